What follows belongs to an exercise in optimizing a design on an open flow for small area; a production flow would make more cautious choices.
At most, simulation tests tie the RTL to the original design; equivalence was not proved.
Runs are listed by start time; runs that overlapped did not see each other's results, and the first one shown may already differ from the original design.
The series may have gaps, and a smaller design here may also do less where the tests do not look.
No functional check of the RTL was part of runs 1 and 4 to 7.
The clock port is modelled as an ideal driver; clocking choices that lean on that would not hold on a real chip.
Power is estimated from default activity; no workload was simulated.

==> flow/design.v <==
module RCServo(clk, rst, RxD_data, RCServo_pulse);
input clk;
input rst;
input [9:0] RxD_data;
output RCServo_pulse;
reg [9:0] RxD_data_reg;
always @(posedge clk) if(rst) RxD_data_reg <= 10'd0; else RxD_data_reg <= RxD_data;
parameter ClkDiv = 195;   
reg [7:0] ClkCount;
reg ClkTick;
always @(posedge clk) if(rst) ClkTick <= 1'b0; else ClkTick <= (ClkCount==ClkDiv-2);  
always @(posedge clk) if(rst) ClkCount <= 8'b0; else if(ClkTick) ClkCount <= 8'b0; else ClkCount <= ClkCount + 1'b1; 
reg [11:0] PulseCount;
always @(posedge clk) if(rst) PulseCount <= 12'b0; else if(ClkTick) PulseCount <= PulseCount + 1'b1;  
reg [9:0] RCServo_position;
always @(posedge clk) if(rst) RCServo_position <= 10'd0; else if(PulseCount==0) RCServo_position <= RxD_data_reg; 
reg RCServo_pulse;
always @(posedge clk) if(rst) RCServo_pulse <= 1'b0; else RCServo_pulse <= (PulseCount < {2'b00,RCServo_position}); 
endmodule
module multiplexerServo(select, normalSort, servoTest, muxOut);
input [0:0] select;		 
input [9:0] normalSort, servoTest;	 
output [9:0] muxOut;	 
reg [9:0] muxOut;	 
parameter normal = 1'b0, test = 1'b1;  
always@(select or normalSort or servoTest)
	begin
		case(select)
			normal:
				begin
				muxOut <= normalSort;	 
				end
			test:
				begin
				muxOut <= servoTest;	 
				end
		endcase
	end
endmodule
module multiplexerFour(select, muxOut, startOut, controllerInput, maintenanceInput, controllerStart, maintenanceStart);
input [0:0] select;	 
input controllerStart, maintenanceStart;	 
input [2:0] controllerInput, maintenanceInput;	 
output startOut;	 
output [2:0] muxOut;	 
reg startOut;
reg [2:0] muxOut;
parameter controller = 1'b0, maintenance = 1'b1; 
always@(select or controllerInput or maintenanceStart or controllerStart or maintenanceInput)
	begin
		case(select)
			controller:
				begin
				startOut <= controllerStart;	 
				muxOut <= controllerInput;	 
				end
			maintenance:
				begin
				startOut <= maintenanceStart;	 
				muxOut <= maintenanceInput;	 
				end
		endcase
	end
endmodule
module multiplexerOutput(select, normalOutput, maintenanceOutput, muxOut);
input [0:0] select;		 
input [2:0] normalOutput, maintenanceOutput;	 
output [2:0] muxOut;	 
reg [2:0] muxOut;	 
parameter normal = 1'b0, maintenance = 1'b1;  
always@(select or normalOutput or maintenanceOutput)
	begin
		case(select)
			normal:
				begin
				muxOut <= normalOutput;	 
				end
			maintenance:
				begin
				muxOut <= maintenanceOutput;	 
				end
		endcase
	end
endmodule
module multiplexerSeven(select, mbedInput, controllerOutput, maintenanceOutput);
input [0:0] select;	 
input [6:0] mbedInput;	 
output [6:0] controllerOutput, maintenanceOutput;	 
reg [6:0] controllerOutput, maintenanceOutput;	 
parameter controller = 1'b0, maintenance = 1'b1;  
always@(select or mbedInput)
	begin
		case(select)
			controller:
				begin
				controllerOutput <= mbedInput;	 
				maintenanceOutput <= 7'b0111111;	 
				end
			maintenance:
				begin
				maintenanceOutput <= mbedInput;	 
				controllerOutput <= 7'b1101110;	 
				end
		endcase
	end
endmodule
module multiplexerThree(select, controllerInput, maintenanceInput, controllerStart, maintenanceStart, startOut, muxOut);
input [0:0] select;
input [0:0] controllerStart, maintenanceStart;
input [1:0] controllerInput, maintenanceInput;
output [0:0] startOut;
output [1:0] muxOut;
reg [0:0] startOut;
reg [1:0] muxOut;
parameter controller = 1'b0, maintenance = 1'b1; 
always@(select or controllerStart or controllerInput or maintenanceStart or maintenanceInput)
	begin
		case(select)
			controller:
				begin
				startOut <= controllerStart;
				muxOut <= controllerInput;
				end
			maintenance:
				begin
				startOut <= maintenanceStart;
				muxOut <= maintenanceInput;
				end
		endcase
	end
endmodule
module controller(clk, rst, mbedInput, mbedOutput, sortStart, sortColour, dispenseStart, dispense, sortCompleteIn, dispenseCompleteIn);
input rst;
input clk;					 
input [6:0] mbedInput;		 
input sortCompleteIn, dispenseCompleteIn;
output [2:0] mbedOutput;	 
output [2:0] sortColour;	 
output [0:0] sortStart, dispenseStart;	 
output [1:0] dispense;		 
reg [6:0] mbedInput_reg;	 
reg [6:0] mbedInputCheck;
reg [0:0] sortStart;
reg [2:0] sortColour;
reg [0:0] dispenseStart;
reg [1:0] dispense;			
reg [2:0] mbedOutput;
reg sortCompleteOut, dispenseCompleteOut;
reg recieved;
reg [15:0] count;
always@(posedge clk)
	if(rst)
		begin
		mbedInput_reg <= 0;
		mbedInputCheck <= 0;
		sortStart <= 0;
		sortColour <= 0;
		dispenseStart <= 0;
		dispense <= 0;
		mbedOutput <= 0;
		sortCompleteOut <= 0;
		dispenseCompleteOut <= 0;
		recieved <= 0;
		count <= 0;
		end
	else
	begin
	if(sortCompleteIn == 1'b1)	 
		begin
		sortCompleteOut <= 1'b1;	 
		end
	if(dispenseCompleteIn == 1'b1)  
		begin
		dispenseCompleteOut <= 1'b1;  
		end
	if(mbedInputCheck != mbedInput)
		begin
		mbedInputCheck <= mbedInput;	 
		mbedInput_reg <= mbedInput;	 
		recieved <= 1'b1;	 
		sortCompleteOut <= 1'b0;	 
		dispenseCompleteOut <= 1'b0;	 
		end
	else
		begin
		if(count >= 50000)	 
			begin
			count <= 16'b0;
			recieved <= 1'b0;
			end
		else
			begin
			count <= count + 1'b1;
			end
		end
	sortStart <= mbedInput_reg[0:0];		 
	sortColour <= mbedInput_reg[3:1];	 
	dispenseStart <= mbedInput_reg[4:4];	 
	dispense <= mbedInput_reg[6:5];		 
	mbedOutput[0:0] <= recieved;		 
	mbedOutput[1:1] <= sortCompleteOut;	 
	mbedOutput[2:2] <= dispenseCompleteOut;	 
	end
endmodule
module dispense(clk, rst, start, dispense, dispenseServoRed, dispenseServoGreenBlue, complete, redLED, greenLED, blueLED);
input rst;
input clk, start;  
input [1:0] dispense;	 
output [9:0] dispenseServoRed, dispenseServoGreenBlue;	 
output complete;
output [0:0] redLED, greenLED, blueLED;
reg [3:0] state;  
reg [9:0] dispenseServoRed, dispenseServoGreenBlue;  
reg [14:0] pause;  
reg [1:0] dispense_reg, dispenseCheck;  
reg complete;
reg [0:0] redLED, greenLED, blueLED;
parameter control = 4'd0, red = 4'd1, redSecond = 4'd2, redThird = 4'd3, green = 4'd4, greenSecond = 4'd5, greenThird = 4'd6, blue = 4'd7, blueSecond = 4'd8, blueThird = 4'd9;
always@(posedge clk)
	if(rst)
		begin
		dispenseServoRed <= 10'd440;
		dispenseServoGreenBlue <= 10'd375;
		state <= 0;
		pause <= 0;
		dispense_reg <= 0;
		dispenseCheck <= 0;
		complete <= 0;
		redLED <= 0;
		greenLED <= 0;
		blueLED <= 0;
		end
	else
	begin
		if(dispense != dispenseCheck)	 
			begin
			dispenseCheck <= dispense;	 
			dispense_reg <= dispense;	 
			complete <= 1'b0;
			end
		if(start == 1'b1)	 
			begin
				case(state)
						control:		 
							begin
							if(dispense_reg == 2'b00)	 
								begin
								dispense_reg <= 2'b11;	 
								state <= red;			 
								end
							else if(dispense_reg == 2'b01)	 
								begin
								dispense_reg <= 2'b11;	 
								state <= green;			 
								end
							else if(dispense_reg == 2'b10)	 
								begin
								dispense_reg <= 2'b11;	 
								state <= blue;			 
								end
							else
								begin
								state <= control;		 
								end
							end
						red:			 
							begin
							redLED <= 1'b1;
							dispenseServoRed <= 10'd200;	 
							state <= redSecond;			 
							end
						redSecond:		 
							begin
							if(pause >= 30000)		 
								begin
								pause <= 15'b0;				 
								dispenseServoRed <= 10'd440;	 
								state <= redThird;
								end
							else
								begin
								pause <= pause + 1'b1;		 
								state <= redSecond;		 
								end
							end
						redThird:
							begin
							if(pause >= 20000)		 
								begin
								pause <= 15'b0;
								complete <= 1'b1;	 
								redLED <= 1'b0;
								state <= control;	 
								end
							else
								begin
								pause <= pause + 1'b1;
								state <= redThird;
								end
							end
						green:			 
							begin
							greenLED <= 1'b1;
							dispenseServoGreenBlue <= 10'd355;
							if(pause >= 15000)		 
								begin
								pause <= 15'b0;
								state <= greenSecond;				 
								end
							else
								begin
								pause <= pause + 1'b1;
								state <= green;
								end						
							end
						greenSecond:	 
							begin
							dispenseServoGreenBlue <= 10'd590;	 
							if(pause >= 20000)		 
								begin
								pause <= 15'b0;				 
								state <= greenThird;
								end
							else
								begin
								pause <= pause + 1'b1;		 
								state <= greenSecond;	 
								end
							end
						greenThird:
							begin
							dispenseServoGreenBlue <= 10'd375;	 
							if(pause >= 20000)		 
								begin
								pause <= 15'b0;
								complete <= 1'b1;	 
								greenLED <= 1'b0;
								state <= control;	 
								end
							else
								begin
								pause <= pause + 1'b1;
								state <= greenThird;
								end
							end
						blue:			 
							begin
							blueLED <= 1'b1;
							dispenseServoGreenBlue <= 10'd395;
							if(pause >= 15000)		 
								begin
								pause <= 15'b0;
								state <= blueSecond;			 
								end
							else
								begin
								pause <= pause + 1'b1;
								state <= blue;
								end
							end
						blueSecond:		 
							begin
							dispenseServoGreenBlue <= 10'd10;	 
							if(pause >= 20000)			 
								begin
								pause <= 15'b0;					 
								state <= blueThird;
								end
							else
								begin
								pause <= pause + 1'b1;		 
								state <= blueSecond;	 
								end
							end
						blueThird:
							begin
								dispenseServoGreenBlue <= 10'd375;	 
								if(pause >= 20000)		 
								begin
								pause <= 15'b0;
								complete <= 1'b1;	 
								blueLED <= 1'b0;
								state <= control;	 
								end
							else
								begin
								pause <= pause + 1'b1;
								state <= blueThird;
								end
							end
				endcase
			end
	end	
endmodule
module sort(clk, rst, start, colour, sortServoRedBlue, sortServoGreenOther, sortServoBinRecycle, liftUp, liftDown, complete, redLED, greenLED, blueLED);
input rst;
input clk, start;
input [2:0] colour;
output [9:0] sortServoRedBlue, sortServoGreenOther, sortServoBinRecycle;
output [0:0] liftUp, liftDown;
output complete;
output [0:0] redLED, greenLED, blueLED;
reg [9:0] sortServoRedBlue, sortServoGreenOther, sortServoBinRecycle;
reg [0:0] liftUp, liftDown;
reg [3:0] state;
reg [16:0] pause;
reg [2:0] colour_reg, colourCheck;
reg complete;
reg [0:0] redLED, greenLED, blueLED;
parameter colourSense = 4'd0, red = 4'd1, redSecond = 4'd2, green = 4'd3, greenSecond = 4'd4,
		  blue = 4'd5, blueSecond = 4'd6, bin = 4'd7, binSecond = 4'd8, binThird = 4'd9,
		  recycle = 4'd10, recycleSecond = 4'd11, recycleThird = 4'd12, lift = 4'd13, liftTwo = 4'd14, liftThree = 4'd15;
always@(posedge clk)
	if(rst)
		begin
		sortServoRedBlue <= 10'd355;
		sortServoGreenOther <= 10'd340;
		sortServoBinRecycle <= 10'd580;
		liftUp <= 1'b1;
		liftDown <= 1'b0;
		state <= 0;
		pause <= 0;
		colour_reg <= 0;
		colourCheck <= 0;
		complete <= 0;
		redLED <= 0;
		greenLED <= 0;
		blueLED <= 0;
		end
	else
	begin
		if(colour != colourCheck)
				begin
					colourCheck <= colour;
					colour_reg <= colour;
					complete <= 1'b0;
				end
		if(start == 1'b1)
			begin
				case(state)
					colourSense:					 
						begin
							if(colour_reg == 3'b000)	 
								begin
								colour_reg <= 3'b111;	 
								state <= red;
								end
							else if(colour_reg == 3'b001)  
								begin
								colour_reg <= 3'b111;	 
								state <= green;
								end
							else if(colour_reg == 3'b010)	 
								begin
								colour_reg <= 3'b111;	 
								state <= blue;
								end
							else if(colour_reg == 3'b011)	 
								begin
								colour_reg <= 3'b111;	 
								state <= bin;
								end
							else if(colour_reg == 3'b100)	 
								begin
								colour_reg <= 3'b111;	 
								state <= recycle;
								end
							else if(colour_reg == 3'b101)	 
								begin
								colour_reg <= 3'b111;	 
								state <= lift;
								end
							else
								begin
								state <= colourSense;
								end
						end
					red:							 
						begin
						redLED <= 1'b1;
						sortServoRedBlue <= 10'd570;   
							if(pause >= 20000)		 
								begin
								pause <= 17'b0;                  
								sortServoRedBlue <= 10'd355;     
								state <= redSecond;  
								end
							else
								begin
								pause <= pause + 1'b1;	 
								state <= red;	 
								end                    
						end
					redSecond:
						begin
						if(pause >= 5000)		 
							begin
							pause <= 17'b0;
							complete <= 1'b1;	 
							redLED <= 1'b0;
							state <= colourSense;  
							end
						else
							begin
							pause <= pause + 1'b1;
							state <= redSecond;
							end
						end
					green:							 
						begin
						greenLED <= 1'b1;
						sortServoGreenOther <= 10'd70; 	 
							if(pause >= 20000)		 
								begin
								pause <= 17'b0;
								sortServoGreenOther <= 10'd340;	 
								state <= greenSecond;			 
								end
							else						 
								begin
								pause <= pause + 1'b1;	 
								state <= green;			 
								end				 
						end
					greenSecond:
						begin
						if(pause >= 5000)		 
							begin
							pause <= 17'b0;
							complete <= 1'b1;	 
							greenLED <= 1'b0;
							state <= colourSense;  
							end
						else
							begin
							pause <= pause + 1'b1;	 
							state <= greenSecond;	 
							end	
						end
					blue:							 
						begin
						blueLED <= 1'b1;
						sortServoRedBlue <= 10'd185;   
							if(pause >= 20000)	 
								begin
								pause <= 17'b0;                  
								sortServoRedBlue <= 10'd355;     
								state <= blueSecond;
								end
							else
								begin
								pause <= pause + 1'b1;	 
								state <= blue;	 
								end					
						end
					blueSecond:
						begin
						if(pause >= 5000)	 
							begin
							pause <= 17'b0;
							complete <= 1'b1;	 
							blueLED <= 1'b0;
							state <= colourSense;		 
							end
						else
							begin
							pause <= pause + 1'b1;
							state <= blueSecond;
							end
						end
					bin:							 
						begin
						sortServoGreenOther <= 10'd560;	 
						sortServoBinRecycle <= 10'd350;	 
							if(pause >= 20000)	 
								begin
								pause <= 17'b0;																
								sortServoGreenOther <= 10'd340;	 
								state <= binSecond;	 
								end
							else
								begin
								pause <= pause + 1'b1;	 
								state <= bin;	 
								end			
						end
					binSecond:
						begin
						if(pause >= 20000)	 
								begin
								pause <= 17'b0;
								sortServoBinRecycle <= 10'd580;	 
								state <= binThird;
								end
							else
								begin
								pause <= pause + 1'b1;	 
								state <= binSecond;	 
								end
						end
					binThird:
						begin
						if(pause >= 5000)	 
							begin
							pause <= 17'b0;
							complete <= 1'b1;	 
							state <= colourSense;			 
							end
						else
							begin
							pause <= pause + 1'b1;
							state <= binThird;
							end
						end
					recycle:						 
						begin
						sortServoGreenOther <= 10'd560;	 
						sortServoBinRecycle <= 10'd580;	 
							if(pause >= 20000)	 
								begin
								pause <= 17'b0;								
								sortServoGreenOther <= 10'd340;	 
								state <= recycleSecond;		 
								end
							else
								begin
								pause <= pause + 1'b1;	 
								state <= recycle;	 
								end										
						end
					recycleSecond:
						begin
						if(pause >= 20000)	 
							begin
							pause <= 17'b0;
							sortServoBinRecycle <= 10'd350;	 
							state <= recycleThird;
							end
						else
							begin
							pause <= pause + 1'b1;	 
							state <= recycleSecond;	 
							end	
						end
					recycleThird:
						begin
						if(pause >= 5000)		 
							begin
							pause <= 17'b0;
							complete <= 1'b1;	 
							state <= colourSense;	 
							end
						else
							begin
							pause <= pause + 1'b1;
							state <= recycleThird;
							end
						end
					lift:				 
						begin
						liftUp <= 1'b0; 
						liftDown <= 1'b0; 
						if(pause >= 100000)	 
							begin
							pause <= 17'b0;
							state <= liftTwo;	 
							end
						else
							begin
							pause <= pause + 1'b1;
							state <= lift;
							end
						end
					liftTwo:
						begin
						liftUp <= 1'b1; 
						liftDown <= 1'b0; 
						if(pause >= 10000)		 
							begin
							pause <= 17'b0;
							state <= liftThree;
							end
						else
							begin
							pause <= pause + 1'b1;
							state <= liftTwo;
							end
						end
					liftThree:
						begin
						liftUp <= 1'b1;  
						liftDown <= 1'b1; 
						if(pause >= 100000)		 
							begin
							pause <= 17'b0;
							liftUp <= 1'b1; 
							liftDown <= 1'b0; 
							complete <= 1'b1;	 
							state <= colourSense;
							end
						else
							begin
							pause <= pause + 1'b1;
							state <= liftThree;
							end
						end
				endcase
		end
	end
endmodule
module maintenance(clk, rst, inputSignal, results, sortStart, dispenseStart, sortColour, dispense, sortComplete, dispenseComplete,
			selectRedBlue, selectGreenOther, selectBinRecycle, selectRed, selectGreenBlue, positionRedBlue, positionGreenOther, positionBinRecycle, positionRed, positionGreenBlue, state);
input rst;
input clk;
input [6:0] inputSignal;
input sortComplete, dispenseComplete;
output [2:0] results;
output [2:0] sortColour;	 
output sortStart, dispenseStart;	 
output [1:0] dispense;		 
output [9:0] positionRedBlue, positionGreenOther, positionBinRecycle, positionRed, positionGreenBlue;
output selectRedBlue, selectGreenOther, selectBinRecycle, selectRed, selectGreenBlue;
output [4:0] state;
reg [4:0] state;
reg [0:0] start;
reg [5:0] controlSignal;
reg [5:0] controlSignal_reg;
reg [5:0] controlSignalCheck;
reg [2:0] sortColour;
reg sortStart, dispenseStart;
reg [1:0] dispense;
reg [2:0] results;
reg [0:0] complete;
reg [0:0] received;
reg [14:0] pause;
reg [15:0] count;
reg [9:0] positionRedBlue, positionGreenOther, positionBinRecycle, positionRed, positionGreenBlue;
reg selectRedBlue, selectGreenOther, selectBinRecycle, selectRed, selectGreenBlue;
parameter control = 5'd0, binHopper = 5'd1, dispenseRed = 5'd2, dispenseGreen = 5'd3, dispenseBlue = 5'd4,
		  testRedBlueLeft = 5'd5, testRedBlueCentre = 5'd6, testRedBlueRight = 5'd7, testGreenOtherUp = 5'd8,
		  testGreenOtherCentre = 5'd9, testGreenOtherDown = 5'd10, testBinRecycleLeft = 5'd11,
		  testBinRecycleRight = 5'd12, testRedPush = 5'd13, testRedHome = 5'd14, testGreenBlueLeft = 5'd15,
		  testGreenBlueCentre = 5'd16, testGreenBlueRight = 5'd17, maintenanceEND = 5'd18;
always@(posedge clk)
	if(rst) results <= 3'b0; else
	begin
	results[0:0] <= received;
	results[1:1] <= complete;
	results[2:2] <= 1'b0;
	end
always@(posedge clk)
	if(rst)
		begin
		dispense <= 2'b11;
		sortColour <= 3'b111;
		state <= 0;
		pause <= 0;
		count <= 0;
		start <= 0;
		controlSignal <= 0;
		controlSignal_reg <= 0;
		controlSignalCheck <= 0;
		sortStart <= 0;
		dispenseStart <= 0;
		complete <= 0;
		received <= 0;
		positionRedBlue <= 0;
		positionGreenOther <= 0;
		positionBinRecycle <= 0;
		positionRed <= 0;
		positionGreenBlue <= 0;
		selectRedBlue <= 0;
		selectGreenOther <= 0;
		selectBinRecycle <= 0;
		selectRed <= 0;
		selectGreenBlue <= 0;
		end
	else
	begin
		controlSignal <= inputSignal[5:0];	 
		start <= inputSignal[6:6];			 
		if(controlSignal != controlSignalCheck)	 
			begin
			controlSignalCheck <= controlSignal;	 
			controlSignal_reg <= controlSignal;		 
			received <= 1'b1;	 
			complete <= 1'b0;	 
			end
		else if(count == 50000)	 
			begin
			count <= 16'b0;
			received <= 1'b0;
			end
		else
			begin
			count <= count + 1'b1;
			end
		if(start)	 
			begin
				case(state)
					control:
						begin
							if(controlSignal_reg == 6'b000001)	 
								begin
								controlSignal_reg <= 6'b111111;	 
								state <= binHopper;
								end
							else if(controlSignal_reg == 6'b000010)	 
								begin
								controlSignal_reg <= 6'b111111;	 
								state <= dispenseRed;
								end
							else if(controlSignal_reg == 6'b000011)	 
								begin
								controlSignal_reg <= 6'b111111;	 
								state <= dispenseGreen;
								end
							else if(controlSignal_reg == 6'b000100)	 
								begin
								controlSignal_reg <= 6'b111111;	 
								state <= dispenseBlue;
								end
							else if(controlSignal_reg == 6'b000101)	 
								begin
								controlSignal_reg <= 6'b111111;	 
								state <= testRedBlueLeft;
								end
							else if(controlSignal_reg == 6'b000110)	 
								begin
								controlSignal_reg <= 6'b111111;	 
								state <= testRedBlueCentre;
								end
							else if(controlSignal_reg == 6'b000111)	 
								begin
								controlSignal_reg <= 6'b111111;	 
								state <= testRedBlueRight;
								end
							else if(controlSignal_reg == 6'b001000)	 
								begin
								controlSignal_reg <= 6'b111111;	 
								state <= testGreenOtherUp;
								end
							else if(controlSignal_reg == 6'b001001)	 
								begin
								controlSignal_reg <= 6'b111111;	 
								state <= testGreenOtherCentre;
								end
							else if(controlSignal_reg == 6'b001010)	 
								begin
								controlSignal_reg <= 6'b111111;	 
								state <= testGreenOtherDown;
								end
							else if(controlSignal_reg == 6'b001011)	 
								begin
								controlSignal_reg <= 6'b111111;	 
								state <= testBinRecycleLeft;
								end
							else if(controlSignal_reg == 6'b001100)	 
								begin
								controlSignal_reg <= 6'b111111;	 
								state <= testBinRecycleRight;
								end
							else if(controlSignal_reg == 6'b001101)	 
								begin
								controlSignal_reg <= 6'b111111;	 
								state <= testRedPush;	
								end
							else if(controlSignal_reg == 6'b001110)	 
								begin
								controlSignal_reg <= 6'b111111;	 
								state <= testRedHome;
								end
							else if(controlSignal_reg == 6'b001111)	 
								begin
								controlSignal_reg <= 6'b111111;	 
								state <= testGreenBlueLeft;
								end
							else if(controlSignal_reg == 6'b010000)	 
								begin
								controlSignal_reg <= 6'b111111;	 
								state <= testGreenBlueCentre;
								end
							else if(controlSignal_reg == 6'b010001)	 
								begin
								controlSignal_reg <= 6'b111111;	 
								state <= testGreenBlueRight;
								end
							else if(controlSignal_reg == 6'b010010)	 
								begin
								controlSignal_reg <= 6'b111111;	 
								state <= maintenanceEND;
								end
							else		 
								begin
								state <= control;
								end
						end
					binHopper:			 
						begin
						sortStart <= 1'b1;	 
						sortColour <= 3'b011;	 
						if(sortComplete)	 
							begin
							sortColour <= 3'b111;	 
							sortStart <= 1'b0;		 
							complete <= 1'b1;		 
							state <= control;		
							end
						else				 
							begin
							state <= binHopper;
							end
						end
					dispenseRed:		 
						begin
						dispenseStart <= 1'b1;	 
						dispense <= 2'b00;		 
						if(dispenseComplete)	 
							begin
							dispense <= 2'b11;	 
							dispenseStart <= 1'b0;	 
							complete <= 1'b1;	 
							state <= control;	 
							end
						else
							begin
							state <= dispenseRed;	 
							end
						end
					dispenseGreen:		 
						begin
						dispenseStart <= 1'b1;	 
						dispense <= 2'b01;		 
						if(dispenseComplete)	 
							begin
							dispense <= 2'b11;	 
							dispenseStart <= 1'b0;	 
							complete <= 1'b1;	 
							state <= control;	 
							end
						else
							begin
							state <= dispenseGreen;	 
							end
						end
					dispenseBlue:		 
						begin
						dispenseStart <= 1'b1;	 
						dispense <= 2'b10;		 
						if(dispenseComplete)	 
							begin
							dispense <= 2'b11;	 
							dispenseStart <= 1'b0;	 
							complete <= 1'b1;	 
							state <= control;	 
							end
						else
							begin
							state <= dispenseBlue;  
							end
						end
					testRedBlueLeft:
						begin
						selectRedBlue <= 1'b1;
						positionRedBlue <= 10'd570;	 
						if(pause == 25000)	 
							begin
							pause <= 15'b0;	 
							complete <= 1'b1;
							state <= control;	 
							end
						else
							begin
							pause <= pause + 1'b1;
							state <= testRedBlueLeft;
							end
						end
					testRedBlueCentre:
						begin
						selectRedBlue <= 1'b1;
						positionRedBlue <= 10'd355;	 
						if(pause == 25000)	 
							begin
							pause <= 15'b0;	 
							complete <= 1'b1;
							state <= control;	 
							end
						else
							begin
							pause <= pause + 1'b1;	 
							state <= testRedBlueCentre;	 
							end
						end
					testRedBlueRight:
						begin
						selectRedBlue <= 1'b1;
						positionRedBlue <= 10'd185;	 
						if(pause == 25000)	 
							begin
							pause <= 15'b0;	 
							complete <= 1'b1;
							state <= control;	 
							end
						else
							begin
							pause <= pause + 1'b1;	 
							state <= testRedBlueRight;	 
							end
						end
					testGreenOtherUp:
						begin
						selectGreenOther <= 1'b1;
						positionGreenOther <= 10'd560;	 
						if(pause == 25000)	 
							begin
							pause <= 15'b0;	 
							complete <= 1'b1;
							state <= control;	 
							end
						else
							begin
							pause <= pause + 1'b1;	 
							state <= testGreenOtherUp;	 
							end
						end
					testGreenOtherCentre:
						begin
						selectGreenOther <= 1'b1;
						positionGreenOther <= 10'd340;	 
						if(pause == 25000)	 
							begin
							pause <= 15'b0;	 
							complete <= 1'b1;
							state <= control;	 
							end
						else
							begin
							pause <= pause + 1'b1;	 
							state <= testGreenOtherCentre;	 
							end
						end
					testGreenOtherDown:
						begin
						selectGreenOther <= 1'b1;
						positionGreenOther <= 10'd70;	 
						if(pause == 25000)	 
							begin
							pause <= 15'b0;	 
							complete <= 1'b1;
							state <= control;	 
							end
						else
							begin
							pause <= pause + 1'b1;	 
							state <= testGreenOtherDown;	 
							end
						end
					testBinRecycleLeft:
						begin
						selectBinRecycle <= 1'b1;
						positionBinRecycle <= 10'd350;	 
						if(pause == 25000)	 
							begin
							pause <= 15'b0;	 
							complete <= 1'b1;
							state <= control;	 
							end
						else
							begin
							pause <= pause + 1'b1;	 
							state <= testBinRecycleLeft;	 
							end
						end
					testBinRecycleRight:
						begin
						selectBinRecycle <= 1'b1;
						positionBinRecycle <= 10'd580;	 
						if(pause == 25000)	 
							begin
							pause <= 15'b0;	 
							complete <= 1'b1;
							state <= control;	 
							end
						else
							begin
							pause <= pause + 1'b1;	 
							state <= testBinRecycleRight;	 
							end
						end
					testRedPush:
						begin
						selectRed <= 1'b1;
						positionRed <= 10'd200;	 
						if(pause == 25000)	 
							begin
							pause <= 15'b0;	 
							complete <= 1'b1;
							state <= control;	 
							end
						else
							begin
							pause <= pause + 1'b1;	 
							state <= testRedPush;	 
							end
						end
					testRedHome:
						begin
						selectRed <= 1'b1;
						positionRed <= 10'd440;	 
						if(pause == 25000)	 
							begin
							pause <= 15'b0;	 
							complete <= 1'b1;
							state <= control;	 
							end
						else
							begin
							pause <= pause + 1'b1;	 
							state <= testRedHome;	 
							end
						end
					testGreenBlueLeft:
						begin
						selectGreenBlue <= 1'b1;
						positionGreenBlue <= 10'd550;	 
						if(pause == 25000)	 
							begin
							pause <= 15'b0;	 
							complete <= 1'b1;
							state <= control;	 
							end
						else
							begin
							pause <= pause + 1'b1;	 
							state <= testGreenBlueLeft;	 
							end
						end
					testGreenBlueCentre:
						begin
						selectGreenBlue <= 1'b1;
						positionGreenBlue <= 10'd355;	 
						if(pause == 25000)	 
							begin
							pause <= 15'b0;	 
							complete <= 1'b1;
							state <= control;	 
							end
						else
							begin
							pause <= pause + 1'b1;	 
							state <= testGreenBlueCentre;	 
							end
						end
					testGreenBlueRight:
						begin
						selectGreenBlue <= 1'b1;
						positionGreenBlue <= 10'd10;	 
						if(pause == 25000)	 
							begin
							pause <= 15'b0;	 
							complete <= 1'b1;
							state <= control;	 
							end
						else
							begin
							pause <= pause + 1'b1;	 
							state <= testGreenBlueRight;	 
							end
						end
					maintenanceEND:
						begin
						selectRedBlue <= 1'b1;
						selectGreenOther <= 1'b1;
						selectBinRecycle <= 1'b1;
						selectRed <= 1'b1;
						selectGreenBlue <= 1'b1;
						positionRedBlue <= 10'd355;
						positionGreenOther <= 10'd355;
						positionBinRecycle <= 10'd580;
						positionRed <= 10'd440;
						positionGreenBlue <= 10'd355;
						if(pause == 25000)	 
							begin
							pause <= 15'b0;
							selectRedBlue <= 1'b0;
							selectGreenOther <= 1'b0;
							selectBinRecycle <= 1'b0;
							selectRed <= 1'b0;
							selectGreenBlue <= 1'b0;
							complete <= 1'b1;
							state <= control;
							end
						else
							begin
							pause <= pause + 1'b1;
							state <= maintenanceEND;
							end
						end
				endcase
			end
	end
endmodule
module System(
	clk,
	rst,
	mbed,
	select,
	GreenBlueServoOut,
	RedServoOut,
	BinRecycleServoOut,
	RedBlueServoOut,
	GreenOtherServoOut,
	dispenseBlueLED,
	dispenseComplete,
	dispenseGreenLED,
	dispenseRedLED,
	mainState,
	mbedOutput,
	results,
	sortBlueLED,
	sortComplete,
	sortGreenLED,
	sortRedLED
);
input	clk;
input	rst;
input	[6:0] mbed;
input	[0:0] select;
output	GreenBlueServoOut;
output	RedServoOut;
output	BinRecycleServoOut;
output	RedBlueServoOut;
output	GreenOtherServoOut;
output	[0:0] dispenseBlueLED;
output	[0:0] dispenseComplete;
output	[0:0] dispenseGreenLED;
output	[0:0] dispenseRedLED;
output	[4:0] mainState;
output	[2:0] mbedOutput;
output	[2:0] results;
output	[0:0] sortBlueLED;
output	[0:0] sortComplete;
output	[0:0] sortGreenLED;
output	[0:0] sortRedLED;
wire	[1:0] conDispenseColour;
wire	[0:0] conDispenseStart;
wire	[2:0] conSortColour;
wire	[0:0] conSortStart;
wire	[2:0] controllerOutput;
wire	[0:0] dispenseComplete_ALTERA_SYNTHESIZED;
wire	[9:0] mainBinRecycle;
wire	[1:0] mainDispenseColour;
wire	[0:0] maindispenseStart;
wire	[9:0] mainGreenBlue;
wire	[9:0] mainGreenOther;
wire	[9:0] mainRed;
wire	[9:0] mainRedBlue;
wire	[2:0] mainSortColour;
wire	[0:0] mainSortStart;
wire	[2:0] maintenanceOutput;
wire	[9:0] normalBinRecycle;
wire	[9:0] normalGreenBlue;
wire	[9:0] normalGreenOther;
wire	[9:0] normalRed;
wire	[9:0] normalRedBlue;
wire	[0:0] selectBinRecycle;
wire	[0:0] selectGreenBlue;
wire	[0:0] selectGreenOther;
wire	[0:0] selectRed;
wire	[0:0] selectRedBlue;
wire	[0:0] sortComplete_ALTERA_SYNTHESIZED;
wire	[0:0] startSort;
wire	[9:0] SYNTHESIZED_WIRE_0;
wire	[9:0] SYNTHESIZED_WIRE_1;
wire	[9:0] SYNTHESIZED_WIRE_2;
wire	[2:0] SYNTHESIZED_WIRE_3;
wire	[6:0] SYNTHESIZED_WIRE_4;
wire	[6:0] SYNTHESIZED_WIRE_5;
wire	[0:0] SYNTHESIZED_WIRE_6;
wire	[1:0] SYNTHESIZED_WIRE_7;
wire	[9:0] SYNTHESIZED_WIRE_8;
wire	[9:0] SYNTHESIZED_WIRE_9;
RCServo	b2v_BinRecycleServo(.clk(clk),.rst(rst),
.RxD_data(SYNTHESIZED_WIRE_0),.RCServo_pulse(BinRecycleServoOut));
defparam	b2v_BinRecycleServo.ClkDiv = 4;
multiplexerServo	b2v_BinRecycleServoMux(.normalSort(normalBinRecycle),
.select(selectBinRecycle),.servoTest(mainBinRecycle),.muxOut(SYNTHESIZED_WIRE_0));
defparam	b2v_BinRecycleServoMux.normal = 'b0;
defparam	b2v_BinRecycleServoMux.test = 'b1;
RCServo	b2v_GreenBlueServo(.clk(clk),.rst(rst),
.RxD_data(SYNTHESIZED_WIRE_1),.RCServo_pulse(GreenBlueServoOut));
defparam	b2v_GreenBlueServo.ClkDiv = 4;
multiplexerServo	b2v_GreenBlueServoMux(.normalSort(normalGreenBlue),
.select(selectGreenBlue),.servoTest(mainGreenBlue),.muxOut(SYNTHESIZED_WIRE_1));
defparam	b2v_GreenBlueServoMux.normal = 'b0;
defparam	b2v_GreenBlueServoMux.test = 'b1;
RCServo	b2v_GreenOtherServo(.clk(clk),.rst(rst),
.RxD_data(SYNTHESIZED_WIRE_2),.RCServo_pulse(GreenOtherServoOut));
defparam	b2v_GreenOtherServo.ClkDiv = 4;
multiplexerServo	b2v_GreenOtherServoMux(.normalSort(normalGreenOther),
.select(selectGreenOther),.servoTest(mainGreenOther),.muxOut(SYNTHESIZED_WIRE_2));
defparam	b2v_GreenOtherServoMux.normal = 'b0;
defparam	b2v_GreenOtherServoMux.test = 'b1;
sort	b2v_inst(.clk(clk),.rst(rst),
.start(startSort),.colour(SYNTHESIZED_WIRE_3),.complete(sortComplete_ALTERA_SYNTHESIZED),.blueLED(sortBlueLED),.greenLED(sortGreenLED),.redLED(sortRedLED),.sortServoBinRecycle(normalBinRecycle),.sortServoGreenOther(normalGreenOther),.sortServoRedBlue(normalRedBlue));
defparam	b2v_inst.bin = 'b0111;
defparam	b2v_inst.binSecond = 'b1000;
defparam	b2v_inst.binThird = 'b1001;
defparam	b2v_inst.blue = 'b0101;
defparam	b2v_inst.blueSecond = 'b0110;
defparam	b2v_inst.colourSense = 'b0000;
defparam	b2v_inst.green = 'b0011;
defparam	b2v_inst.greenSecond = 'b0100;
defparam	b2v_inst.recycle = 'b1010;
defparam	b2v_inst.recycleSecond = 'b1011;
defparam	b2v_inst.recycleThird = 'b1100;
defparam	b2v_inst.red = 'b0001;
defparam	b2v_inst.redSecond = 'b0010;
multiplexerFour	b2v_inst11(.controllerStart(conSortStart),
.maintenanceStart(mainSortStart),.controllerInput(conSortColour),.maintenanceInput(mainSortColour),.select(select),.startOut(startSort),.muxOut(SYNTHESIZED_WIRE_3));
defparam	b2v_inst11.controller = 'b0;
defparam	b2v_inst11.maintenance = 'b1;
multiplexerOutput	b2v_inst12(.maintenanceOutput(maintenanceOutput),
.normalOutput(controllerOutput),.select(select),.muxOut(mbedOutput));
defparam	b2v_inst12.maintenance = 'b1;
defparam	b2v_inst12.normal = 'b0;
multiplexerThree	b2v_inst17(.controllerInput(conDispenseColour),
.controllerStart(conDispenseStart),.maintenanceInput(mainDispenseColour),.maintenanceStart(maindispenseStart),.select(select),.muxOut(SYNTHESIZED_WIRE_7),.startOut(SYNTHESIZED_WIRE_6));
defparam	b2v_inst17.controller = 'b0;
defparam	b2v_inst17.maintenance = 'b1;
maintenance	b2v_inst2(.clk(clk),.rst(rst),
.sortComplete(sortComplete_ALTERA_SYNTHESIZED),.dispenseComplete(dispenseComplete_ALTERA_SYNTHESIZED),.inputSignal(SYNTHESIZED_WIRE_4),.sortStart(mainSortStart),.dispenseStart(maindispenseStart),.selectRedBlue(selectRedBlue),.selectGreenOther(selectGreenOther),.selectBinRecycle(selectBinRecycle),.selectRed(selectRed),.selectGreenBlue(selectGreenBlue),.dispense(mainDispenseColour),.positionBinRecycle(mainBinRecycle),.positionGreenBlue(mainGreenBlue),.positionGreenOther(mainGreenOther),.positionRed(mainRed),.positionRedBlue(mainRedBlue),.results(maintenanceOutput),.sortColour(mainSortColour),.state(mainState));
defparam	b2v_inst2.binHopper = 'b00001;
defparam	b2v_inst2.control = 'b00000;
defparam	b2v_inst2.dispenseBlue = 'b00100;
defparam	b2v_inst2.dispenseGreen = 'b00011;
defparam	b2v_inst2.dispenseRed = 'b00010;
defparam	b2v_inst2.maintenanceEND = 'b10010;
defparam	b2v_inst2.testBinRecycleLeft = 'b01011;
defparam	b2v_inst2.testBinRecycleRight = 'b01100;
defparam	b2v_inst2.testGreenBlueCentre = 'b10000;
defparam	b2v_inst2.testGreenBlueLeft = 'b01111;
defparam	b2v_inst2.testGreenBlueRight = 'b10001;
defparam	b2v_inst2.testGreenOtherCentre = 'b01001;
defparam	b2v_inst2.testGreenOtherDown = 'b01010;
defparam	b2v_inst2.testGreenOtherUp = 'b01000;
defparam	b2v_inst2.testRedBlueCentre = 'b00110;
defparam	b2v_inst2.testRedBlueLeft = 'b00101;
defparam	b2v_inst2.testRedBlueRight = 'b00111;
defparam	b2v_inst2.testRedHome = 'b01110;
defparam	b2v_inst2.testRedPush = 'b01101;
controller	b2v_inst3(.clk(clk),.rst(rst),
.sortCompleteIn(sortComplete_ALTERA_SYNTHESIZED),.dispenseCompleteIn(dispenseComplete_ALTERA_SYNTHESIZED),.mbedInput(SYNTHESIZED_WIRE_5),.dispense(conDispenseColour),.dispenseStart(conDispenseStart),.mbedOutput(controllerOutput),.sortColour(conSortColour),.sortStart(conSortStart));
multiplexerSeven	b2v_inst4(.mbedInput(mbed),
.select(select),.controllerOutput(SYNTHESIZED_WIRE_5),.maintenanceOutput(SYNTHESIZED_WIRE_4));
defparam	b2v_inst4.controller = 'b0;
defparam	b2v_inst4.maintenance = 'b1;
dispense	b2v_inst6(.clk(clk),.rst(rst),
.start(SYNTHESIZED_WIRE_6),.dispense(SYNTHESIZED_WIRE_7),.complete(dispenseComplete_ALTERA_SYNTHESIZED),.blueLED(dispenseBlueLED),.dispenseServoGreenBlue(normalGreenBlue),.dispenseServoRed(normalRed),.greenLED(dispenseGreenLED),.redLED(dispenseRedLED));
defparam	b2v_inst6.blue = 'b0111;
defparam	b2v_inst6.blueSecond = 'b1000;
defparam	b2v_inst6.blueThird = 'b1001;
defparam	b2v_inst6.control = 'b0000;
defparam	b2v_inst6.green = 'b0100;
defparam	b2v_inst6.greenSecond = 'b0101;
defparam	b2v_inst6.greenThird = 'b0110;
defparam	b2v_inst6.red = 'b0001;
defparam	b2v_inst6.redSecond = 'b0010;
defparam	b2v_inst6.redThird = 'b0011;
RCServo	b2v_RedBlueServo(.clk(clk),.rst(rst),
.RxD_data(SYNTHESIZED_WIRE_8),.RCServo_pulse(RedBlueServoOut));
defparam	b2v_RedBlueServo.ClkDiv = 4;
multiplexerServo	b2v_RedBlueServoMux(.normalSort(normalRedBlue),
.select(selectRedBlue),.servoTest(mainRedBlue),.muxOut(SYNTHESIZED_WIRE_8));
defparam	b2v_RedBlueServoMux.normal = 'b0;
defparam	b2v_RedBlueServoMux.test = 'b1;
RCServo	b2v_RedServo(.clk(clk),.rst(rst),
.RxD_data(SYNTHESIZED_WIRE_9),.RCServo_pulse(RedServoOut));
defparam	b2v_RedServo.ClkDiv = 4;
multiplexerServo	b2v_RedServoMux(.normalSort(normalRed),
.select(selectRed),.servoTest(mainRed),.muxOut(SYNTHESIZED_WIRE_9));
defparam	b2v_RedServoMux.normal = 'b0;
defparam	b2v_RedServoMux.test = 'b1;
assign	dispenseComplete = dispenseComplete_ALTERA_SYNTHESIZED;
assign	results = maintenanceOutput;
assign	sortComplete = sortComplete_ALTERA_SYNTHESIZED;
endmodule
==> flow/run.sh <==
#!/bin/bash
# synth_recipe.tcl (not shown) runs the flow's synth.tcl, then flattens the netlist and writes it again
# the make line also repeats each setting of config.mk as NAME=value (left out here)
make -C /OpenROAD-flow-scripts/flow DESIGN_CONFIG=/design/flow/config.mk WORK_HOME=/design/flow/orfs CLKGATE_MAP_FILE= SYNTH_SCRIPT=/design/flow/synth_recipe.tcl finish
==> flow/config.mk <==
export PLATFORM = sky130hd
export DESIGN_NAME = System
export DESIGN_NICKNAME = System
export VERILOG_FILES = /design/flow/design.v
export SDC_FILE = /design/flow/constraint.sdc
export NUM_CORES = 4
export LEC_CHECK = 0
export CAP_MARGIN = 20
export CORE_MARGIN = 2
export CORE_UTILIZATION = 40
export SLEW_MARGIN = 20
==> flow/constraint.sdc <==
create_clock -name core_clock -period 10.0 [get_ports {clk}]
set_input_delay 2.0000 -clock core_clock [delete_from_list [all_inputs] [get_ports {clk}]]
set_output_delay 2.0000 -clock core_clock [all_outputs]
set_load 0.01 [all_outputs]
==> impl_results.md, run 1 <==
- Period utilization: just under 60%
- RSZ-0062 raised after global routing: no
- Crit path largest cell delay: 0.73 ns
- Post-Route Setup TNS: 0 ns
- Clock-pin slew on the worst setup and hold paths: 0.06 ns
- Leakage: about 7.3 nW
- Crit end category: output pin
- Synth Register Bits: ~380
- Final ANT Viol Nets: 0
- Wirelength per Cell: 13.8 microns
- Cell variety after synth: 77
- Adder-Cell Fraction of Synth Area: 4.81%
- Critical Path RT: 8.00 ns
- Worst hold slack: 0.446 ns
- Clock Sink Count: 382
- Register area: 7650 sq um
- Setup repair bufs after CTS: 0
- Startpoint Class: input pin
- Drt first pass iters: 5
- Critical path's slowest cell: clkdlybuf4s50_1
- Clock Tree Buf Depth: 3
- Post-Syn Instances: 2,084
- Cell mode on critical path: clkdlybuf4s50_1
- # DRC: 0
- Nets: 2,142
- CTS root buf: clkbuf_16
- Die W: approximately 210 microns
- Largest family of logic cells by synthesized area: simple AND/OR/NAND/NOR gates
- Fin worst setup slack: roughly 4.2 ns
- DRT Wirelength: 37,000 microns
- Rows: 76
- Biggest regs: b2v_inst.pause (17), b2v_inst2.count (16), b2v_inst3.count (16)
- Max_cap viols: 0
- Post-cts resize count: 0
- Worst EP arrival: about 3.8 ns
- Largest net degree at the start of global routing: 155
- Syn_nets: 2,161
- Synth Warn #: 10
- Max reg flops: 17
- Min Tclk post-route: 5.81 ns
- Placer Congestion: 0.839
- Global-route usage over all layers: 16.1%
- Outcome: no timing/DRC/antenna violations
- Critical path class: in2out
- First-pass GRT wire length: 64,000 microns
- Final setup viols: 0
- Worst vdd rail ir drop: 0.000115 V
- Min-Delay Path Class: reg2reg
- Mean post-synth cell area: roughly 8.5 sq um
- Dpl ws: 4.23 ns
- Post-synthesis compound-gate area fraction: 13.5%
- Predominant post-synthesis flop cell: dfxtp_1
- Slew Viols, Final: 0
- # H-tree levels: 2
- Vias: between 10k and 15k
- Crit-path max FO: 18
- Vias per cell: between 5 and 6
- Initial core utilization: 40.8%
- Multi-input logic area: 9230 sq um
- # fillers: 4,217
- CTS tree: yes
- Mux contribution to synthesized area: 3.95%
- Worst Tran Pin Value: 0.953 ns
- Area delta synth->final: 12.4%
- Final Hold Violating Endpoints: 0
- Share of cells above drive strength 1: 4.96%
- CTS Buf Count: 42
- Die height: between 200 and 250 microns
- Diode count: 0
- Total core area: 43,300 sq um
- Post-synthesis async set-or-reset flop share: 0%
- Detailed Place HPWL: 24,700 microns
- F_max: 172 MHz
- Biggest register: b2v_inst.pause
- Vias in the first global route: 13.3k
- Clock Latency Late Sink: 0.56 ns
- Netlist Area Pre-Place: 17,600 sq um
- Simple-Gate Fraction of Synth Area: 23.3%
- Number of top-level pins: 34
- Port Buffers: 32
- Initial antenna violation count: 0
- Hold buffer count at cts: 0
- Global route total overflow: 0
- Xor and xnor area share after synthesis: roughly 6.7%
- Worst path cell trace: clkdlybuf4s50_1, buf_4, nor2b_1, clkdlybuf4s50_1
- Die area: 45,800 sq um
- Cell Pwr Density: between 150 and 200 nW/um^2
- Seq/Total Area, Yosys: 43.3%
- EDFF count, synth: 0
- DRT iter0 DRCs: 928
- Skew final: 0.0190 ns
- Slew Limit Headroom: 35.9%
[Yosys cell counts, drive strengths merged, types with 42 or more instances]
cell type    n  area share (%)
xnor2       56             2.8
nor3        47             1.3
nor2       311             6.7
a21oi      128             3.6
ha          67             4.8
o21ai       93             2.6
and3        42             1.5
inv        100             2.1
nand2      162             3.4
nand3       72             2.0
dfxtp      382              43
clkbuf      81             1.7
mux2i       64             3.6
xor2        79             3.9
[final timing paths]
check,start,end,slack (ns),depth (start not counted)
min,b2v_inst6.dispenseServoGreenBlue[3],b2v_inst6.dispenseServoGreenBlue[3],0.45,2
max reg2reg,b2v_inst3.mbedInput_reg[5],b2v_inst3.count[6],7.48,6
min reg2reg,b2v_inst6.dispenseServoGreenBlue[3],b2v_inst6.dispenseServoGreenBlue[3],0.45,2
max,select[0],mbedOutput[2],4.19,4
[worst max-delay path: cells and delay by family]
kind                   cells  cell delay, ns
buffers and inverters      3            1.65
and+or+nand+nor            1            0.15
[metal layers]
layer | vias to the layer above | GRT usage, % | routed length, microns
met5 | - | 0 | 0
met2 | 229 | 26.2 | 16700
li1 | 7200 | - | -
met4 | 0 | 6.55 | 1090
met1 | 6527 | 21.6 | 18000
met3 | 67 | 2.27 | 1250
[layout by cell type (no fill, tap or decap), drive strengths merged, types with 64 or more instances in the layout]
cell type and n:
xor2 79, nand3 72, ha 67, nor2 311, mux2i 64, dfxtp 382
nand2 162, inv 100, a21oi 128, o21ai 93
[metrics by stage]
| stage | instance area [sq um] | instances | utilization (%) | total power [mW] |
|---|---|---|---|---|
| after floorplan | 17600 | 2084 | - | 1.75 |
| after global placement | 18300 | 2606 | 42.4 | 1.79 |
| after global routing | 19800 | 2683 | 45.8 | 3.54 |
| after CTS | 19800 | 2683 | 45.8 | 3.45 |
| final | 19800 | 2683 | 45.8 | 3.39 |
| after detailed placement | 18300 | 2606 | 42.4 | 1.79 |
[report_power, final]
part	internal, mW	switching, mW	total, mW
sequential	1.56	0.0342	1.59
clock	1.01	0.621	1.64
combinational	0.0700	0.0939	0.164
total	2.64	0.749	3.39
[area by class of cell]
| cell class | count | area share [%] |
|---|---|---|
| Clock inverter | 17 | 1.26 |
| Tap cell | 585 | 3.69 |
| Clock buffer | 60 | 6.21 |
| Sequential cell | 382 | 38.6 |
| Multi-Input combinational cell | 1503 | 46.5 |
| Timing Repair Buffer | 36 | 1.85 |
| Inverter | 100 | 1.89 |
[logic make-up (layout without fill, tap and decap cells)]
| kind of cell | after synthesis | after routing |
|---|---|---|
| other | 1 | 1 |
| adder cells (fa/ha/maj) | 68 | 68 |
| AO/OA/AOI/OAI | 382 | 382 |
| AND/OR/NAND/NOR | 848 | 848 |
| flip-flops | 382 | 382 |
| multiplexers | 69 | 69 |
| XOR/XNOR | 135 | 135 |
| buffers and inverters | 199 | 213 |
==> run 2, diff against run 1 <==
==> flow/design.v (replaced) <==
module System(
	clk,
	rst,
	mbed,
	select,
	GreenBlueServoOut,
	RedServoOut,
	BinRecycleServoOut,
	RedBlueServoOut,
	GreenOtherServoOut,
	dispenseBlueLED,
	dispenseComplete,
	dispenseGreenLED,
	dispenseRedLED,
	mainState,
	mbedOutput,
	results,
	sortBlueLED,
	sortComplete,
	sortGreenLED,
	sortRedLED
);
input	clk;
input	rst;
input	[6:0] mbed;
input	[0:0] select;
output	GreenBlueServoOut;
output	RedServoOut;
output	BinRecycleServoOut;
output	RedBlueServoOut;
output	GreenOtherServoOut;
output	[0:0] dispenseBlueLED;
output	[0:0] dispenseComplete;
output	[0:0] dispenseGreenLED;
output	[0:0] dispenseRedLED;
output	[4:0] mainState;
output	[2:0] mbedOutput;
output	[2:0] results;
output	[0:0] sortBlueLED;
output	[0:0] sortComplete;
output	[0:0] sortGreenLED;
output	[0:0] sortRedLED;
wire [6:0] cIn = select ? 7'b1101110 : mbed;
reg  [6:0] cChk;	 
reg  [6:0] cOut;	 
reg  [2:0] cMo;
reg        cSCO, cDCO, cRcv;
reg  [15:0] cCnt;
wire cChg  = cChk != cIn;
wire cWrap = (cCnt & 16'd50000) == 16'd50000;	 
wire sCmp, dCmp;
always @(posedge clk)
	if (rst) begin
		cChk <= 7'd0;
		cOut <= 7'd0;
		cMo  <= 3'd0;
		cSCO <= 1'b0;
		cDCO <= 1'b0;
		cRcv <= 1'b0;
		cCnt <= 16'd0;
	end else begin
		cChk <= cIn;
		cOut <= cChk;
		cMo  <= {cDCO, cSCO, cRcv};
		cSCO <= ~cChg & (cSCO | sCmp);
		cDCO <= ~cChg & (cDCO | dCmp);
		if (cChg)
			cRcv <= 1'b1;
		else if (cWrap) begin
			cRcv <= 1'b0;
			cCnt <= 16'd0;
		end else
			cCnt <= cCnt + 1'b1;
	end
wire [6:0] mIn = select ? mbed : 7'b0111111;
reg  [5:0]  mY;		 
reg         mChg;	 
reg         mStart;
reg  [4:0]  mR;		 
reg  [4:0]  mState;
reg  [14:0] mPause;
reg  [15:0] mCnt;
reg         mRcv, mCmp;
reg  [1:0]  mRes;
reg         mAct;	 
reg  [1:0]  mRB;	 
reg  [2:0]  mGO;	 
reg  [1:0]  mBR;	 
reg  [1:0]  mRd;	 
reg  [1:0]  mGB;	 
wire [4:0] mEnc  = (~mY[5] & (~mY[4] | (mY[3:0] <= 4'd2))) ? mY[4:0] : 5'd0;
wire       mWrap = (mCnt & 16'd50000) == 16'd50000;	 
wire       mHit  = (mPause & 15'd25000) == 15'd25000;	 
wire       mIdle = mState == 5'd0;
wire       mSortSt = mState == 5'd1;
wire       mDispSt = (mState == 5'd2) | (mState == 5'd3) | (mState == 5'd4);
wire       mTestSt = ~mIdle & ~mSortSt & ~mDispSt;
wire       mEnd    = mState == 5'd18;
wire       mDone   = mStart & ((mSortSt & sCmp) | (mDispSt & dCmp) | (mTestSt & mHit));
wire       mSS = mAct & mSortSt;
wire       mDS = mAct & mDispSt;
wire [2:0] mSortColour = {~mSS, 2'b11};
wire [1:0] mDispense   = {~mDS | mState[2], ~mDS | mState[0]};
always @(posedge clk)
	if (rst) begin
		mY     <= 6'd0;
		mChg   <= 1'b0;
		mStart <= 1'b0;
		mR     <= 5'd0;
		mState <= 5'd0;
		mPause <= 15'd0;
		mCnt   <= 16'd0;
		mRcv   <= 1'b0;
		mCmp   <= 1'b0;
		mRes   <= 2'd0;
		mAct   <= 1'b0;
		mRB    <= 2'd0;
		mGO    <= 3'd0;
		mBR    <= 2'd0;
		mRd    <= 2'd0;
		mGB    <= 2'd0;
	end else begin
		mY     <= mIn[5:0];
		mChg   <= mIn[5:0] != mY;
		mStart <= mIn[6];
		mRes   <= {mCmp, mRcv};
		if (mChg)
			mRcv <= 1'b1;
		else if (mWrap) begin
			mRcv <= 1'b0;
			mCnt <= 16'd0;
		end else
			mCnt <= mCnt + 1'b1;
		if (mDone)
			mCmp <= 1'b1;
		else if (mChg)
			mCmp <= 1'b0;
		if (mStart & mIdle & (mR != 5'd0))
			mR <= 5'd0;
		else if (mChg)
			mR <= mEnc;
		if (mStart) begin
			if (mIdle)
				mState <= mR;
			else if (mDone)
				mState <= 5'd0;
			if (mSortSt) mAct <= ~sCmp;
			if (mDispSt) mAct <= ~dCmp;
			if (mTestSt)
				mPause <= mHit ? 15'd0 : mPause + 1'b1;
			case (mState)
				5'd5:  mRB <= 2'd1;
				5'd6:  mRB <= 2'd2;
				5'd7:  mRB <= 2'd3;
				5'd8:  mGO <= 3'b110;
				5'd9:  mGO <= 3'b100;
				5'd10: mGO <= 3'b101;
				5'd11: mBR <= 2'b11;
				5'd12: mBR <= 2'b10;
				5'd13: mRd <= 2'b11;
				5'd14: mRd <= 2'b10;
				5'd15: mGB <= 2'd1;
				5'd16: mGB <= 2'd2;
				5'd17: mGB <= 2'd3;
				5'd18: begin
					mRB <= mHit ? 2'd0 : 2'd2;
					mGO <= mHit ? 3'b000 : 3'b111;
					mBR <= mHit ? 2'b00 : 2'b10;
					mRd <= mHit ? 2'b00 : 2'b10;
					mGB <= mHit ? 2'd0 : 2'd2;
				end
				default: ;
			endcase
		end
	end
wire       sStart = select ? mSS : cOut[0];
wire [2:0] sCol   = select ? mSortColour : cOut[3:1];
reg  [2:0]  sChk;
reg         sUsed;
reg         sCmpR;
reg  [3:0]  sState;
reg  [16:0] sPause;
reg         sBR;	 
wire [2:0] sReg  = sUsed ? 3'b111 : sChk;
wire       sIdle = sState == 4'd0;
wire       sTake = sStart & sIdle & ~(sReg[2] & sReg[1]);
wire       sP    = |sPause;
reg        sHit, sLast;
always @* begin
	case (sState)
		4'd2, 4'd4, 4'd6, 4'd9, 4'd12:
			sHit = (sPause & 17'd5000) == 17'd5000;
		4'd14:
			sHit = (sPause & 17'd10000) == 17'd10000;
		4'd13, 4'd15:
			sHit = (sPause & 17'd100000) == 17'd100000;
		default:
			sHit = (sPause & 17'd20000) == 17'd20000;
	endcase
	case (sState)
		4'd2, 4'd4, 4'd6, 4'd9, 4'd12, 4'd15: sLast = 1'b1;
		default: sLast = 1'b0;
	endcase
end
always @(posedge clk)
	if (rst) begin
		sChk   <= 3'd0;
		sUsed  <= 1'b0;
		sCmpR  <= 1'b0;
		sState <= 4'd0;
		sPause <= 17'd0;
		sBR    <= 1'b0;
	end else begin
		sChk <= sCol;
		if (sTake)
			sUsed <= 1'b1;
		else if (sCol != sChk)
			sUsed <= 1'b0;
		if (sStart & ~sIdle & sHit & sLast)
			sCmpR <= 1'b1;
		else if (sCol != sChk)
			sCmpR <= 1'b0;
		if (sStart) begin
			if (sIdle) begin
				if (sTake)
					case (sReg)
						3'd0: sState <= 4'd1;
						3'd1: sState <= 4'd3;
						3'd2: sState <= 4'd5;
						3'd3: sState <= 4'd7;
						3'd4: sState <= 4'd10;
						default: sState <= 4'd13;
					endcase
			end else if (sHit) begin
				sPause <= 17'd0;
				sState <= sLast ? 4'd0 : sState + 1'b1;
			end else
				sPause <= sPause + 1'b1;
			if (sState == 4'd7) sBR <= 1'b1;
			if (sState == 4'd8 && sHit) sBR <= 1'b0;
			if (sState == 4'd10) sBR <= 1'b0;
			if (sState == 4'd11 && sHit) sBR <= 1'b1;
		end
	end
assign sCmp = sCmpR;
assign sortRedLED   = (sState == 4'd1 & sP) | (sState == 4'd2);
assign sortGreenLED = (sState == 4'd3 & sP) | (sState == 4'd4);
assign sortBlueLED  = (sState == 4'd5 & sP) | (sState == 4'd6);
assign sortComplete = sCmpR;
wire       dStart = select ? mDS : cOut[4];
wire [1:0] dCol   = select ? mDispense : cOut[6:5];
reg  [1:0]  dChk;
reg         dUsed;
reg         dCmpR;
reg  [3:0]  dState;
reg  [14:0] dPause;
wire [1:0] dReg  = dUsed ? 2'b11 : dChk;
wire       dIdle = dState == 4'd0;
wire       dTake = dStart & dIdle & ~(dReg[1] & dReg[0]);
wire       dP    = |dPause;
reg        dHit, dLast;
always @* begin
	case (dState)
		4'd2:       dHit = (dPause & 15'd30000) == 15'd30000;
		4'd4, 4'd7: dHit = (dPause & 15'd15000) == 15'd15000;
		4'd1:       dHit = 1'b1;
		default:    dHit = (dPause & 15'd20000) == 15'd20000;
	endcase
	case (dState)
		4'd3, 4'd6, 4'd9: dLast = 1'b1;
		default: dLast = 1'b0;
	endcase
end
always @(posedge clk)
	if (rst) begin
		dChk   <= 2'd0;
		dUsed  <= 1'b0;
		dCmpR  <= 1'b0;
		dState <= 4'd0;
		dPause <= 15'd0;
	end else begin
		dChk <= dCol;
		if (dTake)
			dUsed <= 1'b1;
		else if (dCol != dChk)
			dUsed <= 1'b0;
		if (dStart & ~dIdle & dHit & dLast)
			dCmpR <= 1'b1;
		else if (dCol != dChk)
			dCmpR <= 1'b0;
		if (dStart) begin
			if (dIdle) begin
				if (dTake)
					case (dReg)
						2'd0: dState <= 4'd1;
						2'd1: dState <= 4'd4;
						default: dState <= 4'd7;
					endcase
			end else if (dHit) begin
				dPause <= 15'd0;
				dState <= dLast ? 4'd0 : dState + 1'b1;
			end else
				dPause <= dPause + 1'b1;
		end
	end
assign dCmp = dCmpR;
assign dispenseRedLED   = (dState == 4'd2) | (dState == 4'd3);
assign dispenseGreenLED = (dState == 4'd4 & dP) | (dState == 4'd5) | (dState == 4'd6);
assign dispenseBlueLED  = (dState == 4'd7 & dP) | (dState == 4'd8) | (dState == 4'd9);
assign dispenseComplete = dCmpR;
assign mainState  = mState;
assign results    = {1'b0, mRes};
assign mbedOutput = select ? {1'b0, mRes} : cMo;
wire [1:0] nRB = (sState == 4'd1 & sP) ? 2'd1 : (sState == 4'd5 & sP) ? 2'd2 : 2'd0;
wire [1:0] nGO = (sState == 4'd3 & sP) ? 2'd1 :
                 ((sState == 4'd7 | sState == 4'd10) & sP) ? 2'd2 : 2'd0;
wire       nBR = sBR;
wire       nRD = dState == 4'd2;
reg  [2:0] nGB;
always @* begin
	case (dState)
		4'd4: nGB = dP ? 3'd1 : 3'd0;
		4'd5: nGB = dP ? 3'd2 : 3'd1;
		4'd6: nGB = dP ? 3'd0 : 3'd2;
		4'd7: nGB = dP ? 3'd3 : 3'd0;
		4'd8: nGB = dP ? 3'd4 : 3'd3;
		4'd9: nGB = dP ? 3'd0 : 3'd4;
		default: nGB = 3'd0;
	endcase
end
wire [1:0] eRB = (mRB == 2'd0) ? nRB : (mRB == 2'd1) ? 2'd1 : (mRB == 2'd2) ? 2'd0 : 2'd2;
wire [1:0] eGO = mGO[2] ? mGO[1:0] : nGO;
wire       eBR = mBR[1] ? mBR[0] : nBR;
wire       eRD = mRd[1] ? mRd[0] : nRD;
wire [2:0] eGB = (mGB == 2'd0) ? nGB : (mGB == 2'd1) ? 3'd5 : (mGB == 2'd2) ? 3'd1 : 3'd4;
reg  [13:0] pwmCnt;
reg         pwmRun;	 
reg  [1:0]  pRB, pGO;
reg         pBR, pRD;
reg  [2:0]  pGB;
reg         oRB, oGO, oBR, oRD, oGB;
wire [11:0] pc = pwmCnt[13:2];
reg [9:0] vRB, vGO, vBR, vRD, vGB;
always @* begin
	case (pRB)
		2'd1: vRB = 10'd570;
		2'd2: vRB = 10'd185;
		default: vRB = 10'd355;
	endcase
	case (pGO)
		2'd0: vGO = 10'd340;
		2'd1: vGO = 10'd70;
		2'd2: vGO = 10'd560;
		default: vGO = 10'd355;
	endcase
	vBR = pBR ? 10'd350 : 10'd580;
	vRD = pRD ? 10'd200 : 10'd440;
	case (pGB)
		3'd1: vGB = 10'd355;
		3'd2: vGB = 10'd590;
		3'd3: vGB = 10'd395;
		3'd4: vGB = 10'd10;
		3'd5: vGB = 10'd550;
		default: vGB = 10'd375;
	endcase
end
always @(posedge clk)
	if (rst) begin
		pwmCnt <= 14'd0;
		pwmRun <= 1'b0;
		oRB <= 1'b0;
		oGO <= 1'b0;
		oBR <= 1'b0;
		oRD <= 1'b0;
		oGB <= 1'b0;
	end else begin
		pwmCnt <= pwmCnt + 1'b1;
		pwmRun <= pwmRun | pwmCnt[0];
		oRB <= pwmRun & (pc < {2'b00, vRB});
		oGO <= pwmRun & (pc < {2'b00, vGO});
		oBR <= pwmRun & (pc < {2'b00, vBR});
		oRD <= pwmRun & (pc < {2'b00, vRD});
		oGB <= pwmRun & (pc < {2'b00, vGB});
	end
always @(posedge clk)
	if (rst) begin
		pRB <= 2'd0;
		pGO <= 2'd0;
		pBR <= 1'b0;
		pRD <= 1'b0;
		pGB <= 3'd0;
	end else if (pwmCnt == 14'd2) begin
		pRB <= eRB;
		pGO <= eGO;
		pBR <= eBR;
		pRD <= eRD;
		pGB <= eGB;
	end
assign RedBlueServoOut    = oRB;
assign GreenOtherServoOut = oGO;
assign BinRecycleServoOut = oBR;
assign RedServoOut        = oRD;
assign GreenBlueServoOut  = oGB;
endmodule
==> impl_results.md, run 2 <==
- Most common cell in the netlist: dfxtp_1
- Predominant post-synthesis flop cell: dfxtp_1
- Cell variety after synth: 76
- Tot Pwr: about 1.5 mW
- Post-synthesis compound-gate area fraction: between 10% and 20%
- Number of top-level pins: 34
- Worst Tran Pin Value: 0.852 ns
- Die W: 160 microns
- Adder-Cell Fraction of Synth Area: 7.61%
- Synth Register Bits: 180
- Largest net degree at the start of global routing: 67
- Seq/Total Area, Yosys: 37.1%
- Rows: 57
- Worst hold slack: 0.467 ns
- CTS Buf Count: 17
- Simple-Gate Fraction of Synth Area: 25.7%
- Biggest register: sPause
- Syn_nets: 1,259
- Area delta synth->final: 10.9%
- Min-Delay Path Class: reg2reg
- Final ANT Viol Nets: 0
- EDFF count, synth: 0
- # DRC: 0
- Placer Congestion: 0.779
- Leading area contributor after synthesis: dfxtp_1
- Startpoint Class: input pin
- Final setup viols: 0
- Final Hold Violating Endpoints: 0
- Critical path class: in2out
- Initial core utilization: around two fifths
- Synth Warn #: 1
- CTS tree: yes
- Biggest regs: sPause (17), cCnt (16), mCnt (16)
- First-pass GRT wire length: between 30,000 and 40,000 microns
- Wirelength per Cell: 13.3 microns
- Post-Syn Instances: approximately 1.2k
- Worst vdd rail ir drop: 0.0000958 V
- Xor and xnor area share after synthesis: approximately 6.0%
- Clock power frac: 43.0%
- Vias per cell: 5.21
- Post-synthesis async set-or-reset flop share: 0%
- Post-synth top cells: 180 x dfxtp_1, 176 x nor2_1, 91 x nand2_1, 77 x a21oi_1, 59 x ha_1
- RSZ-0062 raised after global routing: no
- Initial antenna violation count: 0
- Period utilization: 56.6%
- Skew final: 0.0145 ns
- Critical Path RT: 8.00 ns
- Setup repair bufs after CTS: 0
- Min Tclk post-route: 5.66 ns
- Crit-path max FO: 36
- Worst EP arrival: 3.66 ns
- Vias in the first global route: 7,301
- DRT iter0 DRCs: 397
- Diode count: 0
- Die area: 25,500 sq um
- CTS root buf: clkbuf_16
- Final instance area: ~11,000 sq um
- # H-tree levels: 4
- Total core area: around 24,000 sq um
- Detailed Place HPWL: 14,200 microns
- Global route total overflow: 0
- Max reg flops: 17
- Clock Latency Late Sink: 0.43 ns
- Commonest non-fill, non-tap cell in the layout: dfxtp_1
- Slew Limit Headroom: a little over two fifths
- Slew Viols, Final: 0
- DRT Wirelength: 20,400 microns
- Vias: ~8k
- Internal power: about 1.1 mW
- Share of cells above drive strength 1: 4.82%
- Die height: 160 microns
- Crit end category: output pin
- Dpl cell area: a little over 10,000 sq um
- Cell Pwr Density: 140 nW/um^2
- Top cells by area, synth: dfxtp_1 37%, ha_1 7.6%, nor2_1 6.8%, a21oi_1 4.0%, xor2_1 3.7%
- Post-cts resize count: 0
- Netlist Area Pre-Place: 9700 sq um
- Nets: 1,259
- Sequential power share: 49.9%
- Most frequent cells in the layout: 180 x dfxtp_1, 176 x nor2_1, 91 x nand2_1
- Yosys top cell area share: 37.1%
- Mux contribution to synthesized area: 1.79%
- Port Buffers: 32
- Post-Route Setup TNS: 0 ns
- NetSw: 0.389 mW
- Mean post-synth cell area: 8.15 sq um
- Drt first pass iters: 5
- Outcome: no timing/DRC/antenna violations
- Clock Tree Buf Depth: 2
- Combinational power share: 7.1%
- Hold buffer count at cts: 0
- Max_cap viols: 0
- Sw Share: 25.9%
- Global-route usage over all layers: 16.2%
- Largest family of logic cells by synthesized area: simple AND/OR/NAND/NOR gates
- F_max: 177 MHz
- Clock-pin slew on the worst setup and hold paths: 0.07 ns
- Clock Sink Count: 180
- Leakage: about 4 nW
[run 2: per-layer routing]
metal	global-route usage [%]	up-vias	share of wire (%)
met4	4.55	0	1.0
met2	26.8	81	46
li1	-	4183	-
met5	0	-	0
met1	22.0	3684	51
met3	2.60	13	1.9
[run 2: final timing paths]
kind              from            end  slack [ns]  depth (start not counted)
min reg2reg       cSCO         cMo[1]        0.47                          1
max reg2reg  mState[1]     sPause[16]        7.20                          7
max          select[0]  mbedOutput[0]        4.34                          4
min               cSCO         cMo[1]        0.47                          1
[run 2: per-stage QoR]
| stage | utilization (%) | std cells | setup slack, ns |
|---|---|---|---|
| after floorplan | - | 1190 | 4.97 |
| after global placement | 42.5 | 1495 | 4.34 |
| after detailed placement | 42.5 | 1495 | 4.34 |
| after CTS | 44.8 | 1527 | 4.33 |
| after global routing | 44.8 | 1527 | 4.27 |
| final | 44.8 | 1527 | 4.34 |
[run 2: worst max-delay path, cell delays in order]
cell and delay (ns):
clkdlybuf4s50_1 0.45, buf_4 0.34, mux2_2 0.38, clkdlybuf4s50_1 0.48
[run 2: kinds of logic (layout without fill, tap and decap cells)]
logic type	after synthesis	after routing
AND/OR/NAND/NOR	510	510
AO/OA/AOI/OAI	250	250
flip-flops	180	180
buffers and inverters	106	119
XOR/XNOR	67	67
adder cells (fa/ha/maj)	59	59
multiplexers	17	17
other	1	1
[run 2: area by class of cell]
class                           count  area, sq um
Tap cell                          324          405
Inverter                           53          199
Multi-Input combinational cell    904         5660
Clock buffer                       20          447
Timing Repair Buffer               34          333
Fill cell                        2411        13300
Sequential cell                   180         3600
Clock inverter                     12          110
[run 2: power groups by stage]
stage | Sequential (mW) | Combinational, mW | Clock, mW
finish | 0.749 | 0.107 | 0.646
detailed placement | 0.766 | 0.108 | 0
floorplan | 0.760 | 0.0839 | 0
CTS | 0.749 | 0.108 | 0.666
global placement | 0.765 | 0.106 | 0
global route | 0.752 | 0.122 | 0.693
==> run 3, diff against run 2 <==
--- a/flow/config.mk
+++ b/flow/config.mk
@@ -9,3 +9,4 @@
 export CORE_MARGIN = 2
-export CORE_UTILIZATION = 40
+export CORE_UTILIZATION = 70
+export PLACE_DENSITY = 0.8
 export SLEW_MARGIN = 20
==> impl_results.md, run 3 <==
- Post-cts resize count: 0
- Post-Route Setup TNS: 0 ns
- Leakage: 3.99 nW
- Outcome: no timing/DRC/antenna violations
- Final Non-Filler Cells: 1,383
- Synth Warn #: 1
- Wirelength per Cell: 14.4 microns
- Hold buffer count at cts: 0
- Finished Core Util: between 70% and 80%
- Diode count: 0
- # DRC: 0
- Crit-path max FO: 36
- Yosys top cell area share: 37.1%
- # H-tree levels: 4
- Top cells by area, synth: dfxtp_1 37%, ha_1 7.6%, nor2_1 6.8%, a21oi_1 4.0%, xor2_1 3.7%
- Rows: 43
- RSZ-0062 raised after global routing: no
- Biggest register: sPause
- Initial antenna violation count: 0
- Seq/Total Area, Yosys: a little under two fifths
- Vias per cell: 5.96
- Die area: 14,800 sq um
- Period utilization: a little under three fifths
- Worst EP arrival: between 3 and 4 ns
- Global-route usage over all layers: 27.1%
- Largest net degree at the start of global routing: 58
- Leading area contributor after synthesis: dfxtp_1
- Most frequent cells in the layout: 180 x dfxtp_1, 176 x nor2_1, 91 x nand2_1
- Slew Limit Headroom: 40.0%
- Nets: 1,259
- Synth Register Bits: 180
- F_max: 177 MHz
- Max reg flops: 17
- Global route total overflow: 0
- Placed cells: 1,351
- Final ANT Viol Nets: 0
- Critical Path RT: ~8 ns
- Clock Tree Buf Depth: 2
- Critical path class: in2out
- Detailed Place HPWL: 13,500 microns
- Die W: between 100 and 150 microns
- Predominant post-synthesis flop cell: dfxtp_1
- Worst Tran Pin Value: 0.894 ns
- CTS tree: yes
- Skew final: 0.00737 ns
- First-pass GRT wire length: 33,500 microns
- Post-Syn Instances: 1,190
- Commonest non-fill, non-tap cell in the layout: dfxtp_1
- Final Hold Violating Endpoints: 0
- Mean post-synth cell area: between 8 and 9 sq um
- Final setup viols: 0
- Biggest regs: sPause (17), cCnt (16), mCnt (16)
- Netlist Area Pre-Place: 9700 sq um
- Number of top-level pins: 34
- CTS root buf: clkbuf_16
- Total core area: 13,700 sq um
- # fillers: 1,017
- Port Buffers: 32
- Most common cell in the netlist: dfxtp_1
- Initial core utilization: between 70% and 80%
- DRT Wirelength: 20,000 microns
- Post-synthesis async set-or-reset flop share: 0%
- Max_cap viols: 0
- Clock Sink Count: 180
- Cell variety after synth: 76
- Min-Delay Path Class: reg2reg
- DRT iter0 DRCs: 646
- Min Tclk post-route: around 5.6 ns
- Slew Viols, Final: 0
- Startpoint Class: input pin
- Register area: 3600 sq um
- Placer Congestion: ~0.84
- Share of cells above drive strength 1: approximately 4.8%
- EDFF count, synth: 0
- Die height: 122 microns
- Worst vdd rail ir drop: around 0.00012 V
- Multi-input logic area: 5660 sq um
- Setup repair bufs after CTS: 0
- Vias in the first global route: 7,341
- Clock-pin slew on the worst setup and hold paths: 0.06 ns
- CTS Buf Count: 17
- Clock Latency Late Sink: 0.43 ns
- Crit end category: output pin
- Area delta synth->final: 9.14%
- Drt first pass iters: 7
- Syn_nets: 1,259
- Cell Pwr Density: about 140 nW/um^2
- Post-synth top cells: 180 x dfxtp_1, 176 x nor2_1, 91 x nand2_1, 77 x a21oi_1, 59 x ha_1
- Vias: 8,240
==> run 3: cell types whose count changed in the layout (fill, tap and decap cells not counted), sizes merged <==
cell / previous run / this run
bufinv: 0 / 1
clkinv: 3 / 4
inv: 61 / 57
clkinvlp: 1 / 3
==> run 3: worst max-delay path: stages <==
cell	delay (ns)
clkdlybuf4s50_1	0.46
buf_4	0.31
mux2_2	0.37
clkdlybuf4s50_1	0.47
==> run 3: worst paths after layout <==
check        startpoint  slack (ns)  cells after the start            end
max           select[0]        4.36                      4  mbedOutput[0]
max reg2reg   sState[2]        7.22                      7     sPause[16]
min reg2reg        cDCO        0.47                      1         cMo[2]
min                cDCO        0.47                      1         cMo[2]
==> run 3: kinds of logic after synthesis <==
group | share of synthesized area (%)
adder cells (fa/ha/maj) | 7.61
buffers and inverters | 4.51
flip-flops | 37.1
AND/OR/NAND/NOR | 25.7
other | 0.0386
XOR/XNOR | 6.05
AO/OA/AOI/OAI | 17.1
multiplexers | 1.79
==> run 3: through the flow <==
step	setup slack [ns]	power (mW)	hold slack, ns	area [sq um]
2_1_floorplan	4.97	0.843	0.433	9700
3_3_place_gp	4.37	0.868	0.447	10000
3_5_place_dp	4.36	0.871	0.453	10000
4_1_cts	4.36	1.51	0.466	10600
5_1_grt	4.28	1.55	0.475	10600
6_report	4.36	1.50	0.465	10600
==> run 3: power breakdown <==
part	switching, mW	total [mW]	leakage (nW)	internal, mW
Clock	0.284	0.639	0.270	0.355
Combinational	0.0628	0.108	2.25	0.0453
Sequential	0.0170	0.750	1.46	0.733
Total	0.364	1.50	3.99	1.13
==> run 3: final cells by class <==
cell class / count / share of cell area, %
sequential: 180 / 34.0
inverter: 53 / 1.88
multi-input combinational: 904 / 53.5
clock inverter: 12 / 1.15
clock buffer: 20 / 4.22
tap: 180 / 2.13
timing repair buffer: 34 / 3.14
==> run 3: layer usage <==
metal | up-vias | track usage, % | part of all wire, %
met5 | - | 0 | 0
met4 | 0 | 7.83 | 1.4
met3 | 23 | 5.01 | 4.2
met2 | 200 | 45.4 | 48
met1 | 3824 | 35.9 | 46
li1 | 4193 | - | -
==> run 4, diff against run 3 <==
--- a/flow/design.v
+++ b/flow/design.v
@@ -68,7 +68,5 @@
 			cRcv <= 1'b1;
-		else if (cWrap) begin
+		else if (cWrap)
 			cRcv <= 1'b0;
-			cCnt <= 16'd0;
-		end else
-			cCnt <= cCnt + 1'b1;
+		cCnt <= (cWrap & ~cChg) ? 16'd0 : cCnt + {15'd0, ~cChg};
 	end
@@ -128,7 +126,6 @@
 			mRcv <= 1'b1;
-		else if (mWrap) begin
+		else if (mWrap)
 			mRcv <= 1'b0;
-			mCnt <= 16'd0;
-		end else
-			mCnt <= mCnt + 1'b1;
+		mCnt <= (mWrap & ~mChg) ? 16'd0 : mCnt + {15'd0, ~mChg};
+		mPause <= (mStart & mTestSt & mHit) ? 15'd0 : mPause + {14'd0, mStart & mTestSt};
 		if (mDone)
@@ -148,4 +145,2 @@
 			if (mDispSt) mAct <= ~dCmp;
-			if (mTestSt)
-				mPause <= mHit ? 15'd0 : mPause + 1'b1;
 			case (mState)
@@ -214,2 +209,3 @@
 		sChk <= sCol;
+		sPause <= (sStart & ~sIdle & sHit) ? 17'd0 : sPause + {16'd0, sStart & ~sIdle};
 		if (sTake)
@@ -233,7 +229,4 @@
 					endcase
-			end else if (sHit) begin
-				sPause <= 17'd0;
+			end else if (sHit)
 				sState <= sLast ? 4'd0 : sState + 1'b1;
-			end else
-				sPause <= sPause + 1'b1;
 			if (sState == 4'd7) sBR <= 1'b1;
@@ -282,2 +275,3 @@
 		dChk <= dCol;
+		dPause <= (dStart & ~dIdle & dHit) ? 15'd0 : dPause + {14'd0, dStart & ~dIdle};
 		if (dTake)
@@ -298,7 +292,4 @@
 					endcase
-			end else if (dHit) begin
-				dPause <= 15'd0;
+			end else if (dHit)
 				dState <= dLast ? 4'd0 : dState + 1'b1;
-			end else
-				dPause <= dPause + 1'b1;
 		end
--- a/flow/config.mk
+++ b/flow/config.mk
@@ -9,4 +9,6 @@
 export CORE_MARGIN = 2
-export CORE_UTILIZATION = 70
-export PLACE_DENSITY = 0.8
+export CORE_UTILIZATION = 60
+export CTS_BUF_LIST = sky130_fd_sc_hd__clkbuf_8
+export CTS_CLUSTER_DIAMETER = 100
+export CTS_CLUSTER_SIZE = 30
 export SLEW_MARGIN = 20
==> impl_results.md, run 4 <==
- Outcome: no timing/DRC/antenna violations
- Internal power: between 1 and 1.5 mW
- Share of cells above drive strength 1: ~3.7%
- Clock power frac: 37.4%
- Die height: 129 microns
- DRT iter0 DRCs: 431
- Final ANT Viol Nets: 0
- Clock Latency Late Sink: between 0.4 and 0.5 ns
- Synth Register Bits: 180
- Nets: 1,219
- Post-synthesis async set-or-reset flop share: 0%
- Startpoint Class: input pin
- Cell Pwr Density: 132 nW/um^2
- Predominant post-synthesis flop cell: dfxtp_1
- Netlist Area Pre-Place: around 9400 sq um
- Worst EP arrival: 3.71 ns
- Critical Path Sink: mbedOutput[1]
- Min Tclk post-route: 5.71 ns
- Leading area contributor after synthesis: dfxtp_1
- Vias per cell: 5.50
- NetSw: approximately 0.34 mW
- Mean post-synth cell area: 8.20 sq um
- Slew Viols, Final: 0
- Worst vdd rail ir drop: 0.0000993 V
- Number of top-level pins: 34
- Setup repair bufs after CTS: 0
- Crit end category: output pin
- Post-cts resize count: 0
- Global route total overflow: 0
- FF-to-FF End: dPause[14]
- RSZ-0062 raised after global routing: no
- Sequential power share: 55.5%
- Vias: 7,541
- Post-Syn Instances: ~1.1k
- Biggest regs: sPause (17), cCnt (16), mCnt (16)
- EDFF count, synth: 0
- Final setup viols: 0
- Area delta synth->final: 8.39%
- Rows: 45
- Port Buffers: 32
- Die area: 16,700 sq um
- Vias in the first global route: 6,847
- Detailed Place HPWL: about 13,000 microns
- Worst Tran Pin Value: just under 0.7 ns
- Initial core utilization: 61.6%
- Combinational power share: 7.1%
- Skew final: 0.0151 ns
- Synth Warn #: 1
- FF-to-FF path depth: 11
- Diode count: 0
- Largest net degree at the start of global routing: 62
- Wirelength per Cell: 13.5 microns
- Post-synth top cells: 203 x nor2_1, 180 x dfxtp_1, 70 x nand2_1, 63 x ha_1, 60 x inv_1
- Syn_nets: 1,219
- Biggest register: sPause
- Min-Delay Path Class: reg2reg
- Setup crit start: select[0]
- Leakage: between 3 and 4 nW
- Seq/Total Area, Yosys: between 30% and 40%
- Max_cap viols: 0
- First-pass GRT wire length: between 30,000 and 40,000 microns
- # H-tree levels: 4
- Post-Route Setup TNS: 0 ns
- Slew Limit Headroom: 54.9%
- Register area: between 3000 and 4000 sq um
- # fillers: 1,318
- F_max: 175 MHz
- Max reg flops: 17
- Die W: 129 microns
- CTS Buf Count: 17
- Hold buffer count at cts: 0
- Cell variety after synth: 65
- Critical path class: in2out
- Clock Tree Buf Depth: 2
- Global-route usage over all layers: about a quarter
- Multi-input logic area: 5360 sq um
- Sw Share: 25.4%
- # DRC: 0
- CTS root buf: clkbuf_8
- Final Hold Violating Endpoints: 0
- Critical Path RT: 8.00 ns
- Clock-pin slew on the worst setup and hold paths: 0.09 ns
- Most common cell in the netlist: nor2_1
- Drt first pass iters: 5
- Reg2reg start: mState[2]
- Crit-path max FO: 43
- Top cells by area, synth: dfxtp_1 38%, ha_1 8.4%, nor2_1 8.1%, xor2_1 5.4%, xnor2_1 3.0%
- Yosys top cell area share: 38.4%
- Commonest non-fill, non-tap cell in the layout: nor2_1
- CTS tree: yes
- Clock Sink Count: 180
- Worst hold slack: about 0.45 ns
- Most frequent cells in the layout: 203 x nor2_1, 180 x dfxtp_1, 70 x nand2_1
- Placer Congestion: 0.845
- Total core area: 15,300 sq um
- Period utilization: between 50% and 60%
- DRT Wirelength: about 19,000 microns
- Initial antenna violation count: 0
- R2R setup slack: 6.77 ns
run 4: cell type report:
type | instances | area share [%]
Timing Repair Buffer | 34 | 3.24
Inverter | 60 | 2.21
Clock inverter | 14 | 1.50
Multi-Input combinational cell | 853 | 52.6
Clock buffer | 18 | 2.43
Sequential cell | 180 | 35.4
Tap cell | 211 | 2.59
run 4: routing by layer:
| metal | vias to the layer above | share of wire [%] | track usage, % | wire length (microns) |
|---|---|---|---|---|
| met1 | 3449 | 51 | 32.6 | 9460 |
| met3 | 18 | 3.1 | 4.54 | 569 |
| met5 | - | 0 | 0 | 0 |
| li1 | 3963 | - | - | - |
| met2 | 111 | 45 | 37.1 | 8310 |
| met4 | 0 | 1.0 | 6.27 | 194 |
run 4: per-stage QoR:
step	setup WS, ns	instance area, sq um	instances	power (mW)	util [%]
3_3_place_gp	4.29	9780	1338	0.858	64.1
6_report	4.29	10200	1370	1.34	66.7
2_1_floorplan	4.52	9400	1146	0.833	-
4_1_cts	4.29	10200	1370	1.36	66.7
5_1_grt	4.23	10200	1370	1.40	66.7
3_5_place_dp	4.29	9780	1338	0.859	64.1
run 4: cells by family after synthesis:
kind of cell,count (synthesis),share of synthesized area (%)
flops,180,38.4
xor+xnor,90,8.39
simple gates,487,24.7
buf+inv,113,4.59
fa+ha+maj,63,8.39
mux,11,1.28
compound gates,201,14.3
other cells,1,0.0399
run 4: worst min-delay path by stage:
stage	slack [ns]	startpoint	depth (start not counted)	end
4_1_cts	0.46	cRcv	2	cMo[0]
2_1_floorplan	0.42	cRcv	2	cMo[0]
6_report	0.45	cRcv	2	cMo[0]
5_1_grt	0.49	cRcv	2	cMo[0]
3_5_place_dp	0.45	cRcv	2	cMo[0]
3_3_place_gp	0.44	cDCO	2	cDCO
run 4: worst max-delay path, cell delays in order:
cell	delay [ns]
clkdlybuf4s50_1	0.45
buf_4	0.38
mux2_2	0.39
clkdlybuf4s50_1	0.47
run 4: power groups by stage:
stage                     sequential, mW  combinational [mW]  clock [mW]
after floorplan                    0.758              0.0753           0
after global placement             0.763              0.0942           0
after detailed placement           0.764              0.0956           0
after CTS                          0.747              0.0964       0.515
after global routing               0.750               0.108       0.546
final                              0.747              0.0955       0.502
==> run 5, diff against run 4 <==
==> flow/flow/run.sh (new file) <==
#!/bin/bash
# Own layout flow: the standard ORFS flow (standard.sh, unchanged synthesis),
# with smaller port buffers and a clock tree without dummy loads.
set -euo pipefail
export BUFFER_PORTS_ARGS="-buffer_cell sky130_fd_sc_hd__buf_1"
export CTS_ARGS="-sink_clustering_enable -repair_clock_nets -dont_use_dummy_load -buf_list sky130_fd_sc_hd__clkbuf_8 -sink_clustering_size 30 -sink_clustering_max_diameter 100"
bash standard.sh synth     > log_1_synth.log     2>&1
bash standard.sh floorplan > log_2_floorplan.log 2>&1
bash standard.sh place     > log_3_place.log     2>&1
bash standard.sh cts       > log_4_cts.log       2>&1
bash standard.sh route     > log_5_route.log     2>&1
bash standard.sh finish    > log_6_finish.log    2>&1
==> flow/standard.sh (new file) <==
#!/bin/bash
# synth_recipe.tcl (not shown) runs the flow's synth.tcl, then flattens the netlist and writes it again
# the make line also repeats each setting of config.mk as NAME=value (left out here)
make -C /OpenROAD-flow-scripts/flow DESIGN_CONFIG=/design/flow/config.mk WORK_HOME=/design/flow/orfs CLKGATE_MAP_FILE= SYNTH_SCRIPT=/design/flow/synth_recipe.tcl "${@:-finish}"
--- a/flow/config.mk
+++ b/flow/config.mk
@@ -10,5 +10,2 @@
 export CORE_UTILIZATION = 60
-export CTS_BUF_LIST = sky130_fd_sc_hd__clkbuf_8
-export CTS_CLUSTER_DIAMETER = 100
-export CTS_CLUSTER_SIZE = 30
 export SLEW_MARGIN = 20
removed: flow/run.sh
==> impl_results.md, run 5 <==
- Clock Sink Count: 180
- Die area: roughly 17,000 sq um
- Initial core utilization: 61.6%
- DRT iter0 DRCs: 548
- Most frequent cells in the layout: 203 x nor2_1, 180 x dfxtp_1, 70 x nand2_1
- Biggest regs: sPause (17), cCnt (16), mCnt (16)
- Initial antenna violation count: 0
- RSZ-0062 raised after global routing: no
- R2R setup slack: 6.75 ns
- Area delta synth->final: 4.59%
- Netlist Area Pre-Place: 9400 sq um
- Nets: 1,219
- Port Buffers: 32
- Seq/Total Area, Yosys: 38.4%
- Worst EP arrival: 2.97 ns
- Internal power: 0.917 mW
- Detailed Place HPWL: between 10,000 and 15,000 microns
- Max_cap viols: 0
- Largest net degree at the start of global routing: 78
- Final Hold Violating Endpoints: 0
- Most common cell in the netlist: nor2_1
- Clock-pin slew on the worst setup and hold paths: around 0.080 ns
- CTS tree: yes
- Clock Latency Late Sink: 0.46 ns
- DRT Wirelength: 18,200 microns
- Predominant post-synthesis flop cell: dfxtp_1
- # DRC: 0
- Sequential power share: 61.8%
- CTS root buf: clkbuf_8
- Yosys top cell area share: 38.4%
- Sw Share: 24.1%
- Setup repair bufs after CTS: 0
- Min-Delay Path Class: reg2reg
- Post-synthesis async set-or-reset flop share: 0%
- Final Non-Filler Cells: 1,355
- Final ANT Viol Nets: 0
- Rows: 45
- Mean post-synth cell area: 8.20 sq um
- Post-Syn Instances: ~1.1k
- Skew final: 0.0305 ns
- Vias per cell: 5.54
- CTS Buf Count: 17
- Top cells by area, synth: dfxtp_1 38%, ha_1 8.4%, nor2_1 8.1%, xor2_1 5.4%, xnor2_1 3.0%
- Synth Warn #: 1
- Crit end category: output pin
- Hold buffer count at cts: 0
- Post-cts resize count: 0
- Cell variety after synth: 65
- Biggest register: sPause
- Global route total overflow: 0
- Crit-path max FO: 43
- Number of top-level pins: 34
- Final setup viols: 0
- Placer Congestion: 0.837
- Worst Tran Pin Value: 0.760 ns
- Commonest non-fill, non-tap cell in the layout: nor2_1
- Share of cells above drive strength 1: 2.71%
- Clock Tree Buf Depth: 2
- Leakage: 3.77 nW
- Dpl cell area: 9590 sq um
- NetSw: 0.291 mW
- Max reg flops: 17
- Slew Limit Headroom: 49.4%
- Die height: 129 microns
- EDFF count, synth: 0
- Vias in the first global route: 6,710
- Critical Path RT: 8.00 ns
- Post-Route Setup TNS: 0 ns
- Tot Pwr: 1.21 mW
- Diode count: 0
- Cell Pwr Density: 123 nW/um^2
- Placed cells: 1,338
- Post-synth top cells: 203 x nor2_1, 180 x dfxtp_1, 70 x nand2_1, 63 x ha_1, 60 x inv_1
- Critical path class: in2out
- Slew Viols, Final: 0
- Period utilization: 49.7%
- F_max: 201 MHz
- Syn_nets: 1,219
- Final instance area: 9830 sq um
- Min Tclk post-route: 4.97 ns
- Global-route usage over all layers: 22.9%
- Die W: 129 microns
- Drt first pass iters: 5
- Combinational power share: 7.5%
- # H-tree levels: 4
- Outcome: no timing/DRC/antenna violations
- Worst vdd rail ir drop: 0.000106 V
- Wirelength per Cell: around 13 microns
- Vias: between 7k and 8k
- Total core area: approximately 15,000 sq um
- Startpoint Class: input pin
- Leading area contributor after synthesis: dfxtp_1
- Clock power frac: 30.7%
- First-pass GRT wire length: about 31,000 microns
- Synth Register Bits: 180
[run 5: cell types whose count changed in the layout (fill, tap and decap cells not counted), sizes merged]
cell	delta
clkdlybuf4s50	-31
bufinv	-2
buf	+29
clkinvlp	-1
clkbuf	+1
clkinv	-5
inv	-6
[run 5: critical path, stage by stage]
cell	delay [ns]
clkbuf_2	0.07
buf_4	0.36
mux2_2	0.39
buf_1	0.12
[run 5: power groups by stage]
stage	Combinational, mW	Clock [mW]	Sequential (mW)
floorplan	0.0753	0	0.758
global placement	0.0896	0	0.763
detailed placement	0.0910	0	0.763
CTS	0.0913	0.385	0.747
global route	0.105	0.412	0.749
finish	0.0902	0.371	0.747
[run 5: logic make-up after synthesis]
kind of cell             Yosys count  share of synthesized area, %
AND/OR/NAND/NOR                  487                          24.7
AO/OA/AOI/OAI                    201                          14.3
flip-flops                       180                          38.4
buffers and inverters            113                          4.59
XOR/XNOR                          90                          8.39
adder cells (fa/ha/maj)           63                          8.39
multiplexers                      11                          1.28
other                              1                        0.0399
[run 5: final cells by class]
class                   count  area (sq um)
repair buffers             34           140
multi-input cells         853          5360
fillers                  1341          5430
inverters                  60           225
clock buffers              17           234
flip-flops and latches    180          3600
well taps                 211           264
[run 5: path summary, 6_finish.rpt]
check | start | cells past startpoint | to
max | select[0] | 4 | mbedOutput[1]
min | cRcv | 2 | cMo[0]
max reg2reg | mState[4] | 11 | sPause[12]
min reg2reg | cRcv | 2 | cMo[0]
[run 5: metrics by stage]
stage          utilization, %  setup slack, ns  hold WS [ns]
4_1_cts                  64.4             5.03         0.457
3_3_place_gp             62.9             5.03         0.437
2_1_floorplan               -             4.52         0.416
6_report                 64.4             5.03         0.457
5_1_grt                  64.4             4.96         0.487
3_5_place_dp             62.9             5.03         0.445
[run 5: per-layer routing]
layer  GRT usage, %  up-vias  wire (microns)
li1               -     3951               -
met3           4.29       19             583
met1           32.5     3416            9310
met5              0        -               0
met2           35.8      114            8100
met4           6.65        0             201
==> run 6, diff against run 5 <==
--- a/flow/design.v
+++ b/flow/design.v
@@ -54,3 +54,4 @@
 		cChk <= 7'd0;
-		cOut <= 7'd0;
+		cOut[0] <= 1'b0;
+		cOut[4] <= 1'b0;
 		cMo  <= 3'd0;
@@ -62,3 +63,4 @@
 		cChk <= cIn;
-		cOut <= cChk;
+		cOut[0] <= cChk[0];
+		cOut[4] <= cChk[4];
 		cMo  <= {cDCO, cSCO, cRcv};
@@ -201,3 +203,2 @@
 	if (rst) begin
-		sChk   <= 3'd0;
 		sUsed  <= 1'b0;
@@ -208,3 +209,2 @@
 	end else begin
-		sChk <= sCol;
 		sPause <= (sStart & ~sIdle & sHit) ? 17'd0 : sPause + {16'd0, sStart & ~sIdle};
@@ -268,3 +268,2 @@
 	if (rst) begin
-		dChk   <= 2'd0;
 		dUsed  <= 1'b0;
@@ -274,3 +273,2 @@
 	end else begin
-		dChk <= dCol;
 		dPause <= (dStart & ~dIdle & dHit) ? 15'd0 : dPause + {14'd0, dStart & ~dIdle};
@@ -296,2 +294,7 @@
 	end
+always @(posedge clk) begin
+	{cOut[6:5], cOut[3:1]} <= {cChk[6:5], cChk[3:1]};
+	sChk <= sCol;
+	dChk <= dCol;
+end
 assign dCmp = dCmpR;
@@ -333,24 +336,26 @@
 wire [11:0] pc = pwmCnt[13:2];
-reg [9:0] vRB, vGO, vBR, vRD, vGB;
+wire pcZero = pc == 12'd0;
+reg eRBq, eGOq, eBRq, eRDq, eGBq;
+wire [9:0] p10 = pc[9:0];
 always @* begin
 	case (pRB)
-		2'd1: vRB = 10'd570;
-		2'd2: vRB = 10'd185;
-		default: vRB = 10'd355;
+		2'd1: eRBq = p10 == 10'd570;
+		2'd2: eRBq = p10 == 10'd185;
+		default: eRBq = p10 == 10'd355;
 	endcase
 	case (pGO)
-		2'd0: vGO = 10'd340;
-		2'd1: vGO = 10'd70;
-		2'd2: vGO = 10'd560;
-		default: vGO = 10'd355;
+		2'd0: eGOq = p10 == 10'd340;
+		2'd1: eGOq = p10 == 10'd70;
+		2'd2: eGOq = p10 == 10'd560;
+		default: eGOq = p10 == 10'd355;
 	endcase
-	vBR = pBR ? 10'd350 : 10'd580;
-	vRD = pRD ? 10'd200 : 10'd440;
+	eBRq = pBR ? (p10 == 10'd350) : (p10 == 10'd580);
+	eRDq = pRD ? (p10 == 10'd200) : (p10 == 10'd440);
 	case (pGB)
-		3'd1: vGB = 10'd355;
-		3'd2: vGB = 10'd590;
-		3'd3: vGB = 10'd395;
-		3'd4: vGB = 10'd10;
-		3'd5: vGB = 10'd550;
-		default: vGB = 10'd375;
+		3'd1: eGBq = p10 == 10'd355;
+		3'd2: eGBq = p10 == 10'd590;
+		3'd3: eGBq = p10 == 10'd395;
+		3'd4: eGBq = p10 == 10'd10;
+		3'd5: eGBq = p10 == 10'd550;
+		default: eGBq = p10 == 10'd375;
 	endcase
@@ -369,16 +374,10 @@
 		pwmRun <= pwmRun | pwmCnt[0];
-		oRB <= pwmRun & (pc < {2'b00, vRB});
-		oGO <= pwmRun & (pc < {2'b00, vGO});
-		oBR <= pwmRun & (pc < {2'b00, vBR});
-		oRD <= pwmRun & (pc < {2'b00, vRD});
-		oGB <= pwmRun & (pc < {2'b00, vGB});
+		oRB <= pwmRun & (pcZero | (oRB & ~eRBq));
+		oGO <= pwmRun & (pcZero | (oGO & ~eGOq));
+		oBR <= pwmRun & (pcZero | (oBR & ~eBRq));
+		oRD <= pwmRun & (pcZero | (oRD & ~eRDq));
+		oGB <= pwmRun & (pcZero | (oGB & ~eGBq));
 	end
 always @(posedge clk)
-	if (rst) begin
-		pRB <= 2'd0;
-		pGO <= 2'd0;
-		pBR <= 1'b0;
-		pRD <= 1'b0;
-		pGB <= 3'd0;
-	end else if (pwmCnt == 14'd2) begin
+	if (pwmCnt == 14'd2) begin
 		pRB <= eRB;
--- a/flow/flow/run.sh
+++ b/flow/flow/run.sh
@@ -5,3 +5,3 @@
 export BUFFER_PORTS_ARGS="-buffer_cell sky130_fd_sc_hd__buf_1"
-export CTS_ARGS="-sink_clustering_enable -repair_clock_nets -dont_use_dummy_load -buf_list sky130_fd_sc_hd__clkbuf_8 -sink_clustering_size 30 -sink_clustering_max_diameter 100"
+export CTS_ARGS="-sink_clustering_enable -repair_clock_nets -dont_use_dummy_load -buf_list sky130_fd_sc_hd__clkbuf_8 -sink_clustering_size 60 -sink_clustering_max_diameter 300"
 bash standard.sh synth     > log_1_synth.log     2>&1
==> impl_results.md, run 6 <==
- Outcome: no timing/DRC/antenna violations
- Global-route usage over all layers: 23.0%
- Dpl ws: 4.69 ns
- Share of cells above drive strength 1: 3.29%
- Final instance area: 9350 sq um
- Nets: 1,136
- # DRC: 0
- Synth Register Bits: 180
- Crit path largest cell delay: 0.60 ns
- Rows: 44
- Global route total overflow: 0
- Min-Delay Path Class: reg2reg
- Placer Congestion: 0.848
- Detailed Place HPWL: 12,700 microns
- Critical path's slowest cell: clkbuf_2
- Clock Latency Late Sink: 0.47 ns
- Worst EP arrival: around 3.2 ns
- Commonest non-fill, non-tap cell in the layout: nor2_1
- Worst vdd rail ir drop: 0.000150 V
- CP delay by family, top: buffers and inverters
- Critical Path RT: 8.00 ns
- Worst Path Buf+Inv: 2
- Leading area contributor after synthesis: dfxtp_1
- Yosys top cell area share: 38.2%
- Startpoint Class: input pin
- F_max: 194 MHz
- Synth Warn #: 1
- Most common cell in the netlist: nor2_1
- Die height: about 130 microns
- Area delta synth->final: 4.34%
- Crit-path max FO: 45
- Slew Limit Headroom: 46.5%
- Min Tclk post-route: slightly above 5 ns
- Period utilization: 51.5%
- Drt first pass iters: 5
- Predominant post-synthesis flop cell: dfxtp_1
- Leakage: 3.33 nW
- Worst Tran Pin Value: between 0.8 and 0.9 ns
- Biggest register: sPause
- EDFF count, synth: 9
- Post-Route Setup TNS: 0 ns
- Vias per cell: 5.74
- Seq/Total Area, Yosys: 41.2%
- # H-tree levels: 4
- Clock Sink Count: 180
- Mean post-synth cell area: 8.22 sq um
- Largest net degree at the start of global routing: 67
- Slew Viols, Final: 0
- Port Buffers: 32
- Die W: 126 microns
- Worst hold slack: 0.381 ns
- Post-cts resize count: 0
- Most frequent cells in the layout: 179 x nor2_1, 171 x dfxtp_1, 93 x nand2_1
- Worst path cell trace: clkbuf_2, mux2_2, buf_1
- Final Hold Violating Endpoints: 0
- DRT iter0 DRCs: 586
- Diode count: 0
- RSZ-0062 raised after global routing: no
- Netlist Area Pre-Place: 8960 sq um
- Dpl cell area: slightly above 9000 sq um
- Post-synthesis async set-or-reset flop share: 0%
- Placed cells: 1,260
- Initial core utilization: 61.4%
- Final setup viols: 0
- CTS Buf Count: 17
- Post-synth top cells: 179 x nor2_1, 171 x dfxtp_1, 93 x nand2_1, 66 x a21oi_1, 55 x xor2_1
- Top cells by area, synth: dfxtp_1 38%, nor2_1 7.5%, xor2_1 5.4%, ha_1 4.3%, nand2_1 3.9%
- DRT Wirelength: 18,200 microns
- Skew final: between 0.02 and 0.03 ns
- Finished Core Util: 64.1%
- CTS root buf: clkbuf_8
- Crit end category: output pin
- Total core area: around 15,000 sq um
- Clock Tree Buf Depth: 2
- Vias: between 7k and 8k
- Post-Syn Instances: 1,090
- Max reg flops: 17
- Critical path class: in2out
- Final Non-Filler Cells: 1,277
- Setup repair bufs after CTS: 0
- Final ANT Viol Nets: 0
- Number of top-level pins: 34
- Hold buffer count at cts: 0
- Fin worst setup slack: 4.85 ns
- Biggest regs: sPause (17), cCnt (16), mCnt (16)
- Wirelength per Cell: 14.3 microns
- CTS tree: yes
- First-pass GRT wire length: 30,400 microns
- Initial antenna violation count: 0
- Syn_nets: between 1k and 1.5k
- Tot Pwr: 1.19 mW
- Vias in the first global route: 6,513
- Max_cap viols: 0
- Cell variety after synth: 72
- Clock-pin slew on the worst setup and hold paths: 0.08 ns
- Die area: 15,900 sq um
- Cell Pwr Density: 127 nW/um^2
-- run 6: changes by cell type after synthesis, sizes merged, moves of 10 or more --
| cell | before | now |
|---|---|---|
| a21oi | 53 | 66 |
| clkbuf | 47 | 36 |
| ha | 63 | 31 |
| nand2 | 70 | 93 |
| nor2 | 203 | 180 |
| or3 | 5 | 15 |
-- run 6: path summary, 6_finish.rpt --
check,from,to,slack [ns],cells after the start
min,cChk[2],cOut[2],0.38,0
max,select[0],mbedOutput[1],4.85,3
max reg2reg,mState[0],sPause[16],6.48,12
min reg2reg,cChk[2],cOut[2],0.38,0
-- run 6: metal layers --
layer	wire length [microns]	GRT usage (%)	vias up
li1	-	-	3792
met1	9060	31.7	3346
met2	8060	36.2	171
met3	806	4.93	17
met4	289	7.63	0
met5	0	0	-
-- run 6: cells by family after synthesis --
group / after synthesis / share of synthesized area [%]
simple gates: 487 / 25.9
flops: 180 / 41.2
fa+ha+maj: 31 / 4.33
compound gates: 195 / 14.3
buf+inv: 100 / 4.66
xor+xnor: 88 / 8.60
mux: 8 / 0.963
other cells: 1 / 0.0418
-- run 6: area by class of cell --
type | instances | area, sq um
Clock buffer | 17 | 234
Fill cell | 1308 | 5240
Inverter | 53 | 199
Multi-Input combinational cell | 810 | 4870
Sequential cell | 180 | 3690
Tap cell | 184 | 230
Timing Repair Buffer | 33 | 130
-- run 6: power breakdown --
group	switching, mW	internal [mW]
Combinational	0.0459	0.0268
Sequential	0.0156	0.737
Clock	0.216	0.150
Total	0.278	0.914
==> run 7, diff against run 6 <==
--- a/flow/flow/run.sh
+++ b/flow/flow/run.sh
@@ -5,3 +5,3 @@
 export BUFFER_PORTS_ARGS="-buffer_cell sky130_fd_sc_hd__buf_1"
-export CTS_ARGS="-sink_clustering_enable -repair_clock_nets -dont_use_dummy_load -buf_list sky130_fd_sc_hd__clkbuf_8 -sink_clustering_size 60 -sink_clustering_max_diameter 300"
+export CTS_ARGS="-sink_clustering_enable -repair_clock_nets -dont_use_dummy_load -buf_list sky130_fd_sc_hd__clkbuf_16 -sink_clustering_size 50 -sink_clustering_max_diameter 300"
 bash standard.sh synth     > log_1_synth.log     2>&1
==> impl_results.md, run 7 <==
- Outcome: no timing/DRC/antenna violations
- Rows: 44
- First-pass GRT wire length: 30,600 microns
- Diode count: 0
- Crit path largest cell delay: 0.61 ns
- Clock Tree Buf Depth: 2
- Area delta synth->final: 6.48%
- Register area: between 3000 and 4000 sq um
- Mean post-synth cell area: 8.22 sq um
- Final instance area: 9540 sq um
- Largest net degree at the start of global routing: 67
- Startpoint Class: input pin
- Placer Congestion: 0.848
- Clock power frac: 39.2%
- DRT Wirelength: 18,300 microns
- Vias in the first global route: 6,574
- Max reg flops: 17
- Post-synthesis async set-or-reset flop share: 0%
- Most frequent cells in the layout: 179 x nor2_1, 171 x dfxtp_1, 93 x nand2_1
- Max_cap viols: 0
- Vias: 7,361
- Detailed Place HPWL: roughly 13,000 microns
- Finished Core Util: 65.4%
- Hold buffer count at cts: 0
- Dpl cell area: 9120 sq um
- Total core area: approximately 15,000 sq um
- Leading area contributor after synthesis: dfxtp_1
- Wirelength per Cell: around 14 microns
- Predominant post-synthesis flop cell: dfxtp_1
- Slew Limit Headroom: 46.1%
- Commonest non-fill, non-tap cell in the layout: nor2_1
- Most common cell in the netlist: nor2_1
- Drt first pass iters: 5
- # H-tree levels: 4
- Final ANT Viol Nets: 0
- Initial antenna violation count: 0
- Post-cts resize count: 0
- Synth Warn #: 1
- Worst hold slack: 0.380 ns
- Clock Latency Late Sink: 0.43 ns
- Final setup viols: 0
- # fillers: 1,288
- NetSw: ~0.30 mW
- Cell variety after synth: 72
- Multi-input logic area: 4870 sq um
- Post-Syn Instances: ~1.1k
- CTS Buf Count: 17
- Critical path class: in2out
- Clock Sink Count: 180
- RSZ-0062 raised after global routing: no
- Skew final: 0.0185 ns
- EDFF count, synth: 9
- Die W: 126 microns
- # DRC: 0
- Nets: 1,136
- Top cells by area, synth: dfxtp_1 38%, nor2_1 7.5%, xor2_1 5.4%, ha_1 4.3%, nand2_1 3.9%
- Dpl ws: approximately 4.7 ns
- Final Hold Violating Endpoints: 0
- Worst path cell trace: clkbuf_2, mux2_2, buf_1
- Number of top-level pins: 34
- Period utilization: 51.5%
- Yosys top cell area share: 38.2%
- Combinational power share: 5.3%
- Slew Viols, Final: 0
- CTS tree: yes
- Share of cells above drive strength 1: 3.29%
- Fin worst setup slack: 4.85 ns
- Worst Tran Pin Value: 0.809 ns
- Critical Path RT: around 8 ns
- Post-synth top cells: 179 x nor2_1, 171 x dfxtp_1, 93 x nand2_1, 66 x a21oi_1, 55 x xor2_1
- Crit-path max FO: 45
- Leakage: roughly 3.4 nW
- Netlist Area Pre-Place: 8960 sq um
- Min-Delay Path Class: reg2reg
- Internal power: 1.06 mW
- Initial core utilization: 61.4%
- Biggest regs: sPause (17), cCnt (16), mCnt (16)
- Sw Share: between 20% and 30%
- Port Buffers: 32
- Setup repair bufs after CTS: 0
- Synth Register Bits: 180
- Vias per cell: 5.76
- Post-Route Setup TNS: 0 ns
- Syn_nets: 1,131
- Cell Pwr Density: 142 nW/um^2
- Min Tclk post-route: 5.15 ns
- Critical path's slowest cell: clkbuf_2
- Seq/Total Area, Yosys: 41.2%
- F_max: around 190 MHz
- Worst EP arrival: ~3.2 ns
- Die area: 15,900 sq um
- Crit end category: output pin
- Sequential power share: 55.5%
- Die height: 126 microns
- Biggest register: sPause
- DRT iter0 DRCs: roughly 580
- Global route total overflow: 0
- Global-route usage over all layers: ~23%
- Worst vdd rail ir drop: between 0.0001 and 0.00015 V
- CTS root buf: clkbuf_16
- Clock-pin slew on the worst setup and hold paths: 0.06 ns
[run 7: cell counts after synthesis]
Identical to the previous run, type by type.
[run 7: path summary, 6_finish.rpt]
check,depth (start not counted),endpoint,slack [ns],from
hold reg to reg,0,cOut[2],0.38,cChk[2]
setup reg to reg,12,sPause[16],6.45,mState[0]
hold / removal,0,cOut[2],0.38,cChk[2]
setup / recovery,3,mbedOutput[1],4.85,select[0]
[run 7: critical path: cells and delay by family]
kind	cells	cell delay [ns]
buffers and inverters	2	0.73
multiplexers	1	0.41
[run 7: layout make-up]
class / count / share of cell area [%]
flip-flops and latches: 180 / 38.7
inverters: 53 / 2.08
well taps: 184 / 2.41
repair buffers: 33 / 1.36
multi-input cells: 810 / 51.0
clock buffers: 17 / 4.46
[run 7: routing by layer]
| layer | routed length, microns | global-route usage [%] |
|---|---|---|
| met1 | 8980 | 31.9 |
| met2 | 8110 | 36.4 |
| met3 | 880 | 4.63 |
| met4 | 359 | 8.66 |
| met5 | 0 | 0 |
[run 7: logic make-up (layout without fill, tap and decap cells)]
group / count (synthesis) / in the layout / synth area share, %
DFF: 180 / 180 / 41.2
xor gates and xnor gates: 88 / 88 / 8.60
other: 1 / 1 / 0.0418
and+or+nand+nor: 487 / 487 / 25.9
buffers and inverters: 100 / 103 / 4.66
AOI/OAI and AO/OA: 195 / 195 / 14.3
adders and majority gates: 31 / 31 / 4.33
muxes: 8 / 8 / 0.963
[run 7: per-stage QoR]
| stage | std cells | power [mW] |
|---|---|---|
| finish | 1277 | 1.36 |
| CTS | 1277 | 1.37 |
| floorplan | 1090 | 0.822 |
| global placement | 1260 | 0.840 |
| global route | 1277 | 1.41 |
| detailed placement | 1260 | 0.841 |
[run 7: power groups by stage]
stage / Combinational [mW] / Clock [mW] / Sequential [mW]
2_1_floorplan: 0.0588 / 0 / 0.764
3_3_place_gp: 0.0712 / 0 / 0.769
3_5_place_dp: 0.0721 / 0 / 0.769
4_1_cts: 0.0728 / 0.548 / 0.753
5_1_grt: 0.0825 / 0.567 / 0.756
6_report: 0.0726 / 0.532 / 0.754
==> run 8, diff against run 7 <==
--- a/flow/design.v
+++ b/flow/design.v
@@ -336,26 +336,29 @@
 wire [11:0] pc = pwmCnt[13:2];
-wire pcZero = pc == 12'd0;
+wire pcZ = pc == 12'd0;
+wire k0  = pcZ & (pwmCnt[1:0] == 2'd0);
+wire k2  = pcZ & (pwmCnt[1:0] == 2'd2);
 reg eRBq, eGOq, eBRq, eRDq, eGBq;
-wire [9:0] p10 = pc[9:0];
 always @* begin
 	case (pRB)
-		2'd1: eRBq = p10 == 10'd570;
-		2'd2: eRBq = p10 == 10'd185;
-		default: eRBq = p10 == 10'd355;
+		2'd1: eRBq = &{pc[9], pc[5:3], pc[1]};		 
+		2'd2: eRBq = &{pc[7], pc[5:3], pc[0]};		 
+		default: eRBq = &{pc[8], pc[6:5], pc[1:0]};	 
 	endcase
 	case (pGO)
-		2'd0: eGOq = p10 == 10'd340;
-		2'd1: eGOq = p10 == 10'd70;
-		2'd2: eGOq = p10 == 10'd560;
-		default: eGOq = p10 == 10'd355;
+		2'd0: eGOq = &{pc[8], pc[6], pc[4], pc[2]};	 
+		2'd1: eGOq = &{pc[6], pc[2:1]};			 
+		2'd2: eGOq = &{pc[9], pc[5:4]};			 
+		default: eGOq = &{pc[8], pc[6:5], pc[1:0]};	 
 	endcase
-	eBRq = pBR ? (p10 == 10'd350) : (p10 == 10'd580);
-	eRDq = pRD ? (p10 == 10'd200) : (p10 == 10'd440);
+	eBRq = pBR ? &{pc[8], pc[6], pc[4:1]}		 
+	           : &{pc[9], pc[6], pc[2]};		 
+	eRDq = pRD ? &{pc[7:6], pc[3]}			 
+	           : &{pc[8:7], pc[5:3]};		 
 	case (pGB)
-		3'd1: eGBq = p10 == 10'd355;
-		3'd2: eGBq = p10 == 10'd590;
-		3'd3: eGBq = p10 == 10'd395;
-		3'd4: eGBq = p10 == 10'd10;
-		3'd5: eGBq = p10 == 10'd550;
-		default: eGBq = p10 == 10'd375;
+		3'd1: eGBq = &{pc[8], pc[6:5], pc[1:0]};	 
+		3'd2: eGBq = &{pc[9], pc[6], pc[3:1]};		 
+		3'd3: eGBq = &{pc[8:7], pc[3], pc[1:0]};	 
+		3'd4: eGBq = &{pc[3], pc[1]};			 
+		3'd5: eGBq = &{pc[9], pc[5], pc[2:1]};		 
+		default: eGBq = &{pc[8], pc[6:4], pc[2:0]};	 
 	endcase
@@ -373,11 +376,11 @@
 		pwmCnt <= pwmCnt + 1'b1;
-		pwmRun <= pwmRun | pwmCnt[0];
-		oRB <= pwmRun & (pcZero | (oRB & ~eRBq));
-		oGO <= pwmRun & (pcZero | (oGO & ~eGOq));
-		oBR <= pwmRun & (pcZero | (oBR & ~eBRq));
-		oRD <= pwmRun & (pcZero | (oRD & ~eRDq));
-		oGB <= pwmRun & (pcZero | (oGB & ~eGBq));
+		pwmRun <= pwmRun | k2;
+		oRB <= (k0 & pwmRun) | (k2 & ~pwmRun) | (oRB & ~eRBq);
+		oGO <= (k0 & pwmRun) | (k2 & ~pwmRun) | (oGO & ~eGOq);
+		oBR <= (k0 & pwmRun) | (k2 & ~pwmRun) | (oBR & ~eBRq);
+		oRD <= (k0 & pwmRun) | (k2 & ~pwmRun) | (oRD & ~eRDq);
+		oGB <= (k0 & pwmRun) | (k2 & ~pwmRun) | (oGB & ~eGBq);
 	end
 always @(posedge clk)
-	if (pwmCnt == 14'd2) begin
+	if (k2) begin
 		pRB <= eRB;
--- a/flow/flow/run.sh
+++ b/flow/flow/run.sh
@@ -5,3 +5,3 @@
 export BUFFER_PORTS_ARGS="-buffer_cell sky130_fd_sc_hd__buf_1"
-export CTS_ARGS="-sink_clustering_enable -repair_clock_nets -dont_use_dummy_load -buf_list sky130_fd_sc_hd__clkbuf_16 -sink_clustering_size 50 -sink_clustering_max_diameter 300"
+export CTS_ARGS="-sink_clustering_enable -repair_clock_nets -dont_use_dummy_load -root_buf sky130_fd_sc_hd__clkbuf_4 -buf_list sky130_fd_sc_hd__clkbuf_8"
 bash standard.sh synth     > log_1_synth.log     2>&1
==> impl_results.md, run 8 <==
- Slew Viols, Final: 0
- First-pass GRT wire length: between 20,000 and 30,000 microns
- Final ANT Viol Nets: 0
- Post-cts resize count: 0
- Worst path cell trace: buf_1, buf_4, mux2_2, buf_1
- Max reg flops: 17
- Drt first pass iters: 5
- Worst vdd rail ir drop: 0.000110 V
- Final setup viols: 0
- Final Hold Violating Endpoints: 0
- Die area: 15,600 sq um
- Total core area: 14,400 sq um
- Clock Tree Buf Depth: 2
- Clock Latency Late Sink: 0.60 ns
- Reg2reg start: mState[1]
- Clock power frac: 30.6%
- # fillers: 1,293
- HP Start: cChk[1]
- Crit-path max FO: 32
- Largest net degree at the start of global routing: 70
- Area delta synth->final: 4.89%
- Worst Tran Pin Value: 0.907 ns
- Initial antenna violation count: 1
- Rows: 44
- Cell Pwr Density: 129 nW/um^2
- RSZ-0062 raised after global routing: no
- Max_cap viols: 0
- Vias per cell: approximately 5.7
- Combinational power share: 5.8%
- GRT busiest layer: met2
- Most frequent cells in the layout: 171 x dfxtp_1, 136 x nor2_1, 95 x nand2_1
- DRT iter0 DRCs: 380
- Dpl ws: 5.15 ns
- Finished Core Util: 63.9%
- Post-synthesis async set-or-reset flop share: 0%
- Critical path class: in2out
- Top cells by area, synth: dfxtp_1 39%, nor2_1 5.8%, xor2_1 4.7%, nand2_1 4.1%, ha_1 4.0%
- Nets: 1,086
- NetSw: 0.275 mW
- EDFF count, synth: 9
- Met2 Usage GRT: between 30% and 40%
- Synth Warn #: 1
- R2R setup slack: just under 7 ns
- F_max: slightly above 200 MHz
- Critical Path RT: 8.00 ns
- Cell mode on critical path: buf_1
- Worst Hold End: cOut[1]
- Post-synth top cells: 171 x dfxtp_1, 136 x nor2_1, 95 x nand2_1, 57 x a21oi_1, 47 x xor2_1
- Yosys top cell area share: 39.1%
- M3 GR Usage: 3.99%
- CTS tree: yes
- Multi-input logic area: 4730 sq um
- Critical path's slowest cell: mux2_2
- Die height: 125 microns
- DRT Wirelength: 17,600 microns
- Share of cells above drive strength 1: 3.82%
- Biggest regs: sPause (17), cCnt (16), mCnt (16)
- Die W: 125 microns
- Sequential power share: 63.6%
- Initial core utilization: 60.9%
- Vias: 7,052
- Post-Syn Instances: around 1.0k
- Slew Limit Headroom: 38.7%
- Predominant post-synthesis flop cell: dfxtp_1
- Crit path largest cell delay: ~0.37 ns
- Hold buffer count at cts: 0
- Port Buffers: 32
- Post-Route Setup TNS: 0 ns
- Worst hold slack: 0.372 ns
- Register area: 3690 sq um
- Hold Crit Depth: 0
- FF-to-FF path depth: 12
- FF-to-FF End: dPause[14]
- Skew final: 0.0329 ns
- Vias in the first global route: between 6k and 7k
- Min-Delay Path Class: reg2reg
- Internal power: 0.908 mW
- Synth Register Bits: 180
- Global-route usage over all layers: 22.7%
- Global route total overflow: 0
- Syn_nets: 1,080
- Cell variety after synth: 71
- Fin worst setup slack: 5.15 ns
- Crit end category: output pin
- Most common cell in the netlist: dfxtp_1
- Commonest non-fill, non-tap cell in the layout: dfxtp_1
- Min Tclk post-route: a little under 5 ns
- Wirelength per Cell: 14.3 microns
- Setup repair bufs after CTS: 0
- Startpoint Class: input pin
- CTS root buf: clkbuf_4
- Clock Sink Count: 180
- Outcome: no timing/DRC/antenna violations
- Placer Congestion: 0.842
- Mean post-synth cell area: 8.40 sq um
- Leading area contributor after synthesis: dfxtp_1
- Leakage: 3.27 nW
- Sw Share: 23.2%
- CTS Buf Count: 17
- Seq/Total Area, Yosys: between 40% and 50%
- Worst EP arrival: 2.85 ns
- Tot Pwr: 1.18 mW
- Detailed Place HPWL: 12,100 microns
- Clock-pin slew on the worst setup and hold paths: 0.07 ns
- Number of top-level pins: 34
- # H-tree levels: 4
- Met1 Use GR: 32.1%
- Biggest register: sPause
- # DRC: 0
- Netlist Area Pre-Place: 8760 sq um
- Period utilization: 48.5%
run 8: cell types whose count changed after synthesis, sizes merged, moves of 8 or more:
cell   before  now
xor2       55   47
inv        52   41
a21oi      66   57
nor2      180  136
run 8: final cells by class:
class	instances	share of cell area (%)
diodes	1	0.0272
clock buffers	17	2.48
inverters	41	1.68
multi-input cells	773	51.5
flip-flops and latches	180	40.2
well taps	184	2.51
repair buffers	35	1.57
run 8: power groups by stage:
stage,combinational [mW],clock (mW),sequential (mW)
after floorplan,0.0514,0,0.765
after global placement,0.0675,0,0.768
after detailed placement,0.0680,0,0.769
after CTS,0.0683,0.373,0.752
after global routing,0.0773,0.394,0.755
final,0.0680,0.362,0.752
run 8: how the worst max path moves through the flow:
stage / start / end / slack, ns / depth (start not counted)
floorplan: select[0] / mbedOutput[0] / 5.09 / 3
global placement: select[0] / mbedOutput[0] / 5.15 / 4
detailed placement: select[0] / mbedOutput[0] / 5.15 / 4
CTS: select[0] / mbedOutput[1] / 5.15 / 4
global route: select[0] / mbedOutput[0] / 5.07 / 4
finish: select[0] / mbedOutput[1] / 5.15 / 4
run 8: stage by stage:
stage / std cells / instance area [sq um]
global route: 1231 / 9190
detailed placement: 1213 / 8950
CTS: 1230 / 9180
finish: 1231 / 9190
global placement: 1213 / 8950
floorplan: 1042 / 8760
run 8: metal layers:
layer	up-vias	wire length, microns
met5	-	0
met4	0	239
met3	21	521
met2	115	7870
met1	3264	8930
li1	3652	-
run 8: logic make-up after synthesis:
| group | after synthesis | synth area share [%] |
|---|---|---|
| simple gates | 454 | 25.3 |
| compound gates | 192 | 14.4 |
| flops | 180 | 42.2 |
| buf+inv | 89 | 3.93 |
| xor+xnor | 84 | 8.40 |
| fa+ha+maj | 28 | 4.00 |
| mux | 14 | 1.77 |
| other cells | 1 | 0.0428 |
run 8: worst max-delay path: cells and delay by family:
kind | cells | cell delay, ns
buffers and inverters | 3 | 0.47
muxes | 1 | 0.37
==> run 9, diff against run 8 <==
==> flow/run.sh (new file) <==
#!/bin/bash
# synth_recipe.tcl (not shown) runs the flow's synth.tcl, then flattens the netlist and writes it again
# the make line also repeats each setting of config.mk as NAME=value (left out here)
make -C /OpenROAD-flow-scripts/flow DESIGN_CONFIG=/design/flow/config.mk WORK_HOME=/design/flow/orfs CLKGATE_MAP_FILE= SYNTH_SCRIPT=/design/flow/synth_recipe.tcl finish
--- a/flow/config.mk
+++ b/flow/config.mk
@@ -10,2 +10,3 @@
 export CORE_UTILIZATION = 60
+export CTS_BUF_LIST = sky130_fd_sc_hd__clkbuf_8
 export SLEW_MARGIN = 20
removed: flow/flow/run.sh
removed: flow/standard.sh
==> impl_results.md, run 9 <==
- Outcome: no timing/DRC/antenna violations
- CTS tree: yes
- Post-cts resize count: 0
- Reg2reg start: mState[1]
- Initial core utilization: 60.9%
- Most frequent cells in the layout: 171 x dfxtp_1, 136 x nor2_1, 95 x nand2_1
- CTS root buf: clkbuf_8
- Initial antenna violation count: 0
- Leakage: 3.43 nW
- Clock Tree Buf Depth: 2
- Slew Viols, Final: 0
- Vias: 7,060
- Period utilization: 56.8%
- Critical path class: in2out
- Min-Delay Path Class: reg2reg
- CTS Buf Count: 17
- Global route total overflow: 0
- Top cells by area, synth: dfxtp_1 39%, nor2_1 5.8%, xor2_1 4.7%, nand2_1 4.1%, ha_1 4.0%
- Wirelength per Cell: approximately 14 microns
- Slew Limit Headroom: 39.1%
- Critical Path RT: around 8 ns
- Hold buffer count at cts: 0
- Clock-pin slew on the worst setup and hold paths: 0.08 ns
- Critical Path Sink: mbedOutput[0]
- Vias per cell: 5.67
- Most common cell in the netlist: dfxtp_1
- Biggest register: sPause
- Worst EP arrival: about 3.7 ns
- Netlist Area Pre-Place: between 8000 and 9000 sq um
- Max reg flops: 17
- Number of top-level pins: 34
- Clock power frac: 37.1%
- Sw Share: 24.1%
- Mean post-synth cell area: 8.40 sq um
- FF-to-FF path depth: 11
- Post-Route Setup TNS: 0 ns
- DRT Wirelength: 17,400 microns
- Placer Congestion: ~0.83
- # H-tree levels: 4
- Commonest non-fill, non-tap cell in the layout: dfxtp_1
- Cell Pwr Density: about 140 nW/um^2
- Clock Latency Late Sink: about 0.47 ns
- Worst vdd rail ir drop: 0.000150 V
- Final ANT Viol Nets: 0
- Min Tclk post-route: 5.68 ns
- First-pass GRT wire length: 29,600 microns
- Vias in the first global route: 6,395
- Synth Register Bits: 180
- Final setup viols: 0
- Clock Sink Count: 180
- Leading area contributor after synthesis: dfxtp_1
- Setup crit start: select[0]
- Final Hold Violating Endpoints: 0
- FF-to-FF End: sPause[12]
- RSZ-0062 raised after global routing: no
- Biggest regs: sPause (17), cCnt (16), mCnt (16)
- Skew final: 0.0128 ns
- Worst Tran Pin Value: 0.901 ns
- DRT iter0 DRCs: 403
- Predominant post-synthesis flop cell: dfxtp_1
- Share of cells above drive strength 1: under 10%
- Max_cap viols: 0
- Dpl ws: 4.32 ns
- Detailed Place HPWL: 12,000 microns
- Diode count: 0
- Post-synth top cells: 171 x dfxtp_1, 136 x nor2_1, 95 x nand2_1, 57 x a21oi_1, 47 x xor2_1
- Crit-path max FO: 29
- Setup repair bufs after CTS: 0
- Seq/Total Area, Yosys: 42.2%
- Largest net degree at the start of global routing: 71
- Sequential power share: 57.3%
- Drt first pass iters: 5
- Synth Warn #: 1
- F_max: 176 MHz
- Die W: between 100 and 150 microns
- Port Buffers: 32
- R2R setup slack: 6.81 ns
- Die area: 15,600 sq um
- Nets: 1,087
- Global-route usage over all layers: between 20 and 25%
- NetSw: around 0.32 mW
- Total core area: 14,400 sq um
- Cell variety after synth: 71
- Syn_nets: approximately 1.1k
- Internal power: 0.996 mW
- Yosys top cell area share: 39.1%
- Rows: 44
- EDFF count, synth: 9
- Combinational power share: 5.6%
- Die height: about 120 microns
- Crit end category: output pin
- Startpoint Class: input pin
- Post-synthesis async set-or-reset flop share: 0%
- Post-Syn Instances: ~1.0k
- Area delta synth->final: 8.87%
- Fin worst setup slack: about 4.3 ns
- # DRC: 0
-- run 9: per-stage QoR --
stage	std cells	area, sq um	hold slack (ns)	util [%]	total power [mW]
finish	1246	9530	0.369	66.4	1.31
global route	1246	9530	0.379	66.4	1.37
CTS	1246	9530	0.370	66.4	1.33
detailed placement	1214	9150	0.358	63.7	0.843
global placement	1213	9140	0.362	63.6	0.842
floorplan	1042	8760	0.347	-	0.817
-- run 9: power groups by stage --
stage	Combinational, mW	Clock (mW)	Sequential (mW)
global route	0.0833	0.529	0.755
global placement	0.0735	0	0.768
detailed placement	0.0742	0	0.769
finish	0.0741	0.487	0.752
floorplan	0.0514	0	0.765
CTS	0.0747	0.500	0.752
-- run 9: kinds of logic after synthesis --
kind of cell	share of synthesized area (%)
compound gates	14.4
buf+inv	3.93
flops	42.2
fa+ha+maj	4.00
xor+xnor	8.40
mux	1.77
other cells	0.0428
simple gates	25.3
-- run 9: how the worst min path moves through the flow --
stage,end,slack (ns),cells past startpoint,startpoint
2_1_floorplan,cOut[1],0.35,0,cChk[1]
3_3_place_gp,cOut[1],0.36,0,cChk[1]
3_5_place_dp,cOut[1],0.36,0,cChk[1]
4_1_cts,cOut[1],0.37,0,cChk[1]
5_1_grt,cOut[1],0.38,0,cChk[1]
6_report,cOut[1],0.37,0,cChk[1]
-- run 9: layer usage --
| metal | part of all wire, % | vias up | global-route usage [%] |
|---|---|---|---|
| met5 | 0 | - | 0 |
| met4 | 1.1 | 0 | 6.47 |
| met3 | 3.7 | 18 | 5.63 |
| met2 | 45 | 115 | 36.2 |
| met1 | 50 | 3255 | 30.8 |
| li1 | - | 3672 | - |
-- run 9: cell type report --
type / count / area, sq um
repair buffers: 36 / 345
well taps: 184 / 230
inverters: 41 / 154
clock inverters: 14 / 139
clock buffers: 18 / 248
fillers: 1267 / 4830
flip-flops and latches: 180 / 3690
multi-input cells: 773 / 4720
-- run 9: worst max-delay path, stage by stage --
cell and delay [ns]:
clkdlybuf4s50_1 0.53, buf_4 0.30, mux2_2 0.37, clkdlybuf4s50_1 0.48
==> run 10, diff against run 9 <==
--- a/flow/design.v
+++ b/flow/design.v
@@ -42,2 +42,6 @@
 output	[0:0] sortRedLED;
+wire [15:0] cCntInc, mCntInc;
+wire [14:0] mPauseInc, dPauseInc;
+wire [16:0] sPauseInc;
+wire [13:0] pwmCntInc;
 wire [6:0] cIn = select ? 7'b1101110 : mbed;
@@ -72,3 +76,3 @@
 			cRcv <= 1'b0;
-		cCnt <= (cWrap & ~cChg) ? 16'd0 : cCnt + {15'd0, ~cChg};
+		cCnt <= (cWrap & ~cChg) ? 16'd0 : cCntInc;
 	end
@@ -90,3 +94,3 @@
 reg  [1:0]  mGB;	 
-wire [4:0] mEnc  = (~mY[5] & (~mY[4] | (mY[3:0] <= 4'd2))) ? mY[4:0] : 5'd0;
+wire [4:0] mEnc  = (~mY[5] & (~mY[4] | (~mY[3] & ~mY[2] & ~(mY[1] & mY[0])))) ? mY[4:0] : 5'd0;
 wire       mWrap = (mCnt & 16'd50000) == 16'd50000;	 
@@ -130,4 +134,4 @@
 			mRcv <= 1'b0;
-		mCnt <= (mWrap & ~mChg) ? 16'd0 : mCnt + {15'd0, ~mChg};
-		mPause <= (mStart & mTestSt & mHit) ? 15'd0 : mPause + {14'd0, mStart & mTestSt};
+		mCnt <= (mWrap & ~mChg) ? 16'd0 : mCntInc;
+		mPause <= (mStart & mTestSt & mHit) ? 15'd0 : mPauseInc;
 		if (mDone)
@@ -185,2 +189,3 @@
 reg        sHit, sLast;
+wire [3:0] sNext;
 always @* begin
@@ -209,3 +214,3 @@
 	end else begin
-		sPause <= (sStart & ~sIdle & sHit) ? 17'd0 : sPause + {16'd0, sStart & ~sIdle};
+		sPause <= (sStart & ~sIdle & sHit) ? 17'd0 : sPauseInc;
 		if (sTake)
@@ -230,3 +235,3 @@
 			end else if (sHit)
-				sState <= sLast ? 4'd0 : sState + 1'b1;
+				sState <= sLast ? 4'd0 : sNext;
 			if (sState == 4'd7) sBR <= 1'b1;
@@ -254,2 +259,3 @@
 reg        dHit, dLast;
+wire [3:0] dNext;
 always @* begin
@@ -273,3 +279,3 @@
 	end else begin
-		dPause <= (dStart & ~dIdle & dHit) ? 15'd0 : dPause + {14'd0, dStart & ~dIdle};
+		dPause <= (dStart & ~dIdle & dHit) ? 15'd0 : dPauseInc;
 		if (dTake)
@@ -291,3 +297,3 @@
 			end else if (dHit)
-				dState <= dLast ? 4'd0 : dState + 1'b1;
+				dState <= dLast ? 4'd0 : dNext;
 		end
@@ -375,3 +381,3 @@
 	end else begin
-		pwmCnt <= pwmCnt + 1'b1;
+		pwmCnt <= pwmCntInc;
 		pwmRun <= pwmRun | k2;
@@ -396,2 +402,24 @@
 assign GreenBlueServoOut  = oGB;
+rippleInc #(16) u_cCnt  (.q(cCnt),   .ci(~cChg),               .s(cCntInc));
+rippleInc #(16) u_mCnt  (.q(mCnt),   .ci(~mChg),               .s(mCntInc));
+rippleInc #(15) u_mPause(.q(mPause), .ci(mStart & mTestSt),    .s(mPauseInc));
+rippleInc #(17) u_sPause(.q(sPause), .ci(sStart & ~sIdle),     .s(sPauseInc));
+rippleInc #(15) u_dPause(.q(dPause), .ci(dStart & ~dIdle),     .s(dPauseInc));
+rippleInc #(4)  u_sSt   (.q(sState), .ci(1'b1),                .s(sNext));
+rippleInc #(4)  u_dSt   (.q(dState), .ci(1'b1),                .s(dNext));
+rippleInc #(14) u_pwm   (.q(pwmCnt), .ci(1'b1),                .s(pwmCntInc));
+endmodule
+module rippleInc #(parameter W = 8) (q, ci, s);
+input  [W-1:0] q;
+input          ci;
+output [W-1:0] s;
+wire   [W:0]   c;
+assign c[0] = ci;
+genvar i;
+generate
+	for (i = 0; i < W; i = i + 1) begin : g
+		assign s[i]   = q[i] ^ c[i];
+		assign c[i+1] = q[i] & c[i];
+	end
+endgenerate
 endmodule
==> flow/flow/run.sh (new file) <==
#!/bin/bash
# Own layout flow: the standard ORFS flow (standard.sh, unchanged synthesis),
# with smaller port buffers and a clock tree without dummy loads.
set -euo pipefail
export BUFFER_PORTS_ARGS="-buffer_cell sky130_fd_sc_hd__buf_1"
export CTS_ARGS="-sink_clustering_enable -repair_clock_nets -dont_use_dummy_load -root_buf sky130_fd_sc_hd__clkbuf_4 -buf_list sky130_fd_sc_hd__clkbuf_8"
bash standard.sh synth     > log_1_synth.log     2>&1
bash standard.sh floorplan > log_2_floorplan.log 2>&1
bash standard.sh place     > log_3_place.log     2>&1
bash standard.sh cts       > log_4_cts.log       2>&1
bash standard.sh route     > log_5_route.log     2>&1
bash standard.sh finish    > log_6_finish.log    2>&1
==> flow/standard.sh (new file) <==
#!/bin/bash
# synth_recipe.tcl (not shown) runs the flow's synth.tcl, then flattens the netlist and writes it again
# the make line also repeats each setting of config.mk as NAME=value (left out here)
make -C /OpenROAD-flow-scripts/flow DESIGN_CONFIG=/design/flow/config.mk WORK_HOME=/design/flow/orfs CLKGATE_MAP_FILE= SYNTH_SCRIPT=/design/flow/synth_recipe.tcl "${@:-finish}"
--- a/flow/config.mk
+++ b/flow/config.mk
@@ -10,3 +10,2 @@
 export CORE_UTILIZATION = 60
-export CTS_BUF_LIST = sky130_fd_sc_hd__clkbuf_8
 export SLEW_MARGIN = 20
removed: flow/run.sh
==> impl_results.md, run 10 <==
- DRT Wirelength: 16,200 microns
- Seq/Total Area, Yosys: 43.1%
- Worst Tran Pin Value: 0.894 ns
- Post-Syn Instances: 890
- Most common cell in the netlist: dfxtp_1
- Commonest non-fill, non-tap cell in the layout: dfxtp_1
- Post-cts resize count: 0
- CP delay by family, top: adder cells
- Slew Viols, Final: 0
- Post-Route Setup TNS: 0 ns
- CTS Buf Count: 17
- Most frequent cells in the layout: 171 x dfxtp_1, 104 x ha_1, 77 x nor2_1
- Leakage: 3.94 nW
- CTS tree: yes
- First-pass GRT wire length: approximately 27,000 microns
- Combinational power share: slightly below 6%
- Number of top-level pins: 34
- Sw Share: 22.9%
- Vias in the first global route: about 5.8k
- Sequential power share: 63.8%
- Die area: 15,200 sq um
- Slew Limit Headroom: 40.4%
- Die height: 123 microns
- F_max: around 170 MHz
- Clock-pin slew on the worst setup and hold paths: 0.09 ns
- Worst EP arrival: ~6.3 ns
- Dpl ws: 3.59 ns
- Critical path's slowest cell: a41oi_2
- Finished Core Util: around 65%
- EDFF count, synth: 9
- # H-tree levels: 4
- Total core area: roughly 14,000 sq um
- Crit-path max FO: 44
- Final ANT Viol Nets: 0
- Global route total overflow: 0
- NetSw: 0.270 mW
- DRT iter0 DRCs: 365
- RSZ-0062 raised after global routing: no
- Synth Register Bits: 180
- Post-synthesis async set-or-reset flop share: 0%
- Crit path largest cell delay: 0.47 ns
- Critical path class: in2reg
- Skew final: ~0.03 ns
- Detailed Place HPWL: 11,700 microns
- Internal power: around 0.9 mW
- Post-synth top cells: 171 x dfxtp_1, 104 x ha_1, 77 x nor2_1, 72 x and2_1, 54 x a21oi_1
- Worst Path Buf+Inv: 2
- Biggest register: sPause
- # DRC: 0
- Initial antenna violation count: 1
- Vias per cell: roughly 5.8
- Predominant post-synthesis flop cell: dfxtp_1
- Die W: 123 microns
- Startpoint Class: input pin
- Final Hold Violating Endpoints: 0
- Nets: 1,021
- Clock power frac: 30.4%
- Biggest regs: sPause (17), cCnt (16), mCnt (16)
- Yosys top cell area share: 40.0%
- Clock Sink Count: 180
- # fillers: around 1.2k
- Synth Warn #: 1
- Critical Path RT: 10.48 ns
- Syn_nets: between 1k and 1.5k
- Largest net degree at the start of global routing: 80
- Cell Pwr Density: about 130 nW/um^2
- Hold buffer count at cts: 0
- Setup repair bufs after CTS: 0
- Fin worst setup slack: 4.20 ns
- Worst vdd rail ir drop: between 0.0001 and 0.00015 V
- Initial core utilization: 61.5%
- Min Tclk post-route: 5.80 ns
- Leading area contributor after synthesis: dfxtp_1
- Placer Congestion: 0.855
- Netlist Area Pre-Place: 8560 sq um
- CTS root buf: clkbuf_4
- Share of cells above drive strength 1: 5.30%
- Final setup viols: 0
- Max_cap viols: 0
- Period utilization: 58.0%
- Cell variety after synth: 71
- Vias: 6,278
- Max reg flops: 17
- Clock Tree Buf Depth: 2
- Rows: 43
- Mean post-synth cell area: 9.62 sq um
- Wirelength per Cell: 14.9 microns
- Global-route usage over all layers: 22.2%
- Port Buffers: 32
- Drt first pass iters: 5
- Area delta synth->final: 5.11%
- Min-Delay Path Class: reg2reg
- Worst path cell trace: buf_1, buf_4, nor2b_1, a41oi_2, nor2_1, ha_1, ha_1, ha_1, ha_1, ha_1, ha_1, ha_1, ha_1, ha_1, ha_1, ha_1, ha_1, ha_1, ha_1, ha_1, ha_1, xor2_1, and2_1
- Cell mode on critical path: ha_1
- Crit end category: register
- Outcome: no timing/DRC/antenna violations
- Clock Latency Late Sink: ~0.60 ns
- Top cells by area, synth: dfxtp_1 40%, ha_1 15%, and2_1 5.3%, nor2_1 3.4%, a21oi_1 3.2%
## run 10: cell count changes after synthesis, moves of 9 or more
cell,delta
ha_1,+76
and2_1,+63
nor2_1,-59
nand2_1,-47
xor2_1,-37
xnor2_1,-29
nand3_1,-26
and3_1,-21
o21ai_0,-21
nand4_1,-16
or3_1,-10
a22oi_1,-9
and2_4,+9
## run 10: worst paths after layout
check / startpoint / endpoint / slack (ns) / depth (start not counted)
hold / removal: cChk[1] / cOut[1] / 0.34 / 0
hold reg to reg: cChk[1] / cOut[1] / 0.34 / 0
setup / recovery: select[0] / sPause[16] / 4.20 / 23
setup reg to reg: mState[1] / sPause[16] / 5.23 / 21
## run 10: stage by stage
| step | instance area [sq um] | std cells | hold slack, ns | power, mW |
|---|---|---|---|---|
| 2_1_floorplan | 8560 | 890 | 0.331 | 0.818 |
| 3_3_place_gp | 8770 | 1068 | 0.344 | 0.833 |
| 3_5_place_dp | 8770 | 1068 | 0.357 | 0.837 |
| 4_1_cts | 9000 | 1085 | 0.348 | 1.19 |
| 5_1_grt | 9000 | 1086 | 0.348 | 1.23 |
| 6_report | 9000 | 1086 | 0.345 | 1.18 |
## run 10: final cells by class
| cell class | instances | area (sq um) | share of cell area, % |
|---|---|---|---|
| inverter | 35 | 131 | 1.46 |
| timing repair buffer | 34 | 136 | 1.52 |
| clock buffer | 17 | 228 | 2.53 |
| multi-input combinational | 639 | 4580 | 50.9 |
| tap | 180 | 225 | 2.50 |
| antenna | 1 | 2.50 | 0.0278 |
| sequential | 180 | 3690 | 41.0 |
## run 10: power groups by stage
stage	Clock, mW	Combinational (mW)	Sequential, mW
floorplan	0	0.0526	0.765
global placement	0	0.0658	0.768
detailed placement	0	0.0682	0.769
CTS	0.372	0.0685	0.752
global route	0.394	0.0771	0.754
finish	0.358	0.0683	0.752
## run 10: metal layers
metal  up-vias  share of wire (%)  track usage, %
li1       3168                  -               -
met1      2922                 46            28.1
met2       155                 47            36.6
met3        33                4.6            4.80
met4         0                2.1            9.52
met5         -                  0               0
## run 10: worst register-to-register path: stages, from the launching register on
cell and delay (ns):
dfxtp_1 0.60, nor2b_1 0.25, a41oi_2 0.53, nor2_1 0.09, ha_1 0.20, ha_1 0.18
ha_1 0.19, ha_1 0.18, ha_1 0.18, ha_1 0.19, ha_1 0.18, ha_1 0.18
ha_1 0.18, ha_1 0.18, ha_1 0.18, ha_1 0.18, ha_1 0.18, ha_1 0.19
ha_1 0.18, ha_1 0.18, xor2_1 0.14, and2_1 0.15
## run 10: cell families (layout without fill, tap and decap cells)
group	Yosys count	count (layout)	share of synthesized area, %
simple gates	339	339	21.4
buf+inv	71	86	3.33
fa+ha+maj	104	104	15.2
xor+xnor	18	18	1.84
mux	8	8	0.994
other cells	1	2	0.0438
compound gates	169	169	14.1
flops	180	180	43.1
==> run 11, diff against run 10 <==
--- a/flow/config.mk
+++ b/flow/config.mk
@@ -9,3 +9,4 @@
 export CORE_MARGIN = 2
-export CORE_UTILIZATION = 60
+export CORE_UTILIZATION = 75
+export PLACE_DENSITY = 0.9
 export SLEW_MARGIN = 20
==> impl_results.md, run 11 <==
- Outcome: no timing/DRC/antenna violations
- Critical path class: in2reg
- Crit end category: register
- RSZ-0062 raised after global routing: no
- Nets: 1,021
- Cell variety after synth: 71
- Period utilization: 57.9%
- Port Buffers: 32
- EDFF count, synth: 9
- Startpoint Class: input pin
- Total core area: 11,300 sq um
- Vias: 6,480
- Placed cells: between 1k and 1.5k
- Slew Limit Headroom: 40.4%
- Syn_nets: 1,004
- DRT Wirelength: 16,700 microns
- Final Non-Filler Cells: between 1k and 1.5k
- F_max: between 150 and 200 MHz
- # H-tree levels: 4
- Fin worst setup slack: 4.21 ns
- Clock Latency Late Sink: 0.60 ns
- Post-synth top cells: 171 x dfxtp_1, 104 x ha_1, 77 x nor2_1, 72 x and2_1, 54 x a21oi_1
- Largest net degree at the start of global routing: 80
- Clock Sink Count: 180
- Seq/Total Area, Yosys: roughly 43%
- Min Tclk post-route: 5.79 ns
- Vias per cell: 6.18
- Number of top-level pins: 34
- Rows: 39
- CTS root buf: clkbuf_4
- Share of cells above drive strength 1: roughly 5.3%
- Area delta synth->final: 4.54%
- Initial antenna violation count: 0
- Biggest regs: sPause (17), cCnt (16), mCnt (16)
- Crit-path max FO: 44
- First-pass GRT wire length: slightly below 30,000 microns
- Biggest register: sPause
- Top cells by area, synth: dfxtp_1 40%, ha_1 15%, and2_1 5.3%, nor2_1 3.4%, a21oi_1 3.2%
- Die area: 12,300 sq um
- Dpl ws: 3.63 ns
- Most frequent cells in the layout: 171 x dfxtp_1, 104 x ha_1, 77 x nor2_1
- Die W: approximately 110 microns
- Cell Pwr Density: 132 nW/um^2
- Setup repair bufs after CTS: 0
- Min-Delay Path Class: reg2reg
- Commonest non-fill, non-tap cell in the layout: dfxtp_1
- # DRC: 0
- Tot Pwr: 1.18 mW
- Post-synthesis async set-or-reset flop share: 0%
- CTS Buf Count: 17
- Diode count: 0
- Final setup viols: 0
- Placer Congestion: 0.859
- Drt first pass iters: 5
- Leakage: about 3.9 nW
- Most common cell in the netlist: dfxtp_1
- Final ANT Viol Nets: 0
- Detailed Place HPWL: 12,000 microns
- FF-to-FF path depth: 21
- CTS tree: yes
- Global route total overflow: 0
- Predominant post-synthesis flop cell: dfxtp_1
- Skew final: 0.0230 ns
- Synth Warn #: 1
- Global-route usage over all layers: 28.6%
- Worst EP arrival: around 6.3 ns
- Slew Viols, Final: 0
- DRT iter0 DRCs: 689
- Mean post-synth cell area: 9.62 sq um
- Critical Path RT: 10.47 ns
- Max reg flops: 17
- Hold buffer count at cts: 0
- Initial core utilization: between 70% and 80%
- Wirelength per Cell: 16.0 microns
- Post-cts resize count: 0
- Worst Tran Pin Value: 0.894 ns
- Yosys top cell area share: 40.0%
- Die height: 111 microns
- Hold Crit Depth: 0
- Clock Tree Buf Depth: 2
- Final Hold Violating Endpoints: 0
- Worst vdd rail ir drop: between 0.0001 and 0.00015 V
- Clock-pin slew on the worst setup and hold paths: 0.09 ns
- Netlist Area Pre-Place: 8560 sq um
- Worst hold slack: 0.346 ns
- Synth Register Bits: 180
- Post-Syn Instances: 890
- Leading area contributor after synthesis: dfxtp_1
- Post-Route Setup TNS: 0 ns
- Max_cap viols: 0
- Vias in the first global route: between 6k and 7k
-- run 11: cell counts after synthesis --
Identical to the previous run, type by type.
-- run 11: worst max-delay path, cell delays in order --
cell	delay, ns
buf_1	0.06
buf_4	0.35
nor2b_1	0.11
a41oi_2	0.47
nor2_1	0.09
ha_1	0.20
ha_1	0.18
ha_1	0.18
ha_1	0.18
ha_1	0.17
ha_1	0.18
ha_1	0.18
ha_1	0.18
ha_1	0.17
ha_1	0.18
ha_1	0.18
ha_1	0.18
ha_1	0.17
ha_1	0.18
ha_1	0.18
ha_1	0.19
xor2_1	0.14
and2_1	0.16
-- run 11: path summary, 6_finish.rpt --
path,start,endpoint,slack (ns)
max reg2reg,mState[1],sPause[16],5.27
min reg2reg,cChk[5],cOut[5],0.35
min,cChk[5],cOut[5],0.35
max,select[0],sPause[16],4.21
-- run 11: per-stage QoR --
step | util [%] | area, sq um
2_1_floorplan | - | 8560
3_3_place_gp | 77.4 | 8720
3_5_place_dp | 77.4 | 8720
4_1_cts | 79.4 | 8950
5_1_grt | 79.4 | 8950
6_report | 79.4 | 8950
-- run 11: power by group --
part / total [mW] / switching [mW] / internal, mW
logic: 0.0696 / 0.0441 / 0.0255
registers: 0.752 / 0.0139 / 0.738
clock network: 0.356 / 0.212 / 0.145
-- run 11: cell families after synthesis --
logic type      share of synthesized area, %
simple gates                            21.4
compound gates                          14.1
other cells                           0.0438
fa+ha+maj                               15.2
xor+xnor                                1.84
buf+inv                                 3.33
flops                                   43.1
mux                                    0.994
-- run 11: area by class of cell --
type | instances | area (sq um)
Multi-Input combinational cell | 639 | 4580
Sequential cell | 180 | 3690
Fill cell | 717 | 2320
Clock buffer | 17 | 228
Tap cell | 143 | 179
Timing Repair Buffer | 34 | 136
Inverter | 35 | 131
-- run 11: metal layers --
| metal | global-route usage (%) | up-vias | wire (microns) | share of wire (%) |
|---|---|---|---|---|
| li1 | - | 3167 | - | - |
| met1 | 34.1 | 3103 | 7120 | 43 |
| met2 | 51.0 | 179 | 8590 | 51 |
| met3 | 6.67 | 31 | 787 | 4.7 |
| met4 | 8.92 | 0 | 237 | 1.4 |
| met5 | 0 | - | 0 | 0 |
==> run 12, diff against run 11 <==
--- a/flow/design.v
+++ b/flow/design.v
@@ -47,3 +47,6 @@
 wire [6:0] cIn = select ? 7'b1101110 : mbed;
-reg  [6:0] cChk;	 
+reg  [6:0] mbD;
+reg        selD;
+wire       r0;
+wire [6:0] cChk = selD ? 7'b1101110 : mbD;	 
 reg  [6:0] cOut;	 
@@ -57,3 +60,2 @@
 	if (rst) begin
-		cChk <= 7'd0;
 		cOut[0] <= 1'b0;
@@ -66,3 +68,2 @@
 	end else begin
-		cChk <= cIn;
 		cOut[0] <= cChk[0];
@@ -79,5 +80,5 @@
 wire [6:0] mIn = select ? mbed : 7'b0111111;
-reg  [5:0]  mY;		 
+wire [5:0]  mY = selD ? mbD[5:0] : {6{~r0}};	 
 reg         mChg;	 
-reg         mStart;
+wire        mStart = selD & mbD[6];
 reg  [4:0]  mR;		 
@@ -109,5 +110,3 @@
 	if (rst) begin
-		mY     <= 6'd0;
 		mChg   <= 1'b0;
-		mStart <= 1'b0;
 		mR     <= 5'd0;
@@ -126,5 +125,3 @@
 	end else begin
-		mY     <= mIn[5:0];
 		mChg   <= mIn[5:0] != mY;
-		mStart <= mIn[6];
 		mRes   <= {mCmp, mRcv};
@@ -302,2 +299,4 @@
 	{cOut[6:5], cOut[3:1]} <= {cChk[6:5], cChk[3:1]};
+	mbD  <= rst ? 7'd0 : mbed;
+	selD <= ~rst & select;
 	sChk <= sCol;
@@ -342,2 +341,3 @@
 wire [11:0] pc = pwmCnt[13:2];
+assign r0 = ~pwmRun & (pwmCnt[1:0] == 2'd0);	 
 wire pcZ = pc == 12'd0;
--- a/flow/config.mk
+++ b/flow/config.mk
@@ -9,4 +9,3 @@
 export CORE_MARGIN = 2
-export CORE_UTILIZATION = 75
-export PLACE_DENSITY = 0.9
+export CORE_UTILIZATION = 60
 export SLEW_MARGIN = 20
==> impl_results.md, run 12 <==
- Predominant post-synthesis flop cell: dfxtp_1
- Rows: 43
- # DRC: 0
- # fillers: 1,133
- F_max: 176 MHz
- Min Tclk post-route: 5.69 ns
- Final Non-Filler Cells: ~1.1k
- Synth Warn #: 1
- Period utilization: 56.9%
- Skew final: 0.0352 ns
- Slew Viols, Final: 0
- Leading area contributor after synthesis: dfxtp_1
- Total core area: 13,900 sq um
- FF-to-FF End: dPause[14]
- Syn_nets: 1,002
- CTS tree: yes
- Cell variety after synth: 79
- Most common cell in the netlist: dfxtp_1
- Crit path largest cell delay: 0.35 ns
- Vias per cell: 5.75
- Placer Congestion: around 0.85
- Detailed Place HPWL: 11,600 microns
- Startpoint Class: input pin
- Reg2reg start: mState[2]
- Final Hold Violating Endpoints: 0
- EDFF count, synth: 9
- Cell Pwr Density: approximately 130 nW/um^2
- Hold Crit Depth: 1
- Post-Route Setup TNS: 0 ns
- Post-synthesis async set-or-reset flop share: 0%
- Clock Latency Late Sink: approximately 0.60 ns
- Vias in the first global route: 5,952
- Commonest non-fill, non-tap cell in the layout: dfxtp_1
- Worst Hold End: pwmCnt[0]
- Min-Delay Path Class: reg2reg
- Port Buffers: 32
- FF-to-FF path depth: 20
- Diode count: 0
- Mean post-synth cell area: 9.64 sq um
- DRT iter0 DRCs: 342
- Leakage: 3.93 nW
- Final ANT Viol Nets: 0
- Most frequent cells in the layout: 165 x dfxtp_1, 104 x ha_1, 81 x and2_1
- Clock-pin slew on the worst setup and hold paths: 0.08 ns
- Biggest register: sPause
- # H-tree levels: 4
- Seq/Total Area, Yosys: 41.7%
- Initial antenna violation count: 0
- Multi-input logic area: 4730 sq um
- Netlist Area Pre-Place: around 8600 sq um
- Initial core utilization: 61.5%
- Area delta synth->final: 5.04%
- Number of top-level pins: 34
- Clock Tree Buf Depth: 2
- Share of cells above drive strength 1: 6.28%
- Max_cap viols: 0
- Final setup viols: 0
- Biggest regs: sPause (17), cCnt (16), mCnt (16)
- Drt first pass iters: 7
- Die area: between 15,000 and 20,000 sq um
- CTS root buf: clkbuf_4
- Max reg flops: 17
- Worst Path Buf+Inv: 3
- Post-synth top cells: 165 x dfxtp_1, 104 x ha_1, 81 x and2_1, 68 x nor2_1, 55 x nand2_1
- Hold buffer count at cts: 0
- HP Start: pwmCnt[0]
- Register area: 3570 sq um
- R2R setup slack: 5.23 ns
- Post-Syn Instances: 888
- First-pass GRT wire length: approximately 27,000 microns
- Post-cts resize count: 0
- Top cells by area, synth: dfxtp_1 39%, ha_1 15%, and2_1 5.9%, edfxtp_1 3.2%, a21oi_1 3.1%
- DRT Wirelength: 15,900 microns
- Worst path cell trace: buf_1, buf_4, inv_1, a32oi_4, a21oi_1, ha_1, ha_1, ha_1, ha_1, ha_1, ha_1, ha_1, ha_1, ha_1, ha_1, ha_1, ha_1, ha_1, ha_1, ha_1, ha_1, xor2_1, and2_1
- Largest net degree at the start of global routing: 68
- Synth Register Bits: 174
- Critical Path RT: 10.47 ns
- Critical path's slowest cell: a32oi_4
- CP delay by family, top: adder cells
- Finished Core Util: 64.6%
- Crit-path max FO: 24
- CTS Buf Count: 17
- Cell mode on critical path: ha_1
- Critical path class: in2reg
- Crit end category: register
- Nets: 1,023
- Slew Limit Headroom: about 42%
- Global route total overflow: 0
- Clock Sink Count: 174
- Die W: 123 microns
- Setup repair bufs after CTS: 0
- Die height: 123 microns
- Worst EP arrival: 6.17 ns
- Vias: 6,245
- Yosys top cell area share: between 30 and 40%
- Worst vdd rail ir drop: 0.000114 V
- RSZ-0062 raised after global routing: no
- Outcome: no timing/DRC/antenna violations
- Placed cells: 1,070
- Worst Tran Pin Value: 0.869 ns
- Wirelength per Cell: 14.6 microns
- Global-route usage over all layers: 22.3%
[run 12: cell count changes after synthesis, moves of 7 or more]
cell      previous run  this run
and2_1              72        81
clkbuf_1            25        16
and2_4               9         0
inv_1               35        25
nand2_1             48        55
nor3_1              23        16
nor2_1              77        68
a22oi_1              0         7
[run 12: worst max-delay path by stage]
| stage | endpoint | depth (start not counted) | startpoint | slack (ns) |
|---|---|---|---|---|
| final | sPause[16] | 23 | select[0] | 4.31 |
| after global routing | sPause[16] | 23 | select[0] | 4.12 |
| after CTS | sPause[16] | 23 | select[0] | 4.33 |
| after detailed placement | sPause[16] | 23 | select[0] | 3.70 |
| after global placement | sPause[16] | 23 | select[0] | 3.80 |
| after floorplan | sPause[16] | 21 | select[0] | 4.31 |
[run 12: cell families after synthesis]
group	after synthesis	synth area share, %
muxes	11	1.37
AOI/OAI and AO/OA	169	14.2
and+or+nand+nor	351	22.4
DFF	174	41.7
xor gates and xnor gates	20	2.05
adders and majority gates	104	15.2
buffers and inverters	58	3.02
other	1	0.0438
[run 12: layout make-up]
cell class / instances / area share, %
clock buffer: 17 / 2.53
inverter: 25 / 1.04
multi-input combinational: 656 / 52.6
sequential: 174 / 39.7
tap: 180 / 2.50
timing repair buffer: 35 / 1.60
[run 12: layer usage]
metal  routed length (microns)  up-vias  track usage (%)
li1                          -     3170                -
met1                      7730     2926             29.1
met2                      7310      128             36.0
met3                       690       21             6.13
met4                       177        0             6.68
met5                         0        -                0
[run 12: power breakdown]
group          leakage [nW]  internal (mW)  switching [mW]
clock network         0.120          0.145           0.207
registers              1.42          0.714          0.0142
logic                  2.39         0.0314          0.0495
total                  3.93          0.890           0.271
[run 12: metrics by stage]
stage | total power [mW] | hold slack, ns | setup WS (ns) | instance area (sq um)
2_1_floorplan | 0.804 | 0.402 | 4.31 | 8560
3_3_place_gp | 0.822 | 0.419 | 3.80 | 8770
3_5_place_dp | 0.825 | 0.422 | 3.70 | 8770
4_1_cts | 1.17 | 0.443 | 4.33 | 8990
5_1_grt | 1.21 | 0.472 | 4.12 | 8990
6_report | 1.16 | 0.439 | 4.31 | 8990
==> run 13, diff against run 12 <==
--- a/flow/flow/run.sh
+++ b/flow/flow/run.sh
@@ -5,3 +5,4 @@
 export BUFFER_PORTS_ARGS="-buffer_cell sky130_fd_sc_hd__buf_1"
-export CTS_ARGS="-sink_clustering_enable -repair_clock_nets -dont_use_dummy_load -root_buf sky130_fd_sc_hd__clkbuf_4 -buf_list sky130_fd_sc_hd__clkbuf_8"
+export CTS_ARGS="-sink_clustering_enable -repair_clock_nets -dont_use_dummy_load -root_buf sky130_fd_sc_hd__clkbuf_4 -buf_list sky130_fd_sc_hd__clkbuf_4"
+export POST_CTS_TCL="$PWD/flow/post_cts.tcl"
 bash standard.sh synth     > log_1_synth.log     2>&1
==> flow/flow/post_cts.tcl (new file) <==
proc fix_clock_leaf_slew { limit } {
  estimate_parasitics -placement
  set n 0
  foreach inst [[ord::get_db_block] getInsts] {
    set m [[$inst getMaster] getName]
    if { $m ne "sky130_fd_sc_hd__clkbuf_4" } { continue }
    set worst 0.0
    foreach it [$inst getITerms] {
      if { ![$it isOutputSignal] } { continue }
      set net [$it getNet]
      if { $net eq "NULL" } { continue }
      foreach sink [$net getITerms] {
        if { [$sink isOutputSignal] } { continue }
        set pin [get_pins [[$sink getInst] getName]/[[$sink getMTerm] getName]]
        set s [get_property $pin slew_max]
        if { $s > $worst } { set worst $s }
      }
    }
    if { $worst > $limit } {
      replace_cell [get_cells [$inst getName]] sky130_fd_sc_hd__clkbuf_8
      incr n
    }
  }
  puts "fix_clock_leaf_slew: upsized $n clock buffers"
  return $n
}

fix_clock_leaf_slew 0.100
set result [catch { detailed_placement } msg]
if { $result != 0 } { error "Detailed placement failed after clock buffer upsizing: $msg" }
check_placement -verbose
==> impl_results.md, run 13 <==
- Outcome: no timing/DRC/antenna violations
- Rows: 43
- CTS tree: yes
- Most common cell in the netlist: dfxtp_1
- Detailed Place HPWL: 11,600 microns
- Total core area: 13,900 sq um
- Placer Congestion: 0.847
- Cell Pwr Density: 128 nW/um^2
- Worst Path Buf+Inv: 3
- Mean post-synth cell area: 9.64 sq um
- Nets: a little over 1k
- Yosys top cell area share: 38.6%
- Worst path cell trace: buf_1, buf_4, inv_1, a32oi_4, a21oi_1, ha_1, ha_1, ha_1, ha_1, ha_1, ha_1, ha_1, ha_1, ha_1, ha_1, ha_1, ha_1, ha_1, ha_1, ha_1, ha_1, xor2_1, and2_1
- DRT iter0 DRCs: 369
- Min Tclk post-route: 5.82 ns
- Clock-pin slew on the worst setup and hold paths: 0.09 ns
- Sw Share: 23.6%
- # fillers: 1,135
- Syn_nets: 1,002
- First-pass GRT wire length: 27,000 microns
- Wirelength per Cell: 14.7 microns
- Hold Crit Depth: 1
- Slew Viols, Final: 0
- Cell variety after synth: 79
- Global route total overflow: 0
- Critical path depth: 23
- Number of top-level pins: 34
- Crit-path max FO: 24
- Die area: 15,200 sq um
- Max_cap viols: 0
- Crit path largest cell delay: around 0.35 ns
- NetSw: ~0.27 mW
- Worst Tran Pin Value: 0.863 ns
- Die W: 123 microns
- Global-route usage over all layers: about 22%
- Vias per cell: 5.75
- Crit end category: register
- Combinational power share: about 7.1%
- Biggest regs: sPause (17), cCnt (16), mCnt (16)
- Slew Limit Headroom: 42.0%
- Critical Path RT: 10.35 ns
- Vias in the first global route: 5,943
- Skew final: 0.0240 ns
- Worst vdd rail ir drop: 0.000114 V
- Final ANT Viol Nets: 0
- Clock Latency Late Sink: 0.45 ns
- CP delay by family, top: adder cells
- Predominant post-synthesis flop cell: dfxtp_1
- Period utilization: 58.2%
- Biggest register: sPause
- Post-Syn Instances: 888
- Final setup viols: 0
- FF-to-FF path depth: 20
- Max reg flops: 17
- Area delta synth->final: 4.75%
- F_max: 172 MHz
- DRT Wirelength: 16,000 microns
- RSZ-0062 raised after global routing: no
- Cell mode on critical path: ha_1
- Seq/Total Area, Yosys: 41.7%
- Worst EP arrival: between 6 and 7 ns
- Largest net degree at the start of global routing: 68
- Netlist Area Pre-Place: around 8600 sq um
- Port Buffers: 32
- Vias: 6,251
- Critical path's slowest cell: a32oi_4
- Share of cells above drive strength 1: 6.28%
- Top cells by area, synth: dfxtp_1 39%, ha_1 15%, and2_1 5.9%, edfxtp_1 3.2%, a21oi_1 3.1%
- Initial core utilization: 61.5%
- Most frequent cells in the layout: 165 x dfxtp_1, 104 x ha_1, 81 x and2_1
- # DRC: 0
- Final Hold Violating Endpoints: 0
- Tot Pwr: ~1.1 mW
- Min-Delay Path Class: reg2reg
- Synth Warn #: 1
- Die height: approximately 120 microns
- Sequential power share: between 60% and 70%
- Leakage: 3.92 nW
- Clock Sink Count: 174
- Post-synthesis async set-or-reset flop share: 0%
- Post-synth top cells: 165 x dfxtp_1, 104 x ha_1, 81 x and2_1, 68 x nor2_1, 55 x nand2_1
- Commonest non-fill, non-tap cell in the layout: dfxtp_1
- Diode count: 0
- Leading area contributor after synthesis: dfxtp_1
- Clock power frac: between 20% and 30%
- EDFF count, synth: 9
- Initial antenna violation count: 0
- Startpoint Class: input pin
- Synth Register Bits: 174
- Internal power: 0.874 mW
- Post-Route Setup TNS: 0 ns
- Critical path class: in2reg
- Drt first pass iters: 5
## run 13: cell counts after synthesis
No cell type changed its count.
## run 13: final cells by class
cell class / count / area [sq um] / share of cell area [%]
timing repair buffer: 35 / 144 / 1.60
clock buffer: 17 / 203 / 2.26
sequential: 174 / 3570 / 39.8
tap: 180 / 225 / 2.51
inverter: 25 / 93.8 / 1.05
multi-input combinational: 656 / 4730 / 52.7
## run 13: power groups by stage
stage	clock, mW	combinational (mW)	sequential, mW
finish	0.335	0.0812	0.728
global placement	0	0.0786	0.743
floorplan	0	0.0634	0.740
detailed placement	0	0.0808	0.744
global route	0.373	0.0918	0.730
## run 13: worst reg2reg max path, stage by stage (launching register included)
cell and delay, ns:
dfxtp_1 0.77, and2b_1 0.29, o211ai_2 0.20, a21boi_2 0.37, nor2_1 0.08, ha_1 0.21, ha_1 0.18, ha_1 0.18
ha_1 0.18, ha_1 0.20, ha_1 0.20, ha_1 0.21, ha_1 0.20, ha_1 0.19, ha_1 0.19, ha_1 0.19
ha_1 0.19, ha_1 0.20, ha_1 0.21, xnor2_1 0.13, nor3_1 0.05
## run 13: path summary, 6_finish.rpt
check | start | to | slack, ns
worst max register to register | mState[2] | dPause[14] | 5.23
worst min register to register | pwmCnt[0] | pwmCnt[0] | 0.44
worst min-delay path | pwmCnt[0] | pwmCnt[0] | 0.44
worst max-delay path | select[0] | sPause[16] | 4.18
## run 13: per-layer routing
| layer | GRT usage, % | part of all wire (%) | vias to the layer above |
|---|---|---|---|
| met1 | 29.1 | 48 | 2928 |
| met5 | 0 | 0 | - |
| li1 | - | - | 3170 |
| met3 | 5.58 | 4.8 | 19 |
| met2 | 36.1 | 46 | 134 |
| met4 | 6.61 | 0.91 | 0 |
## run 13: logic make-up (layout without fill, tap and decap cells)
| family | count (synthesis) | count (layout) | share of synthesized area (%) |
|---|---|---|---|
| flops | 174 | 174 | 41.7 |
| buf+inv | 58 | 77 | 3.02 |
| mux | 11 | 11 | 1.37 |
| compound gates | 169 | 169 | 14.2 |
| simple gates | 351 | 351 | 22.4 |
| fa+ha+maj | 104 | 104 | 15.2 |
| xor+xnor | 20 | 20 | 2.05 |
| other cells | 1 | 1 | 0.0438 |
## run 13: stage by stage
step	util (%)	area, sq um	hold slack (ns)	std cells	setup WS, ns
6_report	64.4	8970	0.438	1087	4.18
3_5_place_dp	62.9	8770	0.422	1070	3.70
5_1_grt	64.4	8970	0.471	1087	3.98
2_1_floorplan	-	8560	0.402	888	4.31
3_3_place_gp	62.9	8770	0.419	1070	3.80
==> run 14, diff against run 13 <==
--- a/flow/flow/run.sh
+++ b/flow/flow/run.sh
@@ -2,3 +2,5 @@
 # Own layout flow: the standard ORFS flow (standard.sh, unchanged synthesis),
-# with smaller port buffers and a clock tree without dummy loads.
+# with smaller port buffers, a clock tree without dummy loads built from
+# clkbuf_4, and the leaf buffers whose clock pins see a slow slew upsized
+# to clkbuf_8 (flow/post_cts.tcl, run at the end of the cts step).
 set -euo pipefail
==> impl_results.md, run 14 <==
- Initial antenna violation count: 0
- Worst Tran Pin Value: 0.863 ns
- Post-synthesis async set-or-reset flop share: 0%
- Syn_nets: 1,002
- DRT iter0 DRCs: approximately 370
- Skew final: ~0.024 ns
- Clock Sink Count: 174
- Biggest regs: sPause (17), cCnt (16), mCnt (16)
- Post-Route Setup TNS: 0 ns
- # DRC: 0
- CP delay by family, top: adder cells
- Most frequent cells in the layout: 165 x dfxtp_1, 104 x ha_1, 81 x and2_1
- Cell mode on critical path: ha_1
- Worst path cell trace: buf_1, buf_4, inv_1, a32oi_4, a21oi_1, ha_1, ha_1, ha_1, ha_1, ha_1, ha_1, ha_1, ha_1, ha_1, ha_1, ha_1, ha_1, ha_1, ha_1, ha_1, ha_1, xor2_1, and2_1
- Vias per cell: roughly 5.8
- Top cells by area, synth: dfxtp_1 39%, ha_1 15%, and2_1 5.9%, edfxtp_1 3.2%, a21oi_1 3.1%
- Cell variety after synth: 79
- Critical path class: in2reg
- Worst Path Buf+Inv: 3
- First-pass GRT wire length: 27,000 microns
- EDFF count, synth: 9
- Min Tclk post-route: 5.82 ns
- Min-Delay Path Class: reg2reg
- Vias: roughly 6.3k
- Biggest register: sPause
- Most common cell in the netlist: dfxtp_1
- Startpoint Class: input pin
- Die area: between 15,000 and 20,000 sq um
- Nets: 1,023
- Worst vdd rail ir drop: 0.000114 V
- CTS tree: yes
- Final Hold Violating Endpoints: 0
- Placer Congestion: approximately 0.85
- Predominant post-synthesis flop cell: dfxtp_1
- Rows: 43
- Diode count: 0
- Drt first pass iters: 5
- Critical path's slowest cell: a32oi_4
- Initial core utilization: 61.5%
- Mean post-synth cell area: 9.64 sq um
- Global-route usage over all layers: 22.2%
- Synth Register Bits: approximately 170
- Detailed Place HPWL: 11,600 microns
- Netlist Area Pre-Place: 8560 sq um
- RSZ-0062 raised after global routing: no
- Global route total overflow: 0
- Final ANT Viol Nets: 0
- Largest net degree at the start of global routing: 68
- F_max: 172 MHz
- Commonest non-fill, non-tap cell in the layout: dfxtp_1
- Seq/Total Area, Yosys: 41.7%
- Cell Pwr Density: 128 nW/um^2
- Post-Syn Instances: 888
- Total core area: 13,900 sq um
- Number of top-level pins: 34
- Slew Limit Headroom: roughly 42%
- Area delta synth->final: 4.75%
- Worst EP arrival: 6.17 ns
- Slew Viols, Final: 0
- Crit path largest cell delay: 0.35 ns
- Die height: approximately 120 microns
- Dpl cell area: 8770 sq um
- Vias in the first global route: 5,943
- Leading area contributor after synthesis: dfxtp_1
- Final Non-Filler Cells: 1,087
- Synth Warn #: 1
- Yosys top cell area share: 38.6%
- Post-synth top cells: 165 x dfxtp_1, 104 x ha_1, 81 x and2_1, 68 x nor2_1, 55 x nand2_1
- Share of cells above drive strength 1: ~6.3%
- Die W: between 100 and 150 microns
- Clock Latency Late Sink: ~0.45 ns
- Worst hold slack: 0.438 ns
- Leakage: 3.92 nW
- Finished Core Util: 64.4%
- Crit end category: register
- Port Buffers: 32
- Clock-pin slew on the worst setup and hold paths: 0.09 ns
- Outcome: no timing/DRC/antenna violations
- Placed cells: 1,070
- Wirelength per Cell: 14.7 microns
- # fillers: 1,135
- Final setup viols: 0
- Max_cap viols: 0
- DRT Wirelength: 16,000 microns
- Crit-path max FO: 24
- Final instance area: 8970 sq um
- Period utilization: between 50% and 60%
- Critical Path RT: 10.35 ns
- Max reg flops: 17
run 14: cell counts in the layout (fill, tap and decap cells not counted):
Identical to the previous run, type by type.
run 14: path summary, 6_finish.rpt:
path / startpoint / to / slack [ns] / cells past startpoint
worst min register to register: pwmCnt[0] / pwmCnt[0] / 0.44 / 1
worst max-delay path: select[0] / sPause[16] / 4.18 / 23
worst min-delay path: pwmCnt[0] / pwmCnt[0] / 0.44 / 1
worst max register to register: mState[2] / dPause[14] / 5.23 / 20
run 14: logic make-up after synthesis:
family	count (synthesis)	synth area share (%)
simple gates	351	22.4
flops	174	41.7
compound gates	169	14.2
fa+ha+maj	104	15.2
buf+inv	58	3.02
xor+xnor	20	2.05
mux	11	1.37
other cells	1	0.0438
run 14: power breakdown:
part	total, mW	internal [mW]	switching (mW)
Sequential	0.728	0.714	0.0142
Combinational	0.0812	0.0314	0.0499
Clock	0.335	0.130	0.205
Total	1.14	0.874	0.269
run 14: worst register-to-register path, delay by kind of cell, from the launching register on:
kind	cells	cell delay, ns
fa+ha+maj	14	2.73
flops	1	0.77
compound gates	2	0.57
simple gates	3	0.42
xor+xnor	1	0.13
run 14: layout make-up:
cell class	instances	area [sq um]	share of cell area, %
Sequential cell	174	3570	39.8
Tap cell	180	225	2.51
Inverter	25	93.8	1.05
Multi-Input combinational cell	656	4730	52.7
Timing Repair Buffer	35	144	1.60
Clock buffer	17	203	2.26
run 14: through the flow:
| step | setup slack (ns) | power (mW) |
|---|---|---|
| after floorplan | 4.31 | 0.804 |
| after global placement | 3.80 | 0.822 |
| after detailed placement | 3.70 | 0.825 |
| after global routing | 3.98 | 1.19 |
| final | 4.18 | 1.14 |
run 14: routing by layer:
metal	part of all wire, %	GRT usage, %	routed length, microns	vias up
met4	0.91	6.61	145	0
met3	4.8	5.58	769	19
li1	-	-	-	3170
met1	48	29.1	7730	2928
met5	0	0	0	-
met2	46	36.1	7320	134
==> run 15, diff against run 14 <==
--- a/flow/design.v
+++ b/flow/design.v
@@ -178,3 +178,4 @@
 reg         sCmpR;
-reg  [3:0]  sState;
+reg  [2:0]  sC;		 
+reg  [1:0]  sPh;	 
 reg  [16:0] sPause;
@@ -182,21 +183,18 @@
 wire [2:0] sReg  = sUsed ? 3'b111 : sChk;
-wire       sIdle = sState == 4'd0;
+wire       sIdle = sPh == 2'd0;
 wire       sTake = sStart & sIdle & ~(sReg[2] & sReg[1]);
 wire       sP    = |sPause;
-reg        sHit, sLast;
-wire [3:0] sNext;
+wire       sLift = sC[2] & sC[0];		 
+wire       sBin  = (sC == 3'd3) | (sC == 3'd4);	 
+wire       sLast = (sPh == 2'd3) | ((sPh == 2'd2) & ~sC[2] & ~(sC[1] & sC[0]));
+wire m5000   = (sPause & 17'd5000)   == 17'd5000;
+wire m10000  = (sPause & 17'd10000)  == 17'd10000;
+wire m20000  = (sPause & 17'd20000)  == 17'd20000;
+wire m100000 = (sPause & 17'd100000) == 17'd100000;
+reg        sHit;
 always @* begin
-	case (sState)
-		4'd2, 4'd4, 4'd6, 4'd9, 4'd12:
-			sHit = (sPause & 17'd5000) == 17'd5000;
-		4'd14:
-			sHit = (sPause & 17'd10000) == 17'd10000;
-		4'd13, 4'd15:
-			sHit = (sPause & 17'd100000) == 17'd100000;
-		default:
-			sHit = (sPause & 17'd20000) == 17'd20000;
-	endcase
-	case (sState)
-		4'd2, 4'd4, 4'd6, 4'd9, 4'd12, 4'd15: sLast = 1'b1;
-		default: sLast = 1'b0;
+	case (sPh)
+		2'd1: sHit = sLift ? m100000 : m20000;
+		2'd2: sHit = sLift ? m10000 : sBin ? m20000 : m5000;
+		default: sHit = sLift ? m100000 : m5000;
 	endcase
@@ -207,3 +205,3 @@
 		sCmpR  <= 1'b0;
-		sState <= 4'd0;
+		sPh    <= 2'd0;
 		sPause <= 17'd0;
@@ -223,22 +221,19 @@
 				if (sTake)
-					case (sReg)
-						3'd0: sState <= 4'd1;
-						3'd1: sState <= 4'd3;
-						3'd2: sState <= 4'd5;
-						3'd3: sState <= 4'd7;
-						3'd4: sState <= 4'd10;
-						default: sState <= 4'd13;
-					endcase
+					sPh <= 2'd1;
 			end else if (sHit)
-				sState <= sLast ? 4'd0 : sNext;
-			if (sState == 4'd7) sBR <= 1'b1;
-			if (sState == 4'd8 && sHit) sBR <= 1'b0;
-			if (sState == 4'd10) sBR <= 1'b0;
-			if (sState == 4'd11 && sHit) sBR <= 1'b1;
+				sPh <= sLast ? 2'd0 : sPh + 1'b1;
+			if (sPh == 2'd1 && sC == 3'd3) sBR <= 1'b1;
+			if (sPh == 2'd2 && sC == 3'd3 && sHit) sBR <= 1'b0;
+			if (sPh == 2'd1 && sC == 3'd4) sBR <= 1'b0;
+			if (sPh == 2'd2 && sC == 3'd4 && sHit) sBR <= 1'b1;
 		end
 	end
+always @(posedge clk)
+	if (sTake) sC <= sReg;
 assign sCmp = sCmpR;
-assign sortRedLED   = (sState == 4'd1 & sP) | (sState == 4'd2);
-assign sortGreenLED = (sState == 4'd3 & sP) | (sState == 4'd4);
-assign sortBlueLED  = (sState == 4'd5 & sP) | (sState == 4'd6);
+wire sRun1 = (sPh == 2'd1) & sP;	 
+wire sLit  = sRun1 | (sPh == 2'd2);
+assign sortRedLED   = sLit & (sC == 3'd0);
+assign sortGreenLED = sLit & (sC == 3'd1);
+assign sortBlueLED  = sLit & (sC == 3'd2);
 assign sortComplete = sCmpR;
@@ -249,20 +244,18 @@
 reg         dCmpR;
-reg  [3:0]  dState;
+reg  [1:0]  dC;		 
+reg  [1:0]  dPh;	 
 reg  [14:0] dPause;
 wire [1:0] dReg  = dUsed ? 2'b11 : dChk;
-wire       dIdle = dState == 4'd0;
+wire       dIdle = dPh == 2'd0;
 wire       dTake = dStart & dIdle & ~(dReg[1] & dReg[0]);
 wire       dP    = |dPause;
-reg        dHit, dLast;
-wire [3:0] dNext;
+wire       dRed  = dC == 2'd0;
+wire       dLast = dPh == 2'd3;
+reg        dHit;
 always @* begin
-	case (dState)
-		4'd2:       dHit = (dPause & 15'd30000) == 15'd30000;
-		4'd4, 4'd7: dHit = (dPause & 15'd15000) == 15'd15000;
-		4'd1:       dHit = 1'b1;
-		default:    dHit = (dPause & 15'd20000) == 15'd20000;
-	endcase
-	case (dState)
-		4'd3, 4'd6, 4'd9: dLast = 1'b1;
-		default: dLast = 1'b0;
+	case (dPh)
+		2'd1:    dHit = dRed | ((dPause & 15'd15000) == 15'd15000);
+		2'd2:    dHit = dRed ? ((dPause & 15'd30000) == 15'd30000)
+		                     : ((dPause & 15'd20000) == 15'd20000);
+		default: dHit = (dPause & 15'd20000) == 15'd20000;
 	endcase
@@ -273,3 +266,3 @@
 		dCmpR  <= 1'b0;
-		dState <= 4'd0;
+		dPh    <= 2'd0;
 		dPause <= 15'd0;
@@ -288,11 +281,9 @@
 				if (dTake)
-					case (dReg)
-						2'd0: dState <= 4'd1;
-						2'd1: dState <= 4'd4;
-						default: dState <= 4'd7;
-					endcase
+					dPh <= 2'd1;
 			end else if (dHit)
-				dState <= dLast ? 4'd0 : dNext;
+				dPh <= dPh + 1'b1;	 
 		end
 	end
+always @(posedge clk)
+	if (dTake) dC <= dReg;
 always @(posedge clk) begin
@@ -305,5 +296,6 @@
 assign dCmp = dCmpR;
-assign dispenseRedLED   = (dState == 4'd2) | (dState == 4'd3);
-assign dispenseGreenLED = (dState == 4'd4 & dP) | (dState == 4'd5) | (dState == 4'd6);
-assign dispenseBlueLED  = (dState == 4'd7 & dP) | (dState == 4'd8) | (dState == 4'd9);
+wire dLit = ((dPh == 2'd1) & dP) | dPh[1];	 
+assign dispenseRedLED   = dRed & dPh[1];
+assign dispenseGreenLED = (dC == 2'd1) & dLit;
+assign dispenseBlueLED  = (dC == 2'd2) & dLit;
 assign dispenseComplete = dCmpR;
@@ -312,19 +304,9 @@
 assign mbedOutput = select ? {1'b0, mRes} : cMo;
-wire [1:0] nRB = (sState == 4'd1 & sP) ? 2'd1 : (sState == 4'd5 & sP) ? 2'd2 : 2'd0;
-wire [1:0] nGO = (sState == 4'd3 & sP) ? 2'd1 :
-                 ((sState == 4'd7 | sState == 4'd10) & sP) ? 2'd2 : 2'd0;
+wire [1:0] nRB = (sRun1 & sC == 3'd0) ? 2'd1 : (sRun1 & sC == 3'd2) ? 2'd2 : 2'd0;
+wire [1:0] nGO = (sRun1 & sC == 3'd1) ? 2'd1 : (sRun1 & sBin) ? 2'd2 : 2'd0;
 wire       nBR = sBR;
-wire       nRD = dState == 4'd2;
-reg  [2:0] nGB;
-always @* begin
-	case (dState)
-		4'd4: nGB = dP ? 3'd1 : 3'd0;
-		4'd5: nGB = dP ? 3'd2 : 3'd1;
-		4'd6: nGB = dP ? 3'd0 : 3'd2;
-		4'd7: nGB = dP ? 3'd3 : 3'd0;
-		4'd8: nGB = dP ? 3'd4 : 3'd3;
-		4'd9: nGB = dP ? 3'd0 : 3'd4;
-		default: nGB = 3'd0;
-	endcase
-end
+wire       nRD = dRed & (dPh == 2'd2);
+wire       gbA = ~dRed & (((dPh == 2'd1) & dP) | ((dPh == 2'd2) & ~dP));
+wire       gbB = ~dRed & (((dPh == 2'd2) & dP) | ((dPh == 2'd3) & ~dP));
+wire [2:0] nGB = {gbB, gbA, dC[1] & (gbA | gbB)};
 wire [1:0] eRB = (mRB == 2'd0) ? nRB : (mRB == 2'd1) ? 2'd1 : (mRB == 2'd2) ? 2'd0 : 2'd2;
@@ -333,3 +315,3 @@
 wire       eRD = mRd[1] ? mRd[0] : nRD;
-wire [2:0] eGB = (mGB == 2'd0) ? nGB : (mGB == 2'd1) ? 3'd5 : (mGB == 2'd2) ? 3'd1 : 3'd4;
+wire [2:0] eGB = (mGB == 2'd0) ? nGB : (mGB == 2'd1) ? 3'b001 : (mGB == 2'd2) ? 3'b010 : 3'b101;
 reg  [13:0] pwmCnt;
@@ -363,7 +345,7 @@
 	case (pGB)
-		3'd1: eGBq = &{pc[8], pc[6:5], pc[1:0]};	 
-		3'd2: eGBq = &{pc[9], pc[6], pc[3:1]};		 
-		3'd3: eGBq = &{pc[8:7], pc[3], pc[1:0]};	 
-		3'd4: eGBq = &{pc[3], pc[1]};			 
-		3'd5: eGBq = &{pc[9], pc[5], pc[2:1]};		 
+		3'b010: eGBq = &{pc[8], pc[6:5], pc[1:0]};	 
+		3'b100: eGBq = &{pc[9], pc[6], pc[3:1]};	 
+		3'b011: eGBq = &{pc[8:7], pc[3], pc[1:0]};	 
+		3'b101: eGBq = &{pc[3], pc[1]};			 
+		3'b001: eGBq = &{pc[9], pc[5], pc[2:1]};	 
 		default: eGBq = &{pc[8], pc[6:4], pc[2:0]};	 
@@ -407,4 +389,2 @@
 rippleInc #(15) u_dPause(.q(dPause), .ci(dStart & ~dIdle),     .s(dPauseInc));
-rippleInc #(4)  u_sSt   (.q(sState), .ci(1'b1),                .s(sNext));
-rippleInc #(4)  u_dSt   (.q(dState), .ci(1'b1),                .s(dNext));
 rippleInc #(14) u_pwm   (.q(pwmCnt), .ci(1'b1),                .s(pwmCntInc));
==> impl_results.md, run 15 <==
- Outcome: no timing/DRC/antenna violations
- Xor and xnor area share after synthesis: 1.91%
- Min Tclk post-route: 5.89 ns
- Worst Tran Pin Value: between 0.8 and 0.9 ns
- Placer Congestion: 0.852
- Detailed Place HPWL: around 11,000 microns
- Crit end category: register
- Drt first pass iters: 6
- Total core area: 13,300 sq um
- Vias in the first global route: 5,577
- Final setup viols: 0
- Adder-Cell Fraction of Synth Area: between 10% and 20%
- Startpoint Class: input pin
- Rows: between 40 and 50
- Simple-Gate Fraction of Synth Area: 21.3%
- Clock-pin slew on the worst setup and hold paths: approximately 0.09 ns
- Met1 Use GR: 28.7%
- Post-Syn Instances: 820
- GRT busiest layer: met2
- Share of cells above drive strength 1: 7.96%
- Most frequent cells in the layout: 161 x dfxtp_1, 103 x ha_1, 74 x and2_1
- NetSw: roughly 0.26 mW
- Met2 Usage GRT: a little under two fifths
- Wirelength per Cell: between 10 and 15 microns
- EDFF count, synth: 14
- Diode count: 0
- Internal power: 0.874 mW
- Skew final: 0.0287 ns
- Initial core utilization: 62.0%
- Max reg flops: 17
- Multi-input logic area: 4370 sq um
- Largest net degree at the start of global routing: 47
- Biggest regs: sPause (17), cCnt (16), mCnt (16)
- Initial antenna violation count: 0
- Combinational power share: under 10%
- Yosys top cell area share: 39.0%
- Mean post-synth cell area: 10.1 sq um
- Min-Delay Path Class: reg2reg
- Worst vdd rail ir drop: 0.000114 V
- Post-synthesis compound-gate area fraction: approximately an eighth
- Die W: 121 microns
- First-pass GRT wire length: 26,200 microns
- Critical Path RT: between 10 and 15 ns
- Leading area contributor after synthesis: dfxtp_1
- Largest family of logic cells by synthesized area: simple AND/OR/NAND/NOR gates
- Die height: 121 microns
- Area delta synth->final: 5.01%
- Final Hold Violating Endpoints: 0
- Post-synth top cells: 161 x dfxtp_1, 103 x ha_1, 74 x and2_1, 46 x nor2_1, 38 x nand2_1
- Commonest non-fill, non-tap cell in the layout: dfxtp_1
- Max_cap viols: 0
- Synth Register Bits: 175
- Vias per cell: around 5.7
- Crit-path max FO: 7
- Number of top-level pins: 34
- Sequential power share: 64.6%
- Sw Share: about 23%
- Final ANT Viol Nets: 0
- Global route total overflow: 0
- Die area: 14,700 sq um
- Slew Viols, Final: 0
- RSZ-0062 raised after global routing: no
- DRT Wirelength: 15,100 microns
- Cell variety after synth: 84
- Worst EP arrival: 6.23 ns
- Nets: 957
- Synth Warn #: 1
- Slew Limit Headroom: 40.1%
- Seq/Total Area, Yosys: 44.0%
- FF-to-FF path depth: 20
- Clock Sink Count: 175
- # fillers: 1,135
- Cell Pwr Density: ~130 nW/um^2
- # DRC: 0
- Syn_nets: 933
- Port Buffers: 32
- Global-route usage over all layers: 22.1%
- CTS tree: yes
- Biggest register: sPause
- Register area: 3640 sq um
- Hold Crit Depth: 1
- Vias: 5,839
- Mux contribution to synthesized area: 1.66%
- Clock power frac: 29.0%
- F_max: 170 MHz
- Post-synthesis async set-or-reset flop share: 0%
- Top cells by area, synth: dfxtp_1 39%, ha_1 16%, and2_1 5.6%, edfxtp_1 5.1%, nor2b_1 2.4%
- Leakage: 3.83 nW
- Critical path class: in2reg
- Clock Latency Late Sink: 0.44 ns
- Post-Route Setup TNS: 0 ns
- Netlist Area Pre-Place: 8270 sq um
- Predominant post-synthesis flop cell: dfxtp_1
- Most common cell in the netlist: dfxtp_1
- Period utilization: 58.9%
- DRT iter0 DRCs: 366
- M3 GR Usage: 5.64%
- Finished Core Util: 65.1%
==> run 15: cell types whose count changed after synthesis, sizes merged, moves of 6 or more <==
cell	before	now
o21a	12	5
a211oi	10	4
inv	25	32
a22oi	7	1
nor2	69	48
nand2	55	38
a21oi	54	36
==> run 15: worst max-delay path, cell delays in order <==
cell	delay, ns
buf_1	0.30
xnor2_1	0.13
a31oi_1	0.23
o32ai_1	0.12
and4_4	0.22
ha_1	0.18
ha_1	0.20
ha_1	0.19
ha_1	0.19
ha_1	0.19
ha_1	0.20
ha_1	0.20
ha_1	0.20
ha_1	0.19
ha_1	0.20
ha_1	0.19
ha_1	0.20
ha_1	0.21
ha_1	0.20
ha_1	0.20
xor2_1	0.13
and2_1	0.15
==> run 15: final cells by class <==
cell class | count | share of cell area (%)
tap | 176 | 2.53
inverter | 33 | 1.43
sequential | 175 | 41.9
timing repair buffer | 33 | 1.50
clock buffer | 17 | 2.26
multi-input combinational | 584 | 50.3
==> run 15: metrics by stage <==
step	power, mW	hold WS [ns]	area (sq um)	cells	setup slack, ns
finish	1.13	0.439	8690	1018	4.11
floorplan	0.802	0.402	8270	820	4.12
global placement	0.819	0.413	8490	1001	3.36
detailed placement	0.821	0.429	8490	1001	3.24
global route	1.19	0.458	8690	1018	3.95
==> run 15: power groups by stage <==
stage / Combinational [mW] / Sequential (mW) / Clock (mW)
after detailed placement: 0.0726 / 0.749 / 0
final: 0.0727 / 0.732 / 0.329
after global placement: 0.0707 / 0.748 / 0
after floorplan: 0.0566 / 0.745 / 0
after global routing: 0.0820 / 0.734 / 0.372
==> run 15: cells by family (layout without fill, tap and decap cells) <==
family / after synthesis / in the layout
xor+xnor: 18 / 18
compound gates: 139 / 139
mux: 13 / 13
buf+inv: 61 / 83
simple gates: 310 / 310
fa+ha+maj: 103 / 103
other cells: 1 / 1
flops: 175 / 175
==> run 15: final timing paths <==
check | start | end | slack [ns]
worst max-delay path | mbed[1] | cCnt[15] | 4.11
worst min-delay path | cOut[2] | sChk[1] | 0.44
worst max register to register | selD | cCnt[15] | 5.41
worst min register to register | cOut[2] | sChk[1] | 0.44
==> run 15: metal layers <==
| metal | part of all wire (%) | wire length [microns] | vias up |
|---|---|---|---|
| li1 | - | - | 2951 |
| met1 | 47 | 7180 | 2730 |
| met2 | 47 | 7090 | 140 |
| met3 | 4.5 | 684 | 18 |
| met4 | 1.2 | 185 | 0 |
| met5 | 0 | 0 | - |
==> run 16, diff against run 15 <==
--- a/flow/design.v
+++ b/flow/design.v
@@ -304,3 +304,3 @@
 assign mbedOutput = select ? {1'b0, mRes} : cMo;
-wire [1:0] nRB = (sRun1 & sC == 3'd0) ? 2'd1 : (sRun1 & sC == 3'd2) ? 2'd2 : 2'd0;
+wire [1:0] nRB = (sRun1 & sC == 3'd0) ? 2'd1 : (sRun1 & sC == 3'd2) ? 2'd3 : 2'd2;
 wire [1:0] nGO = (sRun1 & sC == 3'd1) ? 2'd1 : (sRun1 & sBin) ? 2'd2 : 2'd0;
@@ -310,4 +310,4 @@
 wire       gbB = ~dRed & (((dPh == 2'd2) & dP) | ((dPh == 2'd3) & ~dP));
-wire [2:0] nGB = {gbB, gbA, dC[1] & (gbA | gbB)};
-wire [1:0] eRB = (mRB == 2'd0) ? nRB : (mRB == 2'd1) ? 2'd1 : (mRB == 2'd2) ? 2'd0 : 2'd2;
+wire [2:0] nGB = {(gbA & dC[1]) | (gbB & ~dC[1]), gbA | (gbB & dC[1]), gbB & dC[1]};
+wire [1:0] eRB = (mRB == 2'd0) ? nRB : mRB;
 wire [1:0] eGO = mGO[2] ? mGO[1:0] : nGO;
@@ -315,3 +315,3 @@
 wire       eRD = mRd[1] ? mRd[0] : nRD;
-wire [2:0] eGB = (mGB == 2'd0) ? nGB : (mGB == 2'd1) ? 3'b001 : (mGB == 2'd2) ? 3'b010 : 3'b101;
+wire [2:0] eGB = (mGB == 2'd0) ? nGB : {1'b0, mGB};
 reg  [13:0] pwmCnt;
@@ -331,3 +331,3 @@
 		2'd1: eRBq = &{pc[9], pc[5:3], pc[1]};		 
-		2'd2: eRBq = &{pc[7], pc[5:3], pc[0]};		 
+		2'd3: eRBq = &{pc[7], pc[5:3], pc[0]};		 
 		default: eRBq = &{pc[8], pc[6:5], pc[1:0]};	 
@@ -347,4 +347,4 @@
 		3'b100: eGBq = &{pc[9], pc[6], pc[3:1]};	 
-		3'b011: eGBq = &{pc[8:7], pc[3], pc[1:0]};	 
-		3'b101: eGBq = &{pc[3], pc[1]};			 
+		3'b110: eGBq = &{pc[8:7], pc[3], pc[1:0]};	 
+		3'b011: eGBq = &{pc[3], pc[1]};			 
 		3'b001: eGBq = &{pc[9], pc[5], pc[2:1]};	 
==> impl_results.md, run 16 <==
- Port Buffers: 32
- Cell variety after synth: 73
- Synth Register Bits: 175
- Final Hold Violating Endpoints: 0
- Initial antenna violation count: 0
- Clock-pin slew on the worst setup and hold paths: 0.09 ns
- Cell mode on critical path: ha_1
- Vias per cell: 5.74
- FF-to-FF path depth: 22
- Post-synthesis async set-or-reset flop share: 0%
- Max reg flops: 17
- Outcome: no timing/DRC/antenna violations
- First-pass GRT wire length: 26,700 microns
- Initial core utilization: around three fifths
- Slew Viols, Final: 0
- Post-Route Setup TNS: 0 ns
- Max layer used: met4
- Area delta synth->final: 5.12%
- Biggest register: sPause
- Syn_nets: approximately 930
- Yosys top cell area share: roughly two fifths
- Crit end category: register
- DRT iter0 DRCs: 282
- WL met2: 7130 microns
- R2R setup slack: 5.25 ns
- Met3 WL: 602 microns
- Hold Crit Depth: 1
- Internal power: 0.883 mW
- CTS tree: yes
- Final instance area: 8580 sq um
- EDFF count, synth: 14
- Sequential power share: 64.0%
- Max_cap viols: 0
- NetSw: 0.261 mW
- Total core area: 13,200 sq um
- Netlist Area Pre-Place: a little over 8000 sq um
- Synth Warn #: 1
- Number of top-level pins: 34
- Dpl ws: 3.73 ns
- Clock Latency Late Sink: 0.45 ns
- Sw Share: 22.8%
- Final ANT Viol Nets: 0
- Seq/Total Area, Yosys: 44.6%
- Largest net degree at the start of global routing: 73
- Share of cells above drive strength 1: between 6 and 7%
- Rows: 42
- Slew Limit Headroom: 38.5%
- Startpoint Class: input pin
- Global-route usage over all layers: a little under a quarter
- Clock power frac: about 30%
- Clock Sink Count: 175
- Crit-path max FO: 31
- Dpl cell area: 8370 sq um
- Die area: 14,600 sq um
- DRT Wirelength: 15,100 microns
- Die height: 121 microns
- Worst Tran Pin Value: 0.910 ns
- Leading area contributor after synthesis: dfxtp_1
- Critical Path RT: between 10 and 15 ns
- Post-synth top cells: 161 x dfxtp_1, 96 x ha_1, 86 x and2_1, 52 x nor2_1, 39 x nor2b_1
- Commonest non-fill, non-tap cell in the layout: dfxtp_1
- Biggest regs: sPause (17), cCnt (16), mCnt (16)
- Detailed Place HPWL: 11,100 microns
- Predominant post-synthesis flop cell: dfxtp_1
- Cell Pwr Density: 133 nW/um^2
- Most common cell in the netlist: dfxtp_1
- Fin worst setup slack: between 4 and 5 ns
- Diode count: 0
- Placer Congestion: 0.839
- Most frequent cells in the layout: 161 x dfxtp_1, 96 x ha_1, 86 x and2_1
- Worst vdd rail ir drop: 0.000114 V
- Skew final: between 0.03 and 0.04 ns
- Nets: between 900 and 1k
- Worst EP arrival: 6.09 ns
- Mean post-synth cell area: 9.92 sq um
- Vias: 5,860
- Combinational power share: 6.4%
- Period utilization: 58.1%
- Drt first pass iters: 5
- RSZ-0062 raised after global routing: no
- # DRC: 0
- Top cells by area, synth: dfxtp_1 39%, ha_1 15%, and2_1 6.6%, edfxtp_1 5.1%, nor2b_1 3.0%
- Crit path largest cell delay: about 0.30 ns
- Global route total overflow: 0
- Met1 wire length: just over 7000 microns
- Worst path cell trace: buf_1, buf_4, nor2b_1, a41o_1, nand2b_1, inv_1, ha_1, ha_1, ha_1, ha_1, ha_1, ha_1, ha_1, ha_1, ha_1, ha_1, ha_1, ha_1, ha_1, ha_1, ha_1, ha_1, xnor2_1, nor3_1
- Critical path class: in2reg
- Min-Delay Path Class: reg2reg
- Vias in the first global route: 5,745
- F_max: approximately 170 MHz
- Die W: 121 microns
- Wirelength per Cell: 14.8 microns
- Final setup viols: 0
- Leakage: 3.73 nW
- Critical path's slowest cell: buf_4
- Post-Syn Instances: 823
- Min Tclk post-route: 5.81 ns
==> run 16: cell count changes after synthesis, moves of 7 or more <==
| cell | change |
|---|---|
| nor2b_1 | +7 |
| nand3_1 | -8 |
| a22oi_1 | +7 |
| and2_4 | -10 |
| ha_1 | -7 |
| and2_1 | +12 |
==> run 16: critical path, delay by kind of cell <==
kind | cells | cell delay (ns)
adders and majority gates | 16 | 2.90
buffers and inverters | 3 | 0.42
AOI/OAI and AO/OA | 1 | 0.30
and+or+nand+nor | 3 | 0.33
xor gates and xnor gates | 1 | 0.13
==> run 16: logic make-up (layout without fill, tap and decap cells) <==
kind of cell,after synthesis,after routing,share of synthesized area [%]
compound gates,141,141,11.9
flops,175,175,44.6
xor+xnor,18,18,1.93
fa+ha+maj,96,96,14.7
buf+inv,57,79,3.10
simple gates,325,325,22.4
other cells,1,1,0.0459
mux,10,10,1.32
==> run 16: layout make-up <==
| class | instances | area (sq um) |
|---|---|---|
| fill | 1147 | 4660 |
| multi-input combinational | 591 | 4270 |
| sequential | 175 | 3640 |
| tap | 176 | 220 |
| clock buffer | 17 | 209 |
| timing repair buffer | 34 | 136 |
| inverter | 28 | 105 |
==> run 16: stage by stage <==
stage          hold WS [ns]  util [%]  cells  power (mW)
6_report              0.421      64.8   1021        1.14
5_1_grt               0.450      64.8   1021        1.20
3_5_place_dp          0.426      63.2   1004       0.821
3_3_place_gp          0.414      63.2   1004       0.818
2_1_floorplan         0.402         -    823       0.801
==> run 16: final timing paths <==
check	from	endpoint
max	select[0]	sPause[16]
min	cOut[2]	sChk[1]
max reg2reg	mState[1]	sPause[16]
min reg2reg	cOut[2]	sChk[1]
==> run 16: power groups by stage <==
stage	Combinational [mW]	Sequential, mW	Clock (mW)
3_3_place_gp	0.0698	0.748	0
3_5_place_dp	0.0726	0.749	0
6_report	0.0729	0.733	0.338
2_1_floorplan	0.0553	0.745	0
5_1_grt	0.0834	0.735	0.377
==> run 16: per-layer routing <==
layer,global-route usage (%),vias up
met2,37.4,121
met3,5.57,23
met1,29.3,2762
met5,0,-
met4,7.05,0
li1,-,2954
==> run 17, diff against run 16 <==
--- a/flow/config.mk
+++ b/flow/config.mk
@@ -10,2 +10,3 @@
 export CORE_UTILIZATION = 60
+export PLACE_DENSITY = 0.75
 export SLEW_MARGIN = 20
==> impl_results.md, run 17 <==
- Yosys top cell area share: a little under 40%
- Leakage: 3.73 nW
- Clock Latency Late Sink: 0.45 ns
- Critical path class: in2reg
- Initial antenna violation count: 0
- Crit-path max FO: 31
- Tot Pwr: 1.15 mW
- Outcome: no timing/DRC/antenna violations
- Initial core utilization: about three fifths
- R2R setup slack: 5.24 ns
- Mean post-synth cell area: 9.92 sq um
- Die height: 121 microns
- Post-Route Setup TNS: 0 ns
- CTS tree: yes
- Clock Sink Count: 175
- Global route total overflow: 0
- Startpoint Class: input pin
- Synth Register Bits: 175
- Most frequent cells in the layout: 161 x dfxtp_1, 96 x ha_1, 86 x and2_1
- Seq/Total Area, Yosys: 44.6%
- Min-Delay Path Class: reg2reg
- Vias: 5,840
- Slew Limit Headroom: 42.7%
- Top cells by area, synth: dfxtp_1 39%, ha_1 15%, and2_1 6.6%, edfxtp_1 5.1%, nor2b_1 3.0%
- Port Buffers: 32
- Diode count: 0
- F_max: 174 MHz
- Nets: 953
- Period utilization: 57.6%
- DRT Wirelength: ~15,000 microns
- Slew Viols, Final: 0
- Leading area contributor after synthesis: dfxtp_1
- Critical path's slowest cell: a41o_1
- Final ANT Viol Nets: 0
- Die area: 14,600 sq um
- Commonest non-fill, non-tap cell in the layout: dfxtp_1
- Worst path cell trace: buf_1, buf_4, nor2b_1, a41o_1, nand2b_1, inv_1, ha_1, ha_1, ha_1, ha_1, ha_1, ha_1, ha_1, ha_1, ha_1, ha_1, ha_1, ha_1, ha_1, ha_1, ha_1, ha_1, xnor2_1, nor3_1
- Number of top-level pins: 34
- Netlist Area Pre-Place: roughly 8200 sq um
- Placer Congestion: 0.888
- Final Hold Violating Endpoints: 0
- Biggest regs: sPause (17), cCnt (16), mCnt (16)
- Global-route usage over all layers: 22.1%
- Crit end category: register
- Drt first pass iters: 4
- Predominant post-synthesis flop cell: dfxtp_1
- Detailed Place HPWL: 11,000 microns
- Synth Warn #: 1
- Vias in the first global route: 5,706
- Post-Syn Instances: ~820
- Max_cap viols: 0
- Rows: 42
- Critical Path RT: 10.31 ns
- EDFF count, synth: 14
- RSZ-0062 raised after global routing: no
- Biggest register: sPause
- Post-synthesis async set-or-reset flop share: 0%
- Share of cells above drive strength 1: 6.39%
- Area delta synth->final: 5.12%
- Worst Tran Pin Value: between 0.8 and 0.9 ns
- Cell Pwr Density: 134 nW/um^2
- Syn_nets: 929
- Worst EP arrival: a little over 6 ns
- # fillers: about 1.1k
- Wirelength per Cell: 14.8 microns
- Cell variety after synth: 73
- Min Tclk post-route: 5.76 ns
- Total core area: 13,200 sq um
- Crit path largest cell delay: 0.30 ns
- DRT iter0 DRCs: 271
- Most common cell in the netlist: dfxtp_1
- Post-synth top cells: 161 x dfxtp_1, 96 x ha_1, 86 x and2_1, 52 x nor2_1, 39 x nor2b_1
- Skew final: 0.0317 ns
- Vias per cell: around 5.7
- Final setup viols: 0
- Die W: about 120 microns
- Cell mode on critical path: ha_1
- Max reg flops: 17
- Clock-pin slew on the worst setup and hold paths: around 0.08 ns
- First-pass GRT wire length: 25,800 microns
- # DRC: 0
- Worst vdd rail ir drop: 0.0000939 V
- Largest net degree at the start of global routing: 73
run 17: cell counts after synthesis:
Identical to the previous run, type by type.
run 17: path summary, 6_finish.rpt:
kind                                start         end  cells past startpoint
worst max register to register  mState[1]  sPause[16]                     22
worst min register to register  pwmCnt[0]   pwmCnt[0]                      1
worst max-delay path            select[0]  sPause[16]                     24
worst min-delay path            pwmCnt[0]   pwmCnt[0]                      1
run 17: stage by stage:
step	std cells	utilization, %	area (sq um)	worst slack, ns	hold WS (ns)
floorplan	823	-	8170	4.10	0.402
global placement	1004	63.2	8370	3.93	0.417
detailed placement	1004	63.2	8370	3.77	0.423
global route	1021	64.8	8580	3.97	0.455
finish	1021	64.8	8580	4.24	0.432
run 17: critical path: cells and delay by family:
family | cells | cell delay, ns
adders and majority gates | 16 | 2.87
AOI/OAI and AO/OA | 1 | 0.30
xor gates and xnor gates | 1 | 0.14
buffers and inverters | 3 | 0.41
and+or+nand+nor | 3 | 0.34
run 17: area by class of cell:
type / count / area [sq um] / area share [%]
Tap cell: 176 / 220 / 2.57
Multi-Input combinational cell: 591 / 4270 / 49.7
Timing Repair Buffer: 34 / 136 / 1.59
Inverter: 28 / 105 / 1.22
Clock buffer: 17 / 209 / 2.43
Sequential cell: 175 / 3640 / 42.4
run 17: kinds of logic after synthesis:
| group | share of synthesized area (%) |
|---|---|
| AND/OR/NAND/NOR | 22.4 |
| flip-flops | 44.6 |
| AO/OA/AOI/OAI | 11.9 |
| adder cells (fa/ha/maj) | 14.7 |
| buffers and inverters | 3.10 |
| XOR/XNOR | 1.93 |
| multiplexers | 1.32 |
| other | 0.0459 |
run 17: metal layers:
layer  vias up  track usage [%]  share of wire [%]
met3        21             5.19                3.7
met1      2759             26.3                 45
met2       113             38.4                 49
met4         0             8.43                1.9
met5         -                0                  0
li1       2947                -                  -
run 17: report_power, final:
part           internal, mW  leakage, nW  switching [mW]
combinational        0.0284         2.19          0.0448
clock                 0.134        0.112           0.207
sequential            0.721         1.43          0.0119
==> run 18, diff against run 17 <==
--- a/flow/flow/run.sh
+++ b/flow/flow/run.sh
@@ -8,2 +8,3 @@
 export CTS_ARGS="-sink_clustering_enable -repair_clock_nets -dont_use_dummy_load -root_buf sky130_fd_sc_hd__clkbuf_4 -buf_list sky130_fd_sc_hd__clkbuf_4"
+export RECOVER_POWER=100
 export POST_CTS_TCL="$PWD/flow/post_cts.tcl"
--- a/flow/config.mk
+++ b/flow/config.mk
@@ -10,3 +10,2 @@
 export CORE_UTILIZATION = 60
-export PLACE_DENSITY = 0.75
 export SLEW_MARGIN = 20
==> impl_results.md, run 18 <==
- Outcome: complete, but fails checks
- Violated checks: capacitance limit, slew limit
- Tot Pwr: 1.14 mW
- Syn_nets: 929
- Worst vdd rail ir drop: 0.000113 V
- Die area: 14,600 sq um
- Vias: 5,862
- Netlist Area Pre-Place: 8170 sq um
- Finished Core Util: ~65%
- Crit-path max FO: 31
- DRT iter0 DRCs: 304
- Detailed Place HPWL: 11,100 microns
- Critical Path RT: 10.17 ns
- Commonest non-fill, non-tap cell in the layout: dfxtp_1
- Post-synth top cells: 161 x dfxtp_1, 96 x ha_1, 86 x and2_1, 52 x nor2_1, 39 x nor2b_1
- FF-to-FF path depth: 22
- Largest net degree at the start of global routing: 73
- Most frequent cells in the layout: 161 x dfxtp_1, 96 x ha_1, 55 x and2_0
- Clock-pin slew on the worst setup and hold paths: around 0.090 ns
- Leading area contributor after synthesis: dfxtp_1
- Final setup viols: 0
- Synth Register Bits: 175
- Worst Hold End: sChk[1]
- Port Buffers: 32
- Biggest regs: sPause (17), cCnt (16), mCnt (16)
- # fillers: 1,150
- Skew final: around 0.031 ns
- RSZ-0062 raised after global routing: no
- HP Start: cOut[2]
- Met2 Usage GRT: 37.4%
- DRT Wirelength: ~15,000 microns
- Worst EP arrival: a little under 7 ns
- Hold Crit Depth: 1
- Final ANT Viol Nets: 0
- F_max: 150 MHz
- Initial antenna violation count: 0
- Reg2reg start: mState[1]
- Global route total overflow: 0
- Min-Delay Path Class: reg2reg
- EDFF count, synth: 14
- Met1 Use GR: 29.3%
- Top cells by area, synth: dfxtp_1 39%, ha_1 15%, and2_1 6.6%, edfxtp_1 5.1%, nor2b_1 3.0%
- Diode count: 0
- Wirelength per Cell: 14.8 microns
- # DRC: 0
- Final Hold Violating Endpoints: 0
- CTS tree: yes
- Crit end category: register
- Initial core utilization: 61.7%
- Rows: 42
- Synth Warn #: 1
- Die height: 121 microns
- R2R setup slack: 5.14 ns
- Total core area: 13,200 sq um
- M3 GR Usage: 5.57%
- Startpoint Class: input pin
- Post-Syn Instances: just over 800
- Max_cap viols: 1
- Period utilization: approximately 67%
- Cell Pwr Density: 133 nW/um^2
- GRT busiest layer: met2
- Post-synthesis async set-or-reset flop share: 0%
- Number of top-level pins: 34
- Share of cells above drive strength 1: 5.21%
- Clock Sink Count: 175
- Nets: between 900 and 1k
- Critical path class: in2reg
- First-pass GRT wire length: 26,700 microns
- Most common cell in the netlist: dfxtp_1
- Drt first pass iters: 5
- Area delta synth->final: 4.81%
- Cell variety after synth: 73
- Placer Congestion: roughly 0.84
- Worst Tran Pin Value: roughly 3.2 ns
- Leakage: 3.66 nW
- Vias per cell: 5.74
- Global-route usage over all layers: 22.6%
- Slew Limit Headroom: -115%
- Predominant post-synthesis flop cell: dfxtp_1
- Seq/Total Area, Yosys: 44.6%
- Yosys top cell area share: 39.5%
- Post-Route Setup TNS: 0 ns
- FF-to-FF End: sPause[16]
- Max reg flops: 17
- Biggest register: sPause
- Slew Viols, Final: 73
- Die W: around 120 microns
- Min Tclk post-route: roughly 6.7 ns
- Mean post-synth cell area: 9.92 sq um
- Clock Latency Late Sink: 0.45 ns
- Vias in the first global route: 5,745
## run 18: report_power, final
group	internal (mW)	switching [mW]	leakage (nW)
logic	0.0279	0.0444	2.12
registers	0.721	0.0119	1.43
clock network	0.134	0.204	0.112
## run 18: critical path, stage by stage
cell	delay, ns
buf_1	0.06
clkbuf_1	0.95
nor2b_1	0.13
a41o_1	0.34
nand2b_1	0.17
inv_1	0.06
ha_1	0.17
ha_1	0.18
ha_1	0.18
ha_1	0.18
ha_1	0.17
ha_1	0.18
ha_1	0.19
ha_1	0.18
ha_1	0.18
ha_1	0.18
ha_1	0.18
ha_1	0.18
ha_1	0.18
ha_1	0.19
ha_1	0.18
ha_1	0.19
xnor2_1	0.13
nor3_1	0.06
## run 18: worst max path at each step
stage / startpoint / to / slack [ns] / cells after the start
after detailed placement: select[0] / sPause[16] / 3.73 / 24
after global placement: select[0] / cCnt[15] / 3.89 / 23
after global routing: select[0] / sPause[16] / 2.98 / 24
after floorplan: mbed[5] / cCnt[15] / 4.10 / 23
final: select[0] / sPause[16] / 3.35 / 24
## run 18: logic make-up (layout without fill, tap and decap cells)
kind of cell | after synthesis | after routing | synth area share (%)
AO/OA/AOI/OAI | 141 | 141 | 11.9
buffers and inverters | 57 | 79 | 3.10
flip-flops | 175 | 175 | 44.6
XOR/XNOR | 18 | 18 | 1.93
adder cells (fa/ha/maj) | 96 | 96 | 14.7
AND/OR/NAND/NOR | 325 | 325 | 22.4
multiplexers | 10 | 10 | 1.32
other | 1 | 1 | 0.0459
## run 18: area by class of cell
| cell class | count | area (sq um) | share of cell area, % |
|---|---|---|---|
| Sequential cell | 175 | 3640 | 42.6 |
| Multi-Input combinational cell | 591 | 4250 | 49.7 |
| Clock buffer | 17 | 209 | 2.44 |
| Inverter | 28 | 105 | 1.23 |
| Timing Repair Buffer | 34 | 129 | 1.51 |
| Tap cell | 176 | 220 | 2.57 |
## run 18: metrics by stage
step / worst slack, ns / hold WS (ns) / cells / cell area [sq um]
detailed placement: 3.73 / 0.426 / 1004 / 8370
global route: 2.98 / 0.450 / 1021 / 8560
finish: 3.35 / 0.422 / 1021 / 8560
floorplan: 4.10 / 0.402 / 823 / 8170
global placement: 3.89 / 0.414 / 1004 / 8370
## run 18: routing by layer
layer,up-vias,part of all wire (%)
li1,2953,-
met1,2762,47
met2,121,47
met3,26,3.8
met4,0,1.5
met5,-,0
==> run 19, diff against run 18 <==
--- a/flow/flow/run.sh
+++ b/flow/flow/run.sh
@@ -8,3 +8,2 @@
 export CTS_ARGS="-sink_clustering_enable -repair_clock_nets -dont_use_dummy_load -root_buf sky130_fd_sc_hd__clkbuf_4 -buf_list sky130_fd_sc_hd__clkbuf_4"
-export RECOVER_POWER=100
 export POST_CTS_TCL="$PWD/flow/post_cts.tcl"
--- a/flow/config.mk
+++ b/flow/config.mk
@@ -9,3 +9,4 @@
 export CORE_MARGIN = 2
-export CORE_UTILIZATION = 60
+export CORE_UTILIZATION = 75
+export PLACE_DENSITY = 0.9
 export SLEW_MARGIN = 20
==> impl_results.md, run 19 <==
- Seq/Total Area, Yosys: around 45%
- Largest net degree at the start of global routing: 73
- Leading area contributor after synthesis: dfxtp_1
- Tot Pwr: 1.14 mW
- Slew Viols, Final: 0
- Detailed Place HPWL: 11,600 microns
- First-pass GRT wire length: 26,100 microns
- Global route total overflow: 0
- Vias per cell: 6.16
- Biggest register: sPause
- Initial core utilization: 76.0%
- Yosys top cell area share: 39.5%
- Worst hold slack: 0.448 ns
- Finished Core Util: 79.3%
- Cell Pwr Density: 133 nW/um^2
- Mean post-synth cell area: about 9.9 sq um
- HP Start: cRcv
- Final Hold Violating Endpoints: 0
- Critical path's slowest cell: buf_1
- Drt first pass iters: 6
- Clock power frac: between 20% and 30%
- Clock-pin slew on the worst setup and hold paths: 0.10 ns
- Placer Congestion: 0.908
- Share of cells above drive strength 1: 6.39%
- Vias: 6,066
- # fillers: 718
- Critical path class: in2reg
- Commonest non-fill, non-tap cell in the layout: dfxtp_1
- Post-synthesis async set-or-reset flop share: 0%
- CTS tree: yes
- Leakage: 3.72 nW
- Min Tclk post-route: 5.89 ns
- Biggest regs: sPause (17), cCnt (16), mCnt (16)
- Diode count: 0
- Most common cell in the netlist: dfxtp_1
- Nets: 953
- Die height: 108 microns
- Final setup viols: 0
- Most frequent cells in the layout: 161 x dfxtp_1, 96 x ha_1, 86 x and2_1
- Reg2reg start: mState[1]
- Combinational power share: roughly 6.4%
- Worst path cell trace: buf_1, xnor2_1, a21oi_1, o32ai_1, nand4_1, inv_2, ha_1, ha_1, ha_1, ha_1, ha_1, ha_1, ha_1, ha_1, ha_1, ha_1, ha_1, ha_1, ha_1, ha_1, ha_1, xor2_1, and2_1
- Period utilization: 58.9%
- Sequential power share: approximately 65%
- Predominant post-synthesis flop cell: dfxtp_1
- Cell variety after synth: 73
- Post-Syn Instances: between 800 and 900
- Worst vdd rail ir drop: 0.000124 V
- Initial antenna violation count: 0
- Register area: 3640 sq um
- Worst Tran Pin Value: just under 0.9 ns
- Clock Sink Count: 175
- EDFF count, synth: 14
- Die W: around 110 microns
- Die area: 11,700 sq um
- Crit end category: register
- Worst Path Buf+Inv: 2
- F_max: 170 MHz
- Outcome: no timing/DRC/antenna violations
- Skew final: 0.0339 ns
- Top cells by area, synth: dfxtp_1 39%, ha_1 15%, and2_1 6.6%, edfxtp_1 5.1%, nor2b_1 3.0%
- Area delta synth->final: 4.41%
- # DRC: 0
- Max_cap viols: 0
- Netlist Area Pre-Place: 8170 sq um
- DRT iter0 DRCs: 480
- Synth Register Bits: 175
- Crit path largest cell delay: 0.27 ns
- Total core area: 10,700 sq um
- Wirelength per Cell: ~16 microns
- Synth Warn #: 1
- Critical Path RT: 10.34 ns
- Post-synth top cells: 161 x dfxtp_1, 96 x ha_1, 86 x and2_1, 52 x nor2_1, 39 x nor2b_1
- Port Buffers: 32
- Rows: 38
- Final ANT Viol Nets: 0
- Min-Delay Path Class: reg2reg
- Internal power: 0.875 mW
- Number of top-level pins: 34
- Syn_nets: approximately 930
- Vias in the first global route: 5,814
- Final Non-Filler Cells: just under 1k
- Slew Limit Headroom: about two fifths
- Worst EP arrival: 6.23 ns
- Multi-input logic area: ~4300 sq um
- Setup crit start: mbed[5]
- DRT Wirelength: 15,900 microns
- Startpoint Class: input pin
- Sw Share: 23.0%
- CP delay by family, top: adder cells
- Global-route usage over all layers: 28.3%
- NetSw: 0.261 mW
- Placed cells: 968
- RSZ-0062 raised after global routing: no
- Post-Route Setup TNS: 0 ns
- Max reg flops: 17
- Clock Latency Late Sink: 0.45 ns
- Crit-path max FO: 7
- Cell mode on critical path: ha_1
## run 19: cell counts after synthesis
No cell type changed its count.
## run 19: cell type report
class / instances / share of cell area [%]
Sequential cell: 175 / 42.7
Tap cell: 140 / 2.05
Multi-Input combinational cell: 591 / 50.1
Inverter: 28 / 1.23
Clock buffer: 17 / 2.30
Timing Repair Buffer: 34 / 1.60
## run 19: stage by stage
stage / instance area (sq um) / worst slack [ns]
3_5_place_dp: 8330 / 3.67
2_1_floorplan: 8170 / 4.10
6_report: 8530 / 4.11
3_3_place_gp: 8330 / 3.91
5_1_grt: 8530 / 3.97
## run 19: cells by family (layout without fill, tap and decap cells)
| group | Yosys count | in the layout | synth area share (%) |
|---|---|---|---|
| and+or+nand+nor | 325 | 325 | 22.4 |
| DFF | 175 | 175 | 44.6 |
| AOI/OAI and AO/OA | 141 | 141 | 11.9 |
| adders and majority gates | 96 | 96 | 14.7 |
| buffers and inverters | 57 | 79 | 3.10 |
| xor gates and xnor gates | 18 | 18 | 1.93 |
| muxes | 10 | 10 | 1.32 |
| other | 1 | 1 | 0.0459 |
## run 19: path summary, 6_finish.rpt
path / endpoint / slack [ns] / cells after the start
worst max-delay path: cCnt[15] / 4.11 / 23
worst min-delay path: cMo[0] / 0.45 / 1
worst max register to register: sPause[16] / 5.20 / 22
worst min register to register: cMo[0] / 0.45 / 1
## run 19: power by group through the flow
stage               clock (mW)  combinational, mW  sequential, mW
floorplan                    0             0.0553           0.745
global placement             0             0.0684           0.748
global route             0.361             0.0821           0.735
finish                   0.329             0.0731           0.733
detailed placement           0             0.0723           0.749
## run 19: layer usage
metal | global-route usage (%) | up-vias | share of wire [%]
li1 | - | 2943 | -
met3 | 6.51 | 41 | 5.9
met2 | 50.4 | 243 | 51
met5 | 0 | - | 0
met4 | 11.7 | 0 | 1.9
met1 | 32.9 | 2839 | 42
==> run 20, diff against run 19 <==
--- a/flow/design.v
+++ b/flow/design.v
@@ -152,5 +152,5 @@
 				5'd7:  mRB <= 2'd3;
-				5'd8:  mGO <= 3'b110;
-				5'd9:  mGO <= 3'b100;
-				5'd10: mGO <= 3'b101;
+				5'd8:  mGO <= 3'b100;
+				5'd9:  mGO <= 3'b101;
+				5'd10: mGO <= 3'b110;
 				5'd11: mBR <= 2'b11;
@@ -305,3 +305,3 @@
 wire [1:0] nRB = (sRun1 & sC == 3'd0) ? 2'd1 : (sRun1 & sC == 3'd2) ? 2'd3 : 2'd2;
-wire [1:0] nGO = (sRun1 & sC == 3'd1) ? 2'd1 : (sRun1 & sBin) ? 2'd2 : 2'd0;
+wire [1:0] nGO = (sRun1 & sC == 3'd1) ? 2'd2 : (sRun1 & sBin) ? 2'd0 : 2'd1;
 wire       nBR = sBR;
@@ -335,5 +335,5 @@
 	case (pGO)
-		2'd0: eGOq = &{pc[8], pc[6], pc[4], pc[2]};	 
-		2'd1: eGOq = &{pc[6], pc[2:1]};			 
-		2'd2: eGOq = &{pc[9], pc[5:4]};			 
+		2'd1: eGOq = &{pc[8], pc[6], pc[4], pc[2]};	 
+		2'd2: eGOq = &{pc[6], pc[2:1]};			 
+		2'd0: eGOq = &{pc[9], pc[5:4]};			 
 		default: eGOq = &{pc[8], pc[6:5], pc[1:0]};	 
==> impl_results.md, run 20 <==
- First-pass GRT wire length: 26,300 microns
- Die W: about 110 microns
- Period utilization: between 50% and 60%
- EDFF count, synth: 14
- Synth Register Bits: 175
- Post-Route Setup TNS: 0 ns
- Final setup viols: 0
- Netlist Area Pre-Place: ~8200 sq um
- Dpl cell area: 8320 sq um
- Commonest non-fill, non-tap cell in the layout: dfxtp_1
- Outcome: no timing/DRC/antenna violations
- Number of top-level pins: 34
- Mean post-synth cell area: 10.0 sq um
- Placed cells: 960
- Skew final: between 0.03 and 0.04 ns
- DRT iter0 DRCs: 440
- Clock Latency Late Sink: 0.45 ns
- Drt first pass iters: 5
- Leakage: 3.73 nW
- Placer Congestion: 0.907
- Final instance area: 8520 sq um
- Wirelength per Cell: 15.8 microns
- Largest net degree at the start of global routing: 80
- Die area: 11,700 sq um
- Worst EP arrival: between 6 and 7 ns
- Total core area: 10,700 sq um
- Min-Delay Path Class: reg2reg
- Synth Warn #: 1
- Biggest register: sPause
- Cell variety after synth: between 70 and 80
- Initial core utilization: between 70% and 80%
- Most frequent cells in the layout: 161 x dfxtp_1, 96 x ha_1, 72 x and2_1
- Clock-pin slew on the worst setup and hold paths: 0.09 ns
- Post-synth top cells: 161 x dfxtp_1, 96 x ha_1, 72 x and2_1, 56 x nor2_1
- Diode count: 0
- RSZ-0062 raised after global routing: no
- Yosys top cell area share: 39.5%
- Syn_nets: 923
- Slew Limit Headroom: 35.7%
- CTS tree: yes
- Worst Tran Pin Value: between 0.9 and 1 ns
- Final Hold Violating Endpoints: 0
- Final Non-Filler Cells: around 1,000
- Detailed Place HPWL: 11,300 microns
- Top cells by area, synth: dfxtp_1 39%, ha_1 15%, and2_1 5.5%, edfxtp_1 5.1%, nor2_1 2.6%
- Die height: around 110 microns
- Slew Viols, Final: 0
- Min Tclk post-route: 5.79 ns
- Post-Syn Instances: 817
- Crit end category: register
- Port Buffers: 32
- Nets: 945
- Leading area contributor after synthesis: dfxtp_1
- Vias: ~6.0k
- Global route total overflow: 0
- Biggest regs: sPause (17), cCnt (16), mCnt (16)
- Critical path class: in2reg
- Max_cap viols: 0
- Max reg flops: 17
- Vias in the first global route: about 5.8k
- Seq/Total Area, Yosys: ~45%
- Critical Path RT: 10.33 ns
- Initial antenna violation count: 0
- Cell Pwr Density: ~130 nW/um^2
- Clock Sink Count: 175
- DRT Wirelength: between 15,000 and 20,000 microns
- Predominant post-synthesis flop cell: dfxtp_1
- Share of cells above drive strength 1: 8.00%
- Area delta synth->final: 4.33%
- Worst vdd rail ir drop: 0.000124 V
- # DRC: 0
- F_max: 173 MHz
- Rows: 38
- Crit-path max FO: 6
- Vias per cell: 6.17
- Post-synthesis async set-or-reset flop share: 0%
- Most common cell in the netlist: dfxtp_1
- Final ANT Viol Nets: 0
- Global-route usage over all layers: 28.2%
- Startpoint Class: input pin
[run 20: stage by stage]
| stage | hold WS, ns | setup slack, ns | power, mW | utilization, % |
|---|---|---|---|---|
| after floorplan | 0.402 | 4.13 | 0.802 | - |
| after global placement | 0.412 | 3.88 | 0.815 | 77.4 |
| after detailed placement | 0.427 | 3.75 | 0.820 | 77.4 |
| after global routing | 0.466 | 3.95 | 1.18 | 79.3 |
| final | 0.439 | 4.21 | 1.14 | 79.3 |
[run 20: metal layers]
metal,GRT usage [%],vias up,share of wire (%)
met3,6.81,31,4.8
met1,33.9,2888,44
li1,-,2933,-
met2,48.9,178,49
met4,10.8,0,1.9
met5,0,-,0
[run 20: worst max-delay path: stages]
cell and delay [ns]:
buf_1 0.19, and4bb_2 0.26, a21oi_1 0.12, o32ai_1 0.09
and4_4 0.24, ha_1 0.18, ha_1 0.19, ha_1 0.19
ha_1 0.19, ha_1 0.19, ha_1 0.19, ha_1 0.20
ha_1 0.20, ha_1 0.19, ha_1 0.20, ha_1 0.20
ha_1 0.20, ha_1 0.19, ha_1 0.20, ha_1 0.21
xor2_1 0.13, and2_1 0.14
[run 20: path summary, 6_finish.rpt]
| kind | from | end | slack [ns] | cells after the start |
|---|---|---|---|---|
| worst max register to register | mState[1] | sPause[16] | 5.34 | 21 |
| worst max-delay path | mbed[5] | cCnt[15] | 4.21 | 22 |
| worst min-delay path | cOut[1] | sChk[0] | 0.44 | 1 |
| worst min register to register | cOut[1] | sChk[0] | 0.44 | 1 |
[run 20: where the power goes]
part / internal (mW) / leakage (nW) / switching [mW]
clock network: 0.130 / 0.109 / 0.205
logic: 0.0277 / 2.19 / 0.0455
registers: 0.720 / 1.43 / 0.0118
[run 20: kinds of logic after synthesis]
logic type | count (synthesis) | share of synthesized area (%)
buffers and inverters | 57 | 3.15
adder cells (fa/ha/maj) | 96 | 14.7
AO/OA/AOI/OAI | 135 | 11.7
XOR/XNOR | 18 | 1.93
flip-flops | 175 | 44.6
multiplexers | 13 | 1.70
other | 1 | 0.0459
AND/OR/NAND/NOR | 322 | 22.1
[run 20: layout make-up]
class | instances | area, sq um
multi-input cells | 585 | 4270
flip-flops and latches | 175 | 3640
fillers | 692 | 2220
clock buffers | 17 | 203
well taps | 140 | 175
repair buffers | 34 | 136
inverters | 26 | 97.6

[separate check: timing with driven ports]
The flow's constraints put no driver on any port. The routed layouts listed below were extracted and timed again, unchanged, in two steps. Step 1: set_driving_cell puts a clkbuf_16 on clk and a buf_2 on each other input, an assumption about the parent block. Step 2 times the ports against the registers' clock, not the clock port: input delays grow and output delays shrink by t, the midpoint of the rising clock arrivals with the driver on. a / b / c = ideal ports / drivers / drivers and shift; a / b = the first two.
run | t, ns | slack for setup (ns) | clock arrival spread, ns | pins driven straight from the clock port
run 1 | 0.604 | 4.187 / 4.166 / 4.166 | 0.022 / 0.022 | 1
run 2 | 0.470 | 4.342 / 4.321 / 4.321 | 0.014 / 0.014 | 1
run 3 | 0.467 | 4.361 / 4.340 / 4.340 | 0.008 / 0.008 | 1
run 4 | 0.499 | 4.291 / 4.268 / 4.268 | 0.016 / 0.016 | 1
run 5 | 0.484 | 5.030 / 5.008 / 5.008 | 0.040 / 0.041 | 1
run 6 | 0.487 | 4.846 / 4.825 / 4.732 | 0.041 / 0.040 | 1
run 7 | 0.468 | 4.848 / 4.827 / 4.716 | 0.026 / 0.026 | 1
run 8 | 0.620 | 5.149 / 5.127 / 5.127 | 0.035 / 0.034 | 1
run 9 | 0.500 | 4.317 / 4.294 / 4.294 | 0.014 / 0.015 | 1
run 10 | 0.627 | 4.198 / 4.216 / 3.589 | 0.037 / 0.037 | 1
run 11 | 0.624 | 4.214 / 4.227 / 3.603 | 0.028 / 0.028 | 1
run 12 | 0.621 | 4.307 / 4.319 / 3.699 | 0.035 / 0.035 | 1
run 13 | 0.470 | 4.177 / 4.188 / 3.718 | 0.027 / 0.027 | 1
run 14 | 0.470 | 4.177 / 4.188 / 3.718 | 0.027 / 0.027 | 1
run 15 | 0.461 | 4.105 / 4.121 / 3.661 | 0.029 / 0.029 | 1
run 16 | 0.472 | 4.190 / 4.205 / 3.733 | 0.034 / 0.034 | 1
run 17 | 0.478 | 4.243 / 4.261 / 3.783 | 0.032 / 0.032 | 1
run 18 | 0.470 | 3.349 / 3.364 / 2.894 | 0.031 / 0.032 | 1
run 19 | 0.471 | 4.112 / 4.126 / 3.655 | 0.040 / 0.039 | 1
run 20 | 0.467 | 4.212 / 4.227 / 3.760 | 0.031 / 0.031 | 1
The setup slack of run 11, which loses most, moves by +0.013 ns with the drivers and by -0.611 ns with both steps.
